What follows belongs to an exercise in optimizing a design on an open flow for small area; a production flow would make more cautious choices.
The RTL was checked by simulation tests, not by an equivalence proof against the original design.
Order is by start time. A run may have started before the one above it ended, and the first run may already hold edits.
The series may have gaps, and a smaller design here may also do less where the tests do not look.
No activity file was given, so power comes from the tool's default toggle rates.

**flow/design.v**
```verilog
`timescale 1ns / 1ps
module Seven_Segment(
    input wire [3:0] number,
    output reg [6:0] segment
    );
always@*
    case(number)
        4'd0: segment = 7'b0000001;
        4'd1: segment = 7'b1001111;
        4'd2: segment = 7'b0010010;
        4'd3: segment = 7'b0000110;
        4'd4: segment = 7'b1001100;
        4'd5: segment = 7'b0100100;
        4'd6: segment = 7'b0100000;
        4'd7: segment = 7'b0001111;
        4'd8: segment = 7'b0000000;
        4'd9: segment = 7'b0000100;   
        default: segment = 7'b1111111;
    endcase
endmodule
`timescale 1ns / 1ps
module display_segment(
    input clk,
    input rst,
    input [6:0] left,
    input [6:0] right,
    output reg [6:0]segment,
    output reg [3:0]select
    );
    reg [14:0]counter;  
    wire [6:0]segment_0,segment_1,segment_2,segment_3;
    function [3:0] mod_10(
        input [6:0] number
    );
        begin
            if (number >= 90) 
                mod_10 = 9;
            else if (number >= 80) 
                mod_10 = 8;
            else if (number >= 70) 
                mod_10 = 7;
            else if (number >= 60) 
                mod_10 = 6;
            else if (number >= 50) 
                mod_10 = 5;
            else if (number >= 40) 
                mod_10 = 4;
            else if (number >= 30) 
                mod_10 = 3;
            else if (number >= 20) 
                mod_10 = 2;
            else if (number >= 10) 
                mod_10 = 1;
            else 
                mod_10 = 0;
        end
    endfunction
    Seven_Segment LSB_right(
        .number(right - mod_10(right)*10),
        .segment(segment_0)
    );
    Seven_Segment MSB_right(
        .number(mod_10(right)),
        .segment(segment_1)
    );
    Seven_Segment LSB_left(
        .number(left - mod_10(left)*10),
        .segment(segment_2)
    );
    Seven_Segment MSB_left(
        .number(mod_10(left)),
        .segment(segment_3)
    );
    always@ (posedge clk)
    begin
        if (rst) counter <= 15'd0;
        else counter <= counter + 1;
    end
    always@ (*)
    begin
        case(counter[3:2])  
        2'b00: 
        begin
            segment <= segment_0;
            select <= 4'b0001;
        end
        2'b01: 
        begin
            segment <= segment_1;
            select <= 4'b0010;
        end
        2'b10: 
        begin
            segment <= segment_2;
            select <= 4'b0100;
        end
        2'b11: 
        begin
            segment <= segment_3;
            select <= 4'b1000;
        end        
        endcase
    end
endmodule
`timescale 1ns / 1ps
module debouncer(
    input clk,
    input rst,
    input [3:0] button,
    output reg [3:0] debounced_button
    );
    reg [30:0] count0;
    reg [30:0] count1;
    reg [30:0] count2;
    reg [30:0] count3;
    always @(posedge clk) begin
      if (rst) begin
        count0 <= 0; count1 <= 0; count2 <= 0; count3 <= 0;
        debounced_button <= 4'b0000;
      end else begin
        if (button [0]) begin
            count0 <= count0 + 1;
            if (count0 == 7) begin
                debounced_button[0] <= 1;
            end
        end else begin
            count0 <= 0;
            debounced_button[0] <= 0;
        end
        if (button [1]) begin
            count1 <= count1 + 1;
            if (count1 == 7) begin
                debounced_button[1] <= 1;
            end
        end else begin
            count1 <= 0;
            debounced_button[1] <= 0;
        end
        if (button [2]) begin
            count2 <= count2 + 1;
            if (count2 == 7) begin
                debounced_button[2] <= 1;
            end
        end else begin
            count2 <= 0;
            debounced_button[2] <= 0;
        end
        if (button [3]) begin
            count3 <= count3 + 1;
            if (count3 == 7) begin
                debounced_button[3] <= 1;
            end
        end else begin
            count3 <= 0;
            debounced_button[3] <= 0;
        end
      end
    end
endmodule
`timescale 1ns / 1ps
module signal_controller(
    input clk,
    input rst,
    input start,              
    input reset,              
    input [2:1] button,       
    input [3:0] state,        
    output reg start_countup, reset_countup, btn2_countup, btn1_countup,
    output reg start_countdown, reset_countdown, btn2_countdown, btn1_countdown,
    output reg start_alarm, reset_alarm, btn2_alarm, btn1_alarm,
    output reg start_setup, reset_setup, btn2_setup, btn1_setup,
    output reg reset_clock
);
    always @(posedge clk) begin
        start_countup <= 0; reset_countup <= 0; btn2_countup <= 0; btn1_countup <= 0;
        start_countdown <= 0; reset_countdown <= 0; btn2_countdown <= 0; btn1_countdown <= 0;
        start_alarm <= 0; reset_alarm <= 0; btn2_alarm <= 0; btn1_alarm <= 0;
        start_setup <= 0; reset_setup <= 0; btn2_setup <= 0; btn1_setup <= 0;
        if (rst) begin
            reset_clock <= 0;
        end else case (state)
            4'b0000: begin
                reset_clock <= reset;
            end
            4'b1000: begin  
                start_countup <= start;
                reset_countup <= reset;
                btn2_countup <= button[2];
                btn1_countup <= button[1];
            end
            4'b0100: begin  
                start_countdown <= start;
                reset_countdown <= reset;
                btn2_countdown <= button[2];
                btn1_countdown <= button[1];
            end
            4'b0010: begin  
                start_alarm <= start;
                reset_alarm <= reset;
                btn2_alarm <= button[2];
                btn1_alarm <= button[1];
            end
            4'b0001: begin  
                start_setup <= start;
                reset_setup <= reset;
                btn2_setup <= button[2];
                btn1_setup <= button[1];
            end
            default: begin
                start_countup <= 0; reset_countup <= 0; btn2_countup <= 0; btn1_countup <= 0;
                start_countdown <= 0; reset_countdown <= 0; btn2_countdown <= 0; btn1_countdown <= 0;
                start_alarm <= 0; reset_alarm <= 0; btn2_alarm <= 0; btn1_alarm <= 0;
                start_setup <= 0; reset_setup <= 0; btn2_setup <= 0; btn1_setup <= 0;
            end
        endcase
    end
endmodule
`timescale 1ns / 1ps
module clock(
    input clk,
    input rst,
    input reset,
    input alarm_ready,
    input setup_ready,
    input [6:0] alarm_hour,
    input [6:0] alarm_minute,
    input [6:0] setup_hour,
    input [6:0] setup_minute,
    output reg [6:0] hour,
    output reg [6:0] minute,
    output reg [6:0] second,
    output reg [6:0] hundredth,
    output reg alarm_ring
);
    reg [29:0] count;
    reg setup_ready_sync, alarm_ready_sync;
    always @(posedge clk) begin
        if (rst || reset) begin
            setup_ready_sync <= 0;
            alarm_ready_sync <= 0;
        end else begin
            setup_ready_sync <= setup_ready;
            alarm_ready_sync <= alarm_ready;
        end
    end
    always @(posedge clk) begin
        if (rst || reset) 
            alarm_ring <= 0;
        else if (alarm_ready_sync && (hour == alarm_hour) && (minute == alarm_minute))
            alarm_ring <= 1;
        else 
            alarm_ring <= 0;
    end
    always @(posedge clk) begin
        if (rst || reset) begin
            hour <= 7'd0;
            minute <= 7'd0;
            second <= 7'd0;
            hundredth <= 7'd0;
            count <= 30'd0;
        end else if (setup_ready_sync) begin
            hour <= setup_hour;
            minute <= setup_minute;
            second <= 7'd0;
            hundredth <= 7'd0;
            count <= 30'd0;
        end else begin
            if (count == 4) begin
                count <= 0;
                if (hundredth == 7'd99) begin
                    hundredth <= 7'd0;
                    if (second == 7'd59) begin
                        second <= 0;
                        if (minute == 7'd59) begin
                            minute <= 0;
                            if (hour == 7'd23) 
                                hour <= 0;
                            else 
                                hour <= hour + 1;
                        end else 
                            minute <= minute + 1;
                    end else 
                        second <= second + 1;
                end else 
                    hundredth <= hundredth + 1;
            end else 
                count <= count + 1; 
        end        
    end
endmodule
`timescale 1ns / 1ps
module count_up(
    input clk,
    input rst,
    input start,            
    input reset,
    input save_time_signal,
    input load_time_signal,
    input [1:0] slot,
    output reg [6:0] hour,
    output reg [6:0] minute,
    output reg [6:0] second,
    output reg [6:0] hundredth         
);
    reg start_sync;
    reg [29:0] count;
    reg [6:0] stored_hour[3:0];
    reg [6:0] stored_minute[3:0];
    reg [6:0] stored_second[3:0];
    reg [6:0] stored_hundredth[3:0];
    integer i;
    always @(posedge clk) begin
        if (rst) start_sync <= 0;
        else if (save_time_signal) start_sync <= 0;
        else if (load_time_signal) start_sync <= 0;
        else 
            start_sync <= start;
    end 
    always @(posedge clk) begin
        if (rst) begin
            for (i = 0; i < 4; i = i + 1) begin
                stored_hour[i] <= 7'd0;
                stored_minute[i] <= 7'd0;
                stored_second[i] <= 7'd0;
                stored_hundredth[i] <= 7'd0;
            end
            hour <= 7'd0;
            minute <= 7'd0;
            second <= 7'd0;
            hundredth <= 7'd0;
            count <= 30'd0;
        end else if (reset) begin
            hour <= 7'd0;
            minute <= 7'd0;
            second <= 7'd0;
            hundredth <= 7'd0;
            count <= 30'd0;
        end else begin
            if (save_time_signal) begin
                stored_hour[slot] <= hour;
                stored_minute[slot] <= minute;
                stored_second[slot] <= second;
                stored_hundredth[slot] <= hundredth;
            end
            if (load_time_signal) begin
                hour <= stored_hour[slot];
                minute <= stored_minute[slot];
                second <= stored_second[slot];
                hundredth <= stored_hundredth[slot];
            end
            if (start_sync) begin
                if (count == 4) begin  
                    count <= 0;
                    if (hundredth == 7'd99) begin
                        hundredth <= 7'd0;
                        if (second == 7'd59) begin
                            second <= 0;
                            if(minute == 7'd59) begin
                                minute <= 0;
                                if(hour == 7'd23) begin
                                    hour <= 0;
                                end
                                else hour <= hour + 1;
                            end
                            else minute <= minute + 1;
                        end
                        else second <= second + 1;
                    end 
                    else hundredth <= hundredth + 1;
                end 
                else count <= count + 1;  
            end
        end
    end
endmodule
`timescale 1ns / 1ps
module count_down(
    input clk,
    input rst,
    input reset,
    input start,
    input add_minute_signal,
    input add_second_signal,
    output reg [6:0] hour,             
    output reg [6:0] minute,
    output reg [6:0] second,
    output reg [6:0] hundredth,
    output reg done_signal
);
    reg [29:0] count;
    reg start_sync, add_min_sync, add_sec_sync;
    reg start_first_time;
    reg add_min_last, add_sec_last;
    wire add_min_edge = add_min_sync && (!add_min_last);
    wire add_sec_edge = add_sec_sync && (!add_sec_last);
    always @(posedge clk) begin
        if (rst) begin
            add_min_last <= 0;
            add_sec_last <= 0;
        end else begin
            add_min_last <= add_min_sync;
            add_sec_last <= add_sec_sync;
        end
    end
    always @(posedge clk) begin
      if (rst) begin
        start_sync <= 0;
        add_min_sync <= 0;
        add_sec_sync <= 0;
      end else begin
        if ((hour == 0) && (minute == 0) && (second == 0) && (hundredth == 0)) begin
            start_sync <= 0;   
        end else begin
            start_sync <= start; 
        end
        if (start_sync) begin
            add_min_sync <= 0;
            add_sec_sync <= 0; 
        end else begin
            add_min_sync <= add_minute_signal;
            add_sec_sync <= add_second_signal;
        end
      end
    end
    always @(posedge clk) begin
        if (rst || reset) begin
            hour <= 7'd0;
            minute <= 7'd0;
            second <= 7'd0;
            hundredth <= 7'd0;
            count <= 30'd0;
            done_signal <= 1'b0;
            start_first_time <= 1'b0;
        end
        else if (add_min_edge) minute <= minute + 7'd1;
        else if (add_sec_edge) second <= second + 7'd1;
        else if (start_sync) begin
            start_first_time <= 1;
            done_signal <= 0;
            if (count == 4) begin
                count <= 0;
                if (hundredth == 0) begin
                    hundredth <= 7'd99;
                    if (second == 0) begin
                        second <= 7'd59;
                        if (minute == 0) begin
                            minute <= 7'd59;
                            if (hour != 0) begin
                                hour <= hour - 1;
                            end
                        end else begin
                            minute <= minute - 1;
                        end
                    end else begin
                        second <= second - 1;
                    end
                end else begin
                    hundredth <= hundredth - 1;
                end
            end 
            else count <= count + 1;
        end
        else if (hour == 0 && minute == 0 && second == 0 && hundredth == 0 && start_first_time == 1) 
            done_signal <= 1;
    end
endmodule
`timescale 1ns / 1ps
module alarm(
    input clk,
    input rst,
    input reset,
    input start,
    input add_hour_signal,
    input add_minute_signal,
    output reg [6:0] alarm_hour,
    output reg [6:0] alarm_minute,
    output reg alarm_set
);
    reg add_hour_last, add_min_last;
    wire add_hour_edge = add_hour_last && (!add_hour_signal);
    wire add_min_edge = add_min_last && (!add_minute_signal);
    always @(posedge clk) begin
        if (rst) begin
            add_hour_last <= 0;
            add_min_last <= 0;
        end else begin
            add_hour_last <= add_hour_signal;
            add_min_last <= add_minute_signal;
        end
    end
    always @(posedge clk) begin
        if (rst || reset) begin
            alarm_hour <= 7'd0;
            alarm_minute <= 7'd0;
            alarm_set <= 0;
        end
        else if (start) begin
            alarm_set <= 1;
        end
        else if (add_hour_edge) begin
            alarm_hour <= (alarm_hour == 7'd23) ? 7'd0 : alarm_hour + 1;
        end
        else if (add_min_edge) begin
            alarm_minute <= (alarm_minute == 7'd59) ? 7'd0 : alarm_minute + 1;
        end
    end
endmodule
`timescale 1ns / 1ps
module setup(
    input clk,
    input rst,
    input reset,
    input start,
    input add_hour_signal,
    input add_minute_signal,
    output reg [6:0] setup_hour,
    output reg [6:0] setup_minute,
    output reg setup_ready
    );
    reg add_hour_last, add_min_last;
    wire add_hour_edge = add_hour_last && (!add_hour_signal);
    wire add_min_edge = add_min_last && (!add_minute_signal);
    reg [29:0]ready_counter;
    always @(posedge clk) begin
        if (rst) begin
            add_hour_last <= 0;
            add_min_last <= 0;
        end else begin
            add_hour_last <= add_hour_signal;
            add_min_last <= add_minute_signal;
        end
    end
    always @(posedge clk) begin
        if (rst || reset) begin
            setup_hour <= 7'd0;
            setup_minute <= 7'd0;
            setup_ready <= 0;
            ready_counter <= 0;
        end else begin
            if (add_hour_edge) begin
                setup_hour <= (setup_hour == 7'd23) ? 7'd0 : setup_hour + 1;
            end
            if (add_min_edge) begin
                setup_minute <= (setup_minute == 7'd59) ? 7'd0 : setup_minute + 1;
            end
            if (start && ready_counter == 0) begin
                setup_ready <= 1;
                ready_counter <= 30'd20;  
            end else if (ready_counter > 0) 
                ready_counter <= ready_counter - 1;
            else if (!start && ready_counter == 0) setup_ready <= 0;
        end
    end
endmodule
`timescale 1ns / 1ps
module SportWatch(
    input clk,
    input rst,
    input [3:0] btn,
    input [1:0] sw,            
    output reg [3:0] mode_led,
    output wire cdown_done_signal,
    output wire alarm_ring,
    output wire alarm_ready,
    output wire [6:0] left_seg,
    output wire [3:0] left_dig,
    output wire [6:0] right_seg,
    output wire [3:0] right_dig
);
    reg [6:0] llseg,lrseg,rlseg,rrseg;
    reg [3:0] state;
    parameter   CLOCK = 4'b0000,
                SETUP = 4'b0001,
                ALARM = 4'b0010,
                COUNTDOWN = 4'b0100,
                COUNTUP = 4'b1000;
    wire [6:0] hour_clock,hour_countup,hour_countdown;
    wire [6:0] minute_clock, minute_countup, minute_countdown;
    wire [6:0] second_clock,second_countup, second_countdown;
    wire [6:0] hundredth_clock,hundredth_countup,hundredth_countdown;
    wire [6:0] alarm_hour, alarm_minute;
    wire [6:0] setup_hour, setup_minute;
    wire reset_clock;
    reg start_signal;
    wire start_countup, start_countdown, start_alarm, start_setup;
    reg reset_signal;
    wire reset_countup, reset_countdown, reset_alarm, reset_setup;
    wire load_signal, save_signal;
    wire add_second, add_minute;
    wire add_hour_alarm, add_minute_alarm;
    wire add_hour_setup, add_minute_setup;
    reg [30:0]reset_counter;
    reg reset_active;
    wire setup_ready;
    wire [3:0] button;
    reg button3_last;
    signal_controller SignalController(
        .clk(clk),
        .rst(rst),
        .start(start_signal),
        .reset(reset_signal),
        .button(button[2:1]),
        .state(state[3:0]),
        .start_countup(start_countup), .reset_countup(reset_countup), .btn2_countup(save_signal), .btn1_countup(load_signal),
        .start_countdown(start_countdown), .reset_countdown(reset_countdown), .btn2_countdown(add_minute), .btn1_countdown(add_second),
        .start_alarm(start_alarm), .reset_alarm(reset_alarm), .btn2_alarm(add_hour_alarm), .btn1_alarm(add_minute_alarm),
        .start_setup(start_setup), .reset_setup(reset_setup), .btn2_setup(add_hour_setup), .btn1_setup(add_minute_setup),
        .reset_clock(reset_clock) 
    );
    debouncer Debounce(
        .clk(clk),
        .rst(rst),
        .button(btn),
        .debounced_button(button)
    );
    clock Clock(
        .clk(clk),
        .rst(rst),
        .reset(reset_clock),
        .setup_ready(setup_ready),
        .alarm_ready(alarm_ready),
        .alarm_hour(alarm_hour),
        .alarm_minute(alarm_minute),
        .setup_hour(setup_hour),
        .setup_minute(setup_minute),
        .hour(hour_clock),
        .minute(minute_clock),
        .second(second_clock),
        .hundredth(hundredth_clock),
        .alarm_ring(alarm_ring)
    );
    count_up CountUpMode(
        .clk(clk),
        .rst(rst),
        .reset(reset_countup),
        .start(start_countup),
        .save_time_signal(save_signal),
        .load_time_signal(load_signal),
        .slot(sw),
        .hour(hour_countup),
        .minute(minute_countup),
        .second(second_countup),
        .hundredth(hundredth_countup)
    );
    count_down CountDownMode(
        .clk(clk),
        .rst(rst),
        .reset(reset_countdown),
        .start(start_countdown),
        .add_minute_signal(add_minute),
        .add_second_signal(add_second),
        .hour(hour_countdown),
        .minute(minute_countdown),
        .second(second_countdown),
        .hundredth(hundredth_countdown),
        .done_signal(cdown_done_signal)
    );
    alarm AlarmMode(
        .clk(clk),
        .rst(rst),
        .reset(reset_alarm),
        .start(start_alarm),
        .add_hour_signal(add_hour_alarm),
        .add_minute_signal(add_minute_alarm),
        .alarm_hour(alarm_hour),
        .alarm_minute(alarm_minute),
        .alarm_set(alarm_ready)
    );
    setup SetupMode(
        .clk(clk),
        .rst(rst),
        .reset(reset_setup),
        .start(start_setup),
        .add_hour_signal(add_hour_setup),
        .add_minute_signal(add_minute_setup),
        .setup_hour(setup_hour),
        .setup_minute(setup_minute),
        .setup_ready(setup_ready)
    );
    display_segment Dis7SegLeft(
        .clk(clk),
        .rst(rst),
        .left(llseg),
        .right(lrseg),
        .segment(left_seg),
        .select(left_dig)
    );
    display_segment Dis7SegRight(
        .clk(clk),
        .rst(rst),
        .left(rlseg),
        .right(rrseg),
        .segment(right_seg),
        .select(right_dig)
    );
    function [3:0] changeMode;
        input [3:0] current_mode;
        begin
            case (current_mode)
                4'b0000: changeMode = 4'b0001;
                4'b0001: changeMode = 4'b0010; 
                4'b0010: changeMode = 4'b0100; 
                4'b0100: changeMode = 4'b1000; 
                4'b1000: changeMode = 4'b0000; 
                default: changeMode = 4'b0000;
            endcase
        end
    endfunction
    always @(posedge clk) begin
      if (rst) begin
        state <= CLOCK;
        mode_led <= CLOCK;
        start_signal <= 0;
        button3_last <= 0;
        reset_counter <= 0;
        reset_signal <= 0;
        reset_active <= 0;
      end else begin
        if (button[3] && !button3_last) begin   
            state <= changeMode(state);
            mode_led <= changeMode(mode_led);
            start_signal <= 0; 
        end
        button3_last <= button[3];
        if (button[0]) begin
            reset_counter <= reset_counter + 1;
            if (reset_counter >= 40) begin
                reset_signal <= 1;
                reset_active <= 1;
                start_signal <= 0;
            end
        end
        else begin
            if (reset_counter > 2) begin
                if (!reset_active)  
                    start_signal <= ~start_signal;
            end
            else reset_signal <= 0;
            reset_active <= 0;  
            reset_counter <= 0;
        end
      end
    end
    always @(*) begin
        case (state)
            default: begin
               llseg <= hour_clock;
               lrseg <= minute_clock;
               rlseg <= second_clock;
               rrseg <= hundredth_clock;
            end
            COUNTUP: begin
                llseg <= hour_countup;
                lrseg <= minute_countup;
                rlseg <= second_countup;
                rrseg <= hundredth_countup;
            end
            COUNTDOWN: begin
                llseg <= hour_countdown;
                lrseg <= minute_countdown;
                rlseg <= second_countdown;
                rrseg <= hundredth_countdown;
            end
            ALARM: begin
                llseg <= hour_clock;
                lrseg <= minute_clock;
                rlseg <= alarm_hour;
                rrseg <= alarm_minute;
            end
            SETUP: begin
                llseg <= hour_clock;
                lrseg <= minute_clock;
                rlseg <= setup_hour;
                rrseg <= setup_minute;
            end
        endcase
    end
endmodule
```
**flow/run.sh**
```bash
#!/bin/bash
# synth_recipe.tcl (not shown) runs the flow's synth.tcl, then flattens the netlist and writes it again
# the make line also repeats each setting of config.mk as NAME=value (left out here)
make -C /OpenROAD-flow-scripts/flow DESIGN_CONFIG=/design/flow/config.mk WORK_HOME=/design/flow/orfs CLKGATE_MAP_FILE= SYNTH_SCRIPT=/design/flow/synth_recipe.tcl finish
```
**flow/config.mk**
```make
export PLATFORM = sky130hd
export DESIGN_NAME = SportWatch
export DESIGN_NICKNAME = SportWatch
export VERILOG_FILES = /design/flow/design.v
export SDC_FILE = /design/flow/constraint.sdc
export NUM_CORES = 4
export LEC_CHECK = 0
export CAP_MARGIN = 20
export CORE_MARGIN = 2
export CORE_UTILIZATION = 40
export SLEW_MARGIN = 20
```
**flow/constraint.sdc**
```tcl
create_clock -name core_clock -period 10.0 [get_ports {clk}]
set_input_delay 2.0000 -clock core_clock [delete_from_list [all_inputs] [get_ports {clk}]]
set_output_delay 2.0000 -clock core_clock [all_outputs]
set_load 0.01 [all_outputs]
```
==> results.txt, run 1 <==
Die X approximately 280 um; critical-path maximum fanout 25; Hold Fails Final Rpt 0; Floorplan Core Area 72830 um^2; category of the critical setup timing path reg -> out; number of stages on the worst hold path 1; clock slew at reported path FFs 70 ps; Setup Viol. Count Final 0; sequential share of the synthesized area 41.72%; Worst IR Drop VDD around 0.00014 V; yosys synthesis warning count 12; simple-gate share of the synthesized area 27.04%; fraction of the mapped netlist area in compound gates approximately 11%; Max-slew headroom a little under a third; worst reg-to-reg path cell count 11; multiplexer share of the synthesized area 3.441%; clock tree from TritonCTS yes; number of design-rule violations left by the first detailed-router iteration 1629; overall routed net length ~71000 um; Worst Skew ~70 ps; share of cells above drive strength 1 about 6.6%; number of placement rows slightly below 100; worst min-delay path class reg -> reg; Via density between 5 and 6; dominant combinational cell family by area after synthesis simple AND/OR/NAND/NOR gates; grt ovf 0; Max Clock Freq 118.9 MHz; detailed-router iteration count before antenna repair 7; Pwr per Cell Area ~160 nW/um^2; global routing usage summed across all routing layers around 19%; Min Hold Slack ~440 ps; register area roughly 12000 um^2; filler cell count approximately 7.1k; slack of the critical path roughly 1600 ps; max-cap check violation count 0; critical hold path startpoint Debounce.count2[0]$_SDFF_PP0_; number of buffers inserted for hold repair after clock tree synthesis 0; Syn-to-layout area delta 10.91%; Period minus WS final between 8000 and 9000 ps; Distinct cells, synth 95; RSZ-0062 raised after global routing no; register-to-register path setup slack 6180 ps; global placement routability congestion between 0.9 and 1; R2R Path Start CountUpMode.hundredth[0]$_SDFF_PP0_; count of final max-slew check failures 0; Net count, final ~3.4k; Worst EP arrival approximately 6400 ps; post-cts repair resize count 0; die area 75730 um^2; CTS max path bufs 3; synthesized instance count between 3k and 4k; CTS H-tree lvls 2; post-CTS setup buffers 0; top-level port count 37; count of flip-flops with a built-in enable after synthesis ~110; Worst Max-Slew Pin Slew between 1000 and 1500 ps; post-synthesis instance area approximately 29000 um^2; final core area utilization 44.79%; clock network latency to the later pin of the worst-skew pair between 600 and 700 ps; endpoint of the worst hold path Debounce.count2[0]$_SDFF_PP0_; drt wl/cell 16.43 um; average cell area after synthesis ~8.8 um^2; worst setup slack before clock tree synthesis ~2300 ps; largest net degree at the start of global routing 49; outcome finished clean; critical path required time approximately 8000 ps; vias in the first global route 21.71k; xor and xnor area share after synthesis around 9.2%; crit end category output port; wire length of the first global-routing pass approximately 110000 um; DRC 0; root buffer cell sky130_fd_sc_hd__clkbuf_16; Setup Total Neg Slack 0 ps; I/O Buffers 36; number of synthesized register bits 557; Diodes inserted 0; die height between 200 and 300 um; capture instance of the worst register-to-register path CountUpMode.hour[6]$_SDFF_PP0_; most common flop cell mapped by yosys sky130_fd_sc_hd__dfxtp_1; detailed placer's ending HPWL about 48000 um; Total Power 5.096 mW; number of nets with antenna violations after detailed routing 0; share of synthesized registers carrying an async set or reset 0%; CP startpoint kind flop; number of clock buffers inserted by TritonCTS 61; starting density of the core 40.39%; fraction of the cycle the final worst path needs 84.14%; number of antenna violations at the first check in global routing 2; adder-cell share of the synthesized area under 10%; total via count after detailed routing ~23k; Net Count, Synth between 3k and 4k; Leak Pwr roughly 12 nW; number of sinks driven by the clock tree between 500 and 600; area used by multi-input combinational logic ~16000 um^2
[cell usage in the layout, fill, tap and decap left out, drive strengths merged, types with 81 or more instances in the layout]
cell,count
clkbuf,81
nand2,232
inv,98
nor2,497
and2,104
and3,83
a21oi,154
dfxtp,445
nand4,91
xor2,202
nand3,147
ha,86
edfxtp,112
o21ai,143
xnor2,96
[critical path, stage by stage, from the launching register on]
cell and delay, ps:
sky130_fd_sc_hd__dfxtp_1 580, sky130_fd_sc_hd__buf_4 350, sky130_fd_sc_hd__nor2_1 220, sky130_fd_sc_hd__a211oi_2 580, sky130_fd_sc_hd__a22o_1 310, sky130_fd_sc_hd__or2_0 500
sky130_fd_sc_hd__nor2_1 80, sky130_fd_sc_hd__a21oi_1 190, sky130_fd_sc_hd__nor2_1 50, sky130_fd_sc_hd__o21ai_0 180, sky130_fd_sc_hd__and3_1 260, sky130_fd_sc_hd__ha_1 170
sky130_fd_sc_hd__inv_1 50, sky130_fd_sc_hd__fa_1 370, sky130_fd_sc_hd__xnor2_1 170, sky130_fd_sc_hd__or3_1 480, sky130_fd_sc_hd__and3_1 230, sky130_fd_sc_hd__o311ai_0 360
sky130_fd_sc_hd__o211ai_1 140, sky130_fd_sc_hd__clkdlybuf4s50_1 500
[kinds of logic (layout without fill, tap and decap cells)]
family / count (synthesis) / after routing
AND/OR/NAND/NOR: 1556 / 1556
flip-flops: 557 / 557
AO/OA/AOI/OAI: 507 / 507
XOR/XNOR: 300 / 300
buffers and inverters: 273 / 282
adder cells (fa/ha/maj): 93 / 93
multiplexers: 65 / 65
[worst max-delay path by stage]
stage,start,to,slack (ps),cells after the start
after floorplan,state[2]$_SDFFE_PP0P_,right_seg[2],3770,22
after global placement,state[0]$_SDFFE_PP0P_,right_seg[2],2380,19
after detailed placement,state[0]$_SDFFE_PP0P_,right_seg[2],2280,19
after CTS,state[0]$_SDFFE_PP0P_,right_seg[2],1600,19
after global routing,state[0]$_SDFFE_PP0P_,right_seg[2],1030,19
final,state[0]$_SDFFE_PP0P_,right_seg[2],1590,19
[power breakdown]
| part | internal (mW) | switching [mW] |
|---|---|---|
| logic | 0.162 | 0.218 |
| clock network | 1.33 | 0.980 |
| registers | 2.35 | 0.0489 |
| total | 3.85 | 1.25 |
[final cells by class]
| class | instances | area share, % |
|---|---|---|
| sequential | 557 | 37.61 |
| timing repair buffer | 67 | 1.795 |
| clock buffer | 81 | 5.074 |
| multi-input combinational | 2521 | 49.36 |
| inverter | 99 | 1.139 |
| tap | 959 | 3.678 |
| clock inverter | 35 | 1.342 |
[flip-flops by register name, indices dropped and copies added (netlist names), 28 cells and up]
register	cells
Clock.count	30
CountDownMode.count	30
CountUpMode.count	30
CountUpMode.stored_hour	28
CountUpMode.stored_hundredth	28
CountUpMode.stored_minute	28
CountUpMode.stored_second	28
Debounce.count0	31
Debounce.count1	31
Debounce.count2	31
Debounce.count3	31
SetupMode.ready_counter	30
reset_counter	31
[cells in the mapped netlist (31+ instances only)]
library cell                 n  area share, %
sky130_fd_sc_hd__nor4_1     76            1.6
sky130_fd_sc_hd__a21oi_1   154            2.6
sky130_fd_sc_hd__and3_1     83            1.8
sky130_fd_sc_hd__nor2b_1    33           0.70
sky130_fd_sc_hd__nand3_1   146            2.5
sky130_fd_sc_hd__inv_1      96            1.2
sky130_fd_sc_hd__xor2_1    201            6.0
sky130_fd_sc_hd__a31oi_1    31           0.66
sky130_fd_sc_hd__nor2_1    497            6.3
sky130_fd_sc_hd__and2_1    103            2.2
sky130_fd_sc_hd__clkbuf_1  142            1.8
sky130_fd_sc_hd__nand4_1    91            1.9
sky130_fd_sc_hd__edfxtp_1  112             11
sky130_fd_sc_hd__o21ai_0   137            2.3
sky130_fd_sc_hd__ha_1       86            3.7
sky130_fd_sc_hd__nand2_1   232            3.0
sky130_fd_sc_hd__or3_1      59            1.3
sky130_fd_sc_hd__dfxtp_1   445             30
sky130_fd_sc_hd__nor3_1     64            1.1
sky130_fd_sc_hd__xnor2_1    95            2.8
sky130_fd_sc_hd__nand2b_1   37           0.79
[per-layer routing]
layer,up-vias,part of all wire (%),global-route usage (%)
met5,-,0,0
met4,0,2.7,5.718
met3,109,4.6,2.688
met2,429,44,29.64
met1,10930,48,25.76
li1,11800,-,-
[per-stage QoR]
step / cell area, um^2 / cells
after global routing: 32630 / 4319
after CTS: 32620 / 4319
after detailed placement: 30520 / 4203
final: 32630 / 4319
after floorplan: 29420 / 3351
after global placement: 30500 / 4202
==> inputs of run 2 (changes only) <==
==> flow/design.v (replaced) <==
module Seven_Segment(
    input wire [3:0] number,
    output reg [6:0] segment
    );
always @*
    case (number)
        4'd0: segment = 7'b0000001;
        4'd1: segment = 7'b1001111;
        4'd2: segment = 7'b0010010;
        4'd3: segment = 7'b0000110;
        4'd4: segment = 7'b1001100;
        4'd5: segment = 7'b0100100;
        4'd6: segment = 7'b0100000;
        4'd7: segment = 7'b0001111;
        4'd8: segment = 7'b0000000;
        4'd9: segment = 7'b0000100;
        default: segment = 7'b1111111;
    endcase
endmodule
module display_segment(
    input [6:0] value,       
    input tens,              
    output [6:0] segment
    );
    function [3:0] mod_10(input [6:0] number);
        begin
            if (number >= 90) mod_10 = 9;
            else if (number >= 80) mod_10 = 8;
            else if (number >= 70) mod_10 = 7;
            else if (number >= 60) mod_10 = 6;
            else if (number >= 50) mod_10 = 5;
            else if (number >= 40) mod_10 = 4;
            else if (number >= 30) mod_10 = 3;
            else if (number >= 20) mod_10 = 2;
            else if (number >= 10) mod_10 = 1;
            else mod_10 = 0;
        end
    endfunction
    wire [3:0] t = mod_10(value);
    wire [6:0] ones = value - t * 7'd10;
    Seven_Segment Dec(.number(tens ? t : ones[3:0]), .segment(segment));
endmodule
module debouncer(
    input clk,
    input rst,
    input [3:0] button,
    output reg [3:0] debounced_button
    );
    reg [2:0] count0, count1, count2, count3;
    always @(posedge clk) begin
      if (rst) begin
        count0 <= 0; count1 <= 0; count2 <= 0; count3 <= 0;
        debounced_button <= 4'b0000;
      end else begin
        count0 <= button[0] ? count0 + 3'd1 : 3'd0;
        count1 <= button[1] ? count1 + 3'd1 : 3'd0;
        count2 <= button[2] ? count2 + 3'd1 : 3'd0;
        count3 <= button[3] ? count3 + 3'd1 : 3'd0;
        debounced_button[0] <= button[0] & (debounced_button[0] | (&count0));
        debounced_button[1] <= button[1] & (debounced_button[1] | (&count1));
        debounced_button[2] <= button[2] & (debounced_button[2] | (&count2));
        debounced_button[3] <= button[3] & (debounced_button[3] | (&count3));
      end
    end
endmodule
module signal_controller(
    input clk,
    input rst,
    input start,
    input reset,
    input [2:1] button,
    input [3:0] state,
    output start_countup, reset_countup, btn2_countup, btn1_countup,
    output start_countdown, reset_countdown, btn2_countdown, btn1_countdown,
    output start_alarm, reset_alarm, btn2_alarm, btn1_alarm,
    output start_setup, reset_setup, btn2_setup, btn1_setup,
    output reg reset_clock
);
    reg start_d, reset_d, btn2_d, btn1_d;
    reg [3:0] state_d;
    always @(posedge clk) begin
        state_d <= state;
        if (rst) begin
            start_d <= 0; reset_d <= 0; btn2_d <= 0; btn1_d <= 0;
            reset_clock <= 0;
        end else begin
            start_d <= start; reset_d <= reset;
            btn2_d <= button[2]; btn1_d <= button[1];
            if (state == 4'b0000) reset_clock <= reset;
        end
    end
    wire cup = state_d[3], cdn = state_d[2], alm = state_d[1], stp = state_d[0];
    assign start_countup = start_d & cup,  reset_countup = reset_d & cup;
    assign btn2_countup = btn2_d & cup,    btn1_countup = btn1_d & cup;
    assign start_countdown = start_d & cdn, reset_countdown = reset_d & cdn;
    assign btn2_countdown = btn2_d & cdn,   btn1_countdown = btn1_d & cdn;
    assign start_alarm = start_d & alm,     reset_alarm = reset_d & alm;
    assign btn2_alarm = btn2_d & alm,       btn1_alarm = btn1_d & alm;
    assign start_setup = start_d & stp,     reset_setup = reset_d & stp;
    assign btn2_setup = btn2_d & stp,       btn1_setup = btn1_d & stp;
endmodule
module clock(
    input clk,
    input rst,
    input reset,
    input alarm_ready,
    input setup_ready,
    input [4:0] alarm_hour,
    input [5:0] alarm_minute,
    input [4:0] setup_hour,
    input [5:0] setup_minute,
    output reg [4:0] hour,
    output reg [5:0] minute,
    output reg [5:0] second,
    output reg [6:0] hundredth,
    output reg alarm_ring
);
    reg [2:0] count;
    reg setup_ready_sync, alarm_ready_sync;
    always @(posedge clk) begin
        if (rst || reset) begin
            setup_ready_sync <= 0;
            alarm_ready_sync <= 0;
            alarm_ring <= 0;
        end else begin
            setup_ready_sync <= setup_ready;
            alarm_ready_sync <= alarm_ready;
            alarm_ring <= alarm_ready_sync && (hour == alarm_hour) && (minute == alarm_minute);
        end
    end
    always @(posedge clk) begin
        if (rst || reset) begin
            hour <= 0; minute <= 0; second <= 0; hundredth <= 0; count <= 0;
        end else if (setup_ready_sync) begin
            hour <= setup_hour; minute <= setup_minute;
            second <= 0; hundredth <= 0; count <= 0;
        end else if (count == 4) begin
            count <= 0;
            if (hundredth == 7'd99) begin
                hundredth <= 0;
                if (second == 6'd59) begin
                    second <= 0;
                    if (minute == 6'd59) begin
                        minute <= 0;
                        hour <= (hour == 5'd23) ? 5'd0 : hour + 5'd1;
                    end else minute <= minute + 6'd1;
                end else second <= second + 6'd1;
            end else hundredth <= hundredth + 7'd1;
        end else count <= count + 3'd1;
    end
endmodule
module count_up(
    input clk,
    input rst,
    input start,
    input reset,
    input save_time_signal,
    input load_time_signal,
    input [1:0] slot,
    output reg [4:0] hour,
    output reg [5:0] minute,
    output reg [5:0] second,
    output reg [6:0] hundredth
);
    reg start_sync;
    reg [2:0] count;
    reg [3:0] valid;
    reg [23:0] stored [3:0];
    wire [23:0] lap = valid[slot] ? stored[slot] : 24'd0;
    always @(posedge clk) begin
        if (rst || save_time_signal || load_time_signal) start_sync <= 0;
        else start_sync <= start;
    end
    always @(posedge clk) begin
        if (!rst && !reset && save_time_signal)
            stored[slot] <= {hour, minute, second, hundredth};
    end
    always @(posedge clk) begin
        if (rst) valid <= 0;
        else if (!reset && save_time_signal) valid[slot] <= 1'b1;
    end
    always @(posedge clk) begin
        if (rst || reset) begin
            hour <= 0; minute <= 0; second <= 0; hundredth <= 0; count <= 0;
        end else begin
            if (load_time_signal)
                {hour, minute, second, hundredth} <= lap;
            if (start_sync) begin
                if (count == 4) begin
                    count <= 0;
                    if (hundredth == 7'd99) begin
                        hundredth <= 0;
                        if (second == 6'd59) begin
                            second <= 0;
                            if (minute == 6'd59) begin
                                minute <= 0;
                                hour <= (hour == 5'd23) ? 5'd0 : hour + 5'd1;
                            end else minute <= minute + 6'd1;
                        end else second <= second + 6'd1;
                    end else hundredth <= hundredth + 7'd1;
                end else count <= count + 3'd1;
            end
        end
    end
endmodule
module count_down(
    input clk,
    input rst,
    input reset,
    input start,
    input add_minute_signal,
    input add_second_signal,
    output reg [6:0] minute,
    output reg [6:0] second,
    output reg [6:0] hundredth,
    output reg done_signal
);
    reg [2:0] count;
    reg start_sync, add_min_sync, add_sec_sync;
    reg start_first_time;
    reg add_min_last, add_sec_last;
    wire add_min_edge = add_min_sync && (!add_min_last);
    wire add_sec_edge = add_sec_sync && (!add_sec_last);
    wire zero = (minute == 0) && (second == 0) && (hundredth == 0);
    always @(posedge clk) begin
      if (rst) begin
        add_min_last <= 0; add_sec_last <= 0;
        start_sync <= 0; add_min_sync <= 0; add_sec_sync <= 0;
      end else begin
        add_min_last <= add_min_sync;
        add_sec_last <= add_sec_sync;
        start_sync <= !zero && start;
        add_min_sync <= !start_sync && add_minute_signal;
        add_sec_sync <= !start_sync && add_second_signal;
      end
    end
    always @(posedge clk) begin
        if (rst || reset) begin
            minute <= 0; second <= 0; hundredth <= 0; count <= 0;
            done_signal <= 0; start_first_time <= 0;
        end
        else if (add_min_edge) minute <= minute + 7'd1;
        else if (add_sec_edge) second <= second + 7'd1;
        else if (start_sync) begin
            start_first_time <= 1;
            done_signal <= 0;
            if (count == 4) begin
                count <= 0;
                if (hundredth == 0) begin
                    hundredth <= 7'd99;
                    if (second == 0) begin
                        second <= 7'd59;
                        minute <= (minute == 0) ? 7'd59 : minute - 7'd1;
                    end else second <= second - 7'd1;
                end else hundredth <= hundredth - 7'd1;
            end else count <= count + 3'd1;
        end
        else if (zero && start_first_time) done_signal <= 1;
    end
endmodule
module alarm(
    input clk,
    input rst,
    input reset,
    input start,
    input add_hour_signal,
    input add_minute_signal,
    output reg [4:0] alarm_hour,
    output reg [5:0] alarm_minute,
    output reg alarm_set
);
    reg add_hour_last, add_min_last;
    wire add_hour_edge = add_hour_last && (!add_hour_signal);
    wire add_min_edge = add_min_last && (!add_minute_signal);
    always @(posedge clk) begin
        if (rst) begin
            add_hour_last <= 0;
            add_min_last <= 0;
        end else begin
            add_hour_last <= add_hour_signal;
            add_min_last <= add_minute_signal;
        end
    end
    always @(posedge clk) begin
        if (rst || reset) begin
            alarm_hour <= 0;
            alarm_minute <= 0;
            alarm_set <= 0;
        end
        else if (start) alarm_set <= 1;
        else if (add_hour_edge) alarm_hour <= (alarm_hour == 5'd23) ? 5'd0 : alarm_hour + 5'd1;
        else if (add_min_edge) alarm_minute <= (alarm_minute == 6'd59) ? 6'd0 : alarm_minute + 6'd1;
    end
endmodule
module setup(
    input clk,
    input rst,
    input reset,
    input start,
    input add_hour_signal,
    input add_minute_signal,
    output reg [4:0] setup_hour,
    output reg [5:0] setup_minute,
    output reg setup_ready
    );
    reg add_hour_last, add_min_last;
    wire add_hour_edge = add_hour_last && (!add_hour_signal);
    wire add_min_edge = add_min_last && (!add_minute_signal);
    reg [4:0] ready_counter;    
    always @(posedge clk) begin
        if (rst) begin
            add_hour_last <= 0;
            add_min_last <= 0;
        end else begin
            add_hour_last <= add_hour_signal;
            add_min_last <= add_minute_signal;
        end
    end
    always @(posedge clk) begin
        if (rst || reset) begin
            setup_hour <= 0;
            setup_minute <= 0;
            setup_ready <= 0;
            ready_counter <= 0;
        end else begin
            if (add_hour_edge) setup_hour <= (setup_hour == 5'd23) ? 5'd0 : setup_hour + 5'd1;
            if (add_min_edge) setup_minute <= (setup_minute == 6'd59) ? 6'd0 : setup_minute + 6'd1;
            if (start && ready_counter == 0) begin
                setup_ready <= 1;
                ready_counter <= 5'd20;
            end else if (ready_counter != 0)
                ready_counter <= ready_counter - 5'd1;
            else if (!start) setup_ready <= 0;
        end
    end
endmodule
module SportWatch(
    input clk,
    input rst,
    input [3:0] btn,
    input [1:0] sw,
    output reg [3:0] mode_led,
    output wire cdown_done_signal,
    output wire alarm_ring,
    output wire alarm_ready,
    output wire [6:0] left_seg,
    output wire [3:0] left_dig,
    output wire [6:0] right_seg,
    output wire [3:0] right_dig
);
    wire [4:0] hour_clock, hour_countup, alarm_hour, setup_hour;
    wire [5:0] minute_clock, minute_countup, alarm_minute, setup_minute;
    wire [5:0] second_clock, second_countup;
    wire [6:0] hundredth_clock, hundredth_countup;
    wire [6:0] minute_countdown, second_countdown, hundredth_countdown;
    wire reset_clock;
    reg start_signal;
    wire start_countup, start_countdown, start_alarm, start_setup;
    reg reset_signal;
    wire reset_countup, reset_countdown, reset_alarm, reset_setup;
    wire load_signal, save_signal;
    wire add_second, add_minute;
    wire add_hour_alarm, add_minute_alarm;
    wire add_hour_setup, add_minute_setup;
    reg [5:0] reset_counter;    
    reg reset_active;
    wire setup_ready;
    wire [3:0] button;
    reg button3_last;
    reg [3:0] scan;             
    signal_controller SignalController(
        .clk(clk), .rst(rst),
        .start(start_signal), .reset(reset_signal),
        .button(button[2:1]), .state(mode_led),
        .start_countup(start_countup), .reset_countup(reset_countup), .btn2_countup(save_signal), .btn1_countup(load_signal),
        .start_countdown(start_countdown), .reset_countdown(reset_countdown), .btn2_countdown(add_minute), .btn1_countdown(add_second),
        .start_alarm(start_alarm), .reset_alarm(reset_alarm), .btn2_alarm(add_hour_alarm), .btn1_alarm(add_minute_alarm),
        .start_setup(start_setup), .reset_setup(reset_setup), .btn2_setup(add_hour_setup), .btn1_setup(add_minute_setup),
        .reset_clock(reset_clock)
    );
    debouncer Debounce(.clk(clk), .rst(rst), .button(btn), .debounced_button(button));
    clock Clock(
        .clk(clk), .rst(rst), .reset(reset_clock),
        .setup_ready(setup_ready), .alarm_ready(alarm_ready),
        .alarm_hour(alarm_hour), .alarm_minute(alarm_minute),
        .setup_hour(setup_hour), .setup_minute(setup_minute),
        .hour(hour_clock), .minute(minute_clock), .second(second_clock), .hundredth(hundredth_clock),
        .alarm_ring(alarm_ring)
    );
    count_up CountUpMode(
        .clk(clk), .rst(rst), .reset(reset_countup), .start(start_countup),
        .save_time_signal(save_signal), .load_time_signal(load_signal), .slot(sw),
        .hour(hour_countup), .minute(minute_countup), .second(second_countup), .hundredth(hundredth_countup)
    );
    count_down CountDownMode(
        .clk(clk), .rst(rst), .reset(reset_countdown), .start(start_countdown),
        .add_minute_signal(add_minute), .add_second_signal(add_second),
        .minute(minute_countdown), .second(second_countdown), .hundredth(hundredth_countdown),
        .done_signal(cdown_done_signal)
    );
    alarm AlarmMode(
        .clk(clk), .rst(rst), .reset(reset_alarm), .start(start_alarm),
        .add_hour_signal(add_hour_alarm), .add_minute_signal(add_minute_alarm),
        .alarm_hour(alarm_hour), .alarm_minute(alarm_minute), .alarm_set(alarm_ready)
    );
    setup SetupMode(
        .clk(clk), .rst(rst), .reset(reset_setup), .start(start_setup),
        .add_hour_signal(add_hour_setup), .add_minute_signal(add_minute_setup),
        .setup_hour(setup_hour), .setup_minute(setup_minute), .setup_ready(setup_ready)
    );
    wire reset_reached = reset_counter[5] & reset_counter[3];    
    always @(posedge clk) begin
      if (rst) begin
        mode_led <= 4'b0000;
        start_signal <= 0;
        button3_last <= 0;
        reset_counter <= 0;
        reset_signal <= 0;
        reset_active <= 0;
        scan <= 0;
      end else begin
        scan <= scan + 4'd1;
        if (button[3] && !button3_last) begin
            mode_led <= {mode_led[2:0], ~|mode_led};
            start_signal <= 0;
        end
        button3_last <= button[3];
        if (button[0]) begin
            if (!reset_reached) reset_counter <= reset_counter + 6'd1;
            if (reset_reached) begin
                reset_signal <= 1;
                reset_active <= 1;
                start_signal <= 0;
            end
        end else begin
            if (reset_counter > 2) begin
                if (!reset_active) start_signal <= ~start_signal;
            end
            else reset_signal <= 0;
            reset_active <= 0;
            reset_counter <= 0;
        end
      end
    end
    reg [6:0] left_value, right_value;
    always @(*) begin
        case (mode_led)
            4'b1000: begin
                left_value  = scan[3] ? hour_countup   : minute_countup;
                right_value = scan[3] ? second_countup : hundredth_countup;
            end
            4'b0100: begin
                left_value  = scan[3] ? 7'd0             : minute_countdown;
                right_value = scan[3] ? second_countdown : hundredth_countdown;
            end
            4'b0010: begin
                left_value  = scan[3] ? hour_clock : minute_clock;
                right_value = scan[3] ? alarm_hour : alarm_minute;
            end
            4'b0001: begin
                left_value  = scan[3] ? hour_clock : minute_clock;
                right_value = scan[3] ? setup_hour : setup_minute;
            end
            default: begin
                left_value  = scan[3] ? hour_clock   : minute_clock;
                right_value = scan[3] ? second_clock : hundredth_clock;
            end
        endcase
    end
    display_segment Dis7SegLeft(.value(left_value), .tens(scan[2]), .segment(left_seg));
    display_segment Dis7SegRight(.value(right_value), .tens(scan[2]), .segment(right_seg));
    assign left_dig = 4'b0001 << scan[3:2];
    assign right_dig = left_dig;
endmodule
==> results.txt, run 2 <==
average cell area after synthesis 9.819 um^2 (+12%); Hold Fails Final Rpt 0 (unchanged); root buffer cell sky130_fd_sc_hd__clkbuf_16; fraction of post-synthesis cell area in the top cell type by area 25.00% (-5.3 points); DRC 0 (unchanged); Setup Total Neg Slack 0 ps (unchanged); biggest area contributors in the synthesized netlist sky130_fd_sc_hd__dfxtp_1 25%, sky130_fd_sc_hd__edfxtp_1 21%, sky130_fd_sc_hd__nor2_1 4.9%; global routing usage summed across all routing layers 18.34% (-0.18 points); most frequent standard cell in the layout excluding fill and tap cells sky130_fd_sc_hd__nor2_1; Layout Cell Area excl Fill 15200 um^2 (-53%); detailed placer's ending HPWL 22770 um (-53%); Diodes inserted 0 (unchanged); Leak Pwr 5.476 nW (-53%); Net count, final 1435 (-58%); critical path required time 8000 ps (about the same); post-synthesis cell type with the largest combined area sky130_fd_sc_hd__dfxtp_1; Net Count, Synth 1436 (-58%); Syn-to-layout area delta 12.35%; number of nets with antenna violations after detailed routing 0 (unchanged); final core area utilization 45.45% (+0.66 points); Die X 187.9 um (-32%); grt ovf 0 (unchanged); register area 6267 um^2 (-49%); clock network latency to the later pin of the worst-skew pair 550 ps (-120 ps); yosys synthesis warning count 10 (-2); Internal Pwr Total 1.868 mW (-51%); Floorplan Core Area 33450 um^2 (-54%); critical-path maximum fanout 22 (-12%); sequential share of the synthesized area 46.31% (+4.6 points); combinational fraction of design power 5.9% (-1.6 points); Worst IR Drop VDD 0.0001152 V (-16%); starting density of the core 40.45% (+0.063 points); number of clock buffers inserted by TritonCTS 29 (-52%); detailed-router iteration count before antenna repair 7 (unchanged); outcome finished clean; count of flip-flops with a built-in enable after synthesis 96 (-14%); Worst EP arrival 6570 ps (+160 ps); max-cap check violation count 0 (unchanged); top-level port count 37 (unchanged); Via density 5.603 (+4.0%); number of sinks driven by the clock tree 265 (-52%); portion of total power attributed to the clock network 46.7% (+1.3 points); Worst Max-Slew Pin Slew 932.5 ps (-98.96 ps); die area 35310 um^2 (-53%); number of design-rule violations left by the first detailed-router iteration 811 (-50%); net switching share of the total power 21.95% (-2.5 points); Pwr per Cell Area 157.4 nW/um^2 (+0.79%); wire length of the first global-routing pass 52610 um (-54%); post-CTS setup buffers 0 (unchanged); overall routed net length 32340 um (-54%); filler cell count 3142 (-56%); clock tree from TritonCTS yes; I/O Buffers 36 (unchanged); global placement routability congestion 0.8553 (-5.0%); vias in the first global route 9827 (-55%); commonest cells in the synthesized netlist 177 x sky130_fd_sc_hd__nor2_1, 169 x sky130_fd_sc_hd__dfxtp_1, 103 x sky130_fd_sc_hd__nand2_1; register-to-register path setup slack 6350 ps (+170 ps); clock slew at reported path FFs 60 ps (about the same); largest net degree at the start of global routing 42 (-14%); total via count after detailed routing 10.35k (-56%); number of placement rows 67 (-32%); Distinct cells, synth 86 (-9.5%); post-cts repair resize count 0 (unchanged); register name with the most flops CountUpMode.stored; Max-slew headroom 37.75% (+6.5 points); number of synthesized register bits 265 (-52%); CP startpoint kind flop; most frequent cells in the layout 173 x sky130_fd_sc_hd__nor2_1, 168 x sky130_fd_sc_hd__dfxtp_1, 103 x sky130_fd_sc_hd__nand2_1, 98 x sky130_fd_sc_hd__a21oi_1, 96 x sky130_fd_sc_hd__edfxtp_1; post-synthesis instance area 13530 um^2 (-54%); Setup Viol. Count Final 0 (unchanged); Net Switching 0.5254 mW (-58%); number of buffers inserted for hold repair after clock tree synthesis 0 (unchanged); die height 187.9 um (-32%); worst min-delay path class reg -> reg; RSZ-0062 raised after global routing no; flip-flop count of the largest register after layout 96; fraction of the cycle the final worst path needs 85.69% (+1.5 points); most common flop cell mapped by yosys sky130_fd_sc_hd__dfxtp_1; count of placed standard cells in the final layout, fillers left out 1847 (-57%); synthesized instance count 1378 (-59%); Max Clock Freq 116.7 MHz (-1.8%); Worst Skew 9.299 ps (-58.81 ps); Period minus WS final 8569 ps (+154.7 ps); Total Power 2.393 mW (-53%); category of the critical setup timing path reg -> out; CTS max path bufs 3 (unchanged); drt wl/cell 17.51 um (+6.6%); crit end category output port; leading cell type by number of instances after synthesis sky130_fd_sc_hd__nor2_1; share of cells above drive strength 1 8.649% (+2.0 points); area used by multi-input combinational logic 6820 um^2 (-58%); placed cell count 1794 (-57%); CTS H-tree lvls 1 (-1); count of final max-slew check failures 0 (unchanged); Cell Area, Placed 14190 um^2 (-53%); fraction of power consumed by sequential logic 47.4% (+0.3 points); number of antenna violations at the first check in global routing 0 (-2); share of synthesized registers carrying an async set or reset 0% (unchanged)
[run 2: final cells by class]
| class | instances | area share, % |
|---|---|---|
| multi-input combinational | 1000 | 44.86 |
| sequential | 265 | 41.23 |
| timing repair buffer | 42 | 2.634 |
| clock inverter | 13 | 1.185 |
| clock buffer | 40 | 5.440 |
| inverter | 39 | 0.9630 |
| tap | 448 | 3.687 |
[run 2: critical path, stage by stage (launching register included)]
cell and delay [ps]:
sky130_fd_sc_hd__dfxtp_1 740, sky130_fd_sc_hd__or4b_1 770, sky130_fd_sc_hd__o211a_1 360, sky130_fd_sc_hd__o31ai_1 640, sky130_fd_sc_hd__nor2_1 140, sky130_fd_sc_hd__nor4_1 280, sky130_fd_sc_hd__a211oi_1 120, sky130_fd_sc_hd__nand2_1 80
sky130_fd_sc_hd__inv_1 50, sky130_fd_sc_hd__ha_1 180, sky130_fd_sc_hd__fa_1 410, sky130_fd_sc_hd__or3_1 400, sky130_fd_sc_hd__o211ai_2 190, sky130_fd_sc_hd__nor3_1 80, sky130_fd_sc_hd__nor3_2 600, sky130_fd_sc_hd__nand2b_1 260
sky130_fd_sc_hd__o211a_1 170, sky130_fd_sc_hd__clkdlybuf4s50_1 540
[run 2: path summary, 6_finish.rpt]
path	cells after the start	startpoint	to
hold / removal	1	Debounce.count0[0]$_SDFF_PP0_	Debounce.count0[0]$_SDFF_PP0_
setup reg to reg	10	CountUpMode.hundredth[1]$_SDFF_PP0_	CountUpMode.hour[2]$_SDFF_PP0_
hold reg to reg	1	Debounce.count0[0]$_SDFF_PP0_	Debounce.count0[0]$_SDFF_PP0_
setup / recovery	17	mode_led[2]$_SDFFE_PP0P_	right_seg[0]
[run 2: stage by stage]
stage | setup WS, ps | hold WS [ps]
2_1_floorplan | 3595 | 397.8
3_3_place_gp | 2245 | 407.2
3_5_place_dp | 2076 | 411.8
4_1_cts | 1485 | 421.8
5_1_grt | 943.7 | 440.5
6_report | 1431 | 418.7
[run 2: cell families (layout without fill, tap and decap cells)]
| group | count (synthesis) | in the layout | share of synthesized area (%) |
|---|---|---|---|
| adder cells (fa/ha/maj) | 51 | 51 | 4.809 |
| flip-flops | 265 | 265 | 46.31 |
| XOR/XNOR | 56 | 56 | 3.625 |
| AO/OA/AOI/OAI | 279 | 279 | 13.84 |
| multiplexers | 81 | 81 | 8.406 |
| buffers and inverters | 113 | 134 | 3.505 |
| AND/OR/NAND/NOR | 533 | 533 | 19.50 |
[run 2: power by group through the flow]
| stage | Sequential [mW] | Clock, mW | Combinational, mW |
|---|---|---|---|
| final | 1.13 | 1.12 | 0.141 |
| after CTS | 1.13 | 1.14 | 0.142 |
| after global placement | 1.16 | 0 | 0.140 |
| after floorplan | 1.15 | 0 | 0.104 |
| after detailed placement | 1.16 | 0 | 0.142 |
| after global routing | 1.14 | 1.18 | 0.158 |
[run 2: layer usage]
layer,wire length [um],up-vias,GRT usage (%)
met5,0,-,0
met2,15120,248,30.54
met3,1427,62,2.377
met4,1138,0,6.905
met1,14650,4988,24.37
li1,-,5051,-
==> inputs of run 3 (changes only) <==
--- a/flow/config.mk
+++ b/flow/config.mk
@@ -10,2 +10,4 @@
 export CORE_UTILIZATION = 40
+export CTS_BUF_LIST = sky130_fd_sc_hd__clkbuf_4
+export CTS_CLUSTER_SIZE = 24
 export SLEW_MARGIN = 20
==> results.txt, run 3 <==
post-synthesis cell type with the largest combined area sky130_fd_sc_hd__dfxtp_1; Net Switching 0.5470 mW (+4.1%); RSZ-0062 raised after global routing no; count of flip-flops with a built-in enable after synthesis 96 (unchanged); drt wl/cell 17.12 um (-2.2%); Setup Total Neg Slack 0 ps (unchanged); most frequent cells in the layout 173 x sky130_fd_sc_hd__nor2_1, 168 x sky130_fd_sc_hd__dfxtp_1, 120 x sky130_fd_sc_hd__clkbuf_4, 103 x sky130_fd_sc_hd__nand2_1, 98 x sky130_fd_sc_hd__a21oi_1; Pwr per Cell Area 154.4 nW/um^2 (-1.9%); combinational fraction of design power 6.0% (about the same); Distinct cells, synth 86 (unchanged); outcome finished clean; post-cts repair resize count 0 (unchanged); most common flop cell mapped by yosys sky130_fd_sc_hd__dfxtp_1; Syn-to-layout area delta 12.60%; number of clock buffers inserted by TritonCTS 73 (+150%); Internal Pwr Total 1.805 mW (-3.4%); count of final max-slew check failures 0 (unchanged); max-cap check violation count 0 (unchanged); critical-path maximum fanout 22 (unchanged); Worst IR Drop VDD 0.00007786 V (-32%); leading cell type by number of instances after synthesis sky130_fd_sc_hd__nor2_1; clock network latency to the later pin of the worst-skew pair 690 ps (+140 ps); largest net degree at the start of global routing 42 (unchanged); Max-slew headroom 37.72% (about the same); Period minus WS final 8720 ps (+151.9 ps); Cell Area, Placed 14190 um^2 (unchanged); number of design-rule violations left by the first detailed-router iteration 776 (-4.3%); Setup Viol. Count Final 0 (unchanged); Worst Skew 33.73 ps (+24.44 ps); number of sinks driven by the clock tree 265 (unchanged); number of placement rows 67 (unchanged); number of nets with antenna violations after detailed routing 0 (unchanged); grt ovf 0 (unchanged); die height 187.9 um (unchanged); global placement routability congestion 0.8553 (unchanged); most frequent standard cell in the layout excluding fill and tap cells sky130_fd_sc_hd__nor2_1; average cell area after synthesis 9.819 um^2 (unchanged); CTS H-tree lvls 3 (+2); clock slew at reported path FFs 60 ps (about the same); post-synthesis instance area 13530 um^2 (unchanged); crit end category output port; detailed-router iteration count before antenna repair 5 (-2); slack of the critical path 1280 ps (-151.9 ps); register name with the most flops CountUpMode.stored; post-CTS setup buffers 0 (unchanged); I/O Buffers 36 (unchanged); Die X 187.9 um (unchanged); net switching share of the total power 23.26% (+1.3 points); commonest cells in the synthesized netlist 177 x sky130_fd_sc_hd__nor2_1, 169 x sky130_fd_sc_hd__dfxtp_1, 103 x sky130_fd_sc_hd__nand2_1; Worst Max-Slew Pin Slew 933.0 ps (+0.4809 ps); Via density 5.511 (-1.7%); fraction of post-synthesis cell area in the top cell type by area 25.00% (unchanged); simple-gate share of the synthesized area 19.50% (unchanged); Net Count, Synth 1436 (unchanged); DRC 0 (unchanged); dominant combinational cell family by area after synthesis simple AND/OR/NAND/NOR gates; Net count, final 1479 (+3.1%); flip-flop count of the largest register after layout 96 (unchanged); Floorplan Core Area 33450 um^2 (unchanged); share of synthesized registers carrying an async set or reset 0% (unchanged); fraction of power consumed by sequential logic 48.2% (+0.8 points); total via count after detailed routing 10.63k (+2.7%); Worst EP arrival 6720 ps (+150 ps); die area 35310 um^2 (unchanged); sequential share of the synthesized area 46.31% (unchanged); Hold Fails Final Rpt 0 (unchanged); Leak Pwr 5.603 nW (+2.3%); vias in the first global route 10.23k (+4.1%); CP startpoint kind flop; multiplexer share of the synthesized area 8.406% (unchanged); number of antenna violations at the first check in global routing 2 (+2); wire length of the first global-routing pass 53750 um (+2.2%); yosys synthesis warning count 10 (unchanged); xor and xnor area share after synthesis 3.625% (unchanged); number of buffers inserted for hold repair after clock tree synthesis 0 (unchanged); Layout Cell Area excl Fill 15240 um^2 (+0.22%); fraction of the mapped netlist area in compound gates 13.84% (unchanged); starting density of the core 40.45% (unchanged); critical path required time 8000 ps (about the same); share of cells above drive strength 1 13.52% (+4.9 points); global routing usage summed across all routing layers 18.87% (+0.53 points); worst setup slack before clock tree synthesis 2076 ps (unchanged); overall routed net length 33030 um (+2.1%); fraction of the cycle the final worst path needs 87.20% (+1.5 points); Min Hold Slack 417.8 ps (-0.8800 ps); detailed placer's ending HPWL 22770 um (unchanged); clock tree from TritonCTS yes; CTS max path bufs 3 (unchanged); top-level port count 37 (unchanged); root buffer cell sky130_fd_sc_hd__clkbuf_4; number of synthesized register bits 265 (unchanged); worst min-delay path class reg -> reg; portion of total power attributed to the clock network 45.8% (-0.9 points); biggest area contributors in the synthesized netlist sky130_fd_sc_hd__dfxtp_1 25%, sky130_fd_sc_hd__edfxtp_1 21%, sky130_fd_sc_hd__nor2_1 4.9%; adder-cell share of the synthesized area 4.809% (unchanged); Max Clock Freq 114.7 MHz (-1.7%); category of the critical setup timing path reg -> out; synthesized instance count 1378 (unchanged)
==> run 3: cells by family (layout without fill, tap and decap cells) <==
kind of cell / after synthesis / after routing
and+or+nand+nor: 533 / 533
AOI/OAI and AO/OA: 279 / 279
DFF: 265 / 265
buffers and inverters: 113 / 214
muxes: 81 / 81
xor gates and xnor gates: 56 / 56
adders and majority gates: 51 / 51
other: 0 / 2
==> run 3: power by group through the flow <==
stage / Sequential (mW) / Combinational [mW] / Clock (mW)
after floorplan: 1.15 / 0.104 / 0
after global placement: 1.16 / 0.140 / 0
after detailed placement: 1.16 / 0.142 / 0
after CTS: 1.13 / 0.142 / 1.11
after global routing: 1.13 / 0.158 / 1.17
final: 1.13 / 0.141 / 1.08
==> run 3: path summary, 6_finish.rpt <==
kind	startpoint	to	slack [ps]	cells after the start
hold / removal	Debounce.count0[0]$_SDFF_PP0_	Debounce.count0[0]$_SDFF_PP0_	420	1
setup reg to reg	CountUpMode.hundredth[1]$_SDFF_PP0_	CountUpMode.hour[2]$_SDFF_PP0_	6350	10
hold reg to reg	Debounce.count0[0]$_SDFF_PP0_	Debounce.count0[0]$_SDFF_PP0_	420	1
setup / recovery	mode_led[2]$_SDFFE_PP0P_	right_seg[0]	1280	17
==> run 3: stage by stage <==
stage | total power [mW] | cells | util, %
finish | 2.352 | 1929 | 45.55
global route | 2.461 | 1929 | 45.55
CTS | 2.383 | 1927 | 45.54
detailed placement | 1.299 | 1794 | 42.44
global placement | 1.297 | 1794 | 42.44
floorplan | 1.256 | 1378 | -
==> run 3: cell type report <==
cell class / instances / area [um^2]
Tap cell: 448 / 560.5
Clock inverter: 13 / 135.1
Timing Repair Buffer: 42 / 400.4
Inverter: 39 / 146.4
Fill cell: 3177 / 18210
Antenna cell: 2 / 5.005
Multi-Input combinational cell: 1000 / 6820
Clock buffer: 120 / 900.9
Sequential cell: 265 / 6267
==> run 3: critical path, cell delays in order (launching register included) <==
cell and delay, ps:
sky130_fd_sc_hd__dfxtp_1 740, sky130_fd_sc_hd__or4b_1 770, sky130_fd_sc_hd__o211a_1 360, sky130_fd_sc_hd__o31ai_1 640, sky130_fd_sc_hd__nor2_1 140, sky130_fd_sc_hd__nor4_1 280, sky130_fd_sc_hd__a211oi_1 130, sky130_fd_sc_hd__nand2_1 80
sky130_fd_sc_hd__inv_1 50, sky130_fd_sc_hd__ha_1 180, sky130_fd_sc_hd__fa_1 410, sky130_fd_sc_hd__or3_1 400, sky130_fd_sc_hd__o211ai_2 190, sky130_fd_sc_hd__nor3_1 80, sky130_fd_sc_hd__nor3_2 600, sky130_fd_sc_hd__nand2b_1 260
sky130_fd_sc_hd__o211a_1 170, sky130_fd_sc_hd__clkdlybuf4s50_1 540
==> run 3: routing by layer <==
| metal | routed length [um] | part of all wire, % | global-route usage [%] |
|---|---|---|---|
| met3 | 1699 | 5.1 | 3.968 |
| met5 | 0 | 0 | 0 |
| met1 | 15020 | 45 | 24.46 |
| met4 | 656 | 2.0 | 6.481 |
| met2 | 15650 | 47 | 31.30 |
==> inputs of run 4 (changes only) <==
--- a/flow/design.v
+++ b/flow/design.v
@@ -168,3 +168,8 @@
     reg [23:0] stored [3:0];
-    wire [23:0] lap = valid[slot] ? stored[slot] : 24'd0;
+    wire [3:0] rd = {slot == 2'd3, slot == 2'd2, slot == 2'd1, slot == 2'd0} & valid
+                    & {4{load_time_signal}};
+    wire [23:0] now = {hour, minute, second, hundredth};
+    wire [23:0] held = ({24{rd[0]}} & stored[0]) | ({24{rd[1]}} & stored[1])
+                     | ({24{rd[2]}} & stored[2]) | ({24{rd[3]}} & stored[3])
+                     | ({24{!load_time_signal}} & now);
     always @(posedge clk) begin
@@ -181,2 +186,6 @@
     end
+    wire tick = start_sync && count == 3'd4;
+    wire h_wrap = hundredth == 7'd99, s_wrap = second == 6'd59;
+    wire m_wrap = minute == 6'd59, hr_wrap = hour == 5'd23;
+    wire s_step = tick && h_wrap, m_step = s_step && s_wrap, hr_step = m_step && m_wrap;
     always @(posedge clk) begin
@@ -185,19 +194,7 @@
         end else begin
-            if (load_time_signal)
-                {hour, minute, second, hundredth} <= lap;
-            if (start_sync) begin
-                if (count == 4) begin
-                    count <= 0;
-                    if (hundredth == 7'd99) begin
-                        hundredth <= 0;
-                        if (second == 6'd59) begin
-                            second <= 0;
-                            if (minute == 6'd59) begin
-                                minute <= 0;
-                                hour <= (hour == 5'd23) ? 5'd0 : hour + 5'd1;
-                            end else minute <= minute + 6'd1;
-                        end else second <= second + 6'd1;
-                    end else hundredth <= hundredth + 7'd1;
-                end else count <= count + 3'd1;
-            end
+            hundredth <= tick ? (h_wrap ? 7'd0 : hundredth + 7'd1) : held[6:0];
+            second <= s_step ? (s_wrap ? 6'd0 : second + 6'd1) : held[12:7];
+            minute <= m_step ? (m_wrap ? 6'd0 : minute + 6'd1) : held[18:13];
+            hour <= hr_step ? (hr_wrap ? 5'd0 : hour + 5'd1) : held[23:19];
+            if (start_sync) count <= (count == 3'd4) ? 3'd0 : count + 3'd1;
         end
@@ -223,3 +220,20 @@
     wire add_sec_edge = add_sec_sync && (!add_sec_last);
-    wire zero = (minute == 0) && (second == 0) && (hundredth == 0);
+    wire hz = hundredth == 0, sz = second == 0, mz = minute == 0;
+    wire zero = mz && sz && hz;
+    function [6:0] step(input [6:0] v, input dn);
+        integer i;
+        reg c;
+        begin
+            c = 1'b1;
+            for (i = 0; i < 7; i = i + 1) begin
+                step[i] = v[i] ^ c;
+                c = c & (v[i] ^ dn);
+            end
+        end
+    endfunction
+    wire run = !add_min_edge && !add_sec_edge && start_sync;
+    wire tick = run && count == 4;
+    wire m_dn = tick && hz && sz;
+    wire s_up = !add_min_edge && add_sec_edge;
+    wire s_dn = tick && hz;
     always @(posedge clk) begin
@@ -240,20 +254,15 @@
             done_signal <= 0; start_first_time <= 0;
+        end else begin
+            if (m_dn && mz) minute <= 7'd59;
+            else if (add_min_edge || m_dn) minute <= step(minute, m_dn);
+            if (s_dn && sz) second <= 7'd59;
+            else if (s_up || s_dn) second <= step(second, s_dn);
+            if (tick) hundredth <= hz ? 7'd99 : hundredth - 7'd1;
+            if (run) begin
+                start_first_time <= 1;
+                done_signal <= 0;
+                count <= (count == 4) ? 3'd0 : count + 3'd1;
+            end
+            else if (!add_min_edge && !add_sec_edge && zero && start_first_time) done_signal <= 1;
         end
-        else if (add_min_edge) minute <= minute + 7'd1;
-        else if (add_sec_edge) second <= second + 7'd1;
-        else if (start_sync) begin
-            start_first_time <= 1;
-            done_signal <= 0;
-            if (count == 4) begin
-                count <= 0;
-                if (hundredth == 0) begin
-                    hundredth <= 7'd99;
-                    if (second == 0) begin
-                        second <= 7'd59;
-                        minute <= (minute == 0) ? 7'd59 : minute - 7'd1;
-                    end else second <= second - 7'd1;
-                end else hundredth <= hundredth - 7'd1;
-            end else count <= count + 3'd1;
-        end
-        else if (zero && start_first_time) done_signal <= 1;
     end
==> flow/flow/run.sh (new file) <==
#!/bin/bash
# Own layout flow: the standard synthesis, then its combinational logic
# re-mapped for area by ABC (registers, their names and cell types kept),
# then the standard layout with small port buffers and a clock tree
# without dummy loads.
set -uo pipefail
W=$(pwd)
R=$W/orfs/results/sky130hd/SportWatch/base
LIB=$FLOW_HOME/platforms/sky130hd/lib/sky130_fd_sc_hd__tt_025C_1v80.lib

bash standard.sh synth > synth.log 2>&1 || { echo "synth failed"; exit 1; }
cp $R/1_2_yosys.v $W/synth_standard.v

DU=""
for c in sky130_fd_sc_hd__probe_p_8 sky130_fd_sc_hd__probec_p_8 sky130_fd_sc_hd__lpflow_bleeder_1 sky130_fd_sc_hd__lpflow_clkbufkapwr_1 sky130_fd_sc_hd__lpflow_clkbufkapwr_16 sky130_fd_sc_hd__lpflow_clkbufkapwr_2 sky130_fd_sc_hd__lpflow_clkbufkapwr_4 sky130_fd_sc_hd__lpflow_clkbufkapwr_8 sky130_fd_sc_hd__lpflow_clkinvkapwr_1 sky130_fd_sc_hd__lpflow_clkinvkapwr_16 sky130_fd_sc_hd__lpflow_clkinvkapwr_2 sky130_fd_sc_hd__lpflow_clkinvkapwr_4 sky130_fd_sc_hd__lpflow_clkinvkapwr_8 sky130_fd_sc_hd__lpflow_decapkapwr_12 sky130_fd_sc_hd__lpflow_decapkapwr_3 sky130_fd_sc_hd__lpflow_decapkapwr_4 sky130_fd_sc_hd__lpflow_decapkapwr_6 sky130_fd_sc_hd__lpflow_decapkapwr_8 sky130_fd_sc_hd__lpflow_inputiso0n_1 sky130_fd_sc_hd__lpflow_inputiso0p_1 sky130_fd_sc_hd__lpflow_inputiso1n_1 sky130_fd_sc_hd__lpflow_inputiso1p_1 sky130_fd_sc_hd__lpflow_inputisolatch_1 sky130_fd_sc_hd__lpflow_isobufsrc_1 sky130_fd_sc_hd__lpflow_isobufsrc_16 sky130_fd_sc_hd__lpflow_isobufsrc_2 sky130_fd_sc_hd__lpflow_isobufsrc_4 sky130_fd_sc_hd__lpflow_isobufsrc_8 sky130_fd_sc_hd__lpflow_isobufsrckapwr_16 sky130_fd_sc_hd__lpflow_lsbuf_lh_hl_isowell_tap_1 sky130_fd_sc_hd__lpflow_lsbuf_lh_hl_isowell_tap_2 sky130_fd_sc_hd__lpflow_lsbuf_lh_hl_isowell_tap_4 sky130_fd_sc_hd__lpflow_lsbuf_lh_isowell_4 sky130_fd_sc_hd__lpflow_lsbuf_lh_isowell_tap_1 sky130_fd_sc_hd__lpflow_lsbuf_lh_isowell_tap_2 sky130_fd_sc_hd__lpflow_lsbuf_lh_isowell_tap_4 sky130_fd_sc_hd__fill_1 sky130_fd_sc_hd__fill_2 sky130_fd_sc_hd__fill_4 sky130_fd_sc_hd__fill_8 ; do DU="$DU -dont_use $c"; done
cat > resynth.abc <<'EOA'
strash
&get -n
&deepsyn -T 60
&put
dch -f
map -a
&get -n
&dch
&nf -a -R 1000
&put
EOA
cat > resynth.ys <<EOY
read_liberty -ignore_miss_func $LIB
read_verilog $W/synth_standard.v
hierarchy -top SportWatch
setattr -mod -set keep_hierarchy 1 sky130_fd_sc_hd__df* sky130_fd_sc_hd__edf* sky130_fd_sc_hd__sdf* sky130_fd_sc_hd__dl*
flatten
opt_clean
abc -liberty $LIB $DU -script $W/resynth.abc SportWatch
opt_clean
setundef -zero
hilomap -singleton -hicell sky130_fd_sc_hd__conb_1 HI -locell sky130_fd_sc_hd__conb_1 LO
splitnets
opt_clean -purge
insbuf -buf sky130_fd_sc_hd__buf_4 A X
tee -o $W/resynth_stat.txt stat -liberty $LIB
select SportWatch
write_verilog -noattr -nohex -nodec -selected $W/resynth.v
EOY
yosys -s resynth.ys > resynth.log 2>&1
if [ -s resynth.v ] && grep -q "^module SportWatch" resynth.v; then
  cp resynth.v $R/1_2_yosys.v
  rm -f $R/1_synth.odb
else
  echo "resynthesis failed, keeping the standard netlist"
fi

bash standard.sh \
  BUFFER_PORTS_ARGS="-buffer_cell sky130_fd_sc_hd__buf_1" \
  CTS_ARGS="-sink_clustering_enable -repair_clock_nets -dont_use_dummy_load -buf_list sky130_fd_sc_hd__clkbuf_16 -sink_clustering_size 20 -sink_clustering_max_diameter 80" \
  finish > finish.log 2>&1 || { echo "layout failed"; exit 1; }
==> flow/standard.sh (new file) <==
#!/bin/bash
# synth_recipe.tcl (not shown) runs the flow's synth.tcl, then flattens the netlist and writes it again
# the make line also repeats each setting of config.mk as NAME=value (left out here)
make -C /OpenROAD-flow-scripts/flow DESIGN_CONFIG=/design/flow/config.mk WORK_HOME=/design/flow/orfs CLKGATE_MAP_FILE= SYNTH_SCRIPT=/design/flow/synth_recipe.tcl "${@:-finish}"
--- a/flow/config.mk
+++ b/flow/config.mk
@@ -10,4 +10,2 @@
 export CORE_UTILIZATION = 40
-export CTS_BUF_LIST = sky130_fd_sc_hd__clkbuf_4
-export CTS_CLUSTER_SIZE = 24
 export SLEW_MARGIN = 20
removed: flow/run.sh
==> results.txt, run 4 <==
synthesized instance count 1095 (-21%); category of the critical setup timing path reg -> out; Max-slew headroom 38.73% (+1.0 points); Leak Pwr 4.039 nW (-28%); DRC 0 (unchanged); critical-path maximum fanout 20 (-9.1%); endpoint of the worst hold path reset_active$_SDFFE_PP0P_; vias in the first global route 7982 (-22%); Setup Total Neg Slack 0 ps (unchanged); root buffer cell sky130_fd_sc_hd__clkbuf_16; number of nets with antenna violations after detailed routing 0 (unchanged); number of buffers inserted for hold repair after clock tree synthesis 0 (unchanged); flip-flop count of the largest register after layout 96 (unchanged); number of clock buffers inserted by TritonCTS 17 (-77%); register-to-register path setup slack 6110 ps (-240 ps); count of final max-slew check failures 0 (unchanged); clock slew at reported path FFs 90 ps (+30 ps); number of stages on the worst hold path 2 (+1); critical hold path startpoint reset_active$_SDFFE_PP0P_; detailed placer's ending HPWL 18580 um (-18%); die area 28760 um^2 (-19%); number of design-rule violations left by the first detailed-router iteration 837 (+7.9%); worst reg-to-reg path cell count 15 (+5); CP startpoint kind flop; count of placed standard cells in the final layout, fillers left out 1495 (-22%); Floorplan Core Area 26950 um^2 (-19%); Diodes inserted 0 (-2); grt ovf 0 (unchanged); number of placement rows 60 (-10%); worst setup slack before clock tree synthesis 2853 ps (+776.9 ps); Net count, final 1164 (-21%); die height 169.6 um (-9.8%); I/O Buffers 36 (unchanged); Hold Fails Final Rpt 0 (unchanged); Setup Viol. Count Final 0 (unchanged); Worst Max-Slew Pin Slew 916.8 ps (-16.13 ps); Max Clock Freq 131.9 MHz (+15%); Worst Skew 25.10 ps (-8.638 ps); R2R Path Start Clock.count[0]$_SDFF_PP0_; Die X 169.6 um (-9.8%); CTS max path bufs 3 (unchanged); most frequent standard cell in the layout excluding fill and tap cells sky130_fd_sc_hd__dfxtp_1; Pwr per Cell Area 153.4 nW/um^2 (-0.66%); crit end category output port; drt wl/cell 18.18 um (+6.2%); clock tree from TritonCTS yes; overall routed net length 27180 um (-18%); Period minus WS final 7582 ps (-1138 ps); yosys synthesis warning count 10 (unchanged); clock network latency to the later pin of the worst-skew pair 490 ps (-200 ps); critical path required time 8000 ps (about the same); worst min-delay path class reg -> reg; wire length of the first global-routing pass 43720 um (-19%); Net Count, Synth 1103 (-23%); number of antenna violations at the first check in global routing 0 (-2); average cell area after synthesis 10.02 um^2 (+2.0%); filler cell count 2586 (-19%); number of sinks driven by the clock tree 265 (unchanged); Syn-to-layout area delta 10.08%; RSZ-0062 raised after global routing no; Worst IR Drop VDD 0.0001353 V (+74%); share of cells above drive strength 1 3.640% (-9.9 points); global placement routability congestion 0.8928 (+4.4%); starting density of the core 40.70% (+0.24 points); capture instance of the worst register-to-register path Clock.hour[3]$_SDFFE_PP0P_; Via density 5.732 (+4.0%); outcome finished clean; post-synthesis instance area 10970 um^2 (-19%); global routing usage summed across all routing layers 18.96% (+0.088 points); Worst EP arrival 5580 ps (-1140 ps); fraction of the cycle the final worst path needs 75.82% (-11 points); detailed-router iteration count before antenna repair 6 (+1); top-level port count 37 (unchanged); slack of the critical path 2418 ps (+1138 ps); placed cell count 1478 (-18%); largest net degree at the start of global routing 29 (-31%); total via count after detailed routing 8569 (-19%); post-cts repair resize count 0 (unchanged); register name with the most flops CountUpMode.stored; post-CTS setup buffers 0 (unchanged); max-cap check violation count 0 (unchanged); CTS H-tree lvls 1 (-2); most frequent cells in the layout 169 x sky130_fd_sc_hd__dfxtp_1, 140 x sky130_fd_sc_hd__nand2_1, 102 x sky130_fd_sc_hd__a21oi_1, 98 x sky130_fd_sc_hd__nor2_1, 96 x sky130_fd_sc_hd__edfxtp_1
[run 4: report_power, final]
| part | internal, mW | total, mW | switching (mW) |
|---|---|---|---|
| sequential | 1.12 | 1.14 | 0.0147 |
| clock | 0.303 | 0.639 | 0.336 |
| combinational | 0.0275 | 0.0764 | 0.0489 |
| total | 1.45 | 1.85 | 0.399 |
[run 4: per-layer routing]
metal | wire [um] | global-route usage (%) | up-vias
met5 | 0 | 0 | -
met4 | 480 | 3.828 | 0
met3 | 1329 | 2.379 | 32
met2 | 12970 | 32.80 | 205
met1 | 12400 | 25.63 | 4086
li1 | - | - | 4246
[run 4: how the worst max path moves through the flow]
stage	cells past startpoint	start	endpoint	slack [ps]
6_report	25	mode_led[0]$_SDFFE_PP0P_	right_seg[5]	2420
5_1_grt	25	mode_led[0]$_SDFFE_PP0P_	right_seg[5]	1840
4_1_cts	25	mode_led[0]$_SDFFE_PP0P_	right_seg[5]	2270
3_5_place_dp	25	mode_led[0]$_SDFFE_PP0P_	right_seg[5]	2850
3_3_place_gp	25	mode_led[1]$_SDFFE_PP0P_	right_seg[5]	3130
2_1_floorplan	21	mode_led[2]$_SDFFE_PP0P_	left_seg[6]	2270
[run 4: cell type report]
| cell class | count | area (um^2) | area share (%) |
|---|---|---|---|
| clock buffer | 17 | 425.4 | 3.523 |
| inverter | 21 | 78.83 | 0.6528 |
| multi-input combinational | 801 | 4637 | 38.40 |
| sequential | 265 | 6266 | 51.90 |
| timing repair buffer | 50 | 240.2 | 1.990 |
| tap | 341 | 426.7 | 3.534 |
[run 4: through the flow]
step | hold WS [ps] | utilization (%) | power, mW | instance area [um^2]
floorplan | 413.7 | - | 1.211 | 10970
global placement | 430.5 | 43.18 | 1.235 | 11640
detailed placement | 433.3 | 43.18 | 1.237 | 11640
CTS | 443.4 | 44.75 | 1.869 | 12060
global route | 456.6 | 44.80 | 1.919 | 12070
finish | 443.3 | 44.80 | 1.852 | 12070
[run 4: worst max-delay path, stage by stage, from the launching register on]
cell and delay (ps):
sky130_fd_sc_hd__dfxtp_1 530, sky130_fd_sc_hd__nor2_1 100, sky130_fd_sc_hd__nand2_1 90, sky130_fd_sc_hd__nor2_1 40, sky130_fd_sc_hd__buf_4 210, sky130_fd_sc_hd__nor4_4 650
sky130_fd_sc_hd__a222oi_1 140, sky130_fd_sc_hd__nand2_1 110, sky130_fd_sc_hd__a21boi_0 520, sky130_fd_sc_hd__and2_0 300, sky130_fd_sc_hd__nor2_1 90, sky130_fd_sc_hd__mux2_1 330
sky130_fd_sc_hd__xor2_1 190, sky130_fd_sc_hd__nand2_1 70, sky130_fd_sc_hd__mux2i_1 140, sky130_fd_sc_hd__o21ai_0 170, sky130_fd_sc_hd__nor2b_1 260, sky130_fd_sc_hd__o211ai_1 110
sky130_fd_sc_hd__o21ai_0 140, sky130_fd_sc_hd__nand2b_1 170, sky130_fd_sc_hd__clkinv_1 60, sky130_fd_sc_hd__a21oi_1 220, sky130_fd_sc_hd__clkinv_1 110, sky130_fd_sc_hd__nand2_1 100
sky130_fd_sc_hd__a21boi_0 90, sky130_fd_sc_hd__buf_1 140
==> inputs of run 5 (changes only) <==
--- a/flow/design.v
+++ b/flow/design.v
@@ -46,11 +46,15 @@
     input [3:0] button,
-    output reg [3:0] debounced_button
+    output [3:0] debounced_button,
+    output [5:0] count0           
     );
-    reg [2:0] count0, count1, count2, count3;
+    reg [5:0] count0_r;
+    reg [2:0] count1, count2, count3;
+    reg [3:1] flag;
     always @(posedge clk) begin
       if (rst) begin
-        count0 <= 0; count1 <= 0; count2 <= 0; count3 <= 0;
-        debounced_button <= 4'b0000;
+        count0_r <= 0; count1 <= 0; count2 <= 0; count3 <= 0;
+        flag <= 3'b000;
       end else begin
-        count0 <= button[0] ? count0 + 3'd1 : 3'd0;
+        if (!button[0]) count0_r <= 6'd0;
+        else if (!(count0_r[5] & count0_r[4])) count0_r <= count0_r + 6'd1;
         count1 <= button[1] ? count1 + 3'd1 : 3'd0;
@@ -58,8 +62,9 @@
         count3 <= button[3] ? count3 + 3'd1 : 3'd0;
-        debounced_button[0] <= button[0] & (debounced_button[0] | (&count0));
-        debounced_button[1] <= button[1] & (debounced_button[1] | (&count1));
-        debounced_button[2] <= button[2] & (debounced_button[2] | (&count2));
-        debounced_button[3] <= button[3] & (debounced_button[3] | (&count3));
+        flag[1] <= button[1] & (flag[1] | (&count1));
+        flag[2] <= button[2] & (flag[2] | (&count2));
+        flag[3] <= button[3] & (flag[3] | (&count3));
       end
     end
+    assign count0 = count0_r;
+    assign debounced_button = {flag, |count0_r[5:3]};
 endmodule
@@ -72,2 +77,3 @@
     input [3:0] state,
+    input change,              
     output start_countup, reset_countup, btn2_countup, btn1_countup,
@@ -79,5 +85,5 @@
     reg start_d, reset_d, btn2_d, btn1_d;
-    reg [3:0] state_d;
+    reg changed;                
     always @(posedge clk) begin
-        state_d <= state;
+        changed <= change;
         if (rst) begin
@@ -91,3 +97,6 @@
     end
-    wire cup = state_d[3], cdn = state_d[2], alm = state_d[1], stp = state_d[0];
+    wire cup = changed ? (state == 4'b0000) : state[3];
+    wire cdn = changed ? state[3] : state[2];
+    wire alm = changed ? state[2] : state[1];
+    wire stp = changed ? state[1] : state[0];
     assign start_countup = start_d & cup,  reset_countup = reset_d & cup;
@@ -373,3 +382,4 @@
     wire add_hour_setup, add_minute_setup;
-    reg [5:0] reset_counter;    
+    wire [5:0] count0;
+    reg held_long;              
     reg reset_active;
@@ -379,2 +389,3 @@
     reg [3:0] scan;             
+    wire mode_change = button[3] && !button3_last;
     signal_controller SignalController(
@@ -382,3 +393,3 @@
         .start(start_signal), .reset(reset_signal),
-        .button(button[2:1]), .state(mode_led),
+        .button(button[2:1]), .state(mode_led), .change(mode_change),
         .start_countup(start_countup), .reset_countup(reset_countup), .btn2_countup(save_signal), .btn1_countup(load_signal),
@@ -389,3 +400,3 @@
     );
-    debouncer Debounce(.clk(clk), .rst(rst), .button(btn), .debounced_button(button));
+    debouncer Debounce(.clk(clk), .rst(rst), .button(btn), .debounced_button(button), .count0(count0));
     clock Clock(
@@ -419,3 +430,3 @@
     );
-    wire reset_reached = reset_counter[5] & reset_counter[3];    
+    wire reset_reached = count0[5] & count0[4];    
     always @(posedge clk) begin
@@ -425,3 +436,3 @@
         button3_last <= 0;
-        reset_counter <= 0;
+        held_long <= 0;
         reset_signal <= 0;
@@ -431,3 +442,3 @@
         scan <= scan + 4'd1;
-        if (button[3] && !button3_last) begin
+        if (mode_change) begin
             mode_led <= {mode_led[2:0], ~|mode_led};
@@ -436,4 +447,4 @@
         button3_last <= button[3];
+        held_long <= count0 >= 6'd10;
         if (button[0]) begin
-            if (!reset_reached) reset_counter <= reset_counter + 6'd1;
             if (reset_reached) begin
@@ -444,3 +455,3 @@
         end else begin
-            if (reset_counter > 2) begin
+            if (held_long) begin
                 if (!reset_active) start_signal <= ~start_signal;
@@ -449,3 +460,2 @@
             reset_active <= 0;
-            reset_counter <= 0;
         end
--- a/flow/flow/run.sh
+++ b/flow/flow/run.sh
@@ -55,3 +55,3 @@
   BUFFER_PORTS_ARGS="-buffer_cell sky130_fd_sc_hd__buf_1" \
-  CTS_ARGS="-sink_clustering_enable -repair_clock_nets -dont_use_dummy_load -buf_list sky130_fd_sc_hd__clkbuf_16 -sink_clustering_size 20 -sink_clustering_max_diameter 80" \
+  CTS_ARGS="-sink_clustering_enable -repair_clock_nets -dont_use_dummy_load -buf_list sky130_fd_sc_hd__clkbuf_16 -sink_clustering_size 26 -sink_clustering_max_diameter 80" \
   finish > finish.log 2>&1 || { echo "layout failed"; exit 1; }
--- a/flow/config.mk
+++ b/flow/config.mk
@@ -7,5 +7,5 @@
 export LEC_CHECK = 0
-export CAP_MARGIN = 20
+export CAP_MARGIN = 10
 export CORE_MARGIN = 2
-export CORE_UTILIZATION = 40
-export SLEW_MARGIN = 20
+export CORE_UTILIZATION = 35
+export SLEW_MARGIN = 10
==> results.txt, run 5 <==
total via count after detailed routing 8615 (+0.54%); Via density 5.591 (-2.5%); Worst Skew 26.25 ps (+1.156 ps); most common cell type on the critical path sky130_fd_sc_hd__nor2_1; share of cells above drive strength 1 2.969% (-0.67 points); R2R Path Start CountDownMode.add_min_sync$_SDFF_PP0_; register-to-register path setup slack 5790 ps (-320 ps); global routing usage summed across all routing layers 16.54% (-2.4 points); delay of the slowest cell on the worst path 920 ps (+270 ps); number of clock buffers inserted by TritonCTS 15 (-2); Layout Cell Area excl Fill 11920 um^2 (-1.2%); wire length of the first global-routing pass 43820 um (+0.22%); outcome finished clean; flip-flop count of the largest register after layout 96 (unchanged); clock tree from TritonCTS yes; Setup Total Neg Slack 0 ps (unchanged); Top Metal Used met4; count of placed standard cells in the final layout, fillers left out 1541 (+3.1%); number of design-rule violations left by the first detailed-router iteration 644 (-23%); met3 WL 1770 um (+33%); detailed placer's ending HPWL 19010 um (+2.3%); Crit path buffers/inverters 3 (-1); Period minus WS final 8017 ps (+435.3 ps); number of buffers inserted for hold repair after clock tree synthesis 0 (unchanged); slowest CP cell sky130_fd_sc_hd__nor4_2; average cell area after synthesis 9.948 um^2 (-0.69%); vias in the first global route 8139 (+2.0%); Die X 180.1 um (+6.2%); CTS max path bufs 3 (unchanged); Min Hold Slack 410.5 ps (-32.74 ps); Floorplan Core Area 30590 um^2 (+14%); Cell Area, Placed 11550 um^2 (-0.75%); worst min-delay path class reg -> reg; RSZ-0062 raised after global routing no; Worst IR Drop VDD 0.0001114 V (-18%); die height 180.1 um (+6.2%); crit end category output port; number of antenna violations at the first check in global routing 0 (unchanged); critical-path maximum fanout 25 (+25%); critical hold path startpoint button3_last$_SDFF_PP0_; max-cap check violation count 0 (unchanged); Setup Viol. Count Final 0 (unchanged); category of the critical setup timing path reg -> out; Worst EP arrival 6020 ps (+440 ps); post-CTS setup buffers 0 (unchanged); clock network latency to the later pin of the worst-skew pair 490 ps (about the same); placed cell count 1526 (+3.2%); synthesized instance count 1091 (-0.37%); path length in cells of the critical path 27 (+8.0%); number of placement rows 64 (+6.7%); Max Clock Freq 124.7 MHz (-5.4%); Net Count, Synth 1099 (-0.36%); clock slew at reported path FFs 100 ps (about the same); capture instance of the worst register-to-register path CountDownMode.minute[6]$_SDFFE_PP0N_; I/O Buffers 36 (unchanged); register name with the most flops CountUpMode.stored; category of cells accounting for the largest share of critical-path delay simple AND/OR/NAND/NOR gates; die area 32430 um^2 (+13%); most frequent cells in the layout 163 x sky130_fd_sc_hd__dfxtp_1, 130 x sky130_fd_sc_hd__nand2_1, 107 x sky130_fd_sc_hd__nor2_1, 99 x sky130_fd_sc_hd__a21oi_1, 96 x sky130_fd_sc_hd__edfxtp_1; CP startpoint kind flop; most frequent standard cell in the layout excluding fill and tap cells sky130_fd_sc_hd__dfxtp_1; Hold Fails Final Rpt 0 (unchanged); Pwr per Cell Area 150.4 nW/um^2 (-1.9%); grt ovf 0 (unchanged); Leak Pwr 4.231 nW (+4.7%); starting density of the core 35.48% (-5.2 points); overall routed net length 27200 um (about the same); Diodes inserted 0 (unchanged); critical path required time 8000 ps (about the same); detailed-router iteration count before antenna repair 5 (-1); post-synthesis instance area 10850 um^2 (-1.0%); final core area utilization 38.98% (-5.8 points); routed length on met1 12120 um (-2.3%); top-level port count 37 (unchanged); count of final max-slew check failures 0 (unchanged); number of nets with antenna violations after detailed routing 0 (unchanged); endpoint of the worst hold path SignalController.changed$_DFF_P_; Net count, final 1155 (-0.77%); largest net degree at the start of global routing 29 (unchanged); drt wl/cell 17.65 um (-2.9%); length of routed met2 wiring 12490 um (-3.7%); root buffer cell sky130_fd_sc_hd__clkbuf_16; worst reg-to-reg path cell count 17 (+2); DRC 0 (unchanged); Worst Max-Slew Pin Slew 1122 ps (+205.4 ps); post-cts repair resize count 0 (unchanged); Max-slew headroom 24.78% (-14 points); CTS H-tree lvls 1 (unchanged); global placement routability congestion 0.9127 (+2.2%); number of stages on the worst hold path 1 (-1); number of sinks driven by the clock tree 259 (-2.3%); fraction of the cycle the final worst path needs 80.17% (+4.4 points); yosys synthesis warning count 10 (unchanged); Syn-to-layout area delta 9.868%
## run 5: cell count changes in the layout (fill, tap and decap cells not counted), sizes merged, moves of 7 or more
cell	previous run	this run
a222oi	28	19
a22o	11	18
a22oi	30	21
nand2	140	130
nand3	25	38
nor2	100	111
nor3	44	51
o21ai	50	58
o22ai	18	9
xnor2	19	9
## run 5: worst max-delay path by stage
stage / from / end / slack [ps]
6_report: mode_led[1]$_SDFFE_PP0P_ / right_seg[6] / 1980
5_1_grt: mode_led[1]$_SDFFE_PP0P_ / right_seg[6] / 1360
4_1_cts: mode_led[1]$_SDFFE_PP0P_ / right_seg[6] / 2080
3_5_place_dp: mode_led[0]$_SDFFE_PP0P_ / right_seg[6] / 2640
3_3_place_gp: mode_led[0]$_SDFFE_PP0P_ / right_seg[5] / 2830
2_1_floorplan: mode_led[0]$_SDFFE_PP0P_ / right_seg[6] / 2750
## run 5: layout make-up
type | count | area (um^2)
fillers | 3060 | 18670
inverters | 21 | 78.83
flip-flops and latches | 259 | 6146
well taps | 396 | 495.5
multi-input cells | 803 | 4611
repair buffers | 47 | 217.7
clock buffers | 15 | 375.4
## run 5: report_power, final
group | leakage (nW) | internal [mW] | total (mW) | switching, mW
clock | 0.185 | 0.269 | 0.596 | 0.326
sequential | 2.43 | 1.10 | 1.11 | 0.0138
combinational | 1.62 | 0.0295 | 0.0842 | 0.0547
## run 5: metrics by stage
stage	power [mW]	setup WS, ps
CTS	1.807	2080
detailed placement	1.223	2643
floorplan	1.197	2755
global placement	1.220	2829
finish	1.794	1983
global route	1.857	1356
## run 5: per-layer routing
metal | vias to the layer above | track usage (%)
met5 | - | 0
met4 | 0 | 5.226
met3 | 53 | 3.112
met2 | 232 | 27.33
met1 | 4084 | 22.00
li1 | 4246 | -
==> inputs of run 6 (changes only) <==
==> flow/flow/run.sh (replaced) <==
#!/bin/bash
# Own layout flow:
#  1. the standard synthesis, unchanged;
#  2. its combinational logic re-mapped for area by ABC, with the registers,
#     their names and their cell types kept: four ABC recipes run side by
#     side and the smallest netlist is used;
#  3. the standard layout, with buf_1 port buffers and a clock tree of
#     clkbuf_4 without dummy loads.
# Each tool writes its full output to a log file here.
set -uo pipefail
W=$(pwd)
R=$W/orfs/results/sky130hd/SportWatch/base
LIB=$FLOW_HOME/platforms/sky130hd/lib/sky130_fd_sc_hd__tt_025C_1v80.lib

bash standard.sh synth > synth.log 2>&1 || { echo "synth failed"; exit 1; }
cp $R/1_2_yosys.v $W/synth_standard.v

DU=""
for c in sky130_fd_sc_hd__probe_p_8 sky130_fd_sc_hd__probec_p_8 sky130_fd_sc_hd__lpflow_bleeder_1 sky130_fd_sc_hd__lpflow_clkbufkapwr_1 sky130_fd_sc_hd__lpflow_clkbufkapwr_16 sky130_fd_sc_hd__lpflow_clkbufkapwr_2 sky130_fd_sc_hd__lpflow_clkbufkapwr_4 sky130_fd_sc_hd__lpflow_clkbufkapwr_8 sky130_fd_sc_hd__lpflow_clkinvkapwr_1 sky130_fd_sc_hd__lpflow_clkinvkapwr_16 sky130_fd_sc_hd__lpflow_clkinvkapwr_2 sky130_fd_sc_hd__lpflow_clkinvkapwr_4 sky130_fd_sc_hd__lpflow_clkinvkapwr_8 sky130_fd_sc_hd__lpflow_decapkapwr_12 sky130_fd_sc_hd__lpflow_decapkapwr_3 sky130_fd_sc_hd__lpflow_decapkapwr_4 sky130_fd_sc_hd__lpflow_decapkapwr_6 sky130_fd_sc_hd__lpflow_decapkapwr_8 sky130_fd_sc_hd__lpflow_inputiso0n_1 sky130_fd_sc_hd__lpflow_inputiso0p_1 sky130_fd_sc_hd__lpflow_inputiso1n_1 sky130_fd_sc_hd__lpflow_inputiso1p_1 sky130_fd_sc_hd__lpflow_inputisolatch_1 sky130_fd_sc_hd__lpflow_isobufsrc_1 sky130_fd_sc_hd__lpflow_isobufsrc_16 sky130_fd_sc_hd__lpflow_isobufsrc_2 sky130_fd_sc_hd__lpflow_isobufsrc_4 sky130_fd_sc_hd__lpflow_isobufsrc_8 sky130_fd_sc_hd__lpflow_isobufsrckapwr_16 sky130_fd_sc_hd__lpflow_lsbuf_lh_hl_isowell_tap_1 sky130_fd_sc_hd__lpflow_lsbuf_lh_hl_isowell_tap_2 sky130_fd_sc_hd__lpflow_lsbuf_lh_hl_isowell_tap_4 sky130_fd_sc_hd__lpflow_lsbuf_lh_isowell_4 sky130_fd_sc_hd__lpflow_lsbuf_lh_isowell_tap_1 sky130_fd_sc_hd__lpflow_lsbuf_lh_isowell_tap_2 sky130_fd_sc_hd__lpflow_lsbuf_lh_isowell_tap_4 sky130_fd_sc_hd__fill_1 sky130_fd_sc_hd__fill_2 sky130_fd_sc_hd__fill_4 sky130_fd_sc_hd__fill_8 ; do DU="$DU -dont_use $c"; done

recipe() {
  case $1 in
    1) printf 'strash\n&get -n\n&deepsyn -T 60 -S 1\n&put\ndch -f\namap\n&get -n\n&dch -f\n&nf -a -R 1000\n&put\n' ;;
    2) printf 'strash\n&get -n\n&deepsyn -T 60 -S 2\n&dch -f\n&nf -a -R 1000\n&put\n' ;;
    3) printf 'strash\n&get -n\n&deepsyn -T 60 -S 3\n&put\ndch -f\nmap -a\n&get -n\n&dch\n&nf -a -R 1000\n&put\n' ;;
    4) printf 'strash\n&get -n\n&deepsyn -T 60 -S 4\n&put\ndch -f\namap\n&get -n\n&dch -f\n&nf -a -R 1000\n&put\n' ;;
  esac
}

for i in 1 2 3 4; do
  recipe $i > resynth_$i.abc
  cat > resynth_$i.ys <<EOY
read_liberty -ignore_miss_func $LIB
read_verilog $W/synth_standard.v
hierarchy -top SportWatch
setattr -mod -set keep_hierarchy 1 sky130_fd_sc_hd__df* sky130_fd_sc_hd__edf* sky130_fd_sc_hd__sdf* sky130_fd_sc_hd__dl*
flatten
opt_clean -purge
abc -liberty $LIB $DU -script $W/resynth_$i.abc SportWatch
opt_clean -purge
setundef -zero
hilomap -singleton -hicell sky130_fd_sc_hd__conb_1 HI -locell sky130_fd_sc_hd__conb_1 LO
splitnets
opt_clean -purge
insbuf -buf sky130_fd_sc_hd__buf_4 A X
select SportWatch
tee -o $W/resynth_$i.stat stat -liberty $LIB
write_verilog -noattr -nohex -nodec -selected $W/resynth_$i.v
EOY
  timeout 600 yosys -s resynth_$i.ys > resynth_$i.log 2>&1 &
done
wait

best=""; best_area=""
for i in 1 2 3 4; do
  a=$(grep "Chip area for module" resynth_$i.stat 2>/dev/null | head -1 | awk '{print $NF}')
  if [ -s resynth_$i.v ] && grep -q "^module SportWatch" resynth_$i.v && [ -n "$a" ]; then
    echo "recipe $i: area $a" >> resynth_choice.log
    if [ -z "$best" ] || awk "BEGIN{exit !($a < $best_area)}"; then best=$i; best_area=$a; fi
  fi
done
if [ -n "$best" ]; then
  echo "using recipe $best" >> resynth_choice.log
  cp resynth_$best.v $R/1_2_yosys.v
  rm -f $R/1_synth.odb
else
  echo "resynthesis failed, keeping the standard netlist" >> resynth_choice.log
fi

bash standard.sh \
  BUFFER_PORTS_ARGS="-buffer_cell sky130_fd_sc_hd__buf_1" \
  CTS_ARGS="-sink_clustering_enable -repair_clock_nets -dont_use_dummy_load -buf_list sky130_fd_sc_hd__clkbuf_4 -sink_clustering_size 10 -sink_clustering_max_diameter 40" \
  finish > finish.log 2>&1 || { echo "layout failed"; exit 1; }
==> results.txt, run 6 <==
die height 180.4 um (+0.20%); filler cell count 3062 (+0.065%); Pwr per Cell Area 145.8 nW/um^2 (-3.1%); Setup Viol. Count Final 0 (unchanged); RSZ-0062 raised after global routing no; Hold Fails Final Rpt 0 (unchanged); number of placement rows 64 (unchanged); slack of the critical path 2414 ps (+431.3 ps); category of the critical setup timing path reg -> out; CP startpoint kind flop; critical path required time 8000 ps (about the same); overall routed net length 27740 um (+2.0%); starting density of the core 35.62% (+0.14 points); number of antenna violations at the first check in global routing 2 (+2); number of sinks driven by the clock tree 259 (unchanged); Net count, final 1182 (+2.3%); die area 32560 um^2 (+0.39%); I/O Buffers 36 (unchanged); post-CTS setup buffers 0 (unchanged); wire length of the first global-routing pass 44540 um (+1.7%); share of cells above drive strength 1 5.205% (+2.2 points); R2R Path Start mode_led[2]$_SDFFE_PP0P_; Die X 180.4 um (+0.20%); Worst EP arrival 5590 ps (-430 ps); Period minus WS final 7586 ps (-431.3 ps); average cell area after synthesis 9.979 um^2 (+0.31%); Setup Total Neg Slack 0 ps (unchanged); detailed placer's ending HPWL 19110 um (+0.52%); CTS max path bufs 3 (unchanged); Worst Skew 63.73 ps (+37.48 ps); Syn-to-layout area delta 9.301%; DRC 0 (unchanged); Max Clock Freq 131.8 MHz (+5.7%); flip-flop count of the largest register after layout 96 (unchanged); placed cell count 1530 (+0.26%); Min Hold Slack 439.7 ps (+29.21 ps); detailed-router iteration count before antenna repair 7 (+2); Leak Pwr 4.034 nW (-4.6%); max-cap check violation count 0 (unchanged); count of placed standard cells in the final layout, fillers left out 1570 (+1.9%); Max-slew headroom 28.07% (+3.3 points); total via count after detailed routing 8727 (+1.3%); Net Count, Synth 1100 (+0.091%); endpoint of the worst hold path SignalController.start_d$_SDFF_PP0_; number of clock buffers inserted by TritonCTS 38 (+23); CTS H-tree lvls 2 (+1); count of final max-slew check failures 0 (unchanged); root buffer cell sky130_fd_sc_hd__clkbuf_4; vias in the first global route 8221 (+1.0%); clock tree from TritonCTS yes; clock network latency to the later pin of the worst-skew pair 660 ps (+170 ps); drt wl/cell 17.67 um (+0.11%); Cell Area, Placed 11620 um^2 (+0.62%); number of design-rule violations left by the first detailed-router iteration 839 (+30%); synthesized instance count 1092 (+0.092%); yosys synthesis warning count 10 (unchanged); Floorplan Core Area 30590 um^2 (unchanged); number of stages on the worst hold path 2 (+1); grt ovf 0 (unchanged); post-synthesis instance area 10900 um^2 (+0.40%); largest net degree at the start of global routing 30 (+3.4%); top-level port count 37 (unchanged); global routing usage summed across all routing layers 16.93% (+0.38 points); post-cts repair resize count 0 (unchanged); worst setup slack before clock tree synthesis 3191 ps (+548.7 ps); clock slew at reported path FFs 110 ps (about the same); crit end category output port; Via density 5.559 (-0.57%); Worst IR Drop VDD 0.00008981 V (-19%); Worst Max-Slew Pin Slew 1071 ps (-51.57 ps); worst reg-to-reg path cell count 10 (-7); most frequent cells in the layout 163 x sky130_fd_sc_hd__dfxtp_1, 132 x sky130_fd_sc_hd__nand2_1, 117 x sky130_fd_sc_hd__nor2_1, 96 x sky130_fd_sc_hd__edfxtp_1, 95 x sky130_fd_sc_hd__a21oi_1; global placement routability congestion 0.9055 (-0.79%); critical hold path startpoint start_signal$_SDFF_PP0_; number of nets with antenna violations after detailed routing 0 (unchanged); outcome finished clean; register area 6146 um^2 (unchanged); register-to-register path setup slack 5780 ps (about the same); capture instance of the worst register-to-register path CountUpMode.hour[4]$_SDFF_PP0_; number of buffers inserted for hold repair after clock tree synthesis 0 (unchanged); Layout Cell Area excl Fill 11910 um^2 (-0.11%); area used by multi-input combinational logic 4667 um^2 (+1.2%); most frequent standard cell in the layout excluding fill and tap cells sky130_fd_sc_hd__dfxtp_1; register name with the most flops CountUpMode.stored; critical-path maximum fanout 24 (-4.0%); fraction of the cycle the final worst path needs 75.86% (-4.3 points); worst min-delay path class reg -> reg
-- run 6: critical path, cell delays in order (launching register included) --
cell	delay, ps
sky130_fd_sc_hd__dfxtp_1	580
sky130_fd_sc_hd__nor4b_2	280
sky130_fd_sc_hd__buf_4	300
sky130_fd_sc_hd__nand2b_1	200
sky130_fd_sc_hd__nor3_1	70
sky130_fd_sc_hd__buf_4	180
sky130_fd_sc_hd__a22oi_1	140
sky130_fd_sc_hd__nand2_1	60
sky130_fd_sc_hd__o21ai_0	530
sky130_fd_sc_hd__nand2_1	240
sky130_fd_sc_hd__a21oi_1	220
sky130_fd_sc_hd__nor2_1	60
sky130_fd_sc_hd__nor2_1	110
sky130_fd_sc_hd__o21a_1	180
sky130_fd_sc_hd__xnor2_1	150
sky130_fd_sc_hd__a21oi_1	80
sky130_fd_sc_hd__o21ai_0	180
sky130_fd_sc_hd__clkinv_1	110
sky130_fd_sc_hd__a31oi_1	180
sky130_fd_sc_hd__o22ai_1	160
sky130_fd_sc_hd__nand2_1	150
sky130_fd_sc_hd__o21a_1	160
sky130_fd_sc_hd__or2_0	160
sky130_fd_sc_hd__nand3_1	100
sky130_fd_sc_hd__o21ai_0	150
sky130_fd_sc_hd__buf_1	170
-- run 6: how the worst max path moves through the flow --
stage	startpoint	cells after the start	slack (ps)	end
3_3_place_gp	mode_led[2]$_SDFFE_PP0P_	25	3420	right_seg[5]
5_1_grt	mode_led[2]$_SDFFE_PP0P_	24	1760	right_seg[5]
3_5_place_dp	mode_led[2]$_SDFFE_PP0P_	24	3190	right_seg[5]
4_1_cts	mode_led[2]$_SDFFE_PP0P_	24	2450	right_seg[5]
2_1_floorplan	mode_led[2]$_SDFFE_PP0P_	21	2000	left_seg[6]
6_report	mode_led[2]$_SDFFE_PP0P_	25	2410	right_seg[5]
-- run 6: layer usage --
metal,wire (um),share of wire [%],track usage [%]
met1,12700,46,22.47
met2,13030,47,28.14
met3,1406,5.1,3.416
met4,603,2.2,4.613
met5,0,0,0
-- run 6: report_power, final --
group / internal (mW) / switching [mW]
Sequential: 1.10 / 0.0193
Clock: 0.175 / 0.332
Combinational: 0.0404 / 0.0656
-- run 6: through the flow --
stage	utilization (%)	total power, mW
final	38.94	1.737
after detailed placement	37.99	1.254
after global routing	38.94	1.821
after floorplan	-	1.221
after global placement	37.99	1.252
after CTS	38.92	1.756
-- run 6: final cells by class --
type                       count  share of cell area (%)
timing repair buffer          50                   2.017
clock buffer                  38                   2.395
tap                          396                   4.160
multi-input combinational    806                   39.18
sequential                   259                   51.60
antenna                        2                 0.04202
inverter                      19                  0.5988
==> inputs of run 7 (changes only) <==
--- a/flow/design.v
+++ b/flow/design.v
@@ -326,3 +326,5 @@
     wire add_min_edge = add_min_last && (!add_minute_signal);
-    reg [4:0] ready_counter;    
+    reg [4:0] ready_counter;
+    wire ready_fb = (ready_counter[3] & ready_counter[4])
+                  | (ready_counter[0] & !ready_counter[3] & !ready_counter[4]);
     always @(posedge clk) begin
@@ -347,6 +349,7 @@
                 setup_ready <= 1;
-                ready_counter <= 5'd20;
-            end else if (ready_counter != 0)
-                ready_counter <= ready_counter - 5'd1;
-            else if (!start) setup_ready <= 0;
+                ready_counter <= 5'b00001;
+            end else begin
+                ready_counter <= {ready_counter[3:0], ready_fb};    
+                if (ready_counter == 0) setup_ready <= 0;           
+            end
         end
--- a/flow/flow/run.sh
+++ b/flow/flow/run.sh
@@ -22,6 +22,6 @@
   case $1 in
-    1) printf 'strash\n&get -n\n&deepsyn -T 60 -S 1\n&put\ndch -f\namap\n&get -n\n&dch -f\n&nf -a -R 1000\n&put\n' ;;
-    2) printf 'strash\n&get -n\n&deepsyn -T 60 -S 2\n&dch -f\n&nf -a -R 1000\n&put\n' ;;
-    3) printf 'strash\n&get -n\n&deepsyn -T 60 -S 3\n&put\ndch -f\nmap -a\n&get -n\n&dch\n&nf -a -R 1000\n&put\n' ;;
-    4) printf 'strash\n&get -n\n&deepsyn -T 60 -S 4\n&put\ndch -f\namap\n&get -n\n&dch -f\n&nf -a -R 1000\n&put\n' ;;
+    1) printf 'strash\n&get -n\n&deepsyn -T 90 -S 1\n&put\ndch -f\namap\n&get -n\n&dch -f\n&nf -a -R 1000\n&put\n' ;;
+    2) printf 'strash\n&get -n\n&deepsyn -T 90 -S 2\n&dch -f\n&nf -a -R 1000\n&put\n' ;;
+    3) printf 'strash\n&get -n\n&deepsyn -T 90 -S 3\n&put\ndch -f\nmap -a\n&get -n\n&dch\n&nf -a -R 1000\n&put\n' ;;
+    4) printf 'strash\n&get -n\n&deepsyn -T 90 -S 4\n&put\ndch -f\namap\n&get -n\n&dch -f\n&nf -a -R 1000\n&put\n' ;;
   esac
==> results.txt, run 7 <==
Max-slew headroom 42.34% (+14 points); Pwr per Cell Area 140.7 nW/um^2 (-3.5%); max-cap check violation count 0 (unchanged); placed cell count 1528 (-0.13%); number of nets with antenna violations after detailed routing 0 (unchanged); Worst IR Drop VDD 0.00009009 V (+0.30%); Worst Skew 56.18 ps (-7.545 ps); Diodes inserted 0 (-2); Leak Pwr 3.900 nW (-3.3%); Min Hold Slack 421.4 ps (-18.33 ps); clock network latency to the later pin of the worst-skew pair 620 ps (-40 ps); worst reg-to-reg path cell count 16 (+6); number of sinks driven by the clock tree 259 (unchanged); synthesized instance count 1091 (-0.092%); filler cell count 3062 (unchanged); RSZ-0062 raised after global routing no; flip-flop count of the largest register after layout 96 (unchanged); number of clock buffers inserted by TritonCTS 37 (-2.6%); post-synthesis instance area 10830 um^2 (-0.59%); critical path required time 8000 ps (about the same); detailed-router iteration count before antenna repair 8 (+1); critical-path maximum fanout 10 (-58%); total via count after detailed routing 8688 (-0.45%); Worst EP arrival 6030 ps (+440 ps); worst min-delay path class reg -> reg; fraction of the cycle the final worst path needs 80.31% (+4.5 points); category of the critical setup timing path reg -> out; number of design-rule violations left by the first detailed-router iteration 829 (-1.2%); outcome finished clean; most frequent standard cell in the layout excluding fill and tap cells sky130_fd_sc_hd__dfxtp_1; Setup Total Neg Slack 0 ps (unchanged); post-cts repair resize count 0 (unchanged); post-CTS setup buffers 0 (unchanged); Max Clock Freq 124.5 MHz (-5.5%); slowest CP cell sky130_fd_sc_hd__a221oi_1; Hold Fails Final Rpt 0 (unchanged); Cell Area, Placed 11540 um^2 (-0.68%); area used by multi-input combinational logic 4584 um^2 (-1.8%); clock slew at reported path FFs 90 ps (-20 ps); drt wl/cell 17.50 um (-0.93%); worst setup path startpoint mode_led[1]$_SDFFE_PP0P_; Layout Cell Area excl Fill 11820 um^2 (-0.77%); die height 179.9 um (-0.29%); final core area utilization 38.74% (-0.20 points); DRC 0 (unchanged); number of placement rows 64 (unchanged); top-level port count 37 (unchanged); root buffer cell sky130_fd_sc_hd__clkbuf_4; Period minus WS final 8031 ps (+445.0 ps); Syn-to-layout area delta 9.101%; grt ovf 0 (unchanged); CTS H-tree lvls 2 (unchanged); register name with the most flops CountUpMode.stored; delay of the slowest cell on the worst path 540 ps (-40 ps); die area 32370 um^2 (-0.57%); share of cells above drive strength 1 4.876% (-0.33 points); largest net degree at the start of global routing 28 (-6.7%); global routing usage summed across all routing layers 16.59% (-0.34 points); detailed placer's ending HPWL 18960 um (-0.79%); number of buffers inserted for hold repair after clock tree synthesis 0 (unchanged); crit end category output port; Die X 179.9 um (-0.29%); starting density of the core 35.51% (-0.12 points); yosys synthesis warning count 10 (unchanged); average cell area after synthesis 9.929 um^2 (-0.49%); global placement routability congestion 0.9146 (+1.0%); register area 6146 um^2 (unchanged); Net count, final 1179 (-0.25%); CP startpoint kind flop; CTS max path bufs 3 (unchanged); capture instance of the worst register-to-register path CountDownMode.second[6]$_SDFFE_PP0P_; register-to-register path setup slack 5870 ps (+90 ps); Worst Max-Slew Pin Slew 863.8 ps (-206.9 ps); count of placed standard cells in the final layout, fillers left out 1565 (-0.32%); wire length of the first global-routing pass 43450 um (-2.4%); number of antenna violations at the first check in global routing 0 (-2); Setup Viol. Count Final 0 (unchanged); capturing element of the worst setup path left_seg[0]; I/O Buffers 36 (unchanged); R2R Path Start CountDownMode.add_min_sync$_SDFF_PP0_; most frequent cells in the layout 163 x sky130_fd_sc_hd__dfxtp_1, 129 x sky130_fd_sc_hd__nand2_1, 119 x sky130_fd_sc_hd__nor2_1, 105 x sky130_fd_sc_hd__a21oi_1, 96 x sky130_fd_sc_hd__edfxtp_1; overall routed net length 27390 um (-1.2%); vias in the first global route 8104 (-1.4%); Floorplan Core Area 30510 um^2 (-0.26%); Net Count, Synth 1099 (-0.091%); count of final max-slew check failures 0 (unchanged); Via density 5.551 (-0.13%); clock tree from TritonCTS yes
==> run 7: changes by cell type in the layout (fill, tap and decap cells not counted), sizes merged, moves of 5 or more <==
cell,delta
a21oi,+10
a222oi,+6
a22o,-5
a22oi,-14
and2,+7
nand2b,-6
nor3,+10
==> run 7: routing by layer <==
metal  track usage, %  wire length, um  vias to the layer above
li1                 -                -                     4272
met1            21.94            12220                     4118
met2            28.08            12950                      252
met3            2.532             1666                       46
met4            4.878              558                        0
met5                0                0                        -
==> run 7: worst max-delay path, delay by kind of cell, from the launching register on <==
kind / cells / cell delay (ps)
xor+xnor: 2 / 310
flops: 1 / 410
compound gates: 15 / 3100
simple gates: 10 / 1280
buf+inv: 2 / 300
==> run 7: cell type report <==
cell class                      instances  area share (%)
Tap cell                              396           4.192
Inverter                               22          0.6987
Multi-Input combinational cell        802           38.79
Clock buffer                           37           2.350
Timing Repair Buffer                   49           1.969
Sequential cell                       259           52.00
==> run 7: worst min-delay path by stage <==
stage	start	to	slack, ps	cells past startpoint
2_1_floorplan	button3_last$_SDFF_PP0_	SignalController.changed$_DFF_P_	390	1
3_3_place_gp	button3_last$_SDFF_PP0_	SignalController.changed$_DFF_P_	400	1
3_5_place_dp	button3_last$_SDFF_PP0_	SignalController.changed$_DFF_P_	410	1
4_1_cts	button3_last$_SDFF_PP0_	SignalController.changed$_DFF_P_	420	1
5_1_grt	Clock.count[0]$_SDFF_PP0_	Clock.count[0]$_SDFF_PP0_	460	1
6_report	button3_last$_SDFF_PP0_	SignalController.changed$_DFF_P_	420	1
==> run 7: where the power goes <==
part	internal, mW	switching (mW)	leakage (nW)
logic	0.0220	0.0430	1.68
clock network	0.171	0.325	0.170
registers	1.09	0.00844	2.05
==> run 7: through the flow <==
stage | power [mW] | worst slack (ps)
after floorplan | 1.168 | 2140
after global placement | 1.190 | 2857
after global routing | 1.735 | 1090
after CTS | 1.681 | 1985
final | 1.662 | 1969
after detailed placement | 1.192 | 2709
==> inputs of run 8 (changes only) <==
--- a/flow/flow/run.sh
+++ b/flow/flow/run.sh
@@ -4,4 +4,5 @@
 #  2. its combinational logic re-mapped for area by ABC, with the registers,
-#     their names and their cell types kept: four ABC recipes run side by
-#     side and the smallest netlist is used;
+#     their names and their cell types kept: two rounds, each running four
+#     ABC recipes side by side on the best netlist so far and keeping the
+#     smallest result;
 #  3. the standard layout, with buf_1 port buffers and a clock tree of
@@ -20,8 +21,7 @@
 
-recipe() {
+recipe() {   # recipe <kind> <seed>
   case $1 in
-    1) printf 'strash\n&get -n\n&deepsyn -T 90 -S 1\n&put\ndch -f\namap\n&get -n\n&dch -f\n&nf -a -R 1000\n&put\n' ;;
-    2) printf 'strash\n&get -n\n&deepsyn -T 90 -S 2\n&dch -f\n&nf -a -R 1000\n&put\n' ;;
-    3) printf 'strash\n&get -n\n&deepsyn -T 90 -S 3\n&put\ndch -f\nmap -a\n&get -n\n&dch\n&nf -a -R 1000\n&put\n' ;;
-    4) printf 'strash\n&get -n\n&deepsyn -T 90 -S 4\n&put\ndch -f\namap\n&get -n\n&dch -f\n&nf -a -R 1000\n&put\n' ;;
+    a) printf 'strash\n&get -n\n&deepsyn -T 60 -S %s\n&put\ndch -f\namap\n&get -n\n&dch -f\n&nf -a -R 1000\n&put\n' $2 ;;
+    b) printf 'strash\n&get -n\n&deepsyn -T 60 -S %s\n&dch -f\n&nf -a -R 1000\n&put\n' $2 ;;
+    c) printf 'strash\n&get -n\n&deepsyn -T 60 -S %s\n&put\ndch -f\nmap -a\n&get -n\n&dch\n&nf -a -R 1000\n&put\n' $2 ;;
   esac
@@ -29,7 +29,7 @@
 
-for i in 1 2 3 4; do
-  recipe $i > resynth_$i.abc
-  cat > resynth_$i.ys <<EOY
+resynth() {  # resynth <input netlist> <tag> <kind> <seed>
+  recipe $3 $4 > resynth_$2.abc
+  cat > resynth_$2.ys <<EOY
 read_liberty -ignore_miss_func $LIB
-read_verilog $W/synth_standard.v
+read_verilog $1
 hierarchy -top SportWatch
@@ -38,3 +38,3 @@
 opt_clean -purge
-abc -liberty $LIB $DU -script $W/resynth_$i.abc SportWatch
+abc -liberty $LIB $DU -script $W/resynth_$2.abc SportWatch
 opt_clean -purge
@@ -46,20 +46,31 @@
 select SportWatch
-tee -o $W/resynth_$i.stat stat -liberty $LIB
-write_verilog -noattr -nohex -nodec -selected $W/resynth_$i.v
+tee -o $W/resynth_$2.stat stat -liberty $LIB
+write_verilog -noattr -nohex -nodec -selected $W/resynth_$2.v
 EOY
-  timeout 600 yosys -s resynth_$i.ys > resynth_$i.log 2>&1 &
-done
+  timeout 600 yosys -s resynth_$2.ys > resynth_$2.log 2>&1
+}
+
+best_v=$W/synth_standard.v; best_area=""
+pick() {     # pick <tags...>: keep the smallest valid netlist
+  for t in "$@"; do
+    a=$(grep "Chip area for module" resynth_$t.stat 2>/dev/null | head -1 | awk '{print $NF}')
+    if [ -s resynth_$t.v ] && grep -q "^module SportWatch" resynth_$t.v && [ -n "$a" ]; then
+      echo "recipe $t: area $a" >> resynth_choice.log
+      if [ -z "$best_area" ] || awk "BEGIN{exit !($a < $best_area)}"; then best_v=$W/resynth_$t.v; best_area=$a; fi
+    fi
+  done
+  echo "best so far: $best_v $best_area" >> resynth_choice.log
+}
+
+src=$best_v
+resynth $src 1a a 1 & resynth $src 1b b 2 & resynth $src 1c c 3 & resynth $src 1d a 4 &
 wait
+pick 1a 1b 1c 1d
+src=$best_v
+resynth $src 2a a 5 & resynth $src 2b a 6 & resynth $src 2c c 7 & resynth $src 2d b 8 &
+wait
+pick 2a 2b 2c 2d
 
-best=""; best_area=""
-for i in 1 2 3 4; do
-  a=$(grep "Chip area for module" resynth_$i.stat 2>/dev/null | head -1 | awk '{print $NF}')
-  if [ -s resynth_$i.v ] && grep -q "^module SportWatch" resynth_$i.v && [ -n "$a" ]; then
-    echo "recipe $i: area $a" >> resynth_choice.log
-    if [ -z "$best" ] || awk "BEGIN{exit !($a < $best_area)}"; then best=$i; best_area=$a; fi
-  fi
-done
-if [ -n "$best" ]; then
-  echo "using recipe $best" >> resynth_choice.log
-  cp resynth_$best.v $R/1_2_yosys.v
+if [ "$best_v" != "$W/synth_standard.v" ]; then
+  cp $best_v $R/1_2_yosys.v
   rm -f $R/1_synth.odb
==> results.txt, run 8 <==
vias in the first global route 8104 (unchanged); Net count, final 1179 (unchanged); number of nets with antenna violations after detailed routing 0 (unchanged); most frequent cells in the layout 163 x sky130_fd_sc_hd__dfxtp_1, 129 x sky130_fd_sc_hd__nand2_1, 119 x sky130_fd_sc_hd__nor2_1, 105 x sky130_fd_sc_hd__a21oi_1, 96 x sky130_fd_sc_hd__edfxtp_1; CP startpoint kind flop; starting density of the core 35.51% (unchanged); root buffer cell sky130_fd_sc_hd__clkbuf_4; Layout Cell Area excl Fill 11820 um^2 (unchanged); Via density 5.551 (unchanged); CTS H-tree lvls 2 (unchanged); clock network latency to the later pin of the worst-skew pair 620 ps (about the same); register area 6146 um^2 (unchanged); Worst IR Drop VDD 0.00009009 V (unchanged); Setup Total Neg Slack 0 ps (unchanged); placed cell count 1528 (unchanged); count of placed standard cells in the final layout, fillers left out 1565 (unchanged); detailed-router iteration count before antenna repair 8 (unchanged); RSZ-0062 raised after global routing no; average cell area after synthesis 9.929 um^2 (unchanged); Syn-to-layout area delta 9.101% (unchanged); post-cts repair resize count 0 (unchanged); I/O Buffers 36 (unchanged); gr busiest metal met2; delay of the slowest cell on the worst path 540 ps (about the same); Worst Max-Slew Pin Slew 863.8 ps (unchanged); Period minus WS final 8031 ps (unchanged); flip-flop count of the largest register after layout 96 (unchanged); number of placement rows 64 (unchanged); most frequent standard cell in the layout excluding fill and tap cells sky130_fd_sc_hd__dfxtp_1; overall routed net length 27390 um (unchanged); Die X 179.9 um (unchanged); clock slew at reported path FFs 90 ps (about the same); count of final max-slew check failures 0 (unchanged); worst min-delay path class reg -> reg; Hold Fails Final Rpt 0 (unchanged); outcome finished clean; top-level port count 37 (unchanged); Worst EP arrival 6030 ps (about the same); filler cell count 3062 (unchanged); yosys synthesis warning count 10 (unchanged); crit end category output port; Setup Viol. Count Final 0 (unchanged); post-CTS setup buffers 0 (unchanged); global routing usage summed across all routing layers 16.59% (unchanged); drt wl/cell 17.50 um (unchanged); largest net degree at the start of global routing 28 (unchanged); global-route track usage on met2 28.08% (unchanged); Max Clock Freq 124.5 MHz (unchanged); Worst Skew 56.18 ps (unchanged); number of clock buffers inserted by TritonCTS 37 (unchanged); synthesized instance count 1091 (unchanged); Pwr per Cell Area 140.7 nW/um^2 (unchanged); share of cells above drive strength 1 4.876% (unchanged); Leak Pwr 3.900 nW (unchanged); CTS max path bufs 3 (unchanged); grt ovf 0 (unchanged); fraction of the cycle the final worst path needs 80.31% (unchanged); Total Power 1.662 mW (unchanged); critical-path maximum fanout 10 (unchanged); fraction of met3 tracks used by global routing 2.532% (unchanged); number of sinks driven by the clock tree 259 (unchanged); Cell Area, Placed 11540 um^2 (unchanged); post-synthesis instance area 10830 um^2 (unchanged); area used by multi-input combinational logic 4584 um^2 (unchanged); number of buffers inserted for hold repair after clock tree synthesis 0 (unchanged); category of the critical setup timing path reg -> out; Floorplan Core Area 30510 um^2 (unchanged); clock tree from TritonCTS yes; slowest CP cell sky130_fd_sc_hd__a221oi_1; global placement routability congestion 0.9146 (unchanged); Max-slew headroom 42.34% (unchanged); detailed placer's ending HPWL 18960 um (unchanged); critical path required time 8000 ps (about the same); Diodes inserted 0 (unchanged); total via count after detailed routing 8688 (unchanged); die height 179.9 um (unchanged); met1 routing resource usage after global routing 21.94% (unchanged); wire length of the first global-routing pass 43450 um (unchanged); max-cap check violation count 0 (unchanged); number of antenna violations at the first check in global routing 0 (unchanged); DRC 0 (unchanged); die area 32370 um^2 (unchanged); register name with the most flops CountUpMode.stored; Net Count, Synth 1099 (unchanged); number of design-rule violations left by the first detailed-router iteration 829 (unchanged)
-- run 8: area by class of cell --
cell class	count	area share, %
clock buffer	37	2.350
inverter	22	0.6987
multi-input combinational	802	38.79
sequential	259	52.00
tap	396	4.192
timing repair buffer	49	1.969
-- run 8: routing by layer --
layer	share of wire [%]	up-vias
met4	2.0	0
met2	47	252
li1	-	4272
met5	0	-
met3	6.1	46
met1	45	4118
-- run 8: power breakdown --
| group | internal (mW) | leakage [nW] | total (mW) | switching (mW) |
|---|---|---|---|---|
| Clock | 0.171 | 0.170 | 0.496 | 0.325 |
| Sequential | 1.09 | 2.05 | 1.10 | 0.00844 |
| Combinational | 0.0220 | 1.68 | 0.0650 | 0.0430 |
-- run 8: critical path, delay by kind of cell, from the launching register on --
family	cells	cell delay [ps]
flip-flops	1	410
AO/OA/AOI/OAI	15	3100
buffers and inverters	2	300
AND/OR/NAND/NOR	10	1280
XOR/XNOR	2	310
-- run 8: per-stage QoR --
step	utilization, %	hold WS, ps	setup slack [ps]
4_1_cts	38.74	420.2	1985
2_1_floorplan	-	386.2	2140
3_5_place_dp	37.83	406.6	2709
6_report	38.74	421.4	1969
5_1_grt	38.74	459.0	1090
3_3_place_gp	37.83	402.9	2857
-- run 8: final timing paths --
path                                         startpoint                              endpoint  slack [ps]  cells after the start
setup reg to reg  CountDownMode.add_min_sync$_SDFF_PP0_  CountDownMode.second[6]$_SDFFE_PP0P_        5870                     16
hold / removal                  button3_last$_SDFF_PP0_      SignalController.changed$_DFF_P_         420                      1
hold reg to reg                 button3_last$_SDFF_PP0_      SignalController.changed$_DFF_P_         420                      1
setup / recovery               mode_led[1]$_SDFFE_PP0P_                           left_seg[0]        1970                     29
==> inputs of run 9 (changes only) <==
--- a/flow/design.v
+++ b/flow/design.v
@@ -466,27 +466,15 @@
     end
-    reg [6:0] left_value, right_value;
-    always @(*) begin
-        case (mode_led)
-            4'b1000: begin
-                left_value  = scan[3] ? hour_countup   : minute_countup;
-                right_value = scan[3] ? second_countup : hundredth_countup;
-            end
-            4'b0100: begin
-                left_value  = scan[3] ? 7'd0             : minute_countdown;
-                right_value = scan[3] ? second_countdown : hundredth_countdown;
-            end
-            4'b0010: begin
-                left_value  = scan[3] ? hour_clock : minute_clock;
-                right_value = scan[3] ? alarm_hour : alarm_minute;
-            end
-            4'b0001: begin
-                left_value  = scan[3] ? hour_clock : minute_clock;
-                right_value = scan[3] ? setup_hour : setup_minute;
-            end
-            default: begin
-                left_value  = scan[3] ? hour_clock   : minute_clock;
-                right_value = scan[3] ? second_clock : hundredth_clock;
-            end
-        endcase
-    end
+    wire m_cup = mode_led[3], m_cdn = mode_led[2], m_alm = mode_led[1], m_stp = mode_led[0];
+    wire m_clk = ~(m_cup | m_cdn | m_alm | m_stp);
+    wire hi = scan[3], lo = ~scan[3];
+    wire [6:0] left_value =
+          ({7{m_cup & hi}} & {2'b00, hour_countup}) | ({7{m_cup & lo}} & {1'b0, minute_countup})
+        | ({7{m_cdn & lo}} & minute_countdown)
+        | ({7{~m_cup & ~m_cdn & hi}} & {2'b00, hour_clock}) | ({7{~m_cup & ~m_cdn & lo}} & {1'b0, minute_clock});
+    wire [6:0] right_value =
+          ({7{m_cup & hi}} & {1'b0, second_countup}) | ({7{m_cup & lo}} & hundredth_countup)
+        | ({7{m_cdn & hi}} & second_countdown) | ({7{m_cdn & lo}} & hundredth_countdown)
+        | ({7{m_alm & hi}} & {2'b00, alarm_hour}) | ({7{m_alm & lo}} & {1'b0, alarm_minute})
+        | ({7{m_stp & hi}} & {2'b00, setup_hour}) | ({7{m_stp & lo}} & {1'b0, setup_minute})
+        | ({7{m_clk & hi}} & {1'b0, second_clock}) | ({7{m_clk & lo}} & hundredth_clock);
     display_segment Dis7SegLeft(.value(left_value), .tens(scan[2]), .segment(left_seg));
--- a/flow/flow/run.sh
+++ b/flow/flow/run.sh
@@ -4,3 +4,3 @@
 #  2. its combinational logic re-mapped for area by ABC, with the registers,
-#     their names and their cell types kept: two rounds, each running four
+#     their names and their cell types kept: three rounds, each running four
 #     ABC recipes side by side on the best netlist so far and keeping the
@@ -23,5 +23,5 @@
   case $1 in
-    a) printf 'strash\n&get -n\n&deepsyn -T 60 -S %s\n&put\ndch -f\namap\n&get -n\n&dch -f\n&nf -a -R 1000\n&put\n' $2 ;;
-    b) printf 'strash\n&get -n\n&deepsyn -T 60 -S %s\n&dch -f\n&nf -a -R 1000\n&put\n' $2 ;;
-    c) printf 'strash\n&get -n\n&deepsyn -T 60 -S %s\n&put\ndch -f\nmap -a\n&get -n\n&dch\n&nf -a -R 1000\n&put\n' $2 ;;
+    a) printf 'strash\n&get -n\n&deepsyn -T 120 -S %s\n&put\ndch -f\namap\n&get -n\n&dch -f\n&nf -a -R 1000\n&put\n' $2 ;;
+    b) printf 'strash\n&get -n\n&deepsyn -T 120 -S %s\n&dch -f\n&nf -a -R 1000\n&put\n' $2 ;;
+    c) printf 'strash\n&get -n\n&deepsyn -T 120 -S %s\n&put\ndch -f\nmap -a\n&get -n\n&dch\n&nf -a -R 1000\n&put\n' $2 ;;
   esac
@@ -72,2 +72,6 @@
 pick 2a 2b 2c 2d
+src=$best_v
+resynth $src 3a a 9 & resynth $src 3b c 10 & resynth $src 3c a 11 & resynth $src 3d b 12 &
+wait
+pick 3a 3b 3c 3d
 
==> results.txt, run 9 <==
slowest CP cell sky130_fd_sc_hd__dfxtp_1; Hold Fails Final Rpt 0 (unchanged); DRC 0 (unchanged); clock slew at reported path FFs 110 ps (+20 ps); Cell Area, Placed 11450 um^2 (-0.80%); crit end category output port; register name with the most flops CountUpMode.stored; Worst Skew 41.66 ps (-14.53 ps); Total Power 1.670 mW (+0.46%); Min Hold Slack 446.6 ps (+25.23 ps); number of design-rule violations left by the first detailed-router iteration 669 (-19%); CTS H-tree lvls 2 (unchanged); RSZ-0062 raised after global routing no; wire length of the first global-routing pass 42910 um (-1.2%); Net count, final 1153 (-2.2%); root buffer cell sky130_fd_sc_hd__clkbuf_4; Floorplan Core Area 30430 um^2 (-0.26%); Setup Viol. Count Final 0 (unchanged); register-to-register path setup slack 5540 ps (-330 ps); number of placement rows 64 (unchanged); post-cts repair resize count 0 (unchanged); post-CTS setup buffers 0 (unchanged); fraction of met3 tracks used by global routing 3.117% (+0.58 points); Max Clock Freq 127.6 MHz (+2.5%); Setup Total Neg Slack 0 ps (unchanged); Pwr per Cell Area 142.5 nW/um^2 (+1.3%); detailed placer's ending HPWL 18310 um (-3.4%); category of cells accounting for the largest share of critical-path delay compound AO/OA/AOI/OAI gates; number of antenna violations at the first check in global routing 0 (unchanged); Max-slew headroom 34.81% (-7.5 points); synthesized instance count 1066 (-2.3%); filler cell count 3089 (+0.88%); crit-path cells nor2_1 -> a21oi_1 -> a21boi_0 -> a21o_1 -> nand2_1 -> a21oi_1 -> a221oi_1 -> and3_1 -> nor2_1 -> and2_0 -> o21ai_0 -> and2_0 -> nor3_1 -> a221oi_1 -> and2_0 -> nor2b_1 -> a21oi_1 -> o21ai_0 -> or2_0 -> o22ai_1 -> buf_1; Worst IR Drop VDD 0.00008819 V (-2.1%); starting density of the core 35.30% (-0.20 points); vias in the first global route 7938 (-2.0%); global routing usage summed across all routing layers 17.15% (+0.57 points); fraction of the cycle the final worst path needs 78.36% (-1.9 points); die area 32110 um^2 (-0.82%); clock network latency to the later pin of the worst-skew pair 620 ps (about the same); final core area utilization 38.51% (-0.23 points); number of buffers inserted for hold repair after clock tree synthesis 0 (unchanged); number of sinks driven by the clock tree 259 (unchanged); Diodes inserted 0 (unchanged); critical path required time 8000 ps (about the same); Worst EP arrival 5840 ps (-190 ps); worst min-delay path class reg -> reg; gr busiest metal met2; Leak Pwr 3.917 nW (+0.44%); CTS max path bufs 3 (unchanged); count of final max-slew check failures 0 (unchanged); category of the critical setup timing path reg -> out; detailed-router iteration count before antenna repair 9 (+1); yosys synthesis warning count 10 (unchanged); most frequent cells in the layout 163 x sky130_fd_sc_hd__dfxtp_1, 129 x sky130_fd_sc_hd__nand2_1, 120 x sky130_fd_sc_hd__nor2_1, 96 x sky130_fd_sc_hd__edfxtp_1, 89 x sky130_fd_sc_hd__a21oi_1; Layout Cell Area excl Fill 11720 um^2 (-0.85%); clock tree from TritonCTS yes; number of clock buffers inserted by TritonCTS 36 (-2.7%); met1 routing resource usage after global routing 23.62% (+1.7 points); Crit path buffers/inverters 1 (-1); total via count after detailed routing 8533 (-1.8%); grt ovf 0 (unchanged); global-route track usage on met2 27.56% (-0.51 points); Syn-to-layout area delta 9.084% (about the same); Net Count, Synth 1074 (-2.3%); Via density 5.545 (-0.12%); largest net degree at the start of global routing 30 (+7.1%); average cell area after synthesis 10.08 um^2 (+1.5%); CP startpoint kind flop; max-cap check violation count 0 (unchanged); delay of the slowest cell on the worst path 970 ps (+430 ps); die height 179.2 um (-0.41%); drt wl/cell 17.66 um (+0.90%); post-synthesis instance area 10740 um^2 (-0.83%); Die X 179.2 um (-0.41%); register area 6146 um^2 (unchanged); critical-path maximum fanout 28 (+18); overall routed net length 27180 um (-0.78%); I/O Buffers 36 (unchanged); number of nets with antenna violations after detailed routing 0 (unchanged); Period minus WS final 7836 ps (-194.7 ps); top-level port count 37 (unchanged); area used by multi-input combinational logic 4507 um^2 (-1.7%); Worst Max-Slew Pin Slew 976.5 ps (+112.8 ps); share of cells above drive strength 1 4.899% (+0.023 points); most frequent standard cell in the layout excluding fill and tap cells sky130_fd_sc_hd__dfxtp_1; outcome finished clean; global placement routability congestion 0.8697 (-4.9%); flip-flop count of the largest register after layout 96 (unchanged)
[run 9: routing by layer]
layer | routed length [um] | vias to the layer above
met5 | 0 | -
met1 | 12630 | 4093
li1 | - | 4176
met4 | 616 | 0
met2 | 12250 | 211
met3 | 1685 | 53
[run 9: path summary, 6_finish.rpt]
kind,from,to,depth (start not counted)
hold reg to reg,CountDownMode.start_sync$_SDFF_PP0_,CountDownMode.add_min_sync$_SDFF_PP0_,1
hold / removal,CountDownMode.start_sync$_SDFF_PP0_,CountDownMode.add_min_sync$_SDFF_PP0_,1
setup reg to reg,CountDownMode.add_min_sync$_SDFF_PP0_,CountDownMode.minute[6]$_SDFFE_PP0N_,21
setup / recovery,mode_led[3]$_SDFFE_PP0P_,left_seg[5],21
[run 9: final cells by class]
| type | instances | area share, % |
|---|---|---|
| timing repair buffer | 49 | 1.986 |
| multi-input combinational | 781 | 38.46 |
| sequential | 259 | 52.45 |
| inverter | 18 | 0.5766 |
| tap | 396 | 4.228 |
| clock buffer | 36 | 2.306 |
[run 9: stage by stage]
step	setup WS [ps]	instances
2_1_floorplan	2983	1066
4_1_cts	2185	1539
3_5_place_dp	2879	1503
3_3_place_gp	3082	1503
6_report	2164	1539
5_1_grt	1601	1539
[run 9: report_power, final]
part | switching [mW] | total, mW | internal, mW
logic | 0.0448 | 0.0686 | 0.0238
registers | 0.0109 | 1.10 | 1.09
clock network | 0.330 | 0.497 | 0.167
total | 0.386 | 1.67 | 1.28
==> inputs of run 10 (changes only) <==
--- a/flow/flow/run.sh
+++ b/flow/flow/run.sh
@@ -4,3 +4,3 @@
 #  2. its combinational logic re-mapped for area by ABC, with the registers,
-#     their names and their cell types kept: three rounds, each running four
+#     their names and their cell types kept: two rounds, each running four
 #     ABC recipes side by side on the best netlist so far and keeping the
@@ -23,5 +23,5 @@
   case $1 in
-    a) printf 'strash\n&get -n\n&deepsyn -T 120 -S %s\n&put\ndch -f\namap\n&get -n\n&dch -f\n&nf -a -R 1000\n&put\n' $2 ;;
-    b) printf 'strash\n&get -n\n&deepsyn -T 120 -S %s\n&dch -f\n&nf -a -R 1000\n&put\n' $2 ;;
-    c) printf 'strash\n&get -n\n&deepsyn -T 120 -S %s\n&put\ndch -f\nmap -a\n&get -n\n&dch\n&nf -a -R 1000\n&put\n' $2 ;;
+    a) printf 'strash\n&get -n\n&deepsyn -T 60 -S %s\n&put\ndch -f\namap\n&get -n\n&dch -f\n&nf -a -R 1000\n&put\n' $2 ;;
+    b) printf 'strash\n&get -n\n&deepsyn -T 60 -S %s\n&dch -f\n&nf -a -R 1000\n&put\n' $2 ;;
+    c) printf 'strash\n&get -n\n&deepsyn -T 60 -S %s\n&put\ndch -f\nmap -a\n&get -n\n&dch\n&nf -a -R 1000\n&put\n' $2 ;;
   esac
@@ -72,6 +72,2 @@
 pick 2a 2b 2c 2d
-src=$best_v
-resynth $src 3a a 9 & resynth $src 3b c 10 & resynth $src 3c a 11 & resynth $src 3d b 12 &
-wait
-pick 3a 3b 3c 3d
 
==> results.txt, run 10 <==
outcome finished clean; most common cell type on the critical path sky130_fd_sc_hd__a21oi_1; drt wl/cell 17.62 um (-0.24%); die height 178.8 um (-0.22%); Die X 178.8 um (-0.22%); max-cap check violation count 0 (unchanged); total via count after detailed routing 8440 (-1.1%); Worst IR Drop VDD 0.00008515 V (-3.4%); critical-path maximum fanout 13 (-54%); R2R Path Start mode_led[2]$_SDFFE_PP0P_; number of nets with antenna violations after detailed routing 0 (unchanged); number of placement rows 63 (-1.6%); number of stages on the worst hold path 1 (unchanged); delay of the slowest cell on the worst path 550 ps (-420 ps); Setup Viol. Count Final 0 (unchanged); Min Hold Slack 398.6 ps (-47.99 ps); critical hold path startpoint button3_last$_SDFF_PP0_; CP startpoint kind flop; flip-flop count of the largest register after layout 96 (unchanged); category of the critical setup timing path reg -> out; yosys synthesis warning count 10 (unchanged); crit-path cells nor2_1 -> a21oi_1 -> nor2_1 -> a41oi_1 -> or3_1 -> nand2_1 -> a21oi_1 -> o31ai_1 -> nand2_1 -> xnor2_1 -> nor2b_1 -> clkinv_1 -> a21oi_1 -> nor3_1 -> a21oi_1 -> o21ai_0 -> or2_0 -> nand2_1 -> o21ai_0 -> or2_0 -> nand2b_1 -> o21ai_0 -> buf_1; worst min-delay path class reg -> reg; average cell area after synthesis 10.04 um^2 (-0.36%); critical path required time 8000 ps (about the same); number of clock buffers inserted by TritonCTS 37 (+2.8%); Max Clock Freq 137.1 MHz (+7.4%); Period minus WS final 7294 ps (-542.4 ps); detailed placer's ending HPWL 18630 um (+1.7%); Worst EP arrival 5290 ps (-550 ps); die area 31970 um^2 (-0.45%); slowest CP cell sky130_fd_sc_hd__nor2_1; top-level port count 37 (unchanged); crit end category output port; overall routed net length 27010 um (-0.63%); wire length of the first global-routing pass 42660 um (-0.60%); grt ovf 0 (unchanged); CTS H-tree lvls 2 (unchanged); DRC 0 (unchanged); number of buffers inserted for hold repair after clock tree synthesis 0 (unchanged); most frequent standard cell in the layout excluding fill and tap cells sky130_fd_sc_hd__dfxtp_1; RSZ-0062 raised after global routing no; register area 6146 um^2 (unchanged); Leak Pwr 4.058 nW (+3.6%); area used by multi-input combinational logic 4446 um^2 (-1.4%); post-synthesis instance area 10690 um^2 (-0.45%); I/O Buffers 36 (unchanged); clock tree from TritonCTS yes; share of cells above drive strength 1 4.641% (-0.26 points); placed cell count 1495 (-0.53%); post-cts repair resize count 0 (unchanged); post-CTS setup buffers 0 (unchanged); detailed-router iteration count before antenna repair 9 (unchanged); clock slew at reported path FFs 100 ps (about the same); Setup Total Neg Slack 0 ps (unchanged); Net Count, Synth 1073 (-0.093%); worst reg-to-reg path cell count 12 (-43%); count of final max-slew check failures 0 (unchanged); category of cells accounting for the largest share of critical-path delay simple AND/OR/NAND/NOR gates; Floorplan Core Area 29870 um^2 (-1.8%); clock network latency to the later pin of the worst-skew pair 630 ps (about the same); Via density 5.506 (-0.70%); register name with the most flops CountUpMode.stored; fraction of the cycle the final worst path needs 72.94% (-5.4 points); number of antenna violations at the first check in global routing 2 (+2); global routing usage summed across all routing layers 17.09% (-0.062 points); number of sinks driven by the clock tree 259 (unchanged); endpoint of the worst hold path SignalController.changed$_DFF_P_; capture instance of the worst register-to-register path CountUpMode.hour[4]$_SDFF_PP0_; number of design-rule violations left by the first detailed-router iteration 724 (+8.2%); register-to-register path setup slack 5650 ps (+110 ps); count of placed standard cells in the final layout, fillers left out 1533 (-0.39%); root buffer cell sky130_fd_sc_hd__clkbuf_4; Net count, final 1152 (-0.087%); starting density of the core 35.80% (+0.49 points); Crit path buffers/inverters 2 (+1); worst setup path startpoint mode_led[2]$_SDFFE_PP0P_; Worst Skew 77.89 ps (+36.23 ps); global placement routability congestion 0.9231 (+6.1%); Total Power 1.656 mW (-0.83%); filler cell count 2964 (-4.0%); Max-slew headroom 29.40% (-5.4 points); Syn-to-layout area delta 8.892%; most frequent cells in the layout 163 x sky130_fd_sc_hd__dfxtp_1, 142 x sky130_fd_sc_hd__nand2_1, 110 x sky130_fd_sc_hd__a21oi_1, 107 x sky130_fd_sc_hd__nor2_1, 96 x sky130_fd_sc_hd__edfxtp_1; largest net degree at the start of global routing 31 (+3.3%); CTS max path bufs 3 (unchanged); vias in the first global route 7806 (-1.7%); Hold Fails Final Rpt 0 (unchanged); Worst Max-Slew Pin Slew 1051 ps (+74.34 ps); synthesized instance count 1065 (-0.094%); Pwr per Cell Area 142.2 nW/um^2 (-0.20%)
-- run 10: power by group --
| part | internal, mW | switching [mW] |
|---|---|---|
| clock | 0.171 | 0.324 |
| sequential | 1.09 | 0.00743 |
| combinational | 0.0197 | 0.0414 |
| total | 1.28 | 0.373 |
-- run 10: area by class of cell --
type	count	area share (%)
sequential	259	52.78
multi-input combinational	782	38.18
tap	390	4.190
clock buffer	37	2.385
timing repair buffer	48	1.934
inverter	16	0.5157
antenna	1	0.02149
-- run 10: layer usage --
layer,GRT usage [%],wire length (um)
met1,23.38,12320
met2,27.64,12430
met3,2.926,1595
met4,5.183,664
met5,0,0
-- run 10: stage by stage --
step                utilization [%]  setup slack (ps)  instance area (um^2)
global placement              38.04              3647                 11360
CTS                           38.97              2751                 11640
finish                        38.98              2706                 11640
floorplan                         -              3466                 10690
detailed placement            38.04              3484                 11360
global route                  38.98              2203                 11640
-- run 10: how the worst max path moves through the flow --
stage / to / slack (ps) / cells past startpoint
3_3_place_gp: left_seg[5] / 3650 / 23
6_report: left_seg[5] / 2710 / 23
5_1_grt: left_seg[5] / 2200 / 23
4_1_cts: left_seg[5] / 2750 / 23
3_5_place_dp: left_seg[5] / 3480 / 23
2_1_floorplan: right_seg[5] / 3470 / 19

-- afterwards: timing with drivers on the ports --
The flow's constraints put no driver on any port. The routed layouts listed below were extracted and timed again, unchanged, in two steps.
Step 1 (the two cells are an assumption about what drives the block):
set clk [get_ports {clk}]
set_driving_cell -lib_cell sky130_fd_sc_hd__clkbuf_16 $clk
set_driving_cell -lib_cell sky130_fd_sc_hd__buf_2 [delete_from_list [all_inputs] $clk]
Step 2 also shifts input and output timing later by t, the mid clock arrival at the registers, as if the neighbouring blocks saw the same clock.
Slacks: no drivers / after step 1 / after step 2; pairs: no drivers / after step 1.
run | t (ns) | slack for setup (ns) | clock arrival spread, ns | cell pins on the clock port's net
run 1 | 0.704 | 1.586 / 1.524 / 2.227 | 0.069 / 0.069 | 1
run 2 | 0.594 | 1.431 / 1.377 / 1.971 | 0.016 / 0.016 | 1
run 3 | 0.722 | 1.280 / 1.230 / 1.952 | 0.046 / 0.045 | 1
run 4 | 0.532 | 2.418 / 2.368 / 2.900 | 0.026 / 0.026 | 1
run 5 | 0.526 | 1.983 / 1.937 / 2.462 | 0.027 / 0.027 | 1
run 6 | 0.674 | 2.414 / 2.373 / 3.047 | 0.069 / 0.068 | 1
run 7 | 0.641 | 1.969 / 1.933 / 2.575 | 0.081 / 0.081 | 1
run 8 | 0.641 | 1.969 / 1.933 / 2.575 | 0.081 / 0.081 | 1
run 9 | 0.633 | 2.164 / 2.126 / 2.760 | 0.050 / 0.049 | 1
run 10 | 0.644 | 2.706 / 2.666 / 3.310 | 0.108 / 0.108 | 1
After both steps setup and hold are still met in every run listed.
